Background: an optimization exercise with open tools, aiming at small area. Do not read the settings as production practice. RTL that was checked went through simulation tests only; none was proved equivalent to the original. Runs are listed by start time; runs that overlapped did not see each other's results, and the first one shown may already differ from the original design. Not every run is shown, and edits may drop behaviour that the tests do not exercise. No functional check of the RTL was part of runs 1 to 7. Power and IR drop assume default switching activity.

**flow/config.mk**
```make
export PLATFORM = sky130hd
export DESIGN_NAME = network_sys
export DESIGN_NICKNAME = network_sys
export VERILOG_FILES = /design/flow/design.v
export SDC_FILE = /design/flow/constraint.sdc
export NUM_CORES = 4
export LEC_CHECK = 0
export CAP_MARGIN = 20
export CORE_MARGIN = 2
export CORE_UTILIZATION = 40
export PLACE_DENSITY = 0.6
export SLEW_MARGIN = 20
```
**flow/constraint.sdc**
```tcl
create_clock -name core_clock -period 10.0 [get_ports {clk}]
set_input_delay 2.0000 -clock core_clock [delete_from_list [all_inputs] [get_ports {clk}]]
set_output_delay 2.0000 -clock core_clock [all_outputs]
set_load 0.01 [all_outputs]
```
**flow/run.sh**
```bash
#!/bin/bash
# synth_recipe.tcl (not shown) runs the flow's synth.tcl, then flattens the netlist and writes it again
# the make line also repeats each setting of config.mk as NAME=value (left out here)
make -C /OpenROAD-flow-scripts/flow DESIGN_CONFIG=/design/flow/config.mk WORK_HOME=/design/flow/orfs CLKGATE_MAP_FILE= SYNTH_SCRIPT=/design/flow/synth_recipe.tcl finish
```
**flow/design.v**
```verilog
module buffer_new(data_out, data_in, address, read_address, wr_en, clk, mem_rst);
	output [7:0] data_out;
	output reg [3:0] address;
	input [3:0] read_address;
	input [7:0] data_in;
	input wr_en, clk, mem_rst;
	reg [7:0] m [0:9];
	reg wr_en_delayed, wr_en_edge;
	assign data_out = (read_address < 4'd10) ? m[read_address] : 8'd0;
	integer i;
	always @(posedge clk) begin
		if (~mem_rst) begin
			wr_en_delayed <= 1'b0;
			wr_en_edge <= 1'b0;
		end else begin
			wr_en_delayed <= wr_en;
			wr_en_edge <= wr_en ^ wr_en_delayed;
		end
	end
	always@(posedge clk) begin
		if(~mem_rst) begin
			for(i=0; i<10; i=i+1)
				m[i] <= 8'b0;
			address <= 4'd0;
		end else if (wr_en_edge) begin
			if (wr_en) begin
				if (address < 4'd10)
					m[address] <= data_in;
			end else
				address <= address + 1'd1;
		end
	end
endmodule
module scanner (address, data_out, start_scan, data_in, ready_second_buffer, start_second_buffer, 
				ready_to_transfer, transfer, flush_signal, go_to_standby, state, wr_en, read_inc, clk, rst);
	output reg [2:0] state;
	output wire [7:0] data_out;
	output wire [3:0] address;
	output reg ready_second_buffer, start_second_buffer, ready_to_transfer;
	input [7:0] data_in;
	input start_scan, transfer, go_to_standby, flush_signal, clk, rst;
	input wr_en, read_inc;
	reg [3:0] read_address;
	reg mem_rst, read_inc_delayed, read_inc_edge;
	reg [2:0] next;
	buffer_new buff (data_out, data_in, address, read_address, wr_en, clk, mem_rst);
	parameter lowPower = 3'b000, active = 3'b001, standby = 3'b010, idle = 3'b011, flush = 3'b100, transtage = 3'b101;
	always @(posedge clk) begin
		if (~rst) begin
			state <= lowPower;
		end else begin
			state <= next;
		end
	end
	always @(posedge clk) begin
		if (~rst) begin
			read_inc_delayed <= 1'b0;
			read_inc_edge <= 1'b0;
		end else begin
			read_inc_delayed <= read_inc;
			read_inc_edge <= read_inc ^ read_inc_delayed;
		end
	end
	always @(posedge clk) begin
		if (~rst) begin
			ready_to_transfer <= 1'b0;
			ready_second_buffer <= 1'b0;
			start_second_buffer <= 1'b0;
			mem_rst <= 1'b0;
			read_address <= 4'b0;
			next <= lowPower;
		end else
		case (state)
			lowPower: 	begin
							ready_to_transfer <= 1'b0;
							ready_second_buffer <= 1'b0;
							start_second_buffer <= 1'b0;
							mem_rst <= 1'b0;
							read_address <= 4'b0;
							if (start_scan && transfer == 1'b0)
								next <= active;
							else if (go_to_standby) 
								next <= standby;
							else
								next <= lowPower;
							end
			active:		begin
							mem_rst <= 1'b1;
							if(transfer) begin
								next <= transtage;
							end else if (address == 4'd10) begin
								next <= idle;
							end else 
								next <= active;
							if (address >= 4'd7) begin
								ready_to_transfer <= 1'b1;
								ready_second_buffer <= 1'b1;
							end
							if (address >= 4'd8) 
								start_second_buffer <= 1'b1;
						end
			standby: 	begin
							mem_rst <= 1'b1;
							if (start_scan && transfer == 1'b0) 
								next <= active;
							else 
								next <= standby;
						end
			idle: 		begin
							mem_rst <= 1'b1;
							ready_second_buffer <= 1'b0;
							start_second_buffer <= 1'b0;
							ready_to_transfer <= 1'b1;
							if (transfer) begin
								next <= transtage;
							end
							else if (flush_signal)
								next <= flush;
							else begin
								next <= idle;
							end
						end
			flush: 		begin
							mem_rst <= 1'b0;
							if(address == 4'd0)
								next <= lowPower;
							else
								next <= flush;
						end
			transtage : begin
							mem_rst <= 1'b1;
							if(read_address > 4'd9)
								next <= lowPower;
							else if (read_inc_edge && read_inc) begin
								read_address <= read_address + 1'b1;
								next <= transtage;
							end else 
								next <= transtage;
						end
			default: ;
		endcase
	end
endmodule
module top (data_out1, data_out2, data_out_cpu1, data_out_cpu2, state, state2, ready_to_transfer, ready_to_transfer2, 
			data_in1, data_in2, start_scan, transfer_input, wr_en1, read_inc1, wr_en2, read_inc2, clk, rst);
	output [2:0] state, state2;
	output ready_to_transfer, ready_to_transfer2;
	output wire [7:0] data_out1, data_out2;
	output wire [7:0] data_out_cpu1, data_out_cpu2; 
	input [7:0] data_in1, data_in2;
	input start_scan, transfer_input, wr_en1, read_inc1, wr_en2, read_inc2, clk, rst;
	wire start_scan1, start_second_buffer, ready_to_transfer, ready_second_buffer;  
	wire start_scan2, start_first_buffer, ready_first_buffer, ready_to_transfer2;
	wire [3:0] address1, address2;
	reg flush_signal, flush_signal2, transfer, transfer2;
	assign data_out_cpu1 = data_out1;
	assign data_out_cpu2 = data_out2;
	assign start_scan1 = (start_scan) ? start_scan : start_first_buffer;
	assign start_scan2 = start_second_buffer;
	scanner scan (address1, data_out1, start_scan1, data_in1, ready_second_buffer, start_second_buffer, ready_to_transfer, transfer, flush_signal, ready_second_buffer, state, wr_en1, read_inc1, clk, rst);
	scanner scan2 (address2, data_out2, start_scan2, data_in2, ready_first_buffer, start_first_buffer, ready_to_transfer2, transfer2, flush_signal2, ready_first_buffer, state2, wr_en2, read_inc2, clk, rst);
	always @(posedge clk) begin
		if (~rst) begin
			transfer <= 1'b0;
			transfer2 <= 1'b0;
			flush_signal <= 1'b0;
			flush_signal2 <= 1'b0;
		end else begin
		if (ready_to_transfer && (transfer_input)) transfer <= 1'b1;
		else if (address1 == 4'b0) transfer <= 1'b0;
		if (ready_to_transfer2 && (transfer_input)) transfer2 <= 1'b1;
		else if (address2 == 4'b0) transfer2 <= 1'b0;
		if ((address2 >= 4'd4) && (address1 >= 4'd9)) flush_signal <= 1'b1;
		else flush_signal <= 1'b0;
		if ((address1 >= 4'd4) && (address2 >= 4'd9)) flush_signal2 <= 1'b1;
		else flush_signal2 <= 1'b0;
		end
	end
endmodule
module serial_buffer (bit_out, parallel_in, load, sr_shift, clk, rst);	
	output reg bit_out;
	input [10:0] parallel_in;
	input load, sr_shift, clk, rst;
	reg [10:0] bitShift;
	always@(posedge clk) begin
		if (~rst)
			bitShift <= 11'b11111111111;
		else if (load)
			bitShift <= parallel_in;
		else if (sr_shift)
			bitShift <= {1'b1, bitShift[10:1]};
	end
	always@(posedge clk) begin
		if (~rst)
			bit_out <= 1'b1;
		else if (sr_shift)
			bit_out <= bitShift[0];
	end
endmodule
module serial_out_ctrl(sr_shift, char_sent, trans_en, clk, rst);
	output wire sr_shift;
	output reg char_sent;
	input trans_en, clk, rst;
	reg SR_CLK, SR_CLK_delayed;
	reg [20:0] tBase;
	reg [3:0] BSC, BIC;
	wire tick;
	assign tick = (tBase[7:0] == 8'h7f);
	assign sr_shift = SR_CLK & ~SR_CLK_delayed;
	always@(posedge clk) begin
		if(~rst)
			tBase <= 21'b0;
		else
			tBase <= tBase + 1'b1;
	end
	always@(posedge clk) begin  
		if(~rst)
			BSC <= 4'b0;
		else if (tick) begin
			if(~trans_en) begin
				BSC <= 4'b0;
			end else if (trans_en) begin
				BSC <= BSC + 1'b1;
			end
		end
	end
	always@(posedge clk) begin
		if(~rst) begin
			SR_CLK <= 1'b0;
			SR_CLK_delayed <= 1'b0;
		end else begin
			SR_CLK_delayed <= SR_CLK;
			if (BSC == 4'b1111)
				SR_CLK <= 1'b1;
			else
				SR_CLK <= 1'b0;
		end
	end
	always@(posedge clk) begin
		if(~rst) begin
			BIC <= 4'd0;
			char_sent <= 1'b0;
		end else if (tick) begin
			if(~trans_en)begin
				BIC <= 4'd0;
				char_sent <= 1'b0;
			end else if (BSC == 4'b1111 && BIC < 4'd11)
				BIC <= BIC + 4'd1;
			else if (BIC >= 4'd11) begin
				BIC <= BIC;
				char_sent <= 1'b1;
			end
		end
	end
endmodule
module serial_out(bit_out, char_sent, trans_en, load, data_in, clk, rst);
	output wire bit_out, char_sent;
	input trans_en, load, clk, rst;
	input [7:0] data_in;
	wire [10:0] data_in_full;
	wire parity, sr_shift;
	assign parity =  	(data_in[0] ^ data_in[1]) ^  
                        (data_in[2] ^ data_in[3]) ^ 
                        (data_in[4] ^ data_in[5]) ^  
                        (data_in[6] ^ data_in[7]);
	assign data_in_full = {1'b1, parity, data_in, 1'b0};
	serial_buffer parallel_to_serial (bit_out, data_in_full, load, sr_shift, clk, rst);
	serial_out_ctrl serial_ctrl (sr_shift, char_sent, trans_en, clk, rst);
endmodule
module parallel_buffer (parallel_out, ser_data_in, sr_shift, clk, rst);	
	output wire [10:0] parallel_out;
	input ser_data_in;
	input sr_shift, clk, rst;
	reg [10:0] bitShift;
	always@(posedge clk) begin
		if (~rst) begin
			bitShift <= 11'b11111111111;
		end else if (sr_shift) begin
			bitShift <= {ser_data_in, bitShift[10:1]};
		end
	end
	assign parallel_out = bitShift;
endmodule
module serial_in_ctrl(sr_shift, char_received, ser_data_in, clk, rst);
	output wire sr_shift;
	output reg char_received;
	input ser_data_in, clk, rst;
	reg SR_CLK, SR_CLK_delayed;
	reg [20:0] tBase;
	reg en;
	reg [3:0] BSC,BIC;
	wire tick;
	assign tick = (tBase[7:0] == 8'h7f);
	assign sr_shift = SR_CLK & ~SR_CLK_delayed;
	always@(posedge clk) begin
		if(~rst)
			tBase <= 21'b0;
		else
			tBase <= tBase + 1'b1;
	end
	always@(posedge clk) begin
		if(~rst)
			en <= 1'b0;
		else if (char_received)
			en <= 1'b0;
		else if (~ser_data_in)
			en <= 1'b1;
	end
	always@(posedge clk) begin  
		if(~rst)
			BSC <= 4'b0;
		else if (tick) begin
			if(~en) begin
				BSC <= 4'b0;
			end else if (en) begin
				BSC <= BSC + 1'b1;
			end
		end
	end
	always@(posedge clk) begin
		if(~rst) begin
			SR_CLK <= 1'b0;
			SR_CLK_delayed <= 1'b0;
		end else begin
			SR_CLK_delayed <= SR_CLK;
			if (BSC == 4'b0111)
				SR_CLK <= 1'b1;
			else
				SR_CLK <= 1'b0;
		end
	end
	always@(posedge clk) begin
		if(~rst) begin
			BIC <= 4'd0;
			char_received <= 1'b0;
		end else if (tick) begin
			if(~en)begin
				BIC <= 4'd0;
				char_received <= 1'b0;
			end else if (BSC == 4'b1111 && BIC < 4'd11)
				BIC <= BIC + 4'd1;
			else if (BIC >= 4'd11) begin
				BIC <= BIC;
				char_received <= 1'b1;
			end
		end
	end
endmodule
module serial_in(data_out, char_received, ser_data_in, clk, rst);
	output [7:0] data_out;
	output char_received;
	input ser_data_in, clk, rst;
	wire sr_shift;
	wire [10:0] parallel_out;
	assign data_out = parallel_out[8:1];
	parallel_buffer SR(parallel_out, ser_data_in, sr_shift, clk, rst);
	serial_in_ctrl SR_ctrl(sr_shift, char_received, ser_data_in, clk, rst);
endmodule
module network_sys(ready_to_transfer_in_0, ready_to_transfer_in_1, cpu_data_in_0, cpu_data_in_1, char_received, char_sent, net_data_in,
		ser_data_out, state, state2, hex0, hex1, hex2, hex3,
		ser_data_in, scanner_rst, start_scanning, start_transfer, cpu_data_out_0, cpu_data_out_1, wr_en1, wr_en2, read_inc1, read_inc2,
		trans_en, load, net_data_out, clk, rst);
	output wire [2:0] state, state2;
	output ready_to_transfer_in_0, ready_to_transfer_in_1;
	output ser_data_out;
	output wire [7:0] cpu_data_in_0, cpu_data_in_1;
	output wire char_received, char_sent;
	output wire [7:0] net_data_in;
	output reg [6:0] hex0, hex1, hex2, hex3;
	input clk, rst, ser_data_in;
	input scanner_rst, start_scanning, start_transfer;
	input [7:0] cpu_data_out_0, cpu_data_out_1;
	input wr_en1, wr_en2, read_inc1, read_inc2;
	input trans_en, load;
	input [7:0] net_data_out;
	wire ready_to_transfer_in_0, ready_to_transfer_in_1;
	wire [7:0] data_out1, data_out2;
	wire scan_rst;
   wire [3:0] ones1, ones2, tens1, tens2, hundreds1, hundreds2, ones3, ones4, tens3, tens4, hundreds3, hundreds4;
	wire [7:0] parallel_data_out;
	wire [7:0] parallel_data_in;
	parameter zero = 7'b1000000, one = 7'b1111001, two = 7'b0100100, three = 7'b0110000, four = 7'b0011001, five = 7'b0010010, 
		six = 7'b0000010, seven = 7'b1111000, eight = 7'b0000000, nine = 7'b0011000, off = 7'b1111111;
	assign scan_rst = rst & scanner_rst;
	assign parallel_data_in = net_data_out;
	assign net_data_in = parallel_data_out;
	 top top(
				.data_out1													(data_out1),
				.data_out2													(data_out2),
				.data_out_cpu1												(cpu_data_in_0),
				.data_out_cpu2												(cpu_data_in_1),
				.state														(state),
				.state2														(state2), 
				.ready_to_transfer										(ready_to_transfer_in_0),
				.ready_to_transfer2										(ready_to_transfer_in_1),
				.data_in1													(cpu_data_out_0),
				.data_in2													(cpu_data_out_1),
				.start_scan													(start_scanning),
				.transfer_input											(start_transfer),
				.wr_en1														(wr_en1),
				.read_inc1													(read_inc1),
				.wr_en2														(wr_en2),
				.read_inc2													(read_inc2),
				.clk															(clk), 
				.rst															(scan_rst)
	);
	serial_out ser_out (ser_data_out, char_sent, trans_en, load, parallel_data_in, clk, rst);
	serial_in ser_in (parallel_data_out, char_received, ser_data_in, clk, rst);
	BCD bcd_data_out1 (data_out1, hundreds1, tens1, ones1);
	BCD bcd_data_out2 (data_out2, hundreds2, tens2, ones2);
	BCD bcd_data_in1 (cpu_data_out_0, hundreds3, tens3, ones3);
	BCD bcd_data_in2 (cpu_data_out_1, hundreds4, tens4, ones4);
	always @(posedge clk) begin
		case (ones1)
			4'b0000: hex0 <= zero;
			4'b0001: hex0 <= one;
			4'b0010: hex0 <= two;
			4'b0011: hex0 <= three;
			4'b0100: hex0 <= four;
			4'b0101: hex0 <= five;
			4'b0110: hex0 <= six;
			4'b0111: hex0 <= seven;
			4'b1000: hex0 <= eight;
			4'b1001: hex0 <= nine;
			default: hex0 <= 7'b1111111;
		endcase
		case (ones3)
			4'b0000: hex1 <= zero;
			4'b0001: hex1 <= one;
			4'b0010: hex1 <= two;
			4'b0011: hex1 <= three;
			4'b0100: hex1 <= four;
			4'b0101: hex1 <= five;
			4'b0110: hex1 <= six;
			4'b0111: hex1 <= seven;
			4'b1000: hex1 <= eight;
			4'b1001: hex1 <= nine;
			default: hex1 <= 7'b1111111;
		endcase
		case (ones2)
			4'b0000: hex2 <= zero;
			4'b0001: hex2 <= one;
			4'b0010: hex2 <= two;
			4'b0011: hex2 <= three;
			4'b0100: hex2 <= four;
			4'b0101: hex2 <= five;
			4'b0110: hex2 <= six;
			4'b0111: hex2 <= seven;
			4'b1000: hex2 <= eight;
			4'b1001: hex2 <= nine;
			default: hex2 <= 7'b1111111;
		endcase
		case (ones4)
			4'b0000: hex3 <= zero;
			4'b0001: hex3 <= one;
			4'b0010: hex3 <= two;
			4'b0011: hex3 <= three;
			4'b0100: hex3 <= four;
			4'b0101: hex3 <= five;
			4'b0110: hex3 <= six;
			4'b0111: hex3 <= seven;
			4'b1000: hex3 <= eight;
			4'b1001: hex3 <= nine;
			default: hex3 <= 7'b1111111;
		endcase
	end
endmodule
module BCD(number, hundreds, tens, ones);
   input  [7:0] number;
   output reg [3:0] hundreds;
   output reg [3:0] tens;
   output reg [3:0] ones;
   reg [19:0] shift;
   integer i;
   always @(number)
   begin
      shift[19:8] = 0;
      shift[7:0] = number;
      for (i=0; i<8; i=i+1) begin
         if (shift[11:8] >= 5)
            shift[11:8] = shift[11:8] + 4'd3;
         if (shift[15:12] >= 5)
            shift[15:12] = shift[15:12] + 4'd3;
         if (shift[19:16] >= 5)
            shift[19:16] = shift[19:16] + 4'd3;
         shift = shift << 1;
      end
      hundreds = shift[19:16];
      tens     = shift[15:12];
      ones     = shift[11:8];
   end
endmodule
```
==> results of run 1 <==
==> through the flow <==
step                setup slack (ns)  std cells
floorplan                      2.769       1772
detailed placement             1.839       2427
finish                         1.736       2506
global route                  0.9208       2506
CTS                            1.802       2505
global placement               2.262       2427
==> worst reg2reg max path, delay by kind of cell (launching register included) <==
kind / cells / cell delay (ns)
buffers and inverters: 2 / 0.38
AOI/OAI and AO/OA: 10 / 1.92
xor gates and xnor gates: 2 / 0.77
muxes: 4 / 1.30
and+or+nand+nor: 9 / 1.67
DFF: 1 / 0.69
adders and majority gates: 6 / 1.38
==> cell type report <==
type	instances	area, sq um	share of cell area [%]
Clock buffer	60	1222	5.399
Clock inverter	18	157.7	0.6962
Inverter	93	351.6	1.553
Multi-Input combinational cell	1211	8507	37.57
Sequential cell	400	10570	46.70
Tap cell	615	769.5	3.398
Timing Repair Buffer	109	1061	4.686
==> power groups by stage <==
stage	clock network, W	logic (W)	registers, W
global route	0.00166	0.000417	0.00182
finish	0.00156	0.000374	0.00181
CTS	0.00160	0.000375	0.00181
floorplan	0	0.000231	0.00186
detailed placement	0	0.000371	0.00185
global placement	0	0.000367	0.00185
==> layout by cell type (no fill, tap or decap), types with 5 or more instances in the layout <==
cell / instances
xnor2_1: 41
nor2_1: 198
conb_1: 96
clkbuf_16: 45
a21boi_0: 5
o21ai_1: 8
clkinv_1: 6
mux4_2: 59
dfxtp_1: 141
clkinv_2: 6
o21ai_0: 56
o21a_1: 10
nor3b_1: 6
a21oi_1: 69
a31oi_1: 7
nand4_1: 11
nor2b_1: 34
inv_1: 92
and4_1: 5
nand3b_1: 6
clkdlybuf4s50_1: 98
ha_1: 81
mux2i_1: 71
nand2b_1: 23
or3_1: 5
nand2_1: 122
a21o_1: 10
nand3_1: 39
and2_1: 63
and3_1: 16
xor2_1: 13
clkbuf_1: 11
mux2_2: 11
a41oi_1: 5
a211oi_1: 8
buf_4: 10
a22oi_1: 17
edfxtp_1: 256
nor3_1: 41
==> routing by layer <==
metal,vias to the layer above,routed length [um],global-route usage [%]
li1,6328,-,-
met1,6208,18560,21.79
met2,249,19570,27.13
met3,50,1995,2.794
met4,0,743,4.882
met5,-,0,0
==> cell families after synthesis <==
kind of cell,after synthesis
other,1
buffers and inverters,161
adder cells (fa/ha/maj),81
XOR/XNOR,54
AND/OR/NAND/NOR,587
flip-flops,400
multiplexers,143
AO/OA/AOI/OAI,250
==> final timing paths <==
| path | start | end | slack, ns | cells past startpoint |
|---|---|---|---|---|
| min | ser_out.serial_ctrl.SR_CLK$_SDFF_PN0_ | ser_out.serial_ctrl.SR_CLK_delayed$_SDFF_PN0_ | 0.46 | 1 |
| max | flop | hex2[0]$_DFF_P_ | 1.74 | 33 |
| min reg2reg | ser_out.serial_ctrl.SR_CLK$_SDFF_PN0_ | ser_out.serial_ctrl.SR_CLK_delayed$_SDFF_PN0_ | 0.46 | 1 |
| max reg2reg | flop | hex2[0]$_DFF_P_ | 1.74 | 33 |
==> flip-flops by register name, indices dropped and copies added (netlist names), 8 cells and up, named ones only <==
register,flops
ser_out.parallel_to_serial.bitShift,10
top.scan2.buff.m,128
top.scan.buff.m,128
ser_in.SR_ctrl.tBase,8
ser_out.serial_ctrl.tBase,8
ser_in.SR.bitShift,10
==> synthesized netlist by cell type, drive strengths merged, types with 25 or more instances <==
cell type | n | share of area, %
edfxtp | 256 | 40
nand3 | 39 | 1.0
nor3 | 41 | 1.1
xnor2 | 41 | 1.9
nor2b | 34 | 1.1
ha | 81 | 5.2
o21ai | 64 | 1.7
buf | 25 | 0.72
mux4 | 59 | 6.9
a21oi | 69 | 1.8
and2 | 63 | 2.0
mux2i | 71 | 3.7
inv | 93 | 1.8
clkbuf | 43 | 0.83
nor2 | 198 | 3.8
nand2 | 122 | 2.4
dfxtp | 144 | 15
==> flow_summary.toml, run 1 <==
[route]
drt-initial-drc-count = 939
ant_nets = 0
drt_wl_total_mm = 40.87
viasPerCell = 5.122
vias = 12840
post-route-drc-count = 0
first_pass_iters = 6
routedWlPerCell_um = 16.31

[clock_tree]
clockBufferDepth = 3
cts_hold_buf = 0
clkSinkCount = 400
cts_tree = "done"
cts.clk_slew.worst_paths_ns = 0.06
ctsResizeCount = 0
htreeDepth = 2
clock-root-buffer = "clkbuf_16"
clock_latency_ns = 0.57
post_cts_buffers = 0
cts_made_buffers = 44

[logic_synthesis]
synth_top_family_by_area = "simple AND/OR/NAND/NOR gates"
synthArstFlopShare_pct = 0
synthAdderAreaFrac_pct = 5.231
synth-compound-area-share_pct = 8.435
synthSimpleGateAreaFrac_pct = 14.66
synth-xor-area-share_pct = 2.441
ys_seq_area_share_pct = 54.56
synthCells = 1677
yosys.cell_types.count = 75
ys.flop_type = "edfxtp_1"
syn_area_sq_um = 19370
synthMuxAreaShare_pct = 11.28
yosys_warnings = 9
synth_edf_count = 256
synth-seq-cells = 400
synth_area_per_cell_sq_um = 11.55

[global_route]
antenna_found_initial = 1
grt_max_degree = 59
grt_pass1_wl_mm = 65.43
grt_util_all_layers_pct = 16.29
gr-total-overflow = 0
grt_pass1_vias = 12670

[layout]
final_area_sq_um = 22640
diodes = 0
layout.nets = 1976
area_growth_syn_to_layout_pct = 16.88
drive_above_1_share_pct = 8.302
n_fill_cell = 4366
fin_util_pct = 47.42

[power_and_ir_drop]
p_int_w = 0.002884
p_seq_share_pct = 48.4
p_switching_w = 0.0008595
p_clk_share_pct = 41.6
power_density_nw_per_um2 = 165.3
comb_power_share_pct = 10.0
power.total_w = 0.003743
power_leakage_nw = 8.789
switching_share_pct = 22.96
peakVddDrop_mv = 0.1196

[worst_setup_path]
slowest_stage = "dfxtp_2"
cp.arrival_ns = 8.68
worst-path-buf-inv = 2
crit_required_ns = 10.42
end_kind = "flop"
path_common_cell = "ha_1"
critPathMaxStageDelay_ns = 0.69
start_kind = "flop"
critical_path_class = "reg2reg"
cp_max_fo = 19
cp_top_family = "compound AO/OA/AOI/OAI gates"

[timing]
final.period_utilization_pct = 82.64
setup_viol = 0
whs_ns = 0.4563
finalHoldViolations = 0
min_period_ns = 8.264
slew_viol_final = 0
fmax_mhz = 121.0
setup_tns_ns = 0
rsz0062_at_grt = "false"
fin_skew_ns = 0.01832
slew_headroom_pct = 42.32
tightest_slew_ns = 0.8641

[placed_design]
io_buffers = 98
hpwl_mm = 28.77
dpl_cell_area_sq_um = 21260
gp_congestion = 0.8005

[die]
die_area_sq_um = 50210
die_y_um = 224.1
row_count = 80
initial_utilization_pct = 40.58
ios = 99
core_sq_um = 47750
chipWidth_um = 224.1

[worst_hold_path]
hold_class = "reg2reg"

[job]
cap_violations = 0

[status]
outcome = "finished clean"
==> inputs of run 2 (changes only) <==
==> flow/design.v (replaced) <==
module scanner (address, data_out, start_scan, data_in, ready_second_buffer, start_second_buffer,
				ready_to_transfer, transfer, flush_signal, state, wr_en, read_inc, clk, rst);
	output reg [2:0] state;
	output wire [7:0] data_out;
	output reg [3:0] address;
	output reg ready_second_buffer, start_second_buffer, ready_to_transfer;
	input [7:0] data_in;
	input start_scan, transfer, flush_signal, clk, rst;
	input wr_en, read_inc;
	parameter lowPower = 3'b000, active = 3'b001, standby = 3'b010, idle = 3'b011, flush = 3'b100, transtage = 3'b101;
	reg [2:0] next;
	reg [3:0] read_address;
	reg mem_rst, read_inc_delayed, read_inc_edge;
	reg wr_en_delayed, wr_en_edge;
	reg [7:0] m [0:9];
	wire go_to_standby = ready_second_buffer;
	wire rd_end = (read_address > 4'd9);
	wire [7:0] wdata = data_in & {8{mem_rst}};
	wire wr = wr_en_edge & wr_en;
	assign data_out = rd_end ? 8'd0 : m[read_address];
	always @(posedge clk) begin
		if (~mem_rst) begin
			wr_en_delayed <= 1'b0;
			wr_en_edge <= 1'b0;
			address <= 4'd0;
		end else begin
			wr_en_delayed <= wr_en;
			wr_en_edge <= wr_en ^ wr_en_delayed;
			if (wr_en_edge & ~wr_en)
				address <= address + 1'd1;
		end
	end
	genvar g;
	generate for (g = 0; g < 10; g = g + 1) begin : mem
		always @(posedge clk)
			if (~mem_rst | (wr & (address == g)))
				m[g] <= wdata;
	end endgenerate
	always @(posedge clk) begin
		if (~rst) begin
			state <= lowPower;
			read_inc_delayed <= 1'b0;
			read_inc_edge <= 1'b0;
			mem_rst <= 1'b0;
		end else begin
			state <= next;
			read_inc_delayed <= read_inc;
			read_inc_edge <= read_inc ^ read_inc_delayed;
			mem_rst <= state[1] | state[0];
		end
	end
	always @(posedge clk) begin
		if (~rst) begin
			ready_to_transfer <= 1'b0;
			ready_second_buffer <= 1'b0;
			start_second_buffer <= 1'b0;
			read_address <= 4'b0;
			next <= lowPower;
		end else
		case (state)
			lowPower: 	begin
							ready_to_transfer <= 1'b0;
							ready_second_buffer <= 1'b0;
							start_second_buffer <= 1'b0;
							read_address <= 4'b0;
							if (start_scan && transfer == 1'b0)
								next <= active;
							else if (go_to_standby)
								next <= standby;
							else
								next <= lowPower;
						end
			active:		begin
							if (transfer)
								next <= transtage;
							else if (address == 4'd10)
								next <= idle;
							else
								next <= active;
							if (address >= 4'd7) begin
								ready_to_transfer <= 1'b1;
								ready_second_buffer <= 1'b1;
							end
							if (address >= 4'd8)
								start_second_buffer <= 1'b1;
						end
			standby: 	begin
							if (start_scan && transfer == 1'b0)
								next <= active;
							else
								next <= standby;
						end
			idle: 		begin
							ready_second_buffer <= 1'b0;
							start_second_buffer <= 1'b0;
							ready_to_transfer <= 1'b1;
							if (transfer)
								next <= transtage;
							else if (flush_signal)
								next <= flush;
							else
								next <= idle;
						end
			flush: 		begin
							if (address == 4'd0)
								next <= lowPower;
							else
								next <= flush;
						end
			transtage : begin
							if (rd_end)
								next <= lowPower;
							else begin
								next <= transtage;
								if (read_inc_edge && read_inc)
									read_address <= read_address + 1'b1;
							end
						end
			default: ;
		endcase
	end
endmodule
module top (data_out1, data_out2, state, state2, ready_to_transfer, ready_to_transfer2,
			data_in1, data_in2, start_scan, transfer_input, wr_en1, read_inc1, wr_en2, read_inc2, clk, rst);
	output [2:0] state, state2;
	output ready_to_transfer, ready_to_transfer2;
	output wire [7:0] data_out1, data_out2;
	input [7:0] data_in1, data_in2;
	input start_scan, transfer_input, wr_en1, read_inc1, wr_en2, read_inc2, clk, rst;
	wire start_second_buffer, ready_second_buffer;
	wire start_first_buffer, ready_first_buffer;
	wire [3:0] address1, address2;
	reg flush_signal, flush_signal2, transfer, transfer2;
	scanner scan (address1, data_out1, start_scan | start_first_buffer, data_in1, ready_second_buffer, start_second_buffer, ready_to_transfer, transfer, flush_signal, state, wr_en1, read_inc1, clk, rst);
	scanner scan2 (address2, data_out2, start_second_buffer, data_in2, ready_first_buffer, start_first_buffer, ready_to_transfer2, transfer2, flush_signal2, state2, wr_en2, read_inc2, clk, rst);
	always @(posedge clk) begin
		if (~rst) begin
			transfer <= 1'b0;
			transfer2 <= 1'b0;
			flush_signal <= 1'b0;
			flush_signal2 <= 1'b0;
		end else begin
			if (ready_to_transfer && transfer_input) transfer <= 1'b1;
			else if (address1 == 4'b0) transfer <= 1'b0;
			if (ready_to_transfer2 && transfer_input) transfer2 <= 1'b1;
			else if (address2 == 4'b0) transfer2 <= 1'b0;
			flush_signal <= (address2 >= 4'd4) && (address1 >= 4'd9);
			flush_signal2 <= (address1 >= 4'd4) && (address2 >= 4'd9);
		end
	end
endmodule
module serial_out(bit_out, char_sent, trans_en, load, data_in, tick, shift_t, clk, rst);
	output reg bit_out;
	output wire char_sent;
	input trans_en, load, tick, shift_t, clk, rst;
	input [7:0] data_in;
	reg [3:0] BSC;
	reg [3:0] BIC;
	reg [9:0] bitShift;
	wire parity = ^data_in;
	wire sr_shift = shift_t & (BSC == 4'b1111);
	assign char_sent = BIC[3] & BIC[2];
	always @(posedge clk) begin
		if (~rst) begin
			BSC <= 4'b0;
			BIC <= 4'd0;
		end else if (tick) begin
			if (~trans_en) begin
				BSC <= 4'b0;
				BIC <= 4'd0;
			end else begin
				BSC <= BSC + 1'b1;
				if (BIC >= 4'd11)
					BIC <= 4'd12;
				else if (BSC == 4'b1111)
					BIC <= BIC + 4'd1;
			end
		end
	end
	always @(posedge clk) begin
		if (~rst) begin
			bitShift <= 10'h3ff;
			bit_out <= 1'b1;
		end else begin
			if (load)
				bitShift <= {parity, data_in, 1'b0};
			else if (sr_shift)
				bitShift <= {1'b1, bitShift[9:1]};
			if (sr_shift)
				bit_out <= bitShift[0];
		end
	end
endmodule
module serial_in(data_out, char_received, ser_data_in, tick, shift_t, clk, rst);
	output [7:0] data_out;
	output wire char_received;
	input ser_data_in, tick, shift_t, clk, rst;
	reg en;
	reg [3:0] BSC;
	reg [3:0] BIC;
	reg [10:1] bitShift;
	wire sr_shift = shift_t & (BSC == 4'b0111);
	assign char_received = BIC[3] & BIC[2];
	assign data_out = bitShift[8:1];
	always @(posedge clk) begin
		if (~rst)
			en <= 1'b0;
		else if (char_received)
			en <= 1'b0;
		else if (~ser_data_in)
			en <= 1'b1;
	end
	always @(posedge clk) begin
		if (~rst) begin
			BSC <= 4'b0;
			BIC <= 4'd0;
		end else if (tick) begin
			if (~en) begin
				BSC <= 4'b0;
				BIC <= 4'd0;
			end else begin
				BSC <= BSC + 1'b1;
				if (BIC >= 4'd11)
					BIC <= 4'd12;
				else if (BSC == 4'b1111)
					BIC <= BIC + 4'd1;
			end
		end
	end
	always @(posedge clk) begin
		if (~rst)
			bitShift <= 10'h3ff;
		else if (sr_shift)
			bitShift <= {ser_data_in, bitShift[10:2]};
	end
endmodule
module network_sys(ready_to_transfer_in_0, ready_to_transfer_in_1, cpu_data_in_0, cpu_data_in_1, char_received, char_sent, net_data_in,
		ser_data_out, state, state2, hex0, hex1, hex2, hex3,
		ser_data_in, scanner_rst, start_scanning, start_transfer, cpu_data_out_0, cpu_data_out_1, wr_en1, wr_en2, read_inc1, read_inc2,
		trans_en, load, net_data_out, clk, rst);
	output wire [2:0] state, state2;
	output ready_to_transfer_in_0, ready_to_transfer_in_1;
	output ser_data_out;
	output wire [7:0] cpu_data_in_0, cpu_data_in_1;
	output wire char_received, char_sent;
	output wire [7:0] net_data_in;
	output wire [6:0] hex0, hex1, hex2, hex3;
	input clk, rst, ser_data_in;
	input scanner_rst, start_scanning, start_transfer;
	input [7:0] cpu_data_out_0, cpu_data_out_1;
	input wr_en1, wr_en2, read_inc1, read_inc2;
	input trans_en, load;
	input [7:0] net_data_out;
	wire scan_rst = rst & scanner_rst;
	top top(
		.data_out1(cpu_data_in_0), .data_out2(cpu_data_in_1),
		.state(state), .state2(state2),
		.ready_to_transfer(ready_to_transfer_in_0), .ready_to_transfer2(ready_to_transfer_in_1),
		.data_in1(cpu_data_out_0), .data_in2(cpu_data_out_1),
		.start_scan(start_scanning), .transfer_input(start_transfer),
		.wr_en1(wr_en1), .read_inc1(read_inc1), .wr_en2(wr_en2), .read_inc2(read_inc2),
		.clk(clk), .rst(scan_rst));
	reg [7:0] tBase;
	always @(posedge clk)
		if (~rst) tBase <= 8'd0;
		else tBase <= tBase + 1'b1;
	wire tick = (tBase == 8'd127);
	wire shift_t = (tBase == 8'd129);
	serial_out ser_out (ser_data_out, char_sent, trans_en, load, net_data_out, tick, shift_t, clk, rst);
	serial_in ser_in (net_data_in, char_received, ser_data_in, tick, shift_t, clk, rst);
	function [3:0] ones;
		input [7:0] n;
		ones = {n[7:1] % 7'd5, n[0]};
	endfunction
	function [6:0] seg;
		input [3:0] d;
		case (d)
			4'd0: seg = 7'b1000000;
			4'd1: seg = 7'b1111001;
			4'd2: seg = 7'b0100100;
			4'd3: seg = 7'b0110000;
			4'd4: seg = 7'b0011001;
			4'd5: seg = 7'b0010010;
			4'd6: seg = 7'b0000010;
			4'd7: seg = 7'b1111000;
			4'd8: seg = 7'b0000000;
			4'd9: seg = 7'b0011000;
			default: seg = 7'b1111111;
		endcase
	endfunction
	reg [3:0] d0, d1, d2, d3;
	always @(posedge clk) begin
		d0 <= ones(cpu_data_in_0);
		d1 <= ones(cpu_data_out_0);
		d2 <= ones(cpu_data_in_1);
		d3 <= ones(cpu_data_out_1);
	end
	assign hex0 = seg(d0);
	assign hex1 = seg(d1);
	assign hex2 = seg(d2);
	assign hex3 = seg(d3);
endmodule
--- a/flow/config.mk
+++ b/flow/config.mk
@@ -7,6 +7,6 @@
 export LEC_CHECK = 0
 export CAP_MARGIN = 20
 export CORE_MARGIN = 2
-export CORE_UTILIZATION = 40
-export PLACE_DENSITY = 0.6
+export CORE_UTILIZATION = 70
+export PLACE_DENSITY = 0.8
 export SLEW_MARGIN = 20
==> flow_summary.toml, run 2 <==
[power_and_ir_drop]
peakVddDrop_mv = 0.1483
power_leakage_nw = 6.528
power_density_nw_per_um2 = 152.6
power.total_w = 0.002557

[worst_setup_path]
setup.worst_path.end = "hex2[3]$_DFF_P_"
reg2reg_depth = 29
cp_max_fo = 14
slowest_stage = "or3_4"
cp_num_cells = 29
cp-startpoint = "top.scan2.read_address[0]$_SDFFE_PN0P_"
worst-path-buf-inv = 3
ff2ff_setup_slack_ns = 2.90
rr_endpoint = "hex2[3]$_DFF_P_"
path_common_cell = "ha_1"
cp.arrival_ns = 7.57
critical_path_class = "reg2reg"
critPathMaxStageDelay_ns = 0.46
cp_top_family = "compound AO/OA/AOI/OAI gates"
start_kind = "flop"
end_kind = "flop"
r2r_start = "top.scan2.read_address[0]$_SDFFE_PN0P_"
crit_required_ns = 10.47

[global_route]
grt_pass1_wl_mm = 53.61
gr-total-overflow = 0
antenna_found_initial = 0
grt_pass1_vias = 10970
grt_max_degree = 49
grt_util_all_layers_pct = 29.38

[layout]
top_regs = "top.scan.m (80), top.scan2.m (80)"
area_growth_syn_to_layout_pct = 12.76
fin_util_pct = 79.97
diodes = 0
layout_common_cells = "nand2_1, edfxtp_1, dfxtp_1"
final_common_cell = "nand2_1"
layout.nets = 1615
drive_above_1_share_pct = 7.448

[timing]
tightest_slew_ns = 1.029
fmax_mhz = 140.9
setup_tns_ns = 0
rsz0062_at_grt = "false"
final.period_utilization_pct = 70.99
slew_viol_final = 0
min_period_ns = 7.099
slew_headroom_pct = 31.40
fin_skew_ns = 0.009694
setup_viol = 0
finalHoldViolations = 0

[die]
chipWidth_um = 149.7
die_y_um = 149.7
initial_utilization_pct = 70.92
die_area_sq_um = 22410
ios = 99
row_count = 53
core_sq_um = 20960

[clock_tree]
post_cts_buffers = 0
clock-root-buffer = "clkbuf_16"
clock_latency_ns = 0.55
cts.clk_slew.worst_paths_ns = 0.07
clockBufferDepth = 3
clkSinkCount = 282
cts_made_buffers = 29
cts_tree = "done"
cts_hold_buf = 0
ctsResizeCount = 0
htreeDepth = 1

[route]
vias = 11540
viasPerCell = 6.341
drt_wl_total_mm = 33.46
post-route-drc-count = 0
routedWlPerCell_um = 18.39
first_pass_iters = 8
drt-initial-drc-count = 893
ant_nets = 0

[logic_synthesis]
synth_edf_count = 160
ys_top_cells_by_area = "edfxtp_1, dfxtp_1, ha_1, nand2_1, mux2i_1"
synth-seq-cells = 282
yosys.area.top_type = "edfxtp_1"
synthArstFlopShare_pct = 0
synth_commonest_cells = "nand2_1, edfxtp_1, dfxtp_1, nor2_1, a21oi_1"
ys_seq_area_share_pct = 48.76
yosys.cell_types.count = 103
yosysMostFrequentCell = "nand2_1"
syn_area_sq_um = 14860
synthCells = 1468
ys.flop_type = "edfxtp_1"
yosys_warnings = 6
yosysTopAreaCellShare_pct = 32.33
synth_area_per_cell_sq_um = 10.12

[worst_hold_path]
hold_class = "reg2reg"

[job]
cap_violations = 0

[status]
outcome = "finished clean"

[placed_design]
hpwl_mm = 22.82
io_buffers = 98
gp_congestion = 0.8797
-- run 2: cell types whose count changed after synthesis, sizes merged, moves of 22 or more --
cell,previous run,this run
dfxtp,144,122
mux2i,71,42
nor2,198,100
mux4,59,0
edfxtp,256,160
nand2,122,170
ha,81,58
inv,93,53
-- run 2: cells by family after synthesis --
| group | Yosys count | share of synthesized area [%] |
|---|---|---|
| AOI/OAI and AO/OA | 378 | 18.64 |
| xor gates and xnor gates | 41 | 2.416 |
| DFF | 282 | 48.76 |
| adders and majority gates | 60 | 5.018 |
| and+or+nand+nor | 512 | 17.08 |
| muxes | 59 | 4.117 |
| buffers and inverters | 136 | 3.965 |
-- run 2: cell type report --
class	count	area, sq um
Tap cell	275	344.1
Sequential cell	282	7247
Clock buffer	40	819.5
Inverter	56	212.7
Fill cell	1344	4197
Timing Repair Buffer	102	1011
Multi-Input combinational cell	1050	7025
Clock inverter	14	98.84
-- run 2: worst register-to-register path: cells and delay by family, from the launching register on --
family          cells  cell delay (ns)
xor+xnor            1             0.46
simple gates       10             2.05
flops               1             0.37
compound gates     10             2.45
fa+ha+maj           5             1.44
buf+inv             3             0.27
-- run 2: power by group --
group | leakage (nW) | internal (W) | switching (W) | total [W]
Clock | 0.455 | 0.000597 | 0.000432 | 0.00103
Sequential | 2.96 | 0.00125 | 0.0000132 | 0.00126
Combinational | 3.11 | 0.000127 | 0.000136 | 0.000264
Total | 6.53 | 0.00198 | 0.000581 | 0.00256
-- run 2: stage by stage --
step           hold slack (ns)  cell area (sq um)  worst slack [ns]  cells
2_1_floorplan           0.4402              14860             3.931   1468
3_3_place_gp            0.4508              15840             3.276   1765
3_5_place_dp            0.4595              15840             3.026   1765
4_1_cts                 0.4716              16760             2.988   1819
5_1_grt                 0.4892              16760             2.387   1819
6_report                0.4698              16760             2.901   1819
-- run 2: how the worst min path moves through the flow --
stage,start,endpoint,slack (ns),depth (start not counted)
floorplan,tBase[0]$_SDFF_PN0_,tBase[0]$_SDFF_PN0_,0.44,1
global placement,ser_in.bitShift[10]$_SDFFE_PN1P_,ser_in.bitShift[9]$_SDFFE_PN1P_,0.45,2
CTS,top.scan2.next[2]$_SDFFE_PN0P_,top.scan2.state[2]$_SDFF_PN0_,0.47,1
global route,top.scan.next[1]$_SDFFE_PN0P_,top.scan.state[1]$_SDFF_PN0_,0.49,1
finish,ser_in.bitShift[10]$_SDFFE_PN1P_,ser_in.bitShift[9]$_SDFFE_PN1P_,0.47,2
detailed placement,ser_in.bitShift[10]$_SDFFE_PN1P_,ser_in.bitShift[9]$_SDFFE_PN1P_,0.46,2
-- run 2: routing by layer --
metal  wire [um]  GRT usage (%)
met5           0              0
met4         813          8.396
met3        2380          4.421
met2       16490          50.50
met1       13770          38.95
==> inputs of run 3 (changes only) <==
--- a/flow/config.mk
+++ b/flow/config.mk
@@ -7,6 +7,6 @@
 export LEC_CHECK = 0
 export CAP_MARGIN = 20
 export CORE_MARGIN = 2
-export CORE_UTILIZATION = 70
-export PLACE_DENSITY = 0.8
+export CORE_UTILIZATION = 40
+export PLACE_DENSITY = 0.6
 export SLEW_MARGIN = 20
==> flow_summary.toml, run 3 <==
[logic_synthesis]
synthMuxAreaShare_pct = 4.117
yosys.area.top_type = "edfxtp_1"
yosysMostFrequentCell = "nand2_1"
yosys_warnings = 6
yosysTopAreaCellShare_pct = 32.33
synth_edf_count = 160
synth_commonest_cells = "nand2_1, edfxtp_1, dfxtp_1, nor2_1, a21oi_1"
ys_top_cells_by_area = "edfxtp_1, dfxtp_1, ha_1, nand2_1, mux2i_1"
synth-seq-cells = 282
synth_top_family_by_area = "compound AO/OA/AOI/OAI gates"
yosys.cell_types.count = 103
synthCells = 1468
synth-compound-area-share_pct = 18.64
ys_seq_area_share_pct = 48.76
ys.flop_type = "edfxtp_1"
syn_area_sq_um = 14860
synth_area_per_cell_sq_um = 10.12
synthAdderAreaFrac_pct = 5.018
synthSimpleGateAreaFrac_pct = 17.08
synthArstFlopShare_pct = 0
synth-xor-area-share_pct = 2.416

[power_and_ir_drop]
power_leakage_nw = 6.628
peakVddDrop_mv = 0.1386
power_density_nw_per_um2 = 159.9
power.total_w = 0.002752

[clock_tree]
post_cts_buffers = 0
htreeDepth = 2
clockBufferDepth = 3
clock_latency_ns = 0.54
cts_made_buffers = 34
clkSinkCount = 282
cts.clk_slew.worst_paths_ns = 0.06
ctsResizeCount = 0
cts_tree = "done"
cts_hold_buf = 0
clock-root-buffer = "clkbuf_16"

[timing]
setup_viol = 0
tightest_slew_ns = 0.9594
finalHoldViolations = 0
min_period_ns = 7.151
final.period_utilization_pct = 71.51
rsz0062_at_grt = "false"
fmax_mhz = 139.8
whs_ns = 0.4708
fin_skew_ns = 0.01371
setup_tns_ns = 0
slew_headroom_pct = 35.95
slew_viol_final = 0

[route]
post-route-drc-count = 0
routedWlPerCell_um = 17.35
drt_wl_total_mm = 35.06
vias = 11260
first_pass_iters = 5
drt-initial-drc-count = 683
ant_nets = 0
viasPerCell = 5.571

[die]
row_count = 70
ios = 99
die_y_um = 196.8
initial_utilization_pct = 40.59
chipWidth_um = 196.8
core_sq_um = 36610
die_area_sq_um = 38710

[layout]
diodes = 0
layout.nets = 1623
area_growth_syn_to_layout_pct = 15.82
layout_common_cells = "nand2_1, edfxtp_1, dfxtp_1"
drive_above_1_share_pct = 7.856
fin_util_pct = 47.02
instances_no_fill = 2021
top_regs = "top.scan.m (80), top.scan2.m (80)"
final_common_cell = "nand2_1"

[worst_setup_path]
crit_required_ns = 10.45
start_kind = "flop"
path_common_cell = "ha_1"
r2r_start = "top.scan2.read_address[0]$_SDFFE_PN0P_"
slowest_stage = "xnor2_1"
cp-startpoint = "top.scan2.read_address[0]$_SDFFE_PN0P_"
critPathMaxStageDelay_ns = 0.49
end_kind = "flop"
cp.arrival_ns = 7.60
cp_max_fo = 14
critical_path_class = "reg2reg"
reg2reg_depth = 29

[placed_design]
io_buffers = 98
place_inst = 1960
gp_congestion = 0.8594
hpwl_mm = 24.13

[global_route]
gr-total-overflow = 0
grt_util_all_layers_pct = 18.25
grt_pass1_wl_mm = 57.16
grt_max_degree = 42
antenna_found_initial = 0
grt_pass1_vias = 10970

[status]
outcome = "finished clean"

[worst_hold_path]
holdPathStages = 2
min-delay-start = "ser_in.bitShift[10]$_SDFFE_PN1P_"
hold_class = "reg2reg"

[job]
cap_violations = 0
==> run 3: cell families after synthesis <==
| family | after synthesis |
|---|---|
| simple gates | 512 |
| mux | 59 |
| buf+inv | 136 |
| flops | 282 |
| compound gates | 378 |
| xor+xnor | 41 |
| fa+ha+maj | 60 |
==> run 3: through the flow <==
| stage | setup WS (ns) | cell area (sq um) |
|---|---|---|
| after floorplan | 3.931 | 14860 |
| after global placement | 3.261 | 16100 |
| after detailed placement | 3.001 | 16100 |
| after CTS | 2.927 | 17210 |
| after global routing | 2.248 | 17210 |
| final | 2.849 | 17210 |
==> run 3: power breakdown <==
group | internal (W) | switching (W)
registers | 0.00125 | 0.0000132
logic | 0.000127 | 0.000133
clock network | 0.000746 | 0.000481
==> run 3: routing by layer <==
| metal | routed length [um] | track usage [%] | part of all wire, % |
|---|---|---|---|
| met2 | 15860 | 28.92 | 45 |
| met4 | 800 | 5.931 | 2.3 |
| met3 | 2033 | 3.919 | 5.8 |
| met5 | 0 | 0 | 0 |
| met1 | 16370 | 24.93 | 47 |
==> run 3: critical path, delay by kind of cell (launching register included) <==
kind / cells / cell delay [ns]
AO/OA/AOI/OAI: 10 / 2.49
XOR/XNOR: 1 / 0.49
adder cells (fa/ha/maj): 5 / 1.41
buffers and inverters: 3 / 0.27
flip-flops: 1 / 0.39
AND/OR/NAND/NOR: 10 / 2.02
==> run 3: path summary, 6_finish.rpt <==
kind / endpoint / slack [ns]
max reg2reg: hex2[3]$_DFF_P_ / 2.85
min: ser_in.bitShift[9]$_SDFFE_PN1P_ / 0.47
max: hex2[3]$_DFF_P_ / 2.85
min reg2reg: ser_in.bitShift[9]$_SDFFE_PN1P_ / 0.47
==> run 3: layout make-up <==
type / instances / area (sq um)
clock buffer: 42 / 900.9
clock inverter: 18 / 207.7
fill: 3437 / 19400
inverter: 56 / 212.7
multi-input combinational: 1050 / 7025
sequential: 282 / 7247
tap: 468 / 585.6
timing repair buffer: 105 / 1033
==> inputs of run 4 (changes only) <==
--- a/flow/config.mk
+++ b/flow/config.mk
@@ -5,8 +5,10 @@
 export SDC_FILE = /design/flow/constraint.sdc
 export NUM_CORES = 4
 export LEC_CHECK = 0
+export ABC_AREA = 1
 export CAP_MARGIN = 20
 export CORE_MARGIN = 2
-export CORE_UTILIZATION = 40
-export PLACE_DENSITY = 0.6
+export CORE_UTILIZATION = 60
+export CTS_BUF_LIST = sky130_fd_sc_hd__clkbuf_2 sky130_fd_sc_hd__clkbuf_4 sky130_fd_sc_hd__clkbuf_8
+export PLACE_DENSITY = 0.7
 export SLEW_MARGIN = 20
==> flow_summary.toml, run 4 <==
[die]
ios = 99
chipWidth_um = 157.3
die_area_sq_um = 24740
row_count = 56
core_sq_um = 23260
die_y_um = 157.3
initial_utilization_pct = 60.61

[clock_tree]
clkSinkCount = 282
cts_hold_buf = 0
clock-root-buffer = "clkbuf_8"
ctsResizeCount = 0
post_cts_buffers = 0
cts_tree = "done"
cts.clk_slew.worst_paths_ns = 0.06
clockBufferDepth = 3
cts_made_buffers = 46
htreeDepth = 2
clock_latency_ns = 0.56

[timing]
min_period_ns = 5.706
finalHoldViolations = 0
final.setup.worst_slack_ns = 4.294
fmax_mhz = 175.3
tightest_slew_ns = 1.073
final.period_utilization_pct = 57.06
setup_viol = 0
slew_viol_final = 0
slew_headroom_pct = 27.70
whs_ns = 0.4270
setup_tns_ns = 0
rsz0062_at_grt = "false"
fin_skew_ns = 0.01993

[worst_setup_path]
cp_top_family = "simple AND/OR/NAND/NOR gates"
critical_path_class = "in2reg"
ff2ff_setup_slack_ns = 4.43
cp.arrival_ns = 6.10
start_kind = "primary input"
cp_num_cells = 25
reg2reg_depth = 43
slowest_stage = "clkdlybuf4s50_1"
crit_required_ns = 10.40
path_common_cell = "nand2_1"
worst-path-buf-inv = 4
r2r_start = "top.scan2.read_address[1]$_SDFFE_PN0P_"
cp-startpoint = "cpu_data_out_0[7]"
critPathMaxStageDelay_ns = 0.50
cp_max_fo = 5
rr_endpoint = "hex2[3]$_DFF_P_"
setup.worst_path.end = "hex1[6]$_DFF_P_"
end_kind = "flop"

[global_route]
antenna_found_initial = 0
gr-total-overflow = 0
use_met3_pct = 4.102
grt_pass1_vias = 10260
grt_max_degree = 32
top_usage_layer = "met2"
gr-usage-met2_pct = 40.42
grt_pass1_wl_mm = 47.75
grt_util_all_layers_pct = 23.87
grtUsageMet1_pct = 31.52

[power_and_ir_drop]
power_density_nw_per_um2 = 156.0
power.total_w = 0.002544
power_leakage_nw = 7.514
peakVddDrop_mv = 0.1623

[placed_design]
place_inst = 2043
gp_congestion = 0.8477
hpwl_mm = 21.20
io_buffers = 98
dp_slack_ns = 3.756

[logic_synthesis]
synth_top_family_by_area = "simple AND/OR/NAND/NOR gates"
synth_edf_count = 160
ys.flop_type = "edfxtp_1"
ys_top_cells_by_area = "edfxtp_1, dfxtp_1, nand2_1, inv_1, ha_1"
synth_area_per_cell_sq_um = 8.587
yosysMostFrequentCell = "nand2_1"
synth-compound-area-share_pct = 9.353
syn_area_sq_um = 14100
yosys.cell_types.count = 54
synthSimpleGateAreaFrac_pct = 24.23
synth-xor-area-share_pct = 1.855
synthMuxAreaShare_pct = 0
synthCells = 1642
ys_seq_area_share_pct = 51.40
synth_commonest_cells = "nand2_1, inv_1, edfxtp_1, nor2_1, dfxtp_1"
yosysTopAreaCellShare_pct = 34.08
synthArstFlopShare_pct = 0
synth-seq-cells = 282
yosys_warnings = 6
yosys.area.top_type = "edfxtp_1"
synthAdderAreaFrac_pct = 5.147

[route]
post-route-drc-count = 0
drt-initial-drc-count = 700
routedWlPerCell_um = 13.79
vias = 10960
drt_wl_total_mm = 29.33
ant_nets = 0
viasPerCell = 5.152
first_pass_iters = 5

[layout]
seq_area_sq_um = 7247
layout.nets = 1866
final_common_cell = "nand2_1"
instances_no_fill = 2127
layout_common_cells = "nand2_1, inv_1, edfxtp_1"
drive_above_1_share_pct = 9.735
top_regs = "top.scan.m (80), top.scan2.m (80)"
multi_input_area_sq_um = 5728
diodes = 0
n_fill_cell = 1946
area_growth_syn_to_layout_pct = 15.65

[status]
outcome = "finished clean"

[worst_hold_path]
hold_class = "reg2reg"

[job]
cap_violations = 0
==> run 4: cell types whose count changed after synthesis, moves of 28 or more <==
cell	previous run	this run
a22oi_1	28	0
and2_1	42	0
clkbuf_1	49	13
inv_1	50	242
mux2i_1	42	0
nand2_1	170	385
nand2_2	0	34
nand3_1	32	121
nor2_1	100	138
==> run 4: power by group <==
group	switching [W]	internal (W)	total [W]
combinational	0.000171	0.000136	0.000307
sequential	0.0000158	0.00126	0.00128
clock	0.000447	0.000515	0.000962
total	0.000634	0.00191	0.00254
==> run 4: per-layer routing <==
metal / wire [um] / share of wire (%)
met1: 13280 / 45
met2: 13990 / 48
met3: 1527 / 5.2
met4: 535 / 1.8
met5: 0 / 0
==> run 4: cell type report <==
class / instances / area share (%)
clock buffers: 64 / 4.865
clock inverters: 20 / 0.6138
inverters: 260 / 5.985
multi-input cells: 1073 / 35.13
flip-flops and latches: 282 / 44.44
well taps: 319 / 2.448
repair buffers: 109 / 6.522
==> run 4: cells by family after synthesis <==
group	count (synthesis)
AOI/OAI and AO/OA	221
adders and majority gates	58
and+or+nand+nor	765
DFF	282
xor gates and xnor gates	29
buffers and inverters	287
==> run 4: worst reg2reg max path: cells and delay by family (launching register included) <==
kind / cells / cell delay, ns
and+or+nand+nor: 30 / 3.03
adders and majority gates: 5 / 1.25
buffers and inverters: 7 / 0.62
DFF: 1 / 0.39
AOI/OAI and AO/OA: 1 / 0.19
==> run 4: worst min-delay path by stage <==
stage               depth (start not counted)  slack (ns)                            end                            from
global placement                            2        0.42   top.scan.state[2]$_SDFF_PN0_   top.scan.next[2]$_SDFFE_PN0P_
floorplan                                   2        0.41   top.scan.state[1]$_SDFF_PN0_   top.scan.next[1]$_SDFFE_PN0P_
detailed placement                          2        0.42  top.scan2.state[2]$_SDFF_PN0_  top.scan2.next[2]$_SDFFE_PN0P_
global route                                2        0.45   top.scan.state[1]$_SDFF_PN0_   top.scan.next[1]$_SDFFE_PN0P_
finish                                      2        0.43  top.scan2.state[2]$_SDFF_PN0_  top.scan2.next[2]$_SDFFE_PN0P_
CTS                                         2        0.43  top.scan2.state[2]$_SDFF_PN0_  top.scan2.next[2]$_SDFFE_PN0P_
==> run 4: stage by stage <==
| stage | cell area [sq um] | util (%) |
|---|---|---|
| final | 16310 | 70.10 |
| after global routing | 16310 | 70.10 |
| after CTS | 16310 | 70.10 |
| after detailed placement | 15410 | 66.26 |
| after global placement | 15410 | 66.26 |
| after floorplan | 14100 | - |
==> inputs of run 5 (changes only) <==
==> flow/flow/run.sh (new file) <==
#!/bin/bash
# Own layout flow: the standard flow, except
#  - synthesis maps the logic with flow/abc.script and without ORFS's adder cells
#    (registers come out exactly as in the standard synthesis);
#  - the port buffers are the smallest buffer, sky130_fd_sc_hd__buf_1.
# Each tool's output goes to its own log in this folder.
set -euo pipefail
export OWN_WORK=$(pwd)
export OWN_ABC_SCRIPT=$OWN_WORK/flow/abc.script
sed -e "s#SYNTH_SCRIPT=[^ ]*#SYNTH_SCRIPT=$OWN_WORK/flow/synth.tcl ADDER_MAP_FILE=#" standard.sh > own_synth.sh
bash own_synth.sh synth > synth.log 2>&1
export BUFFER_PORTS_ARGS="-buffer_cell sky130_fd_sc_hd__buf_1"
bash standard.sh > layout.log 2>&1
==> flow/flow/abc.script (new file) <==
&get -n
&deepsyn -T 120
&put
dch
map -a
topo
stime -c
buffer -c
upsize -c
dnsize -c
==> flow/flow/synth.tcl (new file) <==
# Standard synthesis (synth_recipe.tcl), with the final ABC technology mapping
# run through our own area script (deepsyn) instead of ORFS's.
rename abc __orfs_abc
proc abc {args} {
  set i [lsearch -exact $args -script]
  if { $i >= 0 } {
    lset args [expr {$i + 1}] $::env(OWN_ABC_SCRIPT)
  }
  puts "own abc: $args"
  __orfs_abc {*}$args
}
source $::env(OWN_WORK)/synth_recipe.tcl
==> flow/standard.sh (new file) <==
#!/bin/bash
# synth_recipe.tcl (not shown) runs the flow's synth.tcl, then flattens the netlist and writes it again
# the make line also repeats each setting of config.mk as NAME=value (left out here)
make -C /OpenROAD-flow-scripts/flow DESIGN_CONFIG=/design/flow/config.mk WORK_HOME=/design/flow/orfs CLKGATE_MAP_FILE= SYNTH_SCRIPT=/design/flow/synth_recipe.tcl "${@:-finish}"
removed: flow/run.sh
==> flow_summary.toml, run 5 <==
[status]
outcome = "stopped before the end"
stop_stage = "synthesis (1_2_yosys)"
stop_error = "ERROR: TCL interpreter returned an error: can't rename \"abc\": command doesn't exist"

[logic_synthesis]
yosys_warnings = 6
==> inputs of run 6 (changes only) <==
--- a/flow/design.v
+++ b/flow/design.v
@@ -268,32 +268,33 @@
 	wire shift_t = (tBase == 8'd129);
 	serial_out ser_out (ser_data_out, char_sent, trans_en, load, net_data_out, tick, shift_t, clk, rst);
 	serial_in ser_in (net_data_in, char_received, ser_data_in, tick, shift_t, clk, rst);
-	function [3:0] ones;
+	function [3:0] digit;
 		input [7:0] n;
-		ones = {n[7:1] % 7'd5, n[0]};
+		reg [2:0] r;
+		begin
+			r = n[7:1] % 7'd5;
+			digit = {(r == 3'd2) | (r == 3'd3), (r == 3'd1) | (r == 3'd2),
+				(r == 3'd1) | (r == 3'd2) | (r == 3'd4), n[0]};
+		end
 	endfunction
 	function [6:0] seg;
-		input [3:0] d;
-		case (d)
-			4'd0: seg = 7'b1000000;
-			4'd1: seg = 7'b1111001;
-			4'd2: seg = 7'b0100100;
-			4'd3: seg = 7'b0110000;
-			4'd4: seg = 7'b0011001;
-			4'd5: seg = 7'b0010010;
-			4'd6: seg = 7'b0000010;
-			4'd7: seg = 7'b1111000;
-			4'd8: seg = 7'b0000000;
-			4'd9: seg = 7'b0011000;
-			default: seg = 7'b1111111;
-		endcase
+		input [3:0] c;
+		begin
+			seg[0] = (~c[3] & ~c[1] & c[0]) | (c[3] & c[2] & ~c[0]);
+			seg[1] = (c[3] & ~c[2] & ~c[0]) | (c[3] & c[2] & c[0]);
+			seg[2] = (~c[3] & c[2] & ~c[0]);
+			seg[3] = (c[3] & c[2] & ~c[0]) | (~c[2] & c[0]);
+			seg[4] = (c[3] & c[2]) | c[0];
+			seg[5] = (~c[3] & c[2]) | (~c[1] & c[0]);
+			seg[6] = ~((c[3] & ~c[0]) | c[1]);
+		end
 	endfunction
 	reg [3:0] d0, d1, d2, d3;
 	always @(posedge clk) begin
-		d0 <= ones(cpu_data_in_0);
-		d1 <= ones(cpu_data_out_0);
-		d2 <= ones(cpu_data_in_1);
-		d3 <= ones(cpu_data_out_1);
+		d0 <= digit(cpu_data_in_0);
+		d1 <= digit(cpu_data_out_0);
+		d2 <= digit(cpu_data_in_1);
+		d3 <= digit(cpu_data_out_1);
 	end
 	assign hex0 = seg(d0);
 	assign hex1 = seg(d1);
==> flow/flow/synth.tcl (replaced) <==
# Standard synthesis (synth_recipe.tcl), with the final ABC technology mapping
# run through our own area script (deepsyn) instead of ORFS's.
proc abc {args} {
  set i [lsearch -exact $args -script]
  if { $i >= 0 } {
    lset args [expr {$i + 1}] $::env(OWN_ABC_SCRIPT)
  }
  puts "own abc: $args"
  yosys abc {*}$args
}
source $::env(OWN_WORK)/synth_recipe.tcl
==> flow_summary.toml, run 6 <==
[worst_setup_path]
critical_path_class = "reg2out"
cp.arrival_ns = 2.43
r2r_start = "top.scan.read_address[0]$_SDFFE_PN0P_"
start_kind = "flop"
cp-startpoint = "top.scan2.read_address[1]$_SDFFE_PN0P_"
ff2ff_setup_slack_ns = 6.94
end_kind = "output pin"
rr_endpoint = "d0[1]$_DFF_P_"
cp_max_fo = 9
crit_required_ns = 8.00
reg2reg_depth = 17

[die]
row_count = 50
ios = 99
core_sq_um = 18580
initial_utilization_pct = 60.69
die_y_um = 141.1
chipWidth_um = 141.1
die_area_sq_um = 19910

[timing]
setup_tns_ns = 0
tightest_slew_ns = 1.023
fin_skew_ns = 0.01602
fmax_mhz = 226.0
rsz0062_at_grt = "false"
finalHoldViolations = 0
slew_viol_final = 0
setup_viol = 0
slew_headroom_pct = 31.56
min_period_ns = 4.425
final.period_utilization_pct = 44.25

[clock_tree]
clock_latency_ns = 0.56
cts_hold_buf = 0
cts_tree = "done"
clock-root-buffer = "clkbuf_8"
post_cts_buffers = 0
cts_made_buffers = 42
cts.clk_slew.worst_paths_ns = 0.06
clkSinkCount = 270
ctsResizeCount = 0
htreeDepth = 2
clockBufferDepth = 3

[layout]
final_common_cell = "nor2_1"
drive_above_1_share_pct = 8.486
diodes = 0
layout_common_cells = "nor2_1, inv_1, edfxtp_1"
layout.nets = 1310
instances_no_fill = 1542
top_regs = "top.scan.m (80), top.scan2.m (80)"
area_growth_syn_to_layout_pct = 12.80

[route]
drt-initial-drc-count = 748
routedWlPerCell_um = 16.74
vias = 8628
first_pass_iters = 5
ant_nets = 0
drt_wl_total_mm = 25.81
post-route-drc-count = 0
viasPerCell = 5.595

[status]
outcome = "finished clean"

[logic_synthesis]
ys_seq_area_share_pct = 62.13
synth-seq-cells = 270
synthCells = 1142
synth_area_per_cell_sq_um = 9.875
synth_edf_count = 160
ys.flop_type = "edfxtp_1"
yosys_warnings = 6
yosysTopAreaCellShare_pct = 42.61
synthArstFlopShare_pct = 0
synth_commonest_cells = "nor2_1, inv_1, edfxtp_1, nand2_1, dfxtp_1"
yosys.cell_types.count = 58
yosysMostFrequentCell = "nor2_1"
syn_area_sq_um = 11280
yosys.area.top_type = "edfxtp_1"
ys_top_cells_by_area = "edfxtp_1, dfxtp_1, nor2_1, inv_1, nand2_1"

[global_route]
grt_pass1_wl_mm = 40.74
grt_max_degree = 23
antenna_found_initial = 0
gr-total-overflow = 0
grt_util_all_layers_pct = 26.15
grt_pass1_vias = 7970

[job]
cap_violations = 0

[power_and_ir_drop]
power_density_nw_per_um2 = 171.2
power.total_w = 0.002178
power_leakage_nw = 5.267
peakVddDrop_mv = 0.09852

[placed_design]
io_buffers = 98
gp_congestion = 0.9260
hpwl_mm = 18.21
place_inst = 1463

[worst_hold_path]
hold_end = "top.scan.state[0]$_SDFF_PN0_"
min-delay-start = "top.scan.next[0]$_SDFFE_PN0P_"
hold_class = "reg2reg"
holdPathStages = 2
==> run 6: critical path: stages, from the launching register on <==
cell      delay, ns
dfxtp_1        0.36
nor2_1         0.15
inv_2          0.10
nor2_2         0.36
inv_2          0.13
o2111a_1       0.32
o211ai_2       0.27
buf_1          0.18
==> run 6: worst max path at each step <==
stage / to / slack (ns)
after global routing: cpu_data_in_1[6] / 5.40
final: cpu_data_in_1[6] / 5.57
after CTS: cpu_data_in_1[6] / 5.56
after floorplan: ser_in.bitShift[2]$_SDFFE_PN1P_ / 6.57
after detailed placement: top.scan2.m[7][2]$_DFFE_PP_ / 6.07
after global placement: top.scan2.m[4][1]$_DFFE_PP_ / 6.15
==> run 6: power breakdown <==
part | total (W) | switching (W) | internal (W)
logic | 0.0000807 | 0.0000512 | 0.0000295
clock network | 0.000908 | 0.000421 | 0.000487
registers | 0.00119 | 0.00000903 | 0.00118
total | 0.00218 | 0.000481 | 0.00170
==> run 6: kinds of logic after synthesis <==
logic type / share of synthesized area (%)
simple gates: 15.46
flops: 62.13
compound gates: 14.86
buf+inv: 6.857
xor+xnor: 0.6990
==> run 6: area by class of cell <==
class	count	area (sq um)
clock buffers	57	709.4
clock inverters	21	113.9
fillers	1489	5859
inverters	180	675.6
multi-input cells	674	3497
flip-flops and latches	270	7007
well taps	234	292.8
repair buffers	106	425.4
==> run 6: metrics by stage <==
step	utilization, %	hold WS (ns)	setup WS (ns)	instance area (sq um)
2_1_floorplan	-	0.4032	6.573	11280
3_3_place_gp	64.01	0.4096	6.150	11890
3_5_place_dp	64.01	0.4143	6.072	11890
4_1_cts	68.44	0.4200	5.556	12720
5_1_grt	68.46	0.4446	5.401	12720
6_report	68.46	0.4175	5.575	12720
==> run 6: per-layer routing <==
metal	routed length (um)	GRT usage (%)	up-vias
met4	523	8.000	0
li1	-	-	4220
met1	11370	36.98	3990
met2	11530	39.86	371
met5	0	0	-
met3	2391	7.201	47
==> inputs of run 7 (changes only) <==
--- a/flow/design.v
+++ b/flow/design.v
@@ -268,33 +268,32 @@
 	wire shift_t = (tBase == 8'd129);
 	serial_out ser_out (ser_data_out, char_sent, trans_en, load, net_data_out, tick, shift_t, clk, rst);
 	serial_in ser_in (net_data_in, char_received, ser_data_in, tick, shift_t, clk, rst);
-	function [3:0] digit;
+	function [3:0] ones;
 		input [7:0] n;
-		reg [2:0] r;
-		begin
-			r = n[7:1] % 7'd5;
-			digit = {(r == 3'd2) | (r == 3'd3), (r == 3'd1) | (r == 3'd2),
-				(r == 3'd1) | (r == 3'd2) | (r == 3'd4), n[0]};
-		end
+		ones = {n[7:1] % 7'd5, n[0]};
 	endfunction
 	function [6:0] seg;
-		input [3:0] c;
-		begin
-			seg[0] = (~c[3] & ~c[1] & c[0]) | (c[3] & c[2] & ~c[0]);
-			seg[1] = (c[3] & ~c[2] & ~c[0]) | (c[3] & c[2] & c[0]);
-			seg[2] = (~c[3] & c[2] & ~c[0]);
-			seg[3] = (c[3] & c[2] & ~c[0]) | (~c[2] & c[0]);
-			seg[4] = (c[3] & c[2]) | c[0];
-			seg[5] = (~c[3] & c[2]) | (~c[1] & c[0]);
-			seg[6] = ~((c[3] & ~c[0]) | c[1]);
-		end
+		input [3:0] d;
+		case (d)
+			4'd0: seg = 7'b1000000;
+			4'd1: seg = 7'b1111001;
+			4'd2: seg = 7'b0100100;
+			4'd3: seg = 7'b0110000;
+			4'd4: seg = 7'b0011001;
+			4'd5: seg = 7'b0010010;
+			4'd6: seg = 7'b0000010;
+			4'd7: seg = 7'b1111000;
+			4'd8: seg = 7'b0000000;
+			4'd9: seg = 7'b0011000;
+			default: seg = 7'b1111111;
+		endcase
 	endfunction
 	reg [3:0] d0, d1, d2, d3;
 	always @(posedge clk) begin
-		d0 <= digit(cpu_data_in_0);
-		d1 <= digit(cpu_data_out_0);
-		d2 <= digit(cpu_data_in_1);
-		d3 <= digit(cpu_data_out_1);
+		d0 <= ones(cpu_data_in_0);
+		d1 <= ones(cpu_data_out_0);
+		d2 <= ones(cpu_data_in_1);
+		d3 <= ones(cpu_data_out_1);
 	end
 	assign hex0 = seg(d0);
 	assign hex1 = seg(d1);
==> flow_summary.toml, run 7 <==
[power_and_ir_drop]
p_switching_w = 0.0004880
p_clk_share_pct = 42.1
comb_power_share_pct = 3.5
power_density_nw_per_um2 = 174.3
power_leakage_nw = 5.273
switching_share_pct = 21.42
p_int_w = 0.001791
peakVddDrop_mv = 0.1289
p_seq_share_pct = 54.4

[worst_setup_path]
crit_required_ns = 8.00
r2r_start = "top.scan.read_address[3]$_SDFFE_PN0P_"
end_kind = "output pin"
cp_max_fo = 16
ff2ff_setup_slack_ns = 6.38
critical_path_class = "reg2out"
start_kind = "flop"
cp.arrival_ns = 2.69
reg2reg_depth = 20
rr_endpoint = "hex0[3]$_DFF_P_"

[layout]
final_common_cell = "nor2_1"
diodes = 0
layout.nets = 1308
layout_common_cells = "nor2_1, edfxtp_1, inv_1"
multi_input_area_sq_um = 3596
n_fill_cell = 1475
seq_area_sq_um = 7247
fin_util_pct = 69.44
drive_above_1_share_pct = 10.74
area_growth_syn_to_layout_pct = 13.00
top_regs = "top.scan.m (80), top.scan2.m (80)"

[timing]
setup_viol = 0
fin_skew_ns = 0.02673
rsz0062_at_grt = "false"
final.period_utilization_pct = 46.88
setup_tns_ns = 0
tightest_slew_ns = 1.075
min_period_ns = 4.688
finalHoldViolations = 0
final.setup.worst_slack_ns = 5.312
slew_headroom_pct = 27.84
fmax_mhz = 213.3
slew_viol_final = 0

[global_route]
grt_util_all_layers_pct = 25.05
top_usage_layer = "met2"
grt_pass1_wl_mm = 39.94
use_met3_pct = 6.070
grt_pass1_vias = 7980
grtUsageMet1_pct = 34.72
gr-usage-met2_pct = 39.95
grt_max_degree = 24
antenna_found_initial = 0
gr-total-overflow = 0

[clock_tree]
clockBufferDepth = 3
ctsResizeCount = 0
clock_latency_ns = 0.55
cts_tree = "done"
cts.clk_slew.worst_paths_ns = 0.06
clock-root-buffer = "clkbuf_8"
htreeDepth = 2
post_cts_buffers = 0
cts_hold_buf = 0
clkSinkCount = 282
cts_made_buffers = 45

[status]
outcome = "finished clean"

[logic_synthesis]
synth_edf_count = 160
yosys.area.top_type = "edfxtp_1"
synthArstFlopShare_pct = 0
synth-seq-cells = 282
ys_top_cells_by_area = "edfxtp_1, dfxtp_1, nor2_1, inv_1, nand2_1"
ys.flop_type = "edfxtp_1"
yosysTopAreaCellShare_pct = 41.52
yosys_warnings = 6
ys_seq_area_share_pct = 62.63
synth_area_per_cell_sq_um = 10.11
yosys.cell_types.count = 53
yosysMostFrequentCell = "nor2_1"
synth_commonest_cells = "nor2_1, edfxtp_1, inv_1, dfxtp_1, nand2_1"
syn_area_sq_um = 11570
synthCells = 1144

[placed_design]
hpwl_mm = 17.52
gp_congestion = 0.9076
io_buffers = 98
dp_slack_ns = 5.753

[job]
cap_violations = 0

[route]
vias = 8587
drt_wl_total_mm = 25.25
routedWlPerCell_um = 16.14
ant_nets = 0
first_pass_iters = 5
post-route-drc-count = 0
viasPerCell = 5.490
drt-initial-drc-count = 578

[die]
die_y_um = 142.9
chipWidth_um = 142.9
ios = 99
die_area_sq_um = 20410
core_sq_um = 18830
row_count = 50
initial_utilization_pct = 61.45

[worst_hold_path]
hold_class = "reg2reg"
min-delay-start = "top.scan.next[0]$_SDFFE_PN0P_"
holdPathStages = 2
hold_end = "top.scan.state[0]$_SDFF_PN0_"
==> run 7: changes by cell type in the layout (fill, tap and decap cells not counted), moves of 6 or more <==
cell / change
inv_1: -27
a21oi_1: -12
dfxtp_1: +12
a32o_1: +8
clkbuf_8: +8
a221oi_1: +7
a211oi_1: -6
o211ai_1: -6
xnor2_1: -6
==> run 7: final cells by class <==
type | instances | area share, %
Sequential cell | 282 | 55.43
Timing Repair Buffer | 105 | 3.215
Multi-Input combinational cell | 679 | 27.50
Clock inverter | 12 | 0.4019
Inverter | 159 | 4.584
Clock buffer | 67 | 6.383
Tap cell | 260 | 2.488
==> run 7: kinds of logic after synthesis <==
logic type	share of synthesized area [%]
buffers and inverters	6.337
DFF	62.63
AOI/OAI and AO/OA	13.79
and+or+nand+nor	16.64
xor gates and xnor gates	0.6056
==> run 7: stage by stage <==
stage                     hold WS, ns  cells  instance area (sq um)  total power (W)
after floorplan                0.4030   1144                  11570         0.001317
after global placement         0.4120   1485                  12190         0.001342
after detailed placement       0.4124   1485                  12190         0.001344
after CTS                      0.4217   1564                  13080         0.002294
after global routing           0.4380   1564                  13080         0.002358
final                          0.4185   1564                  13080         0.002279
==> run 7: power by group through the flow <==
| stage | Clock (W) | Sequential [W] | Combinational [W] |
|---|---|---|---|
| 2_1_floorplan | 0 | 0.00127 | 0.0000482 |
| 3_3_place_gp | 0 | 0.00126 | 0.0000787 |
| 3_5_place_dp | 0 | 0.00126 | 0.0000802 |
| 4_1_cts | 0.000974 | 0.00124 | 0.0000805 |
| 5_1_grt | 0.00102 | 0.00124 | 0.0000922 |
| 6_report | 0.000959 | 0.00124 | 0.0000804 |
==> run 7: worst max-delay path, cell delays in order, from the launching register on <==
cell,delay [ns]
dfxtp_1,0.72
inv_1,0.21
nor2_1,0.67
a21oi_1,0.09
o22ai_1,0.21
inv_1,0.10
buf_1,0.14
==> run 7: layer usage <==
layer / up-vias / part of all wire, %
met1: 3998 / 44
met2: 300 / 46
met5: - / 0
met3: 38 / 8.1
li1: 4251 / -
met4: 0 / 1.7
==> run 7: how the worst max path moves through the flow <==
| stage | startpoint | endpoint | slack [ns] |
|---|---|---|---|
| 3_3_place_gp | cpu_data_out_1[6] | hex3[0]$_DFF_P_ | 5.87 |
| 5_1_grt | top.scan.read_address[3]$_SDFFE_PN0P_ | cpu_data_in_0[1] | 5.02 |
| 4_1_cts | top.scan.read_address[3]$_SDFFE_PN0P_ | cpu_data_in_0[1] | 5.29 |
| 2_1_floorplan | cpu_data_out_1[6] | hex3[0]$_DFF_P_ | 6.18 |
| 6_report | top.scan.read_address[3]$_SDFFE_PN0P_ | cpu_data_in_0[1] | 5.31 |
| 3_5_place_dp | cpu_data_out_1[6] | hex3[0]$_DFF_P_ | 5.75 |
==> inputs of run 8 (changes only) <==
--- a/flow/design.v
+++ b/flow/design.v
@@ -3,21 +3,26 @@
 	output reg [2:0] state;
 	output wire [7:0] data_out;
 	output reg [3:0] address;
-	output reg ready_second_buffer, start_second_buffer, ready_to_transfer;
+	output wire ready_second_buffer, start_second_buffer, ready_to_transfer;
 	input [7:0] data_in;
 	input start_scan, transfer, flush_signal, clk, rst;
 	input wr_en, read_inc;
 	parameter lowPower = 3'b000, active = 3'b001, standby = 3'b010, idle = 3'b011, flush = 3'b100, transtage = 3'b101;
 	reg [2:0] next;
+	reg [1:0] level;
+	assign ready_to_transfer = level[1] | level[0];
+	assign ready_second_buffer = level[1];
+	assign start_second_buffer = level[1] & level[0];
 	reg [3:0] read_address;
 	reg mem_rst, read_inc_delayed, read_inc_edge;
 	reg wr_en_delayed, wr_en_edge;
 	reg [7:0] m [0:9];
 	wire go_to_standby = ready_second_buffer;
-	wire rd_end = (read_address > 4'd9);
+	wire rd_end = read_address[3] & read_address[1];
 	wire [7:0] wdata = data_in & {8{mem_rst}};
 	wire wr = wr_en_edge & wr_en;
-	assign data_out = rd_end ? 8'd0 : m[read_address];
+	assign data_out = read_address[3] ? (read_address[1] ? 8'd0 : read_address[0] ? m[9] : m[8])
+	                                  : m[read_address[2:0]];
 	always @(posedge clk) begin
 		if (~mem_rst) begin
 			wr_en_delayed <= 1'b0;
@@ -49,75 +54,71 @@
 			mem_rst <= state[1] | state[0];
 		end
 	end
+	wire st_low = ~state[2] & ~state[1] & ~state[0];
+	wire st_active = ~state[2] & ~state[1] & state[0];
+	wire st_standby = state[1] & ~state[0];
+	wire st_idle = state[1] & state[0];
+	wire st_flush = state[2] & ~state[1] & ~state[0];
+	wire st_trans = state[2] & ~state[1] & state[0];
 	always @(posedge clk) begin
 		if (~rst) begin
-			ready_to_transfer <= 1'b0;
-			ready_second_buffer <= 1'b0;
-			start_second_buffer <= 1'b0;
+			level <= 2'd0;
 			read_address <= 4'b0;
 			next <= lowPower;
-		end else
-		case (state)
-			lowPower: 	begin
-							ready_to_transfer <= 1'b0;
-							ready_second_buffer <= 1'b0;
-							start_second_buffer <= 1'b0;
-							read_address <= 4'b0;
-							if (start_scan && transfer == 1'b0)
-								next <= active;
-							else if (go_to_standby)
-								next <= standby;
-							else
-								next <= lowPower;
-						end
-			active:		begin
-							if (transfer)
-								next <= transtage;
-							else if (address == 4'd10)
-								next <= idle;
-							else
-								next <= active;
-							if (address >= 4'd7) begin
-								ready_to_transfer <= 1'b1;
-								ready_second_buffer <= 1'b1;
-							end
-							if (address >= 4'd8)
-								start_second_buffer <= 1'b1;
-						end
-			standby: 	begin
-							if (start_scan && transfer == 1'b0)
-								next <= active;
-							else
-								next <= standby;
-						end
-			idle: 		begin
-							ready_second_buffer <= 1'b0;
-							start_second_buffer <= 1'b0;
-							ready_to_transfer <= 1'b1;
-							if (transfer)
-								next <= transtage;
-							else if (flush_signal)
-								next <= flush;
-							else
-								next <= idle;
-						end
-			flush: 		begin
-							if (address == 4'd0)
-								next <= lowPower;
-							else
-								next <= flush;
-						end
-			transtage : begin
-							if (rd_end)
-								next <= lowPower;
-							else begin
-								next <= transtage;
-								if (read_inc_edge && read_inc)
-									read_address <= read_address + 1'b1;
-							end
-						end
-			default: ;
-		endcase
+		end else begin
+			if (st_low) begin
+				level <= 2'd0;
+				read_address <= 4'b0;
+				if (start_scan && transfer == 1'b0)
+					next <= active;
+				else if (go_to_standby)
+					next <= standby;
+				else
+					next <= lowPower;
+			end
+			if (st_active) begin
+				if (transfer)
+					next <= transtage;
+				else if (address == 4'd10)
+					next <= idle;
+				else
+					next <= active;
+				if (address >= 4'd8)
+					level <= 2'd3;
+				else if (address >= 4'd7 && level != 2'd3)
+					level <= 2'd2;
+			end
+			if (st_standby) begin
+				if (start_scan && transfer == 1'b0)
+					next <= active;
+				else
+					next <= standby;
+			end
+			if (st_idle) begin
+				level <= 2'd1;
+				if (transfer)
+					next <= transtage;
+				else if (flush_signal)
+					next <= flush;
+				else
+					next <= idle;
+			end
+			if (st_flush) begin
+				if (address == 4'd0)
+					next <= lowPower;
+				else
+					next <= flush;
+			end
+			if (st_trans) begin
+				if (rd_end)
+					next <= lowPower;
+				else begin
+					next <= transtage;
+					if (read_inc_edge && read_inc)
+						read_address <= read_address + 1'b1;
+				end
+			end
+		end
 	end
 endmodule
 module top (data_out1, data_out2, state, state2, ready_to_transfer, ready_to_transfer2,
@@ -268,32 +269,33 @@
 	wire shift_t = (tBase == 8'd129);
 	serial_out ser_out (ser_data_out, char_sent, trans_en, load, net_data_out, tick, shift_t, clk, rst);
 	serial_in ser_in (net_data_in, char_received, ser_data_in, tick, shift_t, clk, rst);
-	function [3:0] ones;
+	function [3:0] digit;
 		input [7:0] n;
-		ones = {n[7:1] % 7'd5, n[0]};
+		reg [2:0] r;
+		begin
+			r = n[7:1] % 7'd5;
+			digit = {(r == 3'd2) | (r == 3'd3), (r == 3'd1) | (r == 3'd2),
+				(r == 3'd1) | (r == 3'd2) | (r == 3'd4), n[0]};
+		end
 	endfunction
 	function [6:0] seg;
-		input [3:0] d;
-		case (d)
-			4'd0: seg = 7'b1000000;
-			4'd1: seg = 7'b1111001;
-			4'd2: seg = 7'b0100100;
-			4'd3: seg = 7'b0110000;
-			4'd4: seg = 7'b0011001;
-			4'd5: seg = 7'b0010010;
-			4'd6: seg = 7'b0000010;
-			4'd7: seg = 7'b1111000;
-			4'd8: seg = 7'b0000000;
-			4'd9: seg = 7'b0011000;
-			default: seg = 7'b1111111;
-		endcase
+		input [3:0] c;
+		begin
+			seg[0] = (~c[3] & ~c[1] & c[0]) | (c[3] & c[2] & ~c[0]);
+			seg[1] = (c[3] & ~c[2] & ~c[0]) | (c[3] & c[2] & c[0]);
+			seg[2] = (~c[3] & c[2] & ~c[0]);
+			seg[3] = (c[3] & c[2] & ~c[0]) | (~c[2] & c[0]);
+			seg[4] = (c[3] & c[2]) | c[0];
+			seg[5] = (~c[3] & c[2]) | (~c[1] & c[0]);
+			seg[6] = ~((c[3] & ~c[0]) | c[1]);
+		end
 	endfunction
 	reg [3:0] d0, d1, d2, d3;
 	always @(posedge clk) begin
-		d0 <= ones(cpu_data_in_0);
-		d1 <= ones(cpu_data_out_0);
-		d2 <= ones(cpu_data_in_1);
-		d3 <= ones(cpu_data_out_1);
+		d0 <= digit(cpu_data_in_0);
+		d1 <= digit(cpu_data_out_0);
+		d2 <= digit(cpu_data_in_1);
+		d3 <= digit(cpu_data_out_1);
 	end
 	assign hex0 = seg(d0);
 	assign hex1 = seg(d1);
--- a/flow/flow/run.sh
+++ b/flow/flow/run.sh
@@ -10,4 +10,5 @@
 sed -e "s#SYNTH_SCRIPT=[^ ]*#SYNTH_SCRIPT=$OWN_WORK/flow/synth.tcl ADDER_MAP_FILE=#" standard.sh > own_synth.sh
 bash own_synth.sh synth > synth.log 2>&1
 export BUFFER_PORTS_ARGS="-buffer_cell sky130_fd_sc_hd__buf_1"
+export CTS_ARGS="-sink_clustering_enable -repair_clock_nets -dont_use_dummy_load -buf_list {sky130_fd_sc_hd__clkbuf_8 sky130_fd_sc_hd__clkbuf_16} -sink_clustering_size 25 -sink_clustering_max_diameter 80"
 bash standard.sh > layout.log 2>&1
==> flow_summary.toml, run 8 <==
[status]
outcome = "finished clean"

[power_and_ir_drop]
power_density_nw_per_um2 = 150.9
p_clk_share_pct = 31.0
p_seq_share_pct = 64.5
comb_power_share_pct = 4.5
p_int_w = 0.001453
peakVddDrop_mv = 0.1155
p_switching_w = 0.0003785
switching_share_pct = 20.67
power_leakage_nw = 4.923

[die]
row_count = 49
initial_utilization_pct = 61.47
ios = 99
chipWidth_um = 140.1
die_y_um = 140.1
die_area_sq_um = 19630
core_sq_um = 18090

[clock_tree]
clockBufferDepth = 3
cts_hold_buf = 0
cts.clk_slew.worst_paths_ns = 0.09
ctsResizeCount = 0
cts_made_buffers = 14
clock-root-buffer = "clkbuf_16"
clkSinkCount = 268
cts_tree = "done"
htreeDepth = 1
post_cts_buffers = 0
clock_latency_ns = 0.48

[logic_synthesis]
yosys.area.top_type = "edfxtp_1"
yosys.cell_types.count = 55
synthCells = 1109
synthArstFlopShare_pct = 0
yosysMostFrequentCell = "nor2_1"
yosysTopAreaCellShare_pct = 43.22
ys_top_cells_by_area = "edfxtp_1, dfxtp_1, nor2_1, inv_1, a21oi_1"
yosys_warnings = 6
synth-seq-cells = 268
ys.flop_type = "edfxtp_1"
synth_edf_count = 160
synth_commonest_cells = "nor2_1, edfxtp_1, inv_1, dfxtp_1, nand2_1"
ys_seq_area_share_pct = 62.67
syn_area_sq_um = 11120
synth_area_per_cell_sq_um = 10.02

[global_route]
gr-total-overflow = 0
grt_max_degree = 26
grt_util_all_layers_pct = 23.96
grt_pass1_wl_mm = 38.20
antenna_found_initial = 0
grt_pass1_vias = 7805

[worst_setup_path]
worst-path-buf-inv = 4
cp.arrival_ns = 2.62
end_kind = "output pin"
cp_num_cells = 9
ff2ff_setup_slack_ns = 6.80
crit_chain = "inv_2, nor2_4, inv_2, nor2_1, a22oi_1, a31oi_1, a221oi_1, inv_1, buf_1"
setup.worst_path.end = "cpu_data_in_1[1]"
path_common_cell = "inv_2"
rr_endpoint = "d2[2]$_DFF_P_"
start_kind = "flop"
critical_path_class = "reg2out"
reg2reg_depth = 18
slowest_stage = "dfxtp_1"
critPathMaxStageDelay_ns = 0.63
r2r_start = "top.scan2.read_address[1]$_SDFF_PN0_"
cp_top_family = "flip-flops"
crit_required_ns = 8.00
cp_max_fo = 13
cp-startpoint = "top.scan2.read_address[1]$_SDFF_PN0_"

[timing]
finalHoldViolations = 0
slew_headroom_pct = 32.51
setup_tns_ns = 0
final.period_utilization_pct = 46.17
final.setup.worst_slack_ns = 5.383
fmax_mhz = 216.6
setup_viol = 0
rsz0062_at_grt = "false"
tightest_slew_ns = 1.006
min_period_ns = 4.617
fin_skew_ns = 0.02172
slew_viol_final = 0

[placed_design]
io_buffers = 98
gp_congestion = 0.9309
hpwl_mm = 17.22
dp_slack_ns = 5.922
place_inst = 1433

[layout]
fin_util_pct = 67.09
top_regs = "top.scan.m (80), top.scan2.m (80)"
layout_common_cells = "nor2_1, edfxtp_1, inv_1"
area_growth_syn_to_layout_pct = 9.150
n_fill_cell = 1485
diodes = 0
final_common_cell = "nor2_1"
instances_no_fill = 1447
multi_input_area_sq_um = 3455
layout.nets = 1256
drive_above_1_share_pct = 5.993
seq_area_sq_um = 6967

[route]
post-route-drc-count = 0
met1Wirelength_mm = 10.59
first_pass_iters = 20
wl_met3_mm = 1.432
routedWlPerCell_um = 16.21
highest_layer = "met4"
drt-initial-drc-count = 656
drt_wl_total_mm = 23.46
vias = 8207
ant_nets = 0
viasPerCell = 5.672
met2_length_mm = 11.14

[worst_hold_path]
holdPathStages = 2
hold_class = "reg2reg"

[job]
cap_violations = 0
run 8: cells by family (layout without fill, tap and decap cells):
kind of cell / after synthesis / after routing / synth area share (%)
buffers and inverters: 175 / 284 / 6.303
AND/OR/NAND/NOR: 387 / 387 / 14.94
XOR/XNOR: 10 / 10 / 0.7878
flip-flops: 268 / 268 / 62.67
AO/OA/AOI/OAI: 269 / 269 / 15.31
run 8: metal layers:
layer	GRT usage, %	vias to the layer above
met4	4.678	0
met1	33.19	3882
met3	3.692	26
li1	-	4073
met5	0	-
met2	40.91	226
run 8: area by class of cell:
type                       count  area share, %
timing repair buffer         114          4.021
sequential                   268          57.41
multi-input combinational    666          28.47
clock buffer                  14          2.887
inverter                     156          4.846
tap                          229          2.361
run 8: metrics by stage:
stage | cell area (sq um) | power (W) | hold slack [ns]
floorplan | 11120 | 0.001261 | 0.3883
global placement | 11780 | 0.001287 | 0.3900
detailed placement | 11780 | 0.001289 | 0.4001
CTS | 12130 | 0.001846 | 0.4110
global route | 12130 | 0.001896 | 0.4332
finish | 12130 | 0.001831 | 0.4042
run 8: worst min-delay path by stage:
stage                                        start                             to
floorplan            top.scan.next[0]$_SDFFE_PN0P_   top.scan.state[0]$_SDFF_PN0_
global placement    top.scan2.next[1]$_SDFFE_PN0P_  top.scan2.state[1]$_SDFF_PN0_
detailed placement   top.scan.next[0]$_SDFFE_PN0P_   top.scan.state[0]$_SDFF_PN0_
CTS                  top.scan.next[1]$_SDFFE_PN0P_   top.scan.state[1]$_SDFF_PN0_
global route         top.scan.next[1]$_SDFFE_PN0P_   top.scan.state[1]$_SDFF_PN0_
finish              top.scan2.next[1]$_SDFFE_PN0P_  top.scan2.state[1]$_SDFF_PN0_
run 8: tightest hold or removal path, cell delays in order (launching register included):
cell and delay [ns]:
dfxtp_1 0.31, inv_1 0.04, nor2_1 0.03
run 8: power by group through the flow:
stage	Sequential [W]	Clock, W	Combinational, W
3_3_place_gp	0.00121	0	0.0000805
3_5_place_dp	0.00121	0	0.0000828
5_1_grt	0.00118	0.000617	0.0000950
6_report	0.00118	0.000567	0.0000828
2_1_floorplan	0.00120	0	0.0000566
4_1_cts	0.00118	0.000581	0.0000832
==> inputs of run 9 (changes only) <==
--- a/flow/flow/run.sh
+++ b/flow/flow/run.sh
@@ -10,5 +10,5 @@
 sed -e "s#SYNTH_SCRIPT=[^ ]*#SYNTH_SCRIPT=$OWN_WORK/flow/synth.tcl ADDER_MAP_FILE=#" standard.sh > own_synth.sh
 bash own_synth.sh synth > synth.log 2>&1
 export BUFFER_PORTS_ARGS="-buffer_cell sky130_fd_sc_hd__buf_1"
-export CTS_ARGS="-sink_clustering_enable -repair_clock_nets -dont_use_dummy_load -buf_list {sky130_fd_sc_hd__clkbuf_8 sky130_fd_sc_hd__clkbuf_16} -sink_clustering_size 25 -sink_clustering_max_diameter 80"
+export CTS_ARGS="-sink_clustering_enable -repair_clock_nets -dont_use_dummy_load -buf_list {sky130_fd_sc_hd__clkbuf_4 sky130_fd_sc_hd__clkbuf_8} -sink_clustering_size 16 -sink_clustering_max_diameter 60"
 bash standard.sh > layout.log 2>&1
==> flow_summary.toml, run 9 <==
[logic_synthesis]
yosys.cell_types.count = 55
synth_commonest_cells = "nor2_1, edfxtp_1, inv_1, dfxtp_1, nand2_1"
ys.flop_type = "edfxtp_1"
ys_seq_area_share_pct = 62.67
ys_top_cells_by_area = "edfxtp_1, dfxtp_1, nor2_1, inv_1, a21oi_1"
synth-seq-cells = 268
syn_area_sq_um = 11120
synth_area_per_cell_sq_um = 10.02
synth_edf_count = 160
yosysMostFrequentCell = "nor2_1"
yosys.area.top_type = "edfxtp_1"
synthArstFlopShare_pct = 0
yosys_warnings = 6
synthCells = 1109
yosysTopAreaCellShare_pct = 43.22

[die]
chipWidth_um = 140.1
die_area_sq_um = 19630
ios = 99
core_sq_um = 18090
row_count = 49
die_y_um = 140.1
initial_utilization_pct = 61.47

[route]
viasPerCell = 5.632
first_pass_iters = 20
post-route-drc-count = 0
drt_wl_total_mm = 23.41
drt-initial-drc-count = 657
vias = 8184
routedWlPerCell_um = 16.11
ant_nets = 0

[timing]
setup_viol = 0
whs_ns = 0.4070
final.setup.worst_slack_ns = 5.330
fmax_mhz = 214.1
min_period_ns = 4.670
final.period_utilization_pct = 46.70
setup_tns_ns = 0
slew_headroom_pct = 32.97
tightest_slew_ns = 0.9987
rsz0062_at_grt = "false"
fin_skew_ns = 0.01221
finalHoldViolations = 0
slew_viol_final = 0

[worst_setup_path]
worst-path-buf-inv = 4
crit_chain = "inv_2, nor2_4, inv_2, nor2_1, a22oi_1, a31oi_1, a221oi_1, inv_1, buf_1"
slowest_stage = "dfxtp_1"
critPathMaxStageDelay_ns = 0.64
critical_path_class = "reg2out"
path_common_cell = "inv_2"
start_kind = "flop"
cp_max_fo = 13
crit_required_ns = 8.00
cp.arrival_ns = 2.67
cp_top_family = "flip-flops"
end_kind = "output pin"

[clock_tree]
ctsResizeCount = 0
clockBufferDepth = 3
clock-root-buffer = "clkbuf_8"
htreeDepth = 1
cts.clk_slew.worst_paths_ns = 0.09
cts_made_buffers = 20
post_cts_buffers = 0
clock_latency_ns = 0.52
cts_hold_buf = 0
clkSinkCount = 268
cts_tree = "done"

[power_and_ir_drop]
p_clk_share_pct = 28.2
switching_share_pct = 21.58
power_leakage_nw = 4.894
p_seq_share_pct = 67.1
comb_power_share_pct = 4.7
p_switching_w = 0.0003800
peakVddDrop_mv = 0.1068
power.total_w = 0.001761
p_int_w = 0.001381
power_density_nw_per_um2 = 146.0

[job]
cap_violations = 0

[placed_design]
dp_slack_ns = 5.922
gp_congestion = 0.9309
io_buffers = 98
hpwl_mm = 17.22
dpl_cell_area_sq_um = 11780

[layout]
top_regs = "top.scan.m (80), top.scan2.m (80)"
layout_common_cells = "nor2_1, edfxtp_1, inv_1"
final_common_cell = "nor2_1"
final_area_sq_um = 12060
drive_above_1_share_pct = 6.454
layout.nets = 1262
area_growth_syn_to_layout_pct = 8.475
diodes = 0

[global_route]
grt_max_degree = 22
grt_pass1_vias = 7802
gr-total-overflow = 0
grt_pass1_wl_mm = 38.16
grt_util_all_layers_pct = 24.00
antenna_found_initial = 0

[status]
outcome = "finished clean"

[worst_hold_path]
hold_class = "reg2reg"
run 9: cell types whose count changed in the layout (fill, tap and decap cells not counted):
cell / previous run / this run
clkbuf_8: 0 / 20
clkbuf_16: 14 / 0
run 9: cells by family after synthesis:
family | after synthesis | share of synthesized area, %
AND/OR/NAND/NOR | 387 | 14.94
AO/OA/AOI/OAI | 269 | 15.31
flip-flops | 268 | 62.67
buffers and inverters | 175 | 6.303
XOR/XNOR | 10 | 0.7878
run 9: routing by layer:
metal | track usage (%) | part of all wire [%]
met1 | 33.29 | 45
met2 | 40.24 | 47
met3 | 4.171 | 6.6
met4 | 5.369 | 1.7
met5 | 0 | 0
run 9: stage by stage:
step                instances  util [%]
finish                   1453     66.68
global route             1453     66.68
CTS                      1453     66.68
detailed placement       1433     65.15
global placement         1433     65.15
floorplan                1109         -
run 9: final timing paths:
path	start	end	slack, ns	depth (start not counted)
setup / recovery	top.scan2.read_address[1]$_SDFF_PN0_	cpu_data_in_1[1]	5.33	9
setup reg to reg	top.scan2.read_address[1]$_SDFF_PN0_	d2[2]$_DFF_P_	6.78	18
hold / removal	top.scan.next[1]$_SDFFE_PN0P_	top.scan.state[1]$_SDFF_PN0_	0.41	2
hold reg to reg	top.scan.next[1]$_SDFFE_PN0P_	top.scan.state[1]$_SDFF_PN0_	0.41	2
run 9: final cells by class:
class	count	area, sq um
multi-input combinational	666	3455
fill	1498	6027
tap	229	286.5
clock buffer	20	275.3
sequential	268	6967
timing repair buffer	114	488.0
inverter	156	588.1
run 9: worst reg2reg max path: cells and delay by family, from the launching register on:
kind / cells / cell delay (ns)
and+or+nand+nor: 9 / 1.29
AOI/OAI and AO/OA: 7 / 0.93
DFF: 1 / 0.64
buffers and inverters: 2 / 0.25
run 9: power by group through the flow:
stage	Sequential, W	Combinational, W	Clock, W
global placement	0.00121	0.0000805	0
CTS	0.00118	0.0000831	0.000509
floorplan	0.00120	0.0000566	0
global route	0.00118	0.0000949	0.000544
detailed placement	0.00121	0.0000828	0
finish	0.00118	0.0000829	0.000497
==> inputs of run 10 (changes only) <==
==> flow/flow/abc.script (replaced) <==
&get -n
&deepsyn -T 120
&put
dch
amap
==> flow_summary.toml, run 10 <==
[die]
row_count = 49
die_y_um = 138.3
die_area_sq_um = 19140
chipWidth_um = 138.3
ios = 99
core_sq_um = 17840
initial_utilization_pct = 60.68

[worst_hold_path]
holdPathStages = 1
hold_end = "top.scan.wr_en_edge$_SDFF_PN0_"
hold_class = "reg2reg"
min-delay-start = "top.scan.wr_en_delayed$_SDFF_PN0_"

[clock_tree]
clock-root-buffer = "clkbuf_8"
clkSinkCount = 268
clock_latency_ns = 0.53
htreeDepth = 1
cts_hold_buf = 0
ctsResizeCount = 0
cts_tree = "done"
cts_made_buffers = 20
clockBufferDepth = 3
post_cts_buffers = 0
cts.clk_slew.worst_paths_ns = 0.10

[timing]
fin_skew_ns = 0.02047
setup_viol = 0
slew_headroom_pct = 31.82
slew_viol_final = 0
final.setup.worst_slack_ns = 4.369
tightest_slew_ns = 1.010
min_period_ns = 5.631
whs_ns = 0.4291
final.period_utilization_pct = 56.31
fmax_mhz = 177.6
finalHoldViolations = 0
setup_tns_ns = 0
rsz0062_at_grt = "false"

[global_route]
antenna_found_initial = 0
grt_pass1_vias = 7495
grt_max_degree = 20
grt_pass1_wl_mm = 37.53
grt_util_all_layers_pct = 23.94
gr-total-overflow = 0

[layout]
top_regs = "top.scan.m (80), top.scan2.m (80)"
layout.nets = 1180
area_growth_syn_to_layout_pct = 8.772
diodes = 0
final_common_cell = "nor2_1"
drive_above_1_share_pct = 2.715
layout_common_cells = "nor2_1, edfxtp_1, clkinv_1"
fin_util_pct = 66.01

[logic_synthesis]
ys_top_cells_by_area = "edfxtp_1, dfxtp_1, nor2_1, clkinv_1, o21ai_0"
synthArstFlopShare_pct = 0
synth-seq-cells = 268
yosysMostFrequentCell = "nor2_1"
ys.flop_type = "edfxtp_1"
synth_area_per_cell_sq_um = 10.59
yosys.area.top_type = "edfxtp_1"
yosys.cell_types.count = 45
yosysTopAreaCellShare_pct = 44.38
syn_area_sq_um = 10830
yosys_warnings = 6
ys_seq_area_share_pct = 64.35
synth_edf_count = 160
synth_commonest_cells = "nor2_1, edfxtp_1, clkinv_1, dfxtp_1, o21ai_0"
synthCells = 1022

[worst_setup_path]
ff2ff_setup_slack_ns = 5.50
r2r_start = "top.scan2.read_address[1]$_SDFF_PN0_"
end_kind = "output pin"
cp_max_fo = 12
start_kind = "flop"
cp.arrival_ns = 3.63
critical_path_class = "reg2out"
rr_endpoint = "d2[2]$_DFF_P_"
reg2reg_depth = 18
crit_required_ns = 8.00

[route]
first_pass_iters = 8
post-route-drc-count = 0
routedWlPerCell_um = 16.72
drt_wl_total_mm = 22.92
ant_nets = 0
viasPerCell = 5.799
vias = 7951
drt-initial-drc-count = 783

[status]
outcome = "finished clean"

[placed_design]
gp_congestion = 0.9140
dp_slack_ns = 4.969
hpwl_mm = 16.63
io_buffers = 98

[power_and_ir_drop]
peakVddDrop_mv = 0.1315
power_leakage_nw = 4.253
p_int_w = 0.001380
p_clk_share_pct = 28.3
p_switching_w = 0.0003753
p_seq_share_pct = 67.2
switching_share_pct = 21.38
comb_power_share_pct = 4.5
power_density_nw_per_um2 = 149.0

[job]
cap_violations = 0
## run 10: cell types whose count changed after synthesis, moves of 12 or more
| cell | delta |
|---|---|
| nor3_1 | +23 |
| a222oi_1 | +12 |
| inv_2 | -14 |
| inv_1 | -140 |
| a21oi_1 | -34 |
| a22oi_1 | -37 |
| nand2_1 | -31 |
| clkinv_1 | +108 |
| nor2b_1 | +19 |
## run 10: layout make-up
class	count	area [sq um]
clock buffer	20	275.3
fill	1449	6065
inverter	109	409.1
multi-input combinational	637	3396
sequential	268	6967
tap	229	286.5
timing repair buffer	108	442.9
## run 10: how the worst max path moves through the flow
stage	startpoint	cells past startpoint	slack, ns	to
floorplan	top.scan2.read_address[1]$_SDFF_PN0_	9	5.73	cpu_data_in_1[5]
global placement	top.scan2.read_address[1]$_SDFF_PN0_	10	5.14	cpu_data_in_1[5]
detailed placement	top.scan2.read_address[1]$_SDFF_PN0_	10	4.97	cpu_data_in_1[5]
CTS	top.scan2.read_address[1]$_SDFF_PN0_	10	4.41	cpu_data_in_1[5]
global route	top.scan2.read_address[1]$_SDFF_PN0_	10	3.97	cpu_data_in_1[5]
finish	top.scan2.read_address[1]$_SDFF_PN0_	10	4.37	cpu_data_in_1[5]
## run 10: power by group through the flow
stage | Sequential, W | Clock (W) | Combinational (W)
global placement | 0.00120 | 0 | 0.0000778
detailed placement | 0.00121 | 0 | 0.0000792
global route | 0.00118 | 0.000550 | 0.0000907
CTS | 0.00118 | 0.000515 | 0.0000795
floorplan | 0.00120 | 0 | 0.0000539
finish | 0.00118 | 0.000496 | 0.0000789
## run 10: stage by stage
stage | power [W] | cell area, sq um | std cells
6_report | 0.001755 | 11780 | 1371
5_1_grt | 0.001823 | 11780 | 1371
2_1_floorplan | 0.001257 | 10830 | 1022
3_3_place_gp | 0.001283 | 11500 | 1351
3_5_place_dp | 0.001285 | 11500 | 1351
4_1_cts | 0.001774 | 11780 | 1371
## run 10: metal layers
| layer | vias up | GRT usage (%) | wire length (um) | share of wire (%) |
|---|---|---|---|---|
| li1 | 3972 | - | - | - |
| met5 | - | 0 | 0 | 0 |
| met2 | 263 | 39.76 | 10840 | 47 |
| met4 | 0 | 6.122 | 416 | 1.8 |
| met1 | 3683 | 33.65 | 10090 | 44 |
| met3 | 33 | 3.429 | 1574 | 6.9 |
## run 10: cell families (layout without fill, tap and decap cells)
group / Yosys count / count (layout) / share of synthesized area, %
buf+inv: 117 / 237 / 4.334
flops: 268 / 268 / 64.35
compound gates: 248 / 248 / 15.52
xor+xnor: 2 / 2 / 0.1618
simple gates: 387 / 387 / 15.64
## run 10: worst max-delay path: stages, from the launching register on
cell and delay, ns:
dfxtp_1 0.49, clkinv_1 0.33, nor2_1 0.44, clkinv_1 0.31, nor2_1 0.30, clkinv_1 0.16
o32ai_1 0.14, a2111oi_0 0.11, a222oi_1 0.47, clkinv_1 0.20, buf_1 0.17
==> inputs of run 11 (changes only) <==
--- a/flow/design.v
+++ b/flow/design.v
@@ -44,16 +44,16 @@
 	always @(posedge clk) begin
 		if (~rst) begin
 			state <= lowPower;
-			read_inc_delayed <= 1'b0;
-			read_inc_edge <= 1'b0;
 			mem_rst <= 1'b0;
 		end else begin
 			state <= next;
-			read_inc_delayed <= read_inc;
-			read_inc_edge <= read_inc ^ read_inc_delayed;
 			mem_rst <= state[1] | state[0];
 		end
 	end
+	always @(posedge clk) begin
+		read_inc_delayed <= read_inc;
+		read_inc_edge <= read_inc ^ read_inc_delayed;
+	end
 	wire st_low = ~state[2] & ~state[1] & ~state[0];
 	wire st_active = ~state[2] & ~state[1] & state[0];
 	wire st_standby = state[1] & ~state[0];
--- a/flow/flow/run.sh
+++ b/flow/flow/run.sh
@@ -10,5 +10,5 @@
 sed -e "s#SYNTH_SCRIPT=[^ ]*#SYNTH_SCRIPT=$OWN_WORK/flow/synth.tcl ADDER_MAP_FILE=#" standard.sh > own_synth.sh
 bash own_synth.sh synth > synth.log 2>&1
 export BUFFER_PORTS_ARGS="-buffer_cell sky130_fd_sc_hd__buf_1"
-export CTS_ARGS="-sink_clustering_enable -repair_clock_nets -dont_use_dummy_load -buf_list {sky130_fd_sc_hd__clkbuf_4 sky130_fd_sc_hd__clkbuf_8} -sink_clustering_size 16 -sink_clustering_max_diameter 60"
+export CTS_ARGS="-sink_clustering_enable -repair_clock_nets -dont_use_dummy_load -buf_list {sky130_fd_sc_hd__clkbuf_4 sky130_fd_sc_hd__clkbuf_8} -sink_clustering_size 12 -sink_clustering_max_diameter 50"
 bash standard.sh > layout.log 2>&1
==> flow_summary.toml, run 11 <==
[global_route]
grt_pass1_vias = 7227
grt_max_degree = 18
grt_util_all_layers_pct = 24.48
gr-total-overflow = 0
grt_pass1_wl_mm = 36.07
antenna_found_initial = 0

[worst_hold_path]
hold_end = "top.scan2.state[0]$_SDFF_PN0_"
min-delay-start = "top.scan2.next[0]$_SDFFE_PN0P_"
holdPathStages = 1
hold_class = "reg2reg"

[route]
vias = 7863
post-route-drc-count = 0
drt-initial-drc-count = 600
ant_nets = 0
viasPerCell = 5.812
first_pass_iters = 5
drt_wl_total_mm = 22.94
routedWlPerCell_um = 16.96

[worst_setup_path]
cp_max_fo = 16
rr_endpoint = "d2[2]$_DFF_P_"
end_kind = "output pin"
critical_path_class = "reg2out"
ff2ff_setup_slack_ns = 6.13
reg2reg_depth = 16
r2r_start = "top.scan2.read_address[1]$_SDFF_PN0_"
cp.arrival_ns = 2.98
start_kind = "flop"
crit_required_ns = 8.00

[layout]
final_area_sq_um = 11750
drive_above_1_share_pct = 3.369
layout_common_cells = "nor2_1, edfxtp_1, dfxtp_1"
layout.nets = 1166
final_common_cell = "nor2_1"
instances_no_fill = 1353
top_regs = "top.scan.m (80), top.scan2.m (80)"
diodes = 0
area_growth_syn_to_layout_pct = 9.823

[clock_tree]
clkSinkCount = 268
clock-root-buffer = "clkbuf_8"
clock_latency_ns = 0.55
clockBufferDepth = 3
htreeDepth = 1
cts_made_buffers = 29
cts_tree = "done"
post_cts_buffers = 0
ctsResizeCount = 0
cts.clk_slew.worst_paths_ns = 0.08
cts_hold_buf = 0

[logic_synthesis]
yosys_warnings = 6
synth_edf_count = 160
synthArstFlopShare_pct = 0
syn_area_sq_um = 10700
synth-seq-cells = 268
synth_area_per_cell_sq_um = 10.68
yosysTopAreaCellShare_pct = 44.91
ys.flop_type = "edfxtp_1"
synth_commonest_cells = "nor2_1, edfxtp_1, dfxtp_1, clkinv_1, o21ai_0"
synthCells = 1002
yosys.cell_types.count = 46
ys_top_cells_by_area = "edfxtp_1, dfxtp_1, nor2_1, clkinv_1, o21ai_0"
yosys.area.top_type = "edfxtp_1"
ys_seq_area_share_pct = 65.12
yosysMostFrequentCell = "nor2_1"

[die]
initial_utilization_pct = 61.64
ios = 99
die_y_um = 137.5
core_sq_um = 17360
row_count = 48
chipWidth_um = 137.5
die_area_sq_um = 18920

[placed_design]
hpwl_mm = 16.06
dpl_cell_area_sq_um = 11350
io_buffers = 98
place_inst = 1324
gp_congestion = 0.8428

[timing]
min_period_ns = 4.982
final.period_utilization_pct = 49.82
setup_tns_ns = 0
slew_viol_final = 0
finalHoldViolations = 0
tightest_slew_ns = 1.077
fmax_mhz = 200.7
setup_viol = 0
fin_skew_ns = 0.02398
slew_headroom_pct = 28.22
rsz0062_at_grt = "false"

[power_and_ir_drop]
power_leakage_nw = 4.314
power_density_nw_per_um2 = 157.5
power.total_w = 0.001851
peakVddDrop_mv = 0.09630

[job]
cap_violations = 0

[status]
outcome = "finished clean"
## run 11: cell count changes in the layout (fill, tap and decap cells not counted), moves of 5 or more
cell and change:
nor2_1 +10, a22o_1 -7, o221ai_1 +10, a222oi_1 -11
nor3_1 -7, o22ai_1 +15, nor2b_1 +5, or2_0 +6
o32ai_1 -5, clkinv_1 -13, nand2_1 -6, clkbuf_8 +9
## run 11: final cells by class
| cell class | instances | area (sq um) |
|---|---|---|
| Sequential cell | 268 | 6967 |
| Fill cell | 1349 | 5607 |
| Multi-Input combinational cell | 630 | 3322 |
| Timing Repair Buffer | 105 | 420.4 |
| Clock buffer | 29 | 399.1 |
| Inverter | 96 | 360.3 |
| Tap cell | 225 | 281.5 |
## run 11: stage by stage
stage / setup WS (ns) / util (%) / hold WS, ns
floorplan: 6.180 / - / 0.4112
global placement: 5.730 / 65.34 / 0.4155
detailed placement: 5.641 / 65.40 / 0.4201
CTS: 5.035 / 67.70 / 0.4347
global route: 4.772 / 67.70 / 0.4539
finish: 5.018 / 67.70 / 0.4330
## run 11: power by group
part / internal, W / total [W] / switching (W) / leakage (nW)
logic: 0.0000284 / 0.0000766 / 0.0000482 / 1.26
clock network: 0.000256 / 0.000593 / 0.000336 / 0.209
registers: 0.00117 / 0.00118 / 0.00000982 / 2.85
## run 11: metal layers
metal / vias up / routed length (um) / track usage (%)
met4: 0 / 320 / 6.128
met3: 28 / 1664 / 3.606
met2: 260 / 10300 / 37.73
met5: - / 0 / 0
met1: 3687 / 10660 / 36.84
li1: 3888 / - / -
## run 11: worst max-delay path, stage by stage, from the launching register on
cell and delay [ns]:
dfxtp_1 0.41, nand2_1 0.39, o21ai_0 0.34, nor3_1 0.08, a2111oi_0 0.88, clkinv_1 0.17, buf_1 0.17
## run 11: cell families after synthesis
kind of cell	count (synthesis)	share of synthesized area (%)
flip-flops	268	65.12
AO/OA/AOI/OAI	243	15.09
AND/OR/NAND/NOR	386	15.79
buffers and inverters	104	3.929
XOR/XNOR	1	0.08188
## run 11: worst max-delay path by stage
stage	startpoint	endpoint	slack (ns)	cells after the start
floorplan	top.scan2.read_address[1]$_SDFF_PN0_	cpu_data_in_1[7]	6.18	6
global placement	top.scan.read_address[0]$_SDFF_PN0_	cpu_data_in_0[6]	5.73	7
detailed placement	top.scan.read_address[0]$_SDFF_PN0_	cpu_data_in_0[6]	5.64	6
CTS	top.scan.read_address[0]$_SDFF_PN0_	cpu_data_in_0[6]	5.03	6
global route	top.scan.read_address[0]$_SDFF_PN0_	cpu_data_in_0[6]	4.77	6
finish	top.scan.read_address[0]$_SDFF_PN0_	cpu_data_in_0[6]	5.02	6
==> inputs of run 12 (changes only) <==
--- a/flow/flow/run.sh
+++ b/flow/flow/run.sh
@@ -10,5 +10,5 @@
 sed -e "s#SYNTH_SCRIPT=[^ ]*#SYNTH_SCRIPT=$OWN_WORK/flow/synth.tcl ADDER_MAP_FILE=#" standard.sh > own_synth.sh
 bash own_synth.sh synth > synth.log 2>&1
 export BUFFER_PORTS_ARGS="-buffer_cell sky130_fd_sc_hd__buf_1"
-export CTS_ARGS="-sink_clustering_enable -repair_clock_nets -dont_use_dummy_load -buf_list {sky130_fd_sc_hd__clkbuf_4 sky130_fd_sc_hd__clkbuf_8} -sink_clustering_size 12 -sink_clustering_max_diameter 50"
+export CTS_ARGS="-sink_clustering_enable -repair_clock_nets -dont_use_dummy_load -buf_list {sky130_fd_sc_hd__clkbuf_4} -sink_clustering_size 10 -sink_clustering_max_diameter 40"
 bash standard.sh > layout.log 2>&1
==> flow_summary.toml, run 12 <==
[worst_setup_path]
cp-startpoint = "top.scan.read_address[2]$_SDFF_PN0_"
r2r_start = "top.scan2.read_address[1]$_SDFF_PN0_"
cp.arrival_ns = 3.05
ff2ff_setup_slack_ns = 6.19
rr_endpoint = "d2[2]$_DFF_P_"
crit_required_ns = 8.00
crit_chain = "clkinv_1, nand2_1, o21ai_0, nor3_1, a2111oi_0, clkinv_1, buf_1"
cp_top_family = "compound AO/OA/AOI/OAI gates"
slowest_stage = "a2111oi_0"
cp_max_fo = 16
worst-path-buf-inv = 3
critical_path_class = "reg2out"
end_kind = "output pin"
reg2reg_depth = 16
path_common_cell = "clkinv_1"
critPathMaxStageDelay_ns = 0.88
start_kind = "flop"

[job]
cap_violations = 0

[global_route]
grt_max_degree = 18
gr-total-overflow = 0
grt_pass1_vias = 7310
grt_pass1_wl_mm = 36.02
grt_util_all_layers_pct = 24.58
antenna_found_initial = 1

[route]
drt_wl_total_mm = 22.69
viasPerCell = 5.819
first_pass_iters = 6
routedWlPerCell_um = 16.66
vias = 7926
ant_nets = 0
drt-initial-drc-count = 587
post-route-drc-count = 0

[die]
ios = 99
row_count = 48
chipWidth_um = 137.5
die_area_sq_um = 18920
core_sq_um = 17360
initial_utilization_pct = 61.64
die_y_um = 137.5

[logic_synthesis]
syn_area_sq_um = 10700
yosysTopAreaCellShare_pct = 44.91
synth_edf_count = 160
synthCells = 1002
synthSimpleGateAreaFrac_pct = 15.79
yosys.area.top_type = "edfxtp_1"
yosysMostFrequentCell = "nor2_1"
ys_seq_area_share_pct = 65.12
synth_commonest_cells = "nor2_1, edfxtp_1, dfxtp_1, clkinv_1, o21ai_0"
synthAdderAreaFrac_pct = 0
yosys.cell_types.count = 46
synth_top_family_by_area = "simple AND/OR/NAND/NOR gates"
synthMuxAreaShare_pct = 0
synth_area_per_cell_sq_um = 10.68
yosys_warnings = 6
synth-xor-area-share_pct = 0.08186
synth-seq-cells = 268
ys_top_cells_by_area = "edfxtp_1, dfxtp_1, nor2_1, clkinv_1, o21ai_0"
ys.flop_type = "edfxtp_1"
synthArstFlopShare_pct = 0
synth-compound-area-share_pct = 15.09

[timing]
tightest_slew_ns = 1.034
fin_skew_ns = 0.07470
setup_tns_ns = 0
setup_viol = 0
slew_headroom_pct = 29.28
finalHoldViolations = 0
slew_viol_final = 0
rsz0062_at_grt = "false"
fmax_mhz = 198.1
final.period_utilization_pct = 50.48
min_period_ns = 5.048

[clock_tree]
clockBufferDepth = 3
htreeDepth = 2
clock_latency_ns = 0.64
ctsResizeCount = 0
cts_tree = "done"
cts_hold_buf = 0
cts.clk_slew.worst_paths_ns = 0.10
clock-root-buffer = "clkbuf_4"
post_cts_buffers = 0
cts_made_buffers = 37
clkSinkCount = 268

[layout]
final_common_cell = "nor2_1"
top_regs = "top.scan.m (80), top.scan2.m (80)"
area_growth_syn_to_layout_pct = 8.713
n_fill_cell = 1371
drive_above_1_share_pct = 4.049
layout.nets = 1174
layout_common_cells = "nor2_1, edfxtp_1, dfxtp_1"
final_area_sq_um = 11630
instances_no_fill = 1362

[power_and_ir_drop]
p_int_w = 0.001371
comb_power_share_pct = 4.4
p_seq_share_pct = 67.4
power_leakage_nw = 4.275
switching_share_pct = 21.82
power_density_nw_per_um2 = 150.8
peakVddDrop_mv = 0.1068
power.total_w = 0.001753
p_switching_w = 0.0003826
p_clk_share_pct = 28.3

[status]
outcome = "finished clean"

[placed_design]
gp_congestion = 0.8428
hpwl_mm = 16.06
dpl_cell_area_sq_um = 11350
io_buffers = 98
place_inst = 1324

[worst_hold_path]
hold_end = "top.scan.wr_en_edge$_SDFF_PN0_"
holdPathStages = 1
min-delay-start = "top.scan.wr_en_delayed$_SDFF_PN0_"
hold_class = "reg2reg"
==> run 12: worst register-to-register path: stages, from the launching register on <==
cell,delay (ns)
dfxtp_1,0.34
clkinv_1,0.11
nand2_1,0.38
o22ai_1,0.27
nor3_1,0.08
a2111oi_0,0.77
clkinv_1,0.22
nor2_1,0.17
nand2_1,0.09
o211ai_1,0.12
and3_1,0.29
nor2_1,0.07
a21oi_1,0.16
nor2_1,0.07
a22o_1,0.20
a31oi_1,0.23
o311a_1,0.22
==> run 12: logic make-up after synthesis <==
family,count (synthesis)
compound gates,243
simple gates,386
buf+inv,104
xor+xnor,1
flops,268
==> run 12: how the worst max path moves through the flow <==
stage	end	cells past startpoint	slack, ns
floorplan	cpu_data_in_1[7]	6	6.18
global placement	cpu_data_in_0[6]	7	5.73
detailed placement	cpu_data_in_0[6]	6	5.64
CTS	cpu_data_in_0[6]	7	4.95
global route	cpu_data_in_0[6]	7	4.69
finish	cpu_data_in_0[6]	7	4.95
==> run 12: final cells by class <==
type                            count  area, sq um  share of cell area (%)
Timing Repair Buffer              105        420.4                   3.614
Sequential cell                   268         6967                   59.90
Clock buffer                       37        277.8                   2.388
Tap cell                          225        281.5                   2.420
Antenna cell                        1        2.502                 0.02151
Multi-Input combinational cell    630         3322                   28.56
Inverter                           96        360.3                   3.098
==> run 12: power by group through the flow <==
stage / clock network [W] / logic, W / registers, W
floorplan: 0 / 0.0000523 / 0.00120
global placement: 0 / 0.0000749 / 0.00121
detailed placement: 0 / 0.0000767 / 0.00121
CTS: 0.000511 / 0.0000770 / 0.00118
global route: 0.000548 / 0.0000878 / 0.00118
finish: 0.000496 / 0.0000766 / 0.00118
==> run 12: stage by stage <==
stage                     utilization (%)  hold WS, ns  worst slack, ns
after global routing                67.01       0.4623            4.688
final                               67.01       0.4372            4.952
after detailed placement            65.40       0.4201            5.641
after floorplan                         -       0.4112            6.180
after global placement              65.34       0.4155            5.730
after CTS                           67.00       0.4391            4.947
==> run 12: metal layers <==
layer  GRT usage (%)  share of wire, %  up-vias
met5               0                 0        -
met4           7.446               1.7        0
met3           4.562               7.6       40
met2           37.37                44      284
met1           36.25                47     3682
li1                -                 -     3920
==> inputs of run 13 (changes only) <==
--- a/flow/flow/run.sh
+++ b/flow/flow/run.sh
@@ -10,5 +10,5 @@
 sed -e "s#SYNTH_SCRIPT=[^ ]*#SYNTH_SCRIPT=$OWN_WORK/flow/synth.tcl ADDER_MAP_FILE=#" standard.sh > own_synth.sh
 bash own_synth.sh synth > synth.log 2>&1
 export BUFFER_PORTS_ARGS="-buffer_cell sky130_fd_sc_hd__buf_1"
-export CTS_ARGS="-sink_clustering_enable -repair_clock_nets -dont_use_dummy_load -buf_list {sky130_fd_sc_hd__clkbuf_4} -sink_clustering_size 10 -sink_clustering_max_diameter 40"
+export CTS_ARGS="-sink_clustering_enable -repair_clock_nets -dont_use_dummy_load -buf_list {sky130_fd_sc_hd__clkbuf_4} -sink_clustering_size 10 -sink_clustering_max_diameter 60"
 bash standard.sh > layout.log 2>&1
==> flow_summary.toml, run 13 <==
[worst_setup_path]
cp.arrival_ns = 3.09
r2r_start = "top.scan2.read_address[1]$_SDFF_PN0_"
crit_required_ns = 8.00
start_kind = "flop"
setup.worst_path.end = "cpu_data_in_0[6]"
critical_path_class = "reg2out"
slowest_stage = "a2111oi_0"
reg2reg_depth = 16
critPathMaxStageDelay_ns = 0.88
ff2ff_setup_slack_ns = 6.17
rr_endpoint = "d2[2]$_DFF_P_"
cp_max_fo = 16
end_kind = "output pin"
crit_chain = "nand2_1, o21ai_0, nor3_1, a2111oi_0, clkinv_1, buf_1"
cp-startpoint = "top.scan.read_address[0]$_SDFF_PN0_"

[power_and_ir_drop]
p_switching_w = 0.0003734
p_clk_share_pct = 26.5
p_seq_share_pct = 69.0
peakVddDrop_mv = 0.1003
comb_power_share_pct = 4.5
power_density_nw_per_um2 = 147.7
switching_share_pct = 21.83
p_int_w = 0.001337
power_leakage_nw = 4.243

[layout]
fin_util_pct = 66.71
instances_no_fill = 1355
final_common_cell = "nor2_1"
layout_common_cells = "nor2_1, edfxtp_1, dfxtp_1"
layout.nets = 1167
drive_above_1_share_pct = 3.454
area_growth_syn_to_layout_pct = 8.221
top_regs = "top.scan.m (80), top.scan2.m (80)"

[clock_tree]
cts.clk_slew.worst_paths_ns = 0.11
clockBufferDepth = 3
ctsResizeCount = 0
clkSinkCount = 268
htreeDepth = 1
cts_made_buffers = 30
cts_tree = "done"
cts_hold_buf = 0
post_cts_buffers = 0
clock_latency_ns = 0.67
clock-root-buffer = "clkbuf_4"

[timing]
whs_ns = 0.4392
final.period_utilization_pct = 50.94
rsz0062_at_grt = "false"
setup_viol = 0
finalHoldViolations = 0
fmax_mhz = 196.3
min_period_ns = 5.095
tightest_slew_ns = 1.033
setup_tns_ns = 0
slew_headroom_pct = 29.38
slew_viol_final = 0
fin_skew_ns = 0.02843

[route]
routedWlPerCell_um = 16.72
post-route-drc-count = 0
vias = 7947
first_pass_iters = 5
ant_nets = 0
drt-initial-drc-count = 654
viasPerCell = 5.865
drt_wl_total_mm = 22.66

[placed_design]
gp_congestion = 0.8428
hpwl_mm = 16.06
io_buffers = 98
place_inst = 1324

[logic_synthesis]
yosysMostFrequentCell = "nor2_1"
syn_area_sq_um = 10700
synth_edf_count = 160
yosys_warnings = 6
yosys.cell_types.count = 46
synth_commonest_cells = "nor2_1, edfxtp_1, dfxtp_1, clkinv_1, o21ai_0"
ys.flop_type = "edfxtp_1"
synthCells = 1002
yosysTopAreaCellShare_pct = 44.91
ys_seq_area_share_pct = 65.12
synth-seq-cells = 268
synthArstFlopShare_pct = 0
ys_top_cells_by_area = "edfxtp_1, dfxtp_1, nor2_1, clkinv_1, o21ai_0"
synth_area_per_cell_sq_um = 10.68
yosys.area.top_type = "edfxtp_1"

[die]
die_area_sq_um = 18920
initial_utilization_pct = 61.64
die_y_um = 137.5
core_sq_um = 17360
chipWidth_um = 137.5
ios = 99
row_count = 48

[global_route]
grt_pass1_wl_mm = 35.92
grt_util_all_layers_pct = 24.31
antenna_found_initial = 1
grt_max_degree = 18
gr-total-overflow = 0
grt_pass1_vias = 7262

[worst_hold_path]
hold_class = "reg2reg"

[status]
outcome = "finished clean"

[job]
cap_violations = 0
## run 13: cell counts after synthesis
Identical to the previous run, type by type.
## run 13: final cells by class
class | instances | area, sq um
Sequential cell | 268 | 6967
Fill cell | 1386 | 5778
Multi-Input combinational cell | 630 | 3322
Timing Repair Buffer | 105 | 420.4
Inverter | 96 | 360.3
Tap cell | 225 | 281.5
Clock buffer | 30 | 225.2
Antenna cell | 1 | 2.502
## run 13: logic make-up after synthesis
family	after synthesis	share of synthesized area, %
AND/OR/NAND/NOR	386	15.79
flip-flops	268	65.12
buffers and inverters	104	3.929
AO/OA/AOI/OAI	243	15.09
XOR/XNOR	1	0.08188
## run 13: power by group through the flow
stage               Combinational, W  Sequential (W)  Clock (W)
floorplan                  0.0000523         0.00120          0
global placement           0.0000749         0.00121          0
detailed placement         0.0000767         0.00121          0
CTS                        0.0000770         0.00118   0.000467
global route               0.0000879         0.00118   0.000505
finish                     0.0000766         0.00118   0.000453
## run 13: how the worst min path moves through the flow
stage | cells past startpoint | startpoint | end | slack [ns]
finish | 1 | top.scan.wr_en_delayed$_SDFF_PN0_ | top.scan.wr_en_edge$_SDFF_PN0_ | 0.44
CTS | 1 | top.scan2.read_inc_delayed$_DFF_P_ | top.scan2.read_inc_edge$_DFF_P_ | 0.44
detailed placement | 1 | top.scan2.read_inc_delayed$_DFF_P_ | top.scan2.read_inc_edge$_DFF_P_ | 0.42
floorplan | 1 | top.scan.read_inc_delayed$_DFF_P_ | top.scan.read_inc_edge$_DFF_P_ | 0.41
global route | 1 | top.scan2.read_inc_delayed$_DFF_P_ | top.scan2.read_inc_edge$_DFF_P_ | 0.46
global placement | 1 | top.scan2.next[2]$_SDFFE_PN0P_ | top.scan2.state[2]$_SDFF_PN0_ | 0.42
## run 13: critical path, delay by kind of cell, from the launching register on
kind	cells	cell delay, ns
simple gates	2	0.46
buf+inv	2	0.34
compound gates	2	1.23
flops	1	0.41
## run 13: layer usage
metal / track usage (%) / routed length (um) / vias to the layer above
li1: - / - / 3917
met1: 36.44 / 10570 / 3697
met2: 37.42 / 10040 / 299
met3: 3.679 / 1700 / 34
met4: 6.357 / 350 / 0
met5: 0 / 0 / -
## run 13: through the flow
stage          total power (W)  worst slack, ns  cell area, sq um
2_1_floorplan         0.001256            6.180             10700
3_3_place_gp          0.001281            5.730             11340
3_5_place_dp          0.001283            5.641             11350
4_1_cts               0.001725            4.904             11580
5_1_grt               0.001777            4.631             11580
6_report              0.001711            4.906             11580
==> inputs of run 14 (changes only) <==
--- a/flow/config.mk
+++ b/flow/config.mk
@@ -10,5 +10,6 @@
 export CORE_MARGIN = 2
 export CORE_UTILIZATION = 60
 export CTS_BUF_LIST = sky130_fd_sc_hd__clkbuf_2 sky130_fd_sc_hd__clkbuf_4 sky130_fd_sc_hd__clkbuf_8
+export GPL_TIMING_DRIVEN = 0
 export PLACE_DENSITY = 0.7
 export SLEW_MARGIN = 20
==> flow_summary.toml, run 14 <==
[status]
outcome = "finished clean"

[clock_tree]
cts_hold_buf = 0
ctsResizeCount = 0
clockBufferDepth = 3
clkSinkCount = 268
clock_latency_ns = 0.70
cts_made_buffers = 30
htreeDepth = 1
clock-root-buffer = "clkbuf_4"
post_cts_buffers = 0
cts_tree = "done"
cts.clk_slew.worst_paths_ns = 0.10

[layout]
layout.nets = 1174
drive_above_1_share_pct = 4.225
final_common_cell = "nor2_1"
top_regs = "top.scan.m (80), top.scan2.m (80)"
fin_util_pct = 67.08
layout_common_cells = "nor2_1, edfxtp_1, dfxtp_1"
instances_no_fill = 1362
area_growth_syn_to_layout_pct = 8.830

[logic_synthesis]
yosysMostFrequentCell = "nor2_1"
synth_commonest_cells = "nor2_1, edfxtp_1, dfxtp_1, clkinv_1, o21ai_0"
synthCells = 1002
synth-seq-cells = 268
ys_top_cells_by_area = "edfxtp_1, dfxtp_1, nor2_1, clkinv_1, o21ai_0"
syn_area_sq_um = 10700
yosys.cell_types.count = 46
synthArstFlopShare_pct = 0
synth_edf_count = 160
ys.flop_type = "edfxtp_1"
yosys.area.top_type = "edfxtp_1"
yosysTopAreaCellShare_pct = 44.91
synth_area_per_cell_sq_um = 10.68
yosys_warnings = 6
ys_seq_area_share_pct = 65.12

[placed_design]
place_inst = 1330
gp_congestion = 0.8533
io_buffers = 98
hpwl_mm = 15.47

[timing]
slew_headroom_pct = 30.94
rsz0062_at_grt = "false"
whs_ns = 0.4360
setup_viol = 0
finalHoldViolations = 0
fin_skew_ns = 0.03596
fmax_mhz = 190.8
min_period_ns = 5.242
final.period_utilization_pct = 52.42
tightest_slew_ns = 1.023
setup_tns_ns = 0
slew_viol_final = 0

[worst_setup_path]
reg2reg_depth = 17
cp-startpoint = "top.scan2.read_address[1]$_SDFF_PN0_"
crit_chain = "clkinv_1, nand2_1, o22ai_1, nor3_1, a2111oi_0, clkinv_1, buf_1"
critPathMaxStageDelay_ns = 0.78
cp.arrival_ns = 3.24
crit_required_ns = 8.00
start_kind = "flop"
path_common_cell = "clkinv_1"
worst-path-buf-inv = 3
slowest_stage = "a2111oi_0"
cp_num_cells = 7
end_kind = "output pin"
cp_max_fo = 16
critical_path_class = "reg2out"
r2r_start = "top.scan.read_address[1]$_SDFF_PN0_"
cp_top_family = "compound AO/OA/AOI/OAI gates"

[job]
cap_violations = 0

[die]
initial_utilization_pct = 61.64
row_count = 48
ios = 99
chipWidth_um = 137.5
die_area_sq_um = 18920
die_y_um = 137.5
core_sq_um = 17360

[global_route]
grt_util_all_layers_pct = 24.15
gr-total-overflow = 0
antenna_found_initial = 1
gr-usage-met2_pct = 36.76
top_usage_layer = "met2"
grt_pass1_vias = 7194
grt_pass1_wl_mm = 35.50
grtUsageMet1_pct = 35.94
grt_max_degree = 18
use_met3_pct = 3.790

[route]
routedWlPerCell_um = 16.66
viasPerCell = 5.826
vias = 7935
drt_wl_total_mm = 22.69
first_pass_iters = 6
post-route-drc-count = 0
drt-initial-drc-count = 545
ant_nets = 0

[power_and_ir_drop]
power_leakage_nw = 4.273
peakVddDrop_mv = 0.09078
power.total_w = 0.001717
power_density_nw_per_um2 = 147.4

[worst_hold_path]
holdPathStages = 1
hold_class = "reg2reg"
min-delay-start = "top.scan2.read_inc_delayed$_DFF_P_"
[run 14: cell counts after synthesis]
No cell type changed its count.
[run 14: metrics by stage]
stage	setup slack [ns]	cell area, sq um
detailed placement	5.489	11410
CTS	4.732	11630
floorplan	6.180	10700
finish	4.758	11640
global placement	5.467	11350
global route	4.425	11640
[run 14: final cells by class]
type                    count  area [sq um]
multi-input cells         630          3334
inverters                  96         360.3
fillers                  1373          5713
plain buffers               8         60.06
flip-flops and latches    268          6967
well taps                 225         281.5
clock buffers              30         225.2
diodes                      1         2.502
repair buffers            104         412.9
[run 14: kinds of logic after synthesis]
| group | share of synthesized area (%) |
|---|---|
| simple gates | 15.79 |
| flops | 65.12 |
| compound gates | 15.09 |
| buf+inv | 3.929 |
| xor+xnor | 0.08188 |
[run 14: power breakdown]
part	switching, W	internal [W]	total, W
logic	0.0000483	0.0000284	0.0000767
registers	0.00000947	0.00117	0.00118
clock network	0.000322	0.000137	0.000459
total	0.000380	0.00134	0.00172
[run 14: metal layers]
layer  wire length [um]  up-vias
li1                   -     3926
met1              10580     3721
met2              10050      246
met3               1585       42
met4                471        0
met5                  0        -
[run 14: final timing paths]
path | to | slack (ns)
setup / recovery | cpu_data_in_1[6] | 4.76
hold / removal | top.scan2.read_inc_edge$_DFF_P_ | 0.44
setup reg to reg | d0[2]$_DFF_P_ | 6.08
hold reg to reg | top.scan2.read_inc_edge$_DFF_P_ | 0.44
==> inputs of run 15 (changes only) <==
==> flow/flow/abc.script (replaced) <==
&get -n
&deepsyn -T 120
&put
dch -f
amap -F 3 -A 10
--- a/flow/config.mk
+++ b/flow/config.mk
@@ -10,6 +10,5 @@
 export CORE_MARGIN = 2
 export CORE_UTILIZATION = 60
 export CTS_BUF_LIST = sky130_fd_sc_hd__clkbuf_2 sky130_fd_sc_hd__clkbuf_4 sky130_fd_sc_hd__clkbuf_8
-export GPL_TIMING_DRIVEN = 0
 export PLACE_DENSITY = 0.7
 export SLEW_MARGIN = 20
==> flow_summary.toml, run 15 <==
[layout]
n_fill_cell = 1372
layout_common_cells = "edfxtp_1, nor2_1, clkinv_1, dfxtp_1, buf_1"
final_common_cell = "edfxtp_1"
area_growth_syn_to_layout_pct = 8.272
drive_above_1_share_pct = 3.626
multi_input_area_sq_um = 3236
layout.nets = 1141
seq_area_sq_um = 6967
top_regs = "top.scan.m (80), top.scan2.m (80)"
instances_no_fill = 1329

[timing]
final.period_utilization_pct = 48.81
tightest_slew_ns = 1.066
finalHoldViolations = 0
setup_viol = 0
setup_tns_ns = 0
slew_viol_final = 0
fmax_mhz = 204.9
fin_skew_ns = 0.02609
slew_headroom_pct = 28.92
final.setup.worst_slack_ns = 5.119
min_period_ns = 4.881
whs_ns = 0.4365
rsz0062_at_grt = "false"

[global_route]
grt_pass1_wl_mm = 35.70
grt_util_all_layers_pct = 24.24
antenna_found_initial = 1
gr-total-overflow = 0
grt_max_degree = 18
grt_pass1_vias = 7188

[clock_tree]
post_cts_buffers = 0
cts_made_buffers = 30
cts.clk_slew.worst_paths_ns = 0.11
clkSinkCount = 268
clock-root-buffer = "clkbuf_4"
cts_hold_buf = 0
htreeDepth = 1
clock_latency_ns = 0.66
ctsResizeCount = 0
cts_tree = "done"
clockBufferDepth = 3

[worst_setup_path]
cp.arrival_ns = 2.88
critPathMaxStageDelay_ns = 0.61
cp_max_fo = 16
end_kind = "output pin"
critical_path_class = "reg2out"
crit_chain = "clkinv_1, or2_0, nor2_1, nor3_1, a221oi_1, o21ai_0, buf_1"
ff2ff_setup_slack_ns = 6.06
start_kind = "flop"
crit_required_ns = 8.00
slowest_stage = "or2_0"

[logic_synthesis]
synth_area_per_cell_sq_um = 10.90
synth-xor-area-share_pct = 0.1645
yosysMostFrequentCell = "edfxtp_1"
synthArstFlopShare_pct = 0
synthAdderAreaFrac_pct = 0
yosys_warnings = 6
yosys.area.top_type = "edfxtp_1"
synthSimpleGateAreaFrac_pct = 12.76
ys_top_cells_by_area = "edfxtp_1, dfxtp_1, nor2_1, clkinv_1, o21ai_0"
synth-compound-area-share_pct = 17.28
synth_top_family_by_area = "compound AO/OA/AOI/OAI gates"
synth_edf_count = 160
syn_area_sq_um = 10650
synthCells = 977
ys.flop_type = "edfxtp_1"
synthMuxAreaShare_pct = 0
yosys.cell_types.count = 42
synth-seq-cells = 268
ys_seq_area_share_pct = 65.42
synth_commonest_cells = "edfxtp_1, nor2_1, clkinv_1, dfxtp_1, o21ai_0"
yosysTopAreaCellShare_pct = 45.12

[die]
die_y_um = 137.2
chipWidth_um = 137.2
die_area_sq_um = 18830
ios = 99
initial_utilization_pct = 61.57
row_count = 48
core_sq_um = 17300

[placed_design]
place_inst = 1298
io_buffers = 98
dp_slack_ns = 5.844
gp_congestion = 0.8352
hpwl_mm = 15.57

[power_and_ir_drop]
p_seq_share_pct = 69.0
peakVddDrop_mv = 0.1148
power.total_w = 0.001711
power_density_nw_per_um2 = 148.4
comb_power_share_pct = 4.5
p_int_w = 0.001336
p_switching_w = 0.0003744
switching_share_pct = 21.88
p_clk_share_pct = 26.5
power_leakage_nw = 4.190

[route]
drt-initial-drc-count = 713
first_pass_iters = 5
vias = 7864
post-route-drc-count = 0
ant_nets = 0
drt_wl_total_mm = 22.77
routedWlPerCell_um = 17.13
viasPerCell = 5.917

[job]
cap_violations = 0

[status]
outcome = "finished clean"

[worst_hold_path]
hold_class = "reg2reg"
## run 15: worst paths after layout
kind | end | cells after the start | startpoint
hold / removal | top.scan.state[0]$_SDFF_PN0_ | 1 | top.scan.next[0]$_SDFFE_PN0P_
hold reg to reg | top.scan.state[0]$_SDFF_PN0_ | 1 | top.scan.next[0]$_SDFFE_PN0P_
setup reg to reg | d0[2]$_DFF_P_ | 16 | top.scan.read_address[0]$_SDFF_PN0_
setup / recovery | cpu_data_in_0[2] | 7 | top.scan.read_address[0]$_SDFF_PN0_
## run 15: metal layers
layer / wire, um / vias up / track usage [%]
met5: 0 / - / 0
met4: 315 / 0 / 6.357
met3: 1693 / 33 / 4.231
met2: 10410 / 267 / 38.09
met1: 10350 / 3690 / 35.32
li1: - / 3874 / -
## run 15: through the flow
step,cell area (sq um),utilization (%)
after global routing,11530,66.66
after detailed placement,11290,65.29
after floorplan,10650,-
after global placement,11280,65.23
final,11530,66.66
after CTS,11520,66.59
## run 15: layout make-up
cell class | instances | area share [%]
Tap cell | 225 | 2.442
Multi-Input combinational cell | 593 | 28.06
Timing Repair Buffer | 104 | 3.581
Clock buffer | 30 | 1.953
Antenna cell | 1 | 0.02170
Inverter | 108 | 3.516
Sequential cell | 268 | 60.42
## run 15: cells by family after synthesis
group | count (synthesis)
compound gates | 283
simple gates | 308
buf+inv | 116
xor+xnor | 2
flops | 268
## run 15: power by group through the flow
stage / Combinational (W) / Clock [W] / Sequential, W
2_1_floorplan: 0.0000525 / 0 / 0.00120
3_3_place_gp: 0.0000752 / 0 / 0.00120
3_5_place_dp: 0.0000765 / 0 / 0.00120
4_1_cts: 0.0000768 / 0.000469 / 0.00118
5_1_grt: 0.0000883 / 0.000504 / 0.00118
6_report: 0.0000769 / 0.000454 / 0.00118
## run 15: worst max-delay path: cells and delay by family, from the launching register on
| family | cells | cell delay [ns] |
|---|---|---|
| AND/OR/NAND/NOR | 3 | 0.92 |
| AO/OA/AOI/OAI | 2 | 0.58 |
| flip-flops | 1 | 0.39 |
| buffers and inverters | 2 | 0.34 |
==> inputs of run 16 (changes only) <==
==> flow/flow/synth.tcl (replaced) <==
# Standard synthesis (synth_recipe.tcl), with the final ABC technology mapping
# run through our own area script (deepsyn) instead of ORFS's. The weakest
# (_0) versions of cells whose _1 version has the same area are left out of
# the mapping, so high-fanout nets are not driven by them.
proc abc {args} {
  set i [lsearch -exact $args -script]
  if { $i >= 0 } {
    lset args [expr {$i + 1}] $::env(OWN_ABC_SCRIPT)
  }
  foreach c {a21boi_0 and2_0 o21ai_0 o311ai_0 or2_0} {
    lappend args -dont_use sky130_fd_sc_hd__$c
  }
  puts "own abc: $args"
  yosys abc {*}$args
}
source $::env(OWN_WORK)/synth_recipe.tcl
==> flow_summary.toml, run 16 <==
[global_route]
grt_pass1_wl_mm = 34.71
antenna_found_initial = 2
grt_pass1_vias = 7057
grt_util_all_layers_pct = 23.78
gr-total-overflow = 0
grt_max_degree = 18

[power_and_ir_drop]
p_switching_w = 0.0003709
p_seq_share_pct = 69.1
switching_share_pct = 21.72
power_density_nw_per_um2 = 148.2
peakVddDrop_mv = 0.09183
p_int_w = 0.001337
p_clk_share_pct = 26.4
power_leakage_nw = 4.192
comb_power_share_pct = 4.6

[logic_synthesis]
syn_area_sq_um = 10650
synth_top_family_by_area = "compound AO/OA/AOI/OAI gates"
ys_seq_area_share_pct = 65.42
synthMuxAreaShare_pct = 0
yosysMostFrequentCell = "edfxtp_1"
synth_area_per_cell_sq_um = 10.90
yosys.area.top_type = "edfxtp_1"
ys_top_cells_by_area = "edfxtp_1, dfxtp_1, nor2_1, clkinv_1, o21ai_1"
yosysTopAreaCellShare_pct = 45.12
synthSimpleGateAreaFrac_pct = 12.76
synth-compound-area-share_pct = 17.28
synth-xor-area-share_pct = 0.1645
yosys.cell_types.count = 42
synth_edf_count = 160
yosys_warnings = 6
synth_commonest_cells = "edfxtp_1, nor2_1, clkinv_1, dfxtp_1, o21ai_1"
synthArstFlopShare_pct = 0
synthAdderAreaFrac_pct = 0
synthCells = 977
ys.flop_type = "edfxtp_1"
synth-seq-cells = 268

[die]
chipWidth_um = 137.2
die_y_um = 137.2
row_count = 48
core_sq_um = 17300
ios = 99
die_area_sq_um = 18830
initial_utilization_pct = 61.57

[layout]
layout_common_cells = "edfxtp_1, nor2_1, clkinv_1, dfxtp_1, buf_1"
area_growth_syn_to_layout_pct = 8.189
top_regs = "top.scan.m (80), top.scan2.m (80)"
layout.nets = 1138
seq_area_sq_um = 6967
drive_above_1_share_pct = 3.636
n_fill_cell = 1373
final_common_cell = "edfxtp_1"
final_area_sq_um = 11520
multi_input_area_sq_um = 3249

[job]
cap_violations = 0

[timing]
finalHoldViolations = 0
slew_headroom_pct = 31.95
rsz0062_at_grt = "false"
min_period_ns = 4.782
tightest_slew_ns = 1.014
fmax_mhz = 209.1
setup_tns_ns = 0
setup_viol = 0
final.period_utilization_pct = 47.82
slew_viol_final = 0
fin_skew_ns = 0.04213

[worst_setup_path]
r2r_start = "top.scan2.read_address[1]$_SDFF_PN0_"
critical_path_class = "reg2out"
crit_required_ns = 8.00
start_kind = "flop"
reg2reg_depth = 17
ff2ff_setup_slack_ns = 6.24
cp-startpoint = "top.scan2.read_address[1]$_SDFF_PN0_"
end_kind = "output pin"
rr_endpoint = "d2[2]$_DFF_P_"
cp_max_fo = 16
cp.arrival_ns = 2.78

[clock_tree]
ctsResizeCount = 0
clock_latency_ns = 0.67
cts_hold_buf = 0
post_cts_buffers = 0
cts_tree = "done"
htreeDepth = 1
cts_made_buffers = 30
cts.clk_slew.worst_paths_ns = 0.10
clock-root-buffer = "clkbuf_4"
clockBufferDepth = 3
clkSinkCount = 268

[worst_hold_path]
min-delay-start = "top.scan.read_inc_delayed$_DFF_P_"
hold_end = "top.scan.read_inc_edge$_DFF_P_"
holdPathStages = 1
hold_class = "reg2reg"

[placed_design]
gp_congestion = 0.8407
dpl_cell_area_sq_um = 11260
hpwl_mm = 15.45
io_buffers = 98

[route]
viasPerCell = 5.925
first_pass_iters = 5
drt-initial-drc-count = 613
routedWlPerCell_um = 16.78
vias = 7857
post-route-drc-count = 0
ant_nets = 0
drt_wl_total_mm = 22.26

[status]
outcome = "finished clean"
-- run 16: worst max-delay path by stage --
| stage | end | slack [ns] |
|---|---|---|
| detailed placement | cpu_data_in_1[5] | 5.80 |
| global placement | top.scan.m[4][1]$_DFFE_PP_ | 5.84 |
| finish | cpu_data_in_1[4] | 5.22 |
| floorplan | top.scan.m[5][0]$_DFFE_PP_ | 6.43 |
| global route | cpu_data_in_0[6] | 4.98 |
| CTS | cpu_data_in_1[6] | 5.12 |
-- run 16: kinds of logic after synthesis --
logic type,Yosys count
flip-flops,268
buffers and inverters,116
AND/OR/NAND/NOR,308
AO/OA/AOI/OAI,283
XOR/XNOR,2
-- run 16: routing by layer --
metal / global-route usage [%] / vias up / wire, um
met2: 37.12 / 275 / 9844
met5: 0 / - / 11
met3: 4.930 / 38 / 1749
met4: 6.415 / 2 / 439
met1: 34.25 / 3651 / 10210
li1: - / 3891 / -
-- run 16: cell type report --
class	instances	share of cell area, %
Antenna cell	1	0.02172
Clock buffer	30	1.955
Inverter	108	3.519
Multi-Input combinational cell	593	28.20
Sequential cell	268	60.47
Tap cell	225	2.444
Timing Repair Buffer	101	3.388
-- run 16: worst max-delay path, cell delays in order, from the launching register on --
cell,delay (ns)
dfxtp_1,0.43
clkinv_1,0.19
nand2_1,0.58
o22ai_1,0.16
nor3_1,0.31
a221oi_1,0.13
o31ai_1,0.15
buf_1,0.19
-- run 16: power by group through the flow --
stage                logic, W  clock network, W  registers (W)
floorplan           0.0000538                 0        0.00120
global placement    0.0000767                 0        0.00120
detailed placement  0.0000780                 0        0.00120
CTS                 0.0000783          0.000464        0.00118
global route        0.0000885          0.000503        0.00118
finish              0.0000779          0.000450        0.00118
-- run 16: metrics by stage --
stage	worst slack [ns]	std cells	hold slack, ns	power [W]	util (%)
final	5.218	1326	0.4343	0.001708	66.61
after global routing	4.979	1326	0.4588	0.001774	66.61
after CTS	5.122	1324	0.4382	0.001722	66.39
after detailed placement	5.797	1294	0.4233	0.001283	65.09
after global placement	5.840	1294	0.4152	0.001281	65.06
after floorplan	6.434	977	0.4112	0.001257	-

[separate check: timing with driven ports]
Ports are ideal in the flow. The routed layouts listed here were re-timed in OpenROAD.
Step 1 sets driving cells, clkbuf_16 on the clock port and buf_2 on the other inputs (assumed; they add their load-dependent delay and slew).
Step 2 also shifts input and output timing later by t, the mid clock arrival at the registers, as if the neighbouring blocks saw the same clock.
Three values: ideal ports, drivers, drivers and shift; two values: the first two.
run	shift t [ns]	setup slack, ns	worst setup path at the end	worst data-port slew with drivers (ns)	cell pins on the clock port's net
run 1	0.621	1.736 / 1.736 / 1.736	register to register	0.06	1
run 2	0.589	2.901 / 2.901 / 2.901	register to register	0.05	1
run 3	0.583	2.849 / 2.849 / 2.849	register to register	0.05	1
run 4	0.593	4.294 / 4.315 / 3.722	input to register	0.07	1
run 6	0.589	5.575 / 5.535 / 6.124	register to output	0.06	1
run 7	0.576	5.312 / 5.276 / 5.690	input to register	0.04	1
run 8	0.508	5.383 / 5.340 / 5.848	register to output	0.04	1
run 9	0.552	5.330 / 5.288 / 5.840	register to output	0.05	1
run 10	0.563	4.369 / 4.327 / 4.890	register to output	0.04	1
run 11	0.579	5.018 / 4.977 / 5.556	register to output	0.04	1
run 12	0.640	4.952 / 4.914 / 5.554	register to output	0.04	1
run 13	0.692	4.906 / 4.868 / 5.559	register to output	0.04	1
run 14	0.720	4.758 / 4.719 / 5.439	register to output	0.04	1
run 15	0.689	5.119 / 5.081 / 5.769	register to output	0.05	1
run 16	0.691	5.218 / 5.178 / 5.869	register to output	0.07	1
After both steps setup and hold are still met in every run listed. The setup slack of run 4, which loses most, moves by +0.021 ns with the drivers and by -0.572 ns with both steps.
